What follows belongs to an exercise in optimizing a design on an open flow for small area; a production flow would make more cautious choices. Only simulation tests tie the RTL to the original design; equivalence was not proved. Runs are listed by start time; runs that overlapped did not see each other's results, and the first one shown may already differ from the original design. Not every run is shown, and edits may drop behaviour that the tests do not exercise. No activity file was given, so power comes from the tool's default toggle rates. The flow treats the clock pin as an ideal source, which a real chip does not have.

File: flow/design.v
module	stack	#(parameter STACK_DEPTH=8, LOG2_STACK_DEPTH=3, STACK_WIDTH=72)
		(
		clk, 
		rst_n, 
		data_in, 
		push,
		pop, 
		push_back, 
		read_tos,
		data_vld,
		data_out,
		stack_full, 
		stack_empty
		);
input	clk;
input 	rst_n;
input   [STACK_WIDTH-1:0] data_in;
input	push;
input	pop;
input	push_back;
input	read_tos;
output	data_vld;
output	[STACK_WIDTH-1:0] data_out;
output	stack_full;	
output	stack_empty;	
reg   [STACK_WIDTH-1:0]    STACK[0:STACK_DEPTH-1];
reg   [LOG2_STACK_DEPTH-1:0] top_stack;
reg	data_vld;
reg	[STACK_WIDTH-1:0] data_out;
reg 	stack_full;
wire			      stack_full_next;
wire   [LOG2_STACK_DEPTH-1:0] top_stack_next;
wire   [LOG2_STACK_DEPTH-1:0] top_stack_prev;
wire			      data_valid_next;
parameter MIN_STACK_TOP = 3'h0;
parameter MAX_STACK_TOP = 3'h7;
always @(posedge clk)
begin
	if(!rst_n)
	begin
	stack_full <= 1'b0; 
		top_stack <= 3'h0;
		data_vld  <= 1'b0;
		data_out  <= 72'h0;			
	end	
	else
	begin
	stack_full <= stack_full_next;
	if(push && pop)  
	begin
		STACK[top_stack] <= data_in;
		top_stack 	 <= top_stack_next;
		data_out	 <= STACK[top_stack_prev];
		data_vld 	 <= data_valid_next;
	end
	else if(push)  
	begin
		STACK[top_stack] <= data_in;
		top_stack 	 <= top_stack_next;
		data_vld	 <= data_valid_next;
			data_out  <= 72'h0;			
	end
	else if (pop)  
	begin
		data_out	 <= STACK[top_stack_prev];
		data_vld 	 <= data_valid_next;
		top_stack 	 <= top_stack_next;
	end
	else if(push_back)	 
	begin
		STACK[top_stack_prev] <= data_in;
		data_vld 	 <= data_valid_next;
		top_stack 	 <= top_stack_next;
	end
	else if(read_tos)
	begin
		data_out	 <= STACK[top_stack_prev];
		data_vld 	 <= data_valid_next;
		top_stack 	 <= top_stack_next;	 
	end
	else	
			data_out  <= 72'h0;			
		data_vld 	 <= data_valid_next;
		top_stack 	 <= top_stack_next;
	end
end
assign stack_empty = ((top_stack == MIN_STACK_TOP) && (!stack_full)) ? 1'b1: 1'b0;
assign top_stack_next = push? top_stack + 1'b1 :
			pop ? top_stack - 1'b1 :
			top_stack;
assign top_stack_prev = pop ? top_stack - 1'b1 :
			push_back ? top_stack - 2'b11:
			(top_stack - 1'b1); 
assign data_valid_next = pop ? 1'b1: 1'b0;
assign stack_full_next = ((top_stack == MAX_STACK_TOP) && (top_stack_next == MIN_STACK_TOP)) ? 1'b1: 
			 ((top_stack == MIN_STACK_TOP) && (top_stack_next == MAX_STACK_TOP)) ? 1'b0:
			 stack_full;
endmodule
module 	control_divergence_stack	#(parameter STACK_DEPTH=8, LOG2_STACK_DEPTH=3, STACK_WIDTH=72, PC_WIDTH=32)
					(
					clk, 
					rst_n,
					is_branch, 
					data_in_1, 
					data_in_2,
					new_reconv_PC, 
					fetch_PC,
					stack_full, 
					stack_empty, 
					sm_busy,
					data_out, 
					data_vld
					);
input 	clk;
input	rst_n;
input 	is_branch;
input	[STACK_WIDTH-1:0] data_in_1;
input	[STACK_WIDTH-1:0] data_in_2;
input	[PC_WIDTH-1:0]	  new_reconv_PC;
input	[PC_WIDTH-1:0]	  fetch_PC;
output	stack_full;
output	stack_empty;
output	sm_busy;
output	[STACK_WIDTH-1:0] data_out;
output	data_vld;
parameter SIDLE	= 3'h0;
parameter SPUSH_POP_SAVE = 3'h1;
parameter SPOP	= 3'h2;
parameter SPUSH = 3'h3;
parameter SPUSH_SAVE = 3'h4;
wire 	[PC_WIDTH-1:0] next_reconv_PC;
reg 	[PC_WIDTH-1:0] next_reconv_PC_reg;
wire	[PC_WIDTH-1:0] next_reconv_PC_data;
reg 	[STACK_WIDTH-1:0] popped_data;
wire 	[STACK_WIDTH-1:0] popped_data_next;
reg 	[STACK_WIDTH-1:0] data_in_saved;
wire 	[STACK_WIDTH-1:0] data_in_saved_next;
reg 	[2:0] curr_state;
reg 	[2:0] next_state;
reg 	      read_tos_ff;
wire	[STACK_WIDTH-1:0] data_in;
wire 	push;
wire 	pop;
wire 	push_back;
wire	read_tos;
wire	save_in_data;
stack		#(.STACK_DEPTH(8), .LOG2_STACK_DEPTH(3), .STACK_WIDTH(72))
	STACK	(
		.clk		(clk), 
		.rst_n		(rst_n), 
		.data_in	(data_in), 
		.push		(push),
		.pop		(pop), 
		.push_back	(push_back), 
		.read_tos	(read_tos),
		.data_vld	(data_vld),
		.data_out	(data_out),
		.stack_full	(stack_full),	 
		.stack_empty	(stack_empty)
		);
always @(posedge clk)
begin
	if(!rst_n)
	begin
		curr_state <= SIDLE;
		next_reconv_PC_reg <= 32'h0; 
			popped_data <= 72'h0;
			data_in_saved <= 72'h0;
		read_tos_ff <= 1'b0;
	end
	else
	begin
		curr_state <= next_state;
		next_reconv_PC_reg <= next_reconv_PC_data;
		popped_data <= popped_data_next;
		data_in_saved <= data_in_saved_next;
		read_tos_ff <= read_tos;
	end
end
always @(*)
begin
	case(curr_state)
	SIDLE: 		next_state = (is_branch & !stack_empty) ? SPUSH_POP_SAVE : 
				     (is_branch & stack_empty)  ? SPUSH_SAVE     :
				     (fetch_PC==next_reconv_PC) ? SPOP           : SIDLE;
	SPUSH_POP_SAVE: next_state = SPUSH;
	SPUSH_SAVE    : next_state = SIDLE;
	SPUSH:		next_state = SIDLE;
	SPOP:		next_state = SIDLE;
	default:	next_state = SIDLE;
	endcase
end
assign sm_busy = (curr_state == SIDLE) ? 1'b0: 1'b1;
assign push = 	((curr_state == SIDLE) && (next_state == SPUSH_POP_SAVE)) ? 1'b1:
	 	((curr_state == SIDLE) && (next_state == SPUSH_SAVE))     ? 1'b1:
	 	((curr_state == SPUSH_SAVE) && (next_state == SIDLE))     ? 1'b1:
		((curr_state == SPUSH_POP_SAVE) && (next_state == SPUSH)) ? 1'b1:
		1'b0;
assign pop  =   ((curr_state == SIDLE) && (next_state == SPOP)) 	 ? 1'b1: 
		((curr_state == SIDLE) && (next_state == SPUSH_POP_SAVE)) ? 1'b1:
		1'b0;
assign push_back = ((curr_state == SPUSH) && (next_state == SIDLE)) ? 1'b1: 1'b0;
assign read_tos  = ((curr_state == SPOP) && (next_state == SIDLE)) ? 1'b1: 1'b0;
assign save_in_data = 	((curr_state == SIDLE) && (next_state == SPUSH_POP_SAVE)) ? 1'b1: 
	 		((curr_state == SIDLE) && (next_state == SPUSH_SAVE))     ? 1'b1:
			1'b0;
assign data_in = ((curr_state== SIDLE) && (next_state == SPUSH_POP_SAVE))  ? data_in_1:
	 	 ((curr_state == SIDLE) && (next_state == SPUSH_SAVE))     ? data_in_1:
		 ((curr_state == SPUSH_SAVE) && (next_state == SIDLE))     ? data_in_saved:  
		 ((curr_state == SPUSH_POP_SAVE) && (next_state == SPUSH)) ? data_in_saved: 
		 push_back 						   ? {popped_data[71:32], next_reconv_PC} : 72'h0; 
assign popped_data_next = ((next_state== SPUSH) && (curr_state == SPUSH_POP_SAVE)) ? data_out : popped_data;
assign next_reconv_PC_data	=	((curr_state == SIDLE) && is_branch) ? 	new_reconv_PC :
				        (read_tos_ff && (!stack_empty)) ? data_out[63:32] : next_reconv_PC_reg ;
assign next_reconv_PC = (read_tos_ff && (!stack_empty)) ? data_out[63:32] : next_reconv_PC_reg;
assign data_in_saved_next = save_in_data ? data_in_2: data_in_saved ;
endmodule
File: flow/config.mk
export PLATFORM = sky130hd
export DESIGN_NAME = control_divergence_stack
export DESIGN_NICKNAME = control_divergence_stack
export VERILOG_FILES = /design/flow/design.v
export SDC_FILE = /design/flow/constraint.sdc
export NUM_CORES = 4
export LEC_CHECK = 0
export CAP_MARGIN = 20
export CORE_MARGIN = 2
export CORE_UTILIZATION = 40
export SLEW_MARGIN = 20
File: flow/constraint.sdc
create_clock -name core_clock -period 7.0 [get_ports {clk}]
set_input_delay 1.4000 -clock core_clock [delete_from_list [all_inputs] [get_ports {clk}]]
set_output_delay 1.4000 -clock core_clock [all_outputs]
set_load 0.01 [all_outputs]
File: flow/run.sh
#!/bin/bash
# synth_recipe.tcl (not shown) runs the flow's synth.tcl, then flattens the netlist and writes it again
# the make line also repeats each setting of config.mk as NAME=value (left out here)
make -C /OpenROAD-flow-scripts/flow DESIGN_CONFIG=/design/flow/config.mk WORK_HOME=/design/flow/orfs CLKGATE_MAP_FILE= SYNTH_SCRIPT=/design/flow/synth_recipe.tcl finish
==> results of run 1 <==
final cells by class:
type                            instances  area share (%)
Timing Repair Buffer                  331           8.453
Inverter                                9          0.1006
Multi-Input combinational cell       1189           24.27
Clock inverter                         41           1.204
Antenna cell                            3         0.01948
Clock buffer                          112           5.973
Sequential cell                       801           56.58
Tap cell                             1050           3.409
routing by layer:
metal,up-vias,track usage (%),share of wire [%]
met1,10235,32.33,42
met4,0,5.196,1.6
met3,106,5.152,9.9
met5,-,0,0
met2,928,34.92,46
li1,8667,-,-
stage by stage:
| step | instance area, sq um | total power [W] | hold WS [ps] |
|---|---|---|---|
| floorplan | 31680 | 0.009531 | 436.0 |
| global route | 38540 | 0.01655 | 469.4 |
| CTS | 38520 | 0.01600 | 455.1 |
| detailed placement | 35760 | 0.01153 | 447.0 |
| finish | 38540 | 0.01590 | 455.4 |
| global placement | 35750 | 0.01143 | 441.1 |
Yosys cell counts (all sizes together) (2+ instances only):
master,n,area share [%]
edfxtp,576,55
nand2,382,4.5
dfxtp,225,14
mux4,144,10
clkbuf,135,1.6
a21oi,113,1.8
o21ai,110,1.7
mux2i,75,2.4
a22oi,72,1.7
a211oi,62,1.8
nor2,56,0.66
and2,33,0.66
xnor2,31,0.86
nor2b,30,0.59
nor4bb,26,0.82
buf,16,0.30
inv,9,0.11
nor3,8,0.14
nor4,8,0.16
ha,6,0.24
nand4,4,0.079
xor2,4,0.11
a31oi,3,0.059
and4bb,3,0.12
nand3,3,0.047
or3b,2,0.055
where the power goes:
group | internal (W) | switching [W] | leakage (nW)
sequential | 0.00601 | 0.000437 | 7.14
clock | 0.00268 | 0.00181 | 1.36
combinational | 0.00199 | 0.00297 | 4.40
critical path, cell delays in order, from the launching register on:
cell      delay [ps]
dfxtp_4          470
inv_1            200
ha_1             190
or3b_2           610
buf_4            330
a211oi_1         570
xnor2_1          130
nor4_1           370
nand4_1          230
nor3_2           480
or2_1            230
and2_4           170
inv_2             60
ha_1             200
nor3_1           190
o21ai_0          110
buf_4            210
nor2_4           450
buf_4            490
cells by family (layout without fill, tap and decap cells):
logic type / Yosys count / in the layout / synth area share [%]
multiplexers: 219 / 219 / 12.61
AO/OA/AOI/OAI: 368 / 368 / 7.359
buffers and inverters: 160 / 493 / 2.003
AND/OR/NAND/NOR: 561 / 561 / 7.999
other: 0 / 3 / 0
flip-flops: 801 / 801 / 68.83
adder cells (fa/ha/maj): 6 / 6 / 0.2370
XOR/XNOR: 35 / 35 / 0.9678
how the worst min path moves through the flow:
| stage | slack, ps | end | from | cells past startpoint |
|---|---|---|---|---|
| after floorplan | 440 | data_in_saved[0] | data_in_saved[0] | 2 |
| after global placement | 440 | STACK.data_out[13] | STACK.data_out[13] | 2 |
| after detailed placement | 450 | data_in_saved[0] | data_in_saved[0] | 2 |
| after CTS | 460 | data_in_saved[0] | data_in_saved[0] | 2 |
| after global routing | 470 | data_in_saved[48] | data_in_saved[48] | 2 |
| final | 460 | STACK.data_out[10] | STACK.data_out[10] | 2 |
==> flow_metrics.tcl, run 1 <==
set metrics [dict create \
    ys_seq_area_share_pct 68.83 \
    cts_hold_buf 0 \
    ff2ff_setup_slack_ps 820 \
    maxSlewHeadroom_pct 27.18 \
    cts-root-buf "clkbuf_16" \
    io_buffers 286 \
    drt-initial-drc-count 2438 \
    place_inst 3378 \
    ys_ff_latch 801 \
    clkSinkCount 801 \
    synth_nets 2367 \
    synth-edff-count 576 \
    reg2reg_to "STACK.STACK[2][70]" \
    tns_ps 0 \
    top_regs "STACK.STACK x576, STACK.data_out x72, data_in_saved x72" \
    drive_above_1_share_pct 14.54 \
    hold_viol_final 0 \
    antenna_found_initial 7 \
    fmax_ghz 0.1619 \
    mostFrequentLayoutCell "edfxtp_1" \
    fin_skew_ps 32.61 \
    cts_max_path_buffers 3 \
    post_drt_wl_per_cell_microns 26.07 \
    htree_levels 3 \
    finalMaxSlewViolations 0 \
    grt_pass1_wl_mm 134.0 \
    vdd_drop_max_mv 0.4505 \
    dp_hpwl_mm 60.12 \
    setup_ws_ps 822.9 \
    hold_path_class "reg2reg" \
    final_nets 2632 \
    max_cap_viol_count 0 \
    drt_wl_total_mm 92.19 \
    clkLatencyLatePin_ps 630 \
    largest_reg_flops 576 \
    p_leak_nw 12.90 \
    grtUsageTotal_pct 22.50 \
    crit_required_ps 7250 \
    first_pass_iters 6 \
    cp-end-kind "flip-flop" \
    clkSlewWorstSetupHoldPaths_ps 60 \
    seq_area_sq_mm 0.02181 \
    status "finished clean" \
    power.density_mw_per_mm2 412.5 \
    startpoint "STACK.top_stack[0]" \
    final.min_clock_period_ps 6177 \
    synth.avg_cell_area_sq_um 14.73 \
    final_core_util_pct 48.95 \
    r2r_start "STACK.top_stack[0]" \
    multi_input_area_sq_mm 0.009353 \
    grt_max_degree 80 \
    final_cell_count_no_fill 3536 \
    preCtsSetupSlack_ps 1009 \
    critical_path_class "reg2reg" \
    dieArea_sq_mm 0.08146 \
    avgViaCountPerCell 5.638 \
    worst-r2r-cell-count 18 \
    netlist_area_sq_mm 0.03168 \
    async_flop_share_pct 0 \
    top_register "STACK.STACK" \
    fillers 6660 \
    cts_resized 0 \
    cts_buffers 83 \
    vias 19936 \
    layout_common_cells "edfxtp_1, nand2_1, clkdlybuf4s50_1" \
    cts_post_setup_buffers_inserted 0 \
    drc 0 \
    yosysWarnings 2 \
    initial_core_util_pct 40.23 \
    drtAntennaViolNets 0 \
    rsz0062_at_grt "false" \
    fp.dieH_microns 285.4 \
    ys_types 48 \
    path_max_fanout 27 \
    setup_violations 0 \
    worst_slew_pin_slew_ps 1092 \
    netlist_instances 2150 \
    crit_arrival_ps 6430 \
    coreArea_sq_mm 0.07874 \
    gp_congestion 0.9007 \
    endpoint "STACK.STACK[2][70]" \
    synth_flop_cell "edfxtp_1" \
    cts_tree "yes" \
    die_width_microns 285.4 \
    grt_pass1_vias 19846 \
    fp-row-count 103 \
    overflow 0 \
    post-route-period-util_pct 88.24 \
    critPathLaunchType "flip-flop" \
    syn_to_final_growth_pct 21.68 \
    io_pins 287 \
]
==> run 2: changes to the inputs <==
==> flow/design.v (replaced) <==
module stack #(parameter STACK_DEPTH=8, STACK_WIDTH=72, PC_WIDTH=32)
	(
	input                         clk,
	input  [STACK_DEPTH-1:0]      we_hi,
	input  [STACK_DEPTH-1:0]      we_pc,
	input  [STACK_WIDTH-1:0]      bus_e,
	input  [STACK_WIDTH-1:0]      bus_o,
	input  [STACK_DEPTH-1:0]      rsel,
	output [STACK_WIDTH-1:0]      rd
	);
reg [STACK_WIDTH-1:0] S [0:STACK_DEPTH-1];
genvar r;
generate
for (r = 0; r < STACK_DEPTH; r = r + 1) begin : row
	wire [STACK_WIDTH-1:0] wd = r[0] ? bus_o : bus_e;
	always @(posedge clk) begin
		if (we_hi[r]) S[r][STACK_WIDTH-1:PC_WIDTH] <= wd[STACK_WIDTH-1:PC_WIDTH];
		if (we_pc[r]) S[r][PC_WIDTH-1:0] <= wd[PC_WIDTH-1:0];
	end
end
endgenerate
integer i;
reg [STACK_WIDTH-1:0] rd_r;
always @(*) begin
	rd_r = {STACK_WIDTH{1'b0}};
	for (i = 0; i < STACK_DEPTH; i = i + 1)
		rd_r = rd_r | ({STACK_WIDTH{rsel[i]}} & S[i]);
end
assign rd = rd_r;
endmodule
module 	control_divergence_stack	#(parameter STACK_DEPTH=8, LOG2_STACK_DEPTH=3, STACK_WIDTH=72, PC_WIDTH=32)
					(
					clk,
					rst_n,
					is_branch,
					data_in_1,
					data_in_2,
					new_reconv_PC,
					fetch_PC,
					stack_full,
					stack_empty,
					sm_busy,
					data_out,
					data_vld
					);
input 	clk;
input	rst_n;
input 	is_branch;
input	[STACK_WIDTH-1:0] data_in_1;
input	[STACK_WIDTH-1:0] data_in_2;
input	[PC_WIDTH-1:0]	  new_reconv_PC;
input	[PC_WIDTH-1:0]	  fetch_PC;
output	stack_full;
output	stack_empty;
output	sm_busy;
output	[STACK_WIDTH-1:0] data_out;
output	data_vld;
reg	busy, vld, st_a;
reg	[LOG2_STACK_DEPTH-1:0] top;
reg	full;
reg	[PC_WIDTH-1:0] rpc;
wire	[STACK_WIDTH-1:0] rd;
wire	idle      = !busy;
wire	empty     = (top == 3'd0) && !full;
wire	st_pps    = busy & vld & !st_a;
wire	st_pop    = busy & vld & st_a;
wire	idle_ap   = !busy & st_a;
wire	[PC_WIDTH-1:0] R = (idle_ap && !empty) ? rd[63:32] : rpc;
wire	match     = (fetch_PC == R) && !empty;
wire	br        = idle & is_branch;
wire	do_pop    = idle & !is_branch & match;
wire	inc       = br | (busy & !st_a);
wire	dec       = do_pop;
wire	[LOG2_STACK_DEPTH-1:0] top_p1 = top + 3'd1;
wire	[LOG2_STACK_DEPTH-1:0] top_m1 = top - 3'd1;
wire	[LOG2_STACK_DEPTH-1:0] top_m2 = top - 3'd2;
wire	[LOG2_STACK_DEPTH-1:0] ridx   = st_pps ? top_m2 : st_pop ? top : top_m1;
always @(posedge clk)
begin
	if (!rst_n)
	begin
		busy <= 1'b0;
		vld  <= 1'b0;
		st_a <= 1'b0;
		top  <= 3'd0;
		full <= 1'b0;
	end
	else
	begin
		busy <= br | do_pop | st_pps;
		vld  <= (br & !empty) | do_pop;
		st_a <= do_pop | (busy & vld);
		if (inc)
			top <= top_p1;
		else if (dec)
			top <= top_m1;
		if (inc && top == 3'd7)
			full <= 1'b1;
		else if (dec && top == 3'd0)
			full <= 1'b0;
	end
end
always @(posedge clk)
begin
	if (br)
		rpc <= new_reconv_PC;
	else if (idle_ap && !empty)
		rpc <= rd[63:32];
end
wire	[STACK_WIDTH-1:0] din_e = top[0] ? data_in_2 : data_in_1;
wire	[STACK_WIDTH-1:0] din_o = top[0] ? data_in_1 : data_in_2;
wire	[STACK_WIDTH-1:0] bus_e = {din_e[STACK_WIDTH-1:PC_WIDTH], busy ? rpc : din_e[PC_WIDTH-1:0]};
wire	[STACK_WIDTH-1:0] bus_o = {din_o[STACK_WIDTH-1:PC_WIDTH], busy ? rpc : din_o[PC_WIDTH-1:0]};
wire	[STACK_DEPTH-1:0] sel_t   = 8'd1 << top;
wire	[STACK_DEPTH-1:0] sel_t1  = 8'd1 << top_p1;
wire	[STACK_DEPTH-1:0] rsel    = 8'd1 << ridx;
wire	[STACK_DEPTH-1:0] we_hi   = br ? (sel_t | sel_t1) : 8'd0;
wire	[STACK_DEPTH-1:0] we_pc   = we_hi | (st_pps ? rsel : 8'd0);
stack	#(.STACK_DEPTH(STACK_DEPTH), .STACK_WIDTH(STACK_WIDTH), .PC_WIDTH(PC_WIDTH))
	STACK	(
		.clk	(clk),
		.we_hi	(we_hi),
		.we_pc	(we_pc),
		.bus_e	(bus_e),
		.bus_o	(bus_o),
		.rsel	(rsel),
		.rd	(rd)
		);
assign	sm_busy     = busy;
assign	data_vld    = vld;
assign	stack_full  = full;
assign	stack_empty = empty;
assign	data_out    = rd;
endmodule
==> run 2 against run 1 <==
Still clean. Cell area down 12%. Flip-flop and latch count down 186. Clock-buffer cell count down 26. Critical path depth down 11. Hold slack better by 50 ps. Non-clock buffer count up 28. Final cell count down 5.8%. Sequential share of layout area down 3.5 points. First-iteration DRC count up 5.0%. Combinational power down 35%. Power down 29%. Utilization up 0.68 points. Largest power group unchanged.
==> flow_metrics.tcl, run 2 <==
set metrics [dict create \
    gp_congestion 0.9646 \
    preCtsSetupSlack_ps 1161 \
    vdd_drop_max_mv 0.1557 \
    cp_slowest_stage_delay_ps 1010 \
    cts-root-buf "clkbuf_16" \
    p_seq_share_pct 40.3 \
    drive_above_1_share_pct 13.14 \
    die_width_microns 267.3 \
    synth_top_area_cell "edfxtp_1" \
    final_core_util_pct 49.63 \
    netlist_top_cells_count "edfxtp_1, nand2_1, a21oi_1, mux2i_1, mux2_2" \
    path_max_fanout 25 \
    maxSlewHeadroom_pct 24.21 \
    cts_post_setup_buffers_inserted 0 \
    overflow 0 \
    synth-edff-count 576 \
    grt_max_degree 81 \
    ys_seq_area_share_pct 65.20 \
    cts_resized 0 \
    antenna_found_initial 3 \
    first_pass_iters 6 \
    crit_required_ps 5600 \
    hold_path_class "reg2reg" \
    yosysTopAreaCellShare_pct 62.38 \
    max_cap_viol_count 0 \
    path_cells "nand3b_1, o22ai_1, nand2_1, o21ai_0, nor3b_1, a31oi_1, clkdlybuf4s50_1" \
    tns_ps 0 \
    clkSlewWorstSetupHoldPaths_ps 60 \
    cts_hold_buf 0 \
    ys_ff_latch 615 \
    fmax_ghz 0.1523 \
    ys_types 93 \
    drtAntennaViolNets 0 \
    cp-end-kind "primary output" \
    layout_common_cells "edfxtp_1, clkdlybuf4s50_1, nand2_1" \
    setup_ws_ps 432.6 \
    yosysWarnings 3 \
    crit_buf_inv 1 \
    post-route-period-util_pct 93.82 \
    power.density_mw_per_mm2 330.9 \
    synthTopCellsByArea "edfxtp_1, mux2i_1, mux2_2" \
    worst_slew_pin_slew_ps 1132 \
    p_comb_share_pct 28.5 \
    fillers 5936 \
    p_sw_share_pct 32.21 \
    fp-row-count 96 \
    drc 0 \
    post_drt_wl_per_cell_microns 29.99 \
    top_regs "STACK.S x576, rpc x32, top x3" \
    grtUsageTotal_pct 27.56 \
    clkPwrFrac_pct 31.2 \
    htree_levels 3 \
    synth_most_common_cell "edfxtp_1" \
    vias 20549 \
    async_flop_share_pct 0 \
    setup_violations 0 \
    crit_family "compound AO/OA/AOI/OAI gates" \
    critPathLaunchType "flip-flop" \
    clkLatencyLatePin_ps 620 \
    rsz0062_at_grt "false" \
    dp_hpwl_mm 66.94 \
    cts_max_path_buffers 3 \
    dieArea_sq_mm 0.07144 \
    largest_reg_flops 576 \
    critical_path_class "reg2out" \
    io_buffers 286 \
    netlist_instances 2062 \
    syn_to_final_growth_pct 22.77 \
    synth_nets 2282 \
    synth_flop_cell "edfxtp_1" \
    initial_core_util_pct 40.43 \
    mostFrequentLayoutCell "edfxtp_1" \
    drt_wl_total_mm 99.88 \
    final_nets 2565 \
    final.min_clock_period_ps 6567 \
    grt_pass1_wl_mm 140.5 \
    p_sw_w 0.003628 \
    seq_area_sq_mm 0.01808 \
    netlist_area_sq_mm 0.02773 \
    fp.dieH_microns 267.3 \
    multi_input_area_sq_mm 0.009090 \
    cts_tree "yes" \
    top_register "STACK.S" \
    cp_slowest_cell "dfxtp_1" \
    p_leak_nw 11.55 \
    grt_pass1_vias 19710 \
    hold_viol_final 0 \
    drt-initial-drc-count 2559 \
    fin_skew_ps 17.84 \
    crit_arrival_ps 5170 \
    p_int_w 0.007637 \
    status "finished clean" \
    cts_buffers 66 \
    io_pins 287 \
    coreArea_sq_mm 0.06859 \
    avgViaCountPerCell 6.169 \
    finalMaxSlewViolations 0 \
    synth.avg_cell_area_sq_um 13.45 \
    clkSinkCount 615 \
]
==> run 2: cell count changes in the layout (fill, tap and decap cells not counted), moves of 32 or more <==
cell / change
dfxtp_1: -185
nand2_1: -184
mux4_2: -139
mux2_2: +90
a221oi_1: +61
mux2i_1: +58
o21ai_0: -57
a21oi_1: +43
nand3_1: +43
buf_4: +34
nor2_1: +34
a211oi_1: -32
==> run 2: cell families (layout without fill, tap and decap cells) <==
group	after synthesis	count (layout)	share of synthesized area, %
AND/OR/NAND/NOR	436	436	7.170
multiplexers	232	232	9.025
flip-flops	615	615	65.20
buffers and inverters	172	507	2.640
XOR/XNOR	40	40	1.318
adder cells (fa/ha/maj)	9	9	0.4061
other	0	3	0
AO/OA/AOI/OAI	558	558	14.25
==> run 2: path summary, 6_finish.rpt <==
kind                            startpoint            to  slack, ps  cells past startpoint
worst max-delay path                  busy  data_out[43]        430                      7
worst min-delay path               rpc[28]       rpc[28]        510                      2
worst max register to register      top[0]        top[2]       1480                     13
worst min register to register     rpc[28]       rpc[28]        510                      2
==> run 2: cell type report <==
class / instances / share of cell area, %
Inverter: 28 / 0.3124
Clock inverter: 34 / 1.180
Clock buffer: 86 / 5.190
Timing Repair Buffer: 359 / 10.06
Tap cell: 931 / 3.422
Sequential cell: 615 / 53.12
Multi-Input combinational cell: 1275 / 26.70
Antenna cell: 3 / 0.02205
==> run 2: worst reg2reg max path: stages (launching register included) <==
cell and delay [ps]:
dfxtp_4 710, clkinv_1 280, ha_1 590, a21oi_2 50, buf_4 310, a2bb2oi_1 900
o2111ai_1 770, mux2i_1 530, o32a_1 220, o221ai_1 100, nor3b_1 200, and3_1 360
a31oi_1 150, o31a_1 260
==> run 2: routing by layer <==
layer | wire length [microns] | global-route usage (%)
met4 | 4024 | 11.13
met1 | 38940 | 37.79
met3 | 12620 | 7.310
met2 | 44220 | 41.56
met5 | 84 | 0.6930
==> run 2: per-stage QoR <==
step | hold WS [ps] | total power (W) | cell area [sq um] | instances
floorplan | 463.9 | 0.006165 | 27730 | 2062
global placement | 495.3 | 0.007730 | 31870 | 3208
detailed placement | 495.0 | 0.007758 | 31870 | 3208
CTS | 502.3 | 0.01125 | 34030 | 3328
global route | 533.5 | 0.01161 | 34040 | 3330
finish | 505.8 | 0.01127 | 34040 | 3331
==> run 2: power groups by stage <==
stage	combinational (W)	clock [W]	sequential [W]
after CTS	0.00316	0.00355	0.00454
after global routing	0.00335	0.00370	0.00456
after global placement	0.00313	0	0.00460
after floorplan	0.00161	0	0.00456
after detailed placement	0.00314	0	0.00461
final	0.00321	0.00352	0.00454
==> run 3: changes to the inputs <==
==> flow/flow/run.sh (new file) <==
#!/bin/bash
# The standard layout (standard.sh), with:
#  - the combinational mapping done by an area-oriented abc script,
#  - port buffers of the smallest buffer cell,
#  - a clock tree of clkbuf_4/clkbuf_8 without dummy loads.
set -euo pipefail
here=$(pwd)
export MY_ABC_SCRIPT=$here/flow/area.abc
export BUFFER_PORTS_ARGS="-buffer_cell sky130_fd_sc_hd__buf_1"
export CTS_ARGS="-sink_clustering_enable -repair_clock_nets -dont_use_dummy_load -buf_list {sky130_fd_sc_hd__clkbuf_4 sky130_fd_sc_hd__clkbuf_8} -sink_clustering_size 16 -sink_clustering_max_diameter 50"
sed "s|SYNTH_SCRIPT=[^ ]*|SYNTH_SCRIPT=$here/flow/synth.tcl|" standard.sh > my_standard.sh
grep -q "SYNTH_SCRIPT=$here/flow/synth.tcl" my_standard.sh
bash my_standard.sh > flow.log 2>&1
==> flow/flow/area.abc (new file) <==
strash
dc2
&get -n
&dch -f
&nf -R 1000 -p
&put
topo
==> flow/flow/synth.tcl (new file) <==
# The standard synthesis (synth_recipe.tcl), with only the abc script
# of the combinational mapping replaced by flow/area.abc
proc synth {args} { yosys synth -nofsm -noshare {*}$args }
proc abc {args} {
  set i [lsearch -exact $args -script]
  if {$i >= 0} { lset args [expr {$i + 1}] $::env(MY_ABC_SCRIPT) }
  yosys abc {*}$args
}
source $::env(SCRIPTS_DIR)/synth.tcl
# left out here: clear keep_hierarchy, flatten, clean up, hide names made inside functions, write 1_2_yosys.v
==> flow/standard.sh (new file) <==
#!/bin/bash
# synth_recipe.tcl (not shown) runs the flow's synth.tcl, then flattens the netlist and writes it again
# the make line also repeats each setting of config.mk as NAME=value (left out here)
make -C /OpenROAD-flow-scripts/flow DESIGN_CONFIG=/design/flow/config.mk WORK_HOME=/design/flow/orfs CLKGATE_MAP_FILE= SYNTH_SCRIPT=/design/flow/synth_recipe.tcl "${@:-finish}"
--- a/flow/config.mk
+++ b/flow/config.mk
@@ -8,4 +8,4 @@
 export CAP_MARGIN = 20
 export CORE_MARGIN = 2
-export CORE_UTILIZATION = 40
+export CORE_UTILIZATION = 30
 export SLEW_MARGIN = 20
removed: flow/run.sh
==> run 3 against run 2 <==
Clock-buffer cell count fell by 19. Clock power fell by 43%. Die area rose by 15%. Register-to-register slack improved by 50 ps. Clock skew rose by 48 ps. Critical path type unchanged. First-iteration DRC count fell by 31%. Largest power group unchanged.
==> flow_metrics.tcl, run 3 <==
set metrics [dict create \
    hold_path_class "reg2reg" \
    clkSinkCount 615 \
    fin_skew_ps 66.05 \
    synth_nets 1615 \
    ys_types 33 \
    worst-r2r-cell-count 18 \
    yosysTopAreaCellShare_pct 72.21 \
    critical_path_class "reg2out" \
    first_pass_iters 6 \
    vias 15521 \
    p_leak_nw 8.590 \
    grt_pass1_vias 15722 \
    drt_wl_total_mm 79.70 \
    max_cap_viol_count 0 \
    top_register "STACK.S" \
    setup_ws_ps 1252 \
    crit_arrival_ps 4350 \
    drc 0 \
    clkSlewWorstSetupHoldPaths_ps 60 \
    cts_buffers 67 \
    netlist_area_sq_mm 0.02395 \
    cts_tree "yes" \
    post_drt_wl_per_cell_microns 28.00 \
    power.density_mw_per_mm2 282.1 \
    worst_slew_pin_slew_ps 1129 \
    ys_ff_latch 615 \
    layout_common_cells "edfxtp_1, buf_1, a222oi_1" \
    preCtsSetupSlack_ps 1559 \
    netlist_instances 1395 \
    cpMostUsedCell "buf_4" \
    final_nets 2017 \
    grtUsageTotal_pct 19.03 \
    dpl_cell_area_sq_mm 0.02694 \
    async_flop_share_pct 0 \
    cts_resized 0 \
    largest_reg_flops 576 \
    grt_pass1_wl_mm 112.1 \
    hold_depth 2 \
    dp_hpwl_mm 52.46 \
    grt_max_degree 150 \
    ff2ff_setup_slack_ps 1530 \
    min_to "st_a" \
    r2r_start "top[1]" \
    initial_core_util_pct 30.32 \
    hold_viol_final 0 \
    post-route-period-util_pct 82.12 \
    synth.avg_cell_area_sq_um 17.17 \
    synth_most_common_cell "edfxtp_1" \
    fmax_ghz 0.1740 \
    synth_flop_cell "edfxtp_1" \
    total_power_w 0.007861 \
    final.min_clock_period_ps 5748 \
    gp_congestion 0.8073 \
    dieArea_sq_mm 0.08212 \
    status "finished clean" \
    overflow 0 \
    finalMaxSlewViolations 0 \
    synthTopCellsByArea "edfxtp_1, a222oi_1, mux2i_1" \
    critPathLaunchType "flip-flop" \
    drtAntennaViolNets 0 \
    cp-end-kind "primary output" \
    holdCritStartpoint "vld" \
    syn_to_final_growth_pct 16.32 \
    setup_violations 0 \
    clkLatencyLatePin_ps 650 \
    path_max_fanout 22 \
    netlist_top_cells_count "edfxtp_1, a222oi_1, mux2i_1, a22oi_1, mux2_1" \
    yosysWarnings 3 \
    io_pins 287 \
    reg2reg_to "full" \
    maxSlewHeadroom_pct 24.58 \
    crit_required_ps 5600 \
    cts_max_path_buffers 3 \
    avgViaCountPerCell 5.454 \
    top_regs "STACK.S x576, rpc x32, top x3" \
    synth_top_area_cell "edfxtp_1" \
    multi_input_area_sq_mm 0.006040 \
    rsz0062_at_grt "false" \
    fillers 7541 \
    ys_seq_area_share_pct 75.47 \
    htree_levels 3 \
    coreArea_sq_mm 0.07900 \
    cts_post_setup_buffers_inserted 0 \
    fp-row-count 103 \
    cts_hold_buf 0 \
    cp_slowest_cell "nor2_4" \
    path_cells "clkinv_1, ha_4, a21oi_1, nand2b_1, nor2_4, buf_4, buf_4, a222oi_1, nand4_1, buf_1" \
    vdd_drop_max_mv 0.1062 \
    drive_above_1_share_pct 8.189 \
    die_width_microns 286.6 \
    antenna_found_initial 12 \
    cts-root-buf "clkbuf_8" \
    seq_area_sq_mm 0.01808 \
    mostFrequentLayoutCell "edfxtp_1" \
    final_area_sq_mm 0.02786 \
    cp_slowest_stage_delay_ps 550 \
    fp.dieH_microns 286.6 \
    io_buffers 286 \
    synth-edff-count 576 \
    drt-initial-drc-count 1767 \
]
run 3: cell count changes after synthesis, sizes merged, moves of 19 or more:
| cell | before | now |
|---|---|---|
| clkbuf | 86 | 0 |
| inv | 26 | 0 |
| a221oi | 62 | 7 |
| a22oi | 67 | 91 |
| nor2 | 91 | 57 |
| a22o | 25 | 6 |
| a31oi | 21 | 1 |
| a21oi | 159 | 44 |
| buf | 58 | 0 |
| mux2i | 133 | 94 |
| a222oi | 2 | 123 |
| nand2 | 200 | 56 |
| a32oi | 20 | 0 |
run 3: power breakdown:
part / internal, W / total, W / leakage, nW / switching (W)
logic: 0.000424 / 0.00149 / 2.52 / 0.00107
clock network: 0.000850 / 0.00199 / 0.482 / 0.00114
registers: 0.00431 / 0.00438 / 5.59 / 0.0000743
total: 0.00558 / 0.00786 / 8.59 / 0.00228
run 3: worst max path at each step:
stage	start	to	slack (ps)	cells after the start
final	top[1]	data_out[22]	1250	10
after global routing	top[1]	data_out[22]	930	10
after CTS	top[1]	data_out[22]	1120	10
after detailed placement	top[1]	full	1560	18
after global placement	top[1]	full	1680	18
after floorplan	top[0]	full	-860	14
run 3: area by class of cell:
type / count / area share, %
Sequential cell: 615 / 64.91
Multi-Input combinational cell: 774 / 21.68
Inverter: 6 / 0.08083
Tap cell: 1050 / 4.715
Antenna cell: 1 / 0.008982
Timing Repair Buffer: 333 / 5.299
Clock buffer: 67 / 3.310
run 3: critical path: cells and delay by family, from the launching register on:
kind | cells | cell delay [ps]
buf+inv | 4 | 1270
simple gates | 3 | 990
compound gates | 2 | 620
flops | 1 | 490
fa+ha+maj | 1 | 310
run 3: logic make-up (layout without fill, tap and decap cells):
group                    Yosys count  after routing  share of synthesized area (%)
other                              0              1                              0
multiplexers                     174            174                          7.689
flip-flops                       615            615                          75.47
adder cells (fa/ha/maj)            9              9                         0.4702
AO/OA/AOI/OAI                    357            357                          11.38
AND/OR/NAND/NOR                  207            207                          3.902
XOR/XNOR                          27             27                         0.9873
buffers and inverters              6            406                        0.09402
run 3: metal layers:
layer / wire length (microns) / global-route usage [%]
met1: 32860 / 25.24
met2: 38040 / 30.97
met3: 6306 / 3.863
met4: 2395 / 6.780
met5: 92 / 0
run 3: per-stage QoR:
stage | instances | setup TNS [ps] | utilization, % | hold slack (ps)
floorplan | 1395 | -5452 | - | 551.6
global placement | 2778 | 0 | 34.10 | 575.9
detailed placement | 2778 | 0 | 34.10 | 561.7
CTS | 2845 | 0 | 35.27 | 578.0
global route | 2845 | 0 | 35.27 | 617.1
finish | 2846 | 0 | 35.27 | 584.0
==> run 4: changes to the inputs <==
--- a/flow/design.v
+++ b/flow/design.v
@@ -59,21 +59,20 @@
 reg	[LOG2_STACK_DEPTH-1:0] top;
 reg	full;
-reg	[PC_WIDTH-1:0] rpc;
+reg	[PC_WIDTH-1:0] nrpc_q;
 wire	[STACK_WIDTH-1:0] rd;
 wire	idle      = !busy;
 wire	empty     = (top == 3'd0) && !full;
-wire	st_pps    = busy & vld & !st_a;
+wire	st_save   = busy & !st_a;		 
 wire	st_pop    = busy & vld & st_a;
-wire	idle_ap   = !busy & st_a;
-wire	[PC_WIDTH-1:0] R = (idle_ap && !empty) ? rd[63:32] : rpc;
+wire	[PC_WIDTH-1:0] R = st_a ? rd[63:32] : rd[PC_WIDTH-1:0];
 wire	match     = (fetch_PC == R) && !empty;
 wire	br        = idle & is_branch;
 wire	do_pop    = idle & !is_branch & match;
-wire	inc       = br | (busy & !st_a);
+wire	inc       = br | st_save;
 wire	dec       = do_pop;
 wire	[LOG2_STACK_DEPTH-1:0] top_p1 = top + 3'd1;
 wire	[LOG2_STACK_DEPTH-1:0] top_m1 = top - 3'd1;
-wire	[LOG2_STACK_DEPTH-1:0] top_m2 = top - 3'd2;
-wire	[LOG2_STACK_DEPTH-1:0] ridx   = st_pps ? top_m2 : st_pop ? top : top_m1;
+wire	[LOG2_STACK_DEPTH-1:0] ridx   = busy ? (st_pop ? top : top - 3'd2) :
+					(st_a ? top_m1 : top - 3'd3);
 always @(posedge clk)
 begin
@@ -88,7 +87,7 @@
 	else
 	begin
-		busy <= br | do_pop | st_pps;
+		busy <= br | do_pop | (st_save & vld);
 		vld  <= (br & !empty) | do_pop;
-		st_a <= do_pop | (busy & vld);
+		st_a <= busy ? vld : (do_pop | (st_a & !is_branch));
 		if (inc)
 			top <= top_p1;
@@ -102,19 +101,14 @@
 end
 always @(posedge clk)
-begin
-	if (br)
-		rpc <= new_reconv_PC;
-	else if (idle_ap && !empty)
-		rpc <= rd[63:32];
-end
+	nrpc_q <= new_reconv_PC;
 wire	[STACK_WIDTH-1:0] din_e = top[0] ? data_in_2 : data_in_1;
 wire	[STACK_WIDTH-1:0] din_o = top[0] ? data_in_1 : data_in_2;
-wire	[STACK_WIDTH-1:0] bus_e = {din_e[STACK_WIDTH-1:PC_WIDTH], busy ? rpc : din_e[PC_WIDTH-1:0]};
-wire	[STACK_WIDTH-1:0] bus_o = {din_o[STACK_WIDTH-1:PC_WIDTH], busy ? rpc : din_o[PC_WIDTH-1:0]};
+wire	[STACK_WIDTH-1:0] bus_e = {din_e[STACK_WIDTH-1:PC_WIDTH], busy ? nrpc_q : din_e[PC_WIDTH-1:0]};
+wire	[STACK_WIDTH-1:0] bus_o = {din_o[STACK_WIDTH-1:PC_WIDTH], busy ? nrpc_q : din_o[PC_WIDTH-1:0]};
 wire	[STACK_DEPTH-1:0] sel_t   = 8'd1 << top;
 wire	[STACK_DEPTH-1:0] sel_t1  = 8'd1 << top_p1;
 wire	[STACK_DEPTH-1:0] rsel    = 8'd1 << ridx;
 wire	[STACK_DEPTH-1:0] we_hi   = br ? (sel_t | sel_t1) : 8'd0;
-wire	[STACK_DEPTH-1:0] we_pc   = we_hi | (st_pps ? rsel : 8'd0);
+wire	[STACK_DEPTH-1:0] we_pc   = we_hi | (st_save ? rsel : 8'd0);
 stack	#(.STACK_DEPTH(STACK_DEPTH), .STACK_WIDTH(STACK_WIDTH), .PC_WIDTH(PC_WIDTH))
 	STACK	(
==> run 4 against run 3 <==
Highest routed layer unchanged. Combinational power up 38%. Setup slack worse by 480 ps. Clock skew up 14 ps. Sequential share of layout area up 0.31 points. Still clean. Hold slack better by 33 ps. Synthesized cell count down 2.1%. Sequential power up 3%. Final cell count down 1.2%. Cell area down 0.47%. Die area down 0.75%. Register-to-register slack worse by 760 ps.
==> flow_metrics.tcl, run 4 <==
set metrics [dict create \
    cts_max_path_buffers 3 \
    cts_tree "yes" \
    synthTopCellsByArea "edfxtp_1, a222oi_1, mux2_1" \
    largest_reg_flops 576 \
    status "finished clean" \
    ff2ff_setup_slack_ps 770 \
    hold_path_class "reg2reg" \
    synth.avg_cell_area_sq_um 17.40 \
    synth_flop_cell "edfxtp_1" \
    wl_met3_mm 7.683 \
    setup_violations 0 \
    final_core_util_pct 35.22 \
    cp-end-kind "flip-flop" \
    synth_nets 1586 \
    first_pass_iters 9 \
    critPathLaunchType "flip-flop" \
    dieArea_sq_mm 0.08150 \
    async_flop_share_pct 0 \
    gp_congestion 0.8637 \
    drive_above_1_share_pct 7.666 \
    hold_viol_final 0 \
    fmax_ghz 0.1606 \
    final.min_clock_period_ps 6226 \
    finalMaxSlewViolations 0 \
    dp_hpwl_mm 49.56 \
    reg2reg_to "top[0]" \
    synth_most_common_cell "edfxtp_1" \
    top_register "STACK.S" \
    fp.dieH_microns 285.5 \
    grt_max_degree 74 \
    grtUsageTotal_pct 17.68 \
    seq_area_sq_mm 0.01808 \
    netlist_instances 1366 \
    cts_hold_buf 0 \
    netlist_top_cells_count "edfxtp_1, a222oi_1, a22oi_1, mux2i_1" \
    initial_core_util_pct 30.19 \
    holdCritStartpoint "nrpc_q[7]" \
    netlist_area_sq_mm 0.02377 \
    synthAdderAreaFrac_pct 0.4738 \
    drtAntennaViolNets 0 \
    r2r_start "busy" \
    wl_met1_mm 30.95 \
    rsz0062_at_grt "false" \
    tns_ps 0 \
    yosysTopAreaCellShare_pct 72.77 \
    clkLatencyLatePin_ps 710 \
    drt_wl_total_mm 74.02 \
    total_power_w 0.008431 \
    fin_skew_ps 79.87 \
    drc 0 \
    power.density_mw_per_mm2 304.0 \
    crit_required_ps 7550 \
    htree_levels 2 \
    synth_mux_area_share_pct 7.370 \
    post_drt_wl_per_cell_microns 26.33 \
    layout_common_cells "edfxtp_1, buf_1, a222oi_1" \
    cts_resized 0 \
    place_inst 2749 \
    synth_top_family_by_area "compound AO/OA/AOI/OAI gates" \
    synthSimpleGateAreaFrac_pct 3.880 \
    max_cap_viol_count 0 \
    drt-initial-drc-count 1949 \
    ys_types 35 \
    clkSlewWorstSetupHoldPaths_ps 90 \
    final_cell_count_no_fill 2811 \
    vdd_drop_max_mv 0.1660 \
    path_max_fanout 65 \
    hold_depth 2 \
    antennaDiodeCount 0 \
    antenna_found_initial 3 \
    die_width_microns 285.5 \
    syn_to_final_growth_pct 16.67 \
    clkSinkCount 615 \
    min_to "STACK.S[7][7]" \
    top_regs "STACK.S x576, nrpc_q x32, top x3" \
    synth-compound-area-share_pct 11.05 \
    worst-r2r-cell-count 18 \
    ys_ff_latch 615 \
    synth_top_area_cell "edfxtp_1" \
    multi_input_area_sq_mm 0.005879 \
    p_leak_nw 8.602 \
    coreArea_sq_mm 0.07874 \
    cts-root-buf "clkbuf_8" \
    cts_post_setup_buffers_inserted 0 \
    post-route-period-util_pct 88.95 \
    crit_arrival_ps 6780 \
    mostFrequentLayoutCell "edfxtp_1" \
    synth_xor_area_share_pct 0.8844 \
    cts_buffers 61 \
    io_pins 287 \
    fp-row-count 103 \
    ys_seq_area_share_pct 76.05 \
    io_buffers 286 \
    synth-edff-count 576 \
    critical_path_class "reg2reg" \
    maxSlewHeadroom_pct 22.06 \
    setup_ws_ps 773.5 \
    topRoutingLayerUsed "met5" \
    vias 15118 \
    yosysWarnings 3 \
    met2WireLength_mm 33.06 \
    final_nets 1983 \
    overflow 0 \
    grt_pass1_vias 15042 \
    worst_slew_pin_slew_ps 1166 \
    fillers 7456 \
    avgViaCountPerCell 5.378 \
    preCtsSetupSlack_ps 898.8 \
    grt_pass1_wl_mm 105.1 \
]
[run 4: cell count changes after synthesis, sizes merged, moves of 7 or more]
cell	previous run	this run
a21oi	44	7
mux2i	94	85
nand2	56	66
nor2	57	39
o32ai	0	7
and3	1	9
a21o	9	0
clkinv	6	18
o21ai	68	80
[run 4: kinds of logic after synthesis]
group                      Yosys count
DFF                                615
buffers and inverters               18
muxes                              165
xor gates and xnor gates            24
AOI/OAI and AO/OA                  334
adders and majority gates            9
and+or+nand+nor                    201
[run 4: metal layers]
layer  up-vias  GRT usage (%)
li1       6602              -
met1      7638          23.97
met2       765          27.11
met3       107          5.502
met4         6          5.537
met5         -              0
[run 4: worst max-delay path by stage]
stage | from | endpoint | slack [ps] | cells after the start
global placement | busy | top[1] | 1110 | 18
CTS | busy | top[0] | 880 | 18
detailed placement | top[0] | top[1] | 900 | 17
floorplan | top[0] | top[1] | 120 | 18
global route | busy | top[0] | 420 | 18
finish | busy | top[0] | 770 | 18
[run 4: where the power goes]
part / leakage [nW] / total [W] / switching (W) / internal (W)
sequential: 5.61 / 0.00449 / 0.0000746 / 0.00441
combinational: 2.55 / 0.00206 / 0.00149 / 0.000577
clock: 0.439 / 0.00188 / 0.00111 / 0.000767
[run 4: through the flow]
stage,hold slack (ps),cell area (sq um)
after global placement,615.4,26870
after global routing,677.9,27730
after detailed placement,634.6,26870
final,616.7,27730
after CTS,620.6,27710
after floorplan,575.0,23790
[run 4: area by class of cell]
class                   count  share of cell area, %
flip-flops and latches    615                  65.22
multi-input cells         733                  21.20
repair buffers            334                  5.572
well taps                1050                  4.738
clock buffers              61                  3.028
inverters                  18                 0.2436
[run 4: critical path, cell delays in order (launching register included)]
cell and delay, ps:
dfxtp_4 780, nand3_1 150, nand2_1 130, xnor2_1 130, nand2_1 90, o21a_1 410
nor2_4 1010, buf_4 370, a22oi_1 120, nand3_1 160, mux2i_1 100, xnor2_1 150
nor4_1 480, nand4_1 150, nor4_1 230, nor4b_1 960, or2_0 370, o21ai_0 130
a21oi_1 140
==> run 5: changes to the inputs <==
--- a/flow/flow/run.sh
+++ b/flow/flow/run.sh
@@ -8,5 +8,5 @@
 export MY_ABC_SCRIPT=$here/flow/area.abc
 export BUFFER_PORTS_ARGS="-buffer_cell sky130_fd_sc_hd__buf_1"
-export CTS_ARGS="-sink_clustering_enable -repair_clock_nets -dont_use_dummy_load -buf_list {sky130_fd_sc_hd__clkbuf_4 sky130_fd_sc_hd__clkbuf_8} -sink_clustering_size 16 -sink_clustering_max_diameter 50"
+export CTS_ARGS="-sink_clustering_enable -repair_clock_nets -dont_use_dummy_load -buf_list {sky130_fd_sc_hd__clkbuf_8 sky130_fd_sc_hd__clkbuf_16} -sink_clustering_size 30 -sink_clustering_max_diameter 80"
 sed "s|SYNTH_SCRIPT=[^ ]*|SYNTH_SCRIPT=$here/flow/synth.tcl|" standard.sh > my_standard.sh
 grep -q "SYNTH_SCRIPT=$here/flow/synth.tcl" my_standard.sh
==> run 5 against run 4 <==
Sequential power hardly changed. Critical endpoint is now top[1]. Cell area is 0.41% lower. Synthesized area stayed put. First-iteration DRC count is 2.1% lower. Still clean. Critical path depth is 1 lower. Power is 1.2% lower. Die area stayed put. Synthesized cell count stayed put. Combinational power hardly changed. Clock-buffer cell count is 32 lower.
==> flow_metrics.tcl, run 5 <==
set metrics [dict create \
    ys_seq_area_share_pct 76.05 \
    vias 14970 \
    r2r_start "top[2]" \
    synth_most_common_cell "edfxtp_1" \
    cts_resized 0 \
    p_leak_nw 8.521 \
    tns_ps 0 \
    post-route-period-util_pct 88.95 \
    cp-end-kind "flip-flop" \
    fp.dieH_microns 285.5 \
    cts_post_setup_buffers_inserted 0 \
    final_cell_count_no_fill 2779 \
    io_buffers 286 \
    ys_types 35 \
    cp_slowest_stage_delay_ps 1020 \
    synth_mux_area_share_pct 7.370 \
    syn_to_final_growth_pct 16.19 \
    finalMaxSlewViolations 0 \
    worst-r2r-cell-count 17 \
    critPathLaunchType "flip-flop" \
    first_pass_iters 10 \
    synth_nets 1586 \
    cts_hold_buf 0 \
    clkSlewWorstSetupHoldPaths_ps 110 \
    yosysWarnings 3 \
    largest_reg_flops 576 \
    power.density_mw_per_mm2 301.5 \
    max_cap_viol_count 0 \
    reg2reg_to "top[1]" \
    top_register "STACK.S" \
    fp-row-count 103 \
    rsz0062_at_grt "false" \
    path_max_fanout 31 \
    hold_depth 2 \
    critical_path_class "reg2reg" \
    synth_top_area_cell "edfxtp_1" \
    vdd_drop_max_mv 0.2102 \
    crit_buf_inv 2 \
    htree_levels 1 \
    coreArea_sq_mm 0.07874 \
    fin_skew_ps 63.31 \
    hold_slack_ps 615.3 \
    io_pins 287 \
    die_width_microns 285.5 \
    final_area_sq_mm 0.02762 \
    yosysTopAreaCellShare_pct 72.77 \
    hold_viol_final 0 \
    overflow 0 \
    gp_congestion 0.8637 \
    cp_slowest_cell "nor2_4" \
    maxSlewHeadroom_pct 20.77 \
    dpl_cell_area_sq_mm 0.02687 \
    synth_top_family_by_area "compound AO/OA/AOI/OAI gates" \
    async_flop_share_pct 0 \
    crit_family "simple AND/OR/NAND/NOR gates" \
    post_drt_wl_per_cell_microns 26.31 \
    initial_core_util_pct 30.19 \
    netlist_top_cells_count "edfxtp_1, a222oi_1, a22oi_1, mux2i_1" \
    cts-root-buf "clkbuf_16" \
    fmax_ghz 0.1606 \
    total_power_w 0.008328 \
    layout_common_cells "edfxtp_1, buf_1, a222oi_1" \
    ys_ff_latch 615 \
    avgViaCountPerCell 5.387 \
    dp_hpwl_mm 49.56 \
    synthTopCellsByArea "edfxtp_1, a222oi_1, mux2_1" \
    grt_pass1_wl_mm 103.7 \
    grt_pass1_vias 14672 \
    synth_flop_cell "edfxtp_1" \
    synth_xor_area_share_pct 0.8844 \
    drc 0 \
    drtAntennaViolNets 0 \
    ff2ff_setup_slack_ps 770 \
    top_regs "STACK.S x576, nrpc_q x32, top x3" \
    path_cells "clkinv_1, ha_1, mux2i_1, o21a_1, nor2_4, buf_4, a22oi_1, nand3_1, mux2i_1, xnor2_1, nor4_1, nand4_1, nor4_1, nor4b_1, or2_0, o21ai_0, and2_0" \
    hold_path_class "reg2reg" \
    holdCritStartpoint "nrpc_q[26]" \
    drt-initial-drc-count 1909 \
    synthSimpleGateAreaFrac_pct 3.880 \
    worst_slew_pin_slew_ps 1186 \
    cts_max_path_buffers 3 \
    synth.avg_cell_area_sq_um 17.40 \
    grtUsageTotal_pct 17.35 \
    drt_wl_total_mm 73.13 \
    cts_buffers 29 \
    synth-edff-count 576 \
    final.min_clock_period_ps 6226 \
    antenna_found_initial 3 \
    min_to "STACK.S[7][26]" \
    grt_max_degree 74 \
    netlist_instances 1366 \
    clkSinkCount 615 \
    dieArea_sq_mm 0.08150 \
    setup_violations 0 \
    antennaDiodeCount 0 \
    fillers 7474 \
    drive_above_1_share_pct 5.957 \
    synthAdderAreaFrac_pct 0.4738 \
    final_nets 1951 \
    status "finished clean" \
    synth-compound-area-share_pct 11.05 \
    netlist_area_sq_mm 0.02377 \
    mostFrequentLayoutCell "edfxtp_1" \
    place_inst 2749 \
    clkLatencyLatePin_ps 610 \
    crit_required_ps 7500 \
    cts_tree "yes" \
    crit_arrival_ps 6730 \
]
[run 5: worst max path at each step]
stage	from	end	slack, ps	depth (start not counted)
finish	top[2]	top[1]	770	17
global route	top[2]	top[1]	380	17
CTS	top[2]	top[1]	860	17
detailed placement	top[0]	top[1]	900	17
global placement	busy	top[1]	1110	18
floorplan	top[0]	top[1]	120	18
[run 5: layer usage]
layer	GRT usage, %	up-vias	wire length, microns
li1	-	6551	-
met1	23.97	7568	30860
met2	26.71	759	32620
met3	4.721	86	7489
met4	5.196	6	2125
met5	0	-	35
[run 5: tightest hold or removal path, delay by kind of cell (launching register included)]
family / cells / cell delay, ps
flip-flops: 1 / 290
AO/OA/AOI/OAI: 1 / 170
AND/OR/NAND/NOR: 1 / 50
[run 5: cell families (layout without fill, tap and decap cells)]
kind of cell / after synthesis / in the layout
AOI/OAI and AO/OA: 334 / 334
xor gates and xnor gates: 24 / 24
adders and majority gates: 9 / 9
buffers and inverters: 18 / 381
DFF: 615 / 615
muxes: 165 / 165
and+or+nand+nor: 201 / 201
[run 5: final cells by class]
cell class	instances	area, sq um	area share, %
well taps	1050	1314	4.757
repair buffers	334	1545	5.595
clock buffers	29	725.7	2.628
multi-input cells	733	5879	21.29
flip-flops and latches	615	18080	65.49
inverters	18	67.56	0.2447
[run 5: stage by stage]
step | worst slack (ps) | utilization, %
6_report | 773.8 | 35.07
5_1_grt | 383.8 | 35.07
4_1_cts | 855.6 | 35.05
3_5_place_dp | 898.8 | 34.13
3_3_place_gp | 1113 | 34.13
2_1_floorplan | 115.2 | -
[run 5: where the power goes]
part	total (W)	switching (W)	internal, W	leakage [nW]
clock network	0.00179	0.00105	0.000737	0.357
logic	0.00206	0.00148	0.000576	2.55
registers	0.00448	0.0000745	0.00441	5.61
total	0.00833	0.00261	0.00572	8.52
==> run 6: changes to the inputs <==
==> flow/flow/area.abc (replaced) <==
strash
dc2
&get -n
&dch -f
&nf -R 1000 -p
&put
strash
&get -n
&dch -f
&nf -R 1000 -p
&put
topo
--- a/flow/config.mk
+++ b/flow/config.mk
@@ -6,6 +6,6 @@
 export NUM_CORES = 4
 export LEC_CHECK = 0
-export CAP_MARGIN = 20
+export CAP_MARGIN = 5
 export CORE_MARGIN = 2
 export CORE_UTILIZATION = 30
-export SLEW_MARGIN = 20
+export SLEW_MARGIN = 5
==> run 6 against run 5 <==
Non-clock buffer count increased by 2. Largest cell class unchanged. Routed wire length rose by 0.59%. Utilization shrank 0.063 points. Setup slack better by 320 ps. Critical endpoint is now data_out[58]. Cell area shrank 0.34%. Final cell count is 0.61% higher.
==> flow_metrics.tcl, run 6 <==
set metrics [dict create \
    status "finished clean" \
    initial_core_util_pct 30.11 \
    overflow 0 \
    die_width_microns 284.9 \
    grt_pass1_vias 14681 \
    drt_wl_total_mm 73.56 \
    largest_reg_flops 576 \
    crit_required_ps 5600 \
    ff2ff_setup_slack_ps 1220 \
    synthTopCellsByArea "edfxtp_1, a22oi_1, a222oi_1" \
    crit_arrival_ps 4510 \
    dieArea_sq_mm 0.08118 \
    post_drt_wl_per_cell_microns 26.31 \
    power.density_mw_per_mm2 304.4 \
    drtAntennaViolNets 0 \
    finalMaxSlewViolations 0 \
    ys_types 35 \
    yosysTopAreaCellShare_pct 73.06 \
    critical_path_class "reg2out" \
    min_to "STACK.S[5][30]" \
    synth_top_area_cell "edfxtp_1" \
    coreArea_sq_mm 0.07861 \
    final_nets 1967 \
    rsz0062_at_grt "false" \
    fp-row-count 103 \
    worst-r2r-cell-count 19 \
    ys_ff_latch 615 \
    avgViaCountPerCell 5.424 \
    netlist_area_sq_mm 0.02367 \
    clkPwrFrac_pct 21.4 \
    cts-root-buf "clkbuf_16" \
    cp-end-kind "primary output" \
    top_register "STACK.S" \
    io_buffers 286 \
    p_leak_nw 8.553 \
    drive_above_1_share_pct 6.189 \
    crit_buf_inv 3 \
    grt_max_degree 65 \
    synth_most_common_cell "edfxtp_1" \
    cts_resized 0 \
    clkLatencyLatePin_ps 620 \
    final.min_clock_period_ps 5911 \
    async_flop_share_pct 0 \
    reg2reg_to "top[1]" \
    tns_ps 0 \
    synth-edff-count 576 \
    clkSinkCount 615 \
    yosysWarnings 3 \
    setup_ws_ps 1089 \
    io_pins 287 \
    fin_skew_ps 62.49 \
    vias 15165 \
    hold_path_class "reg2reg" \
    cts_post_setup_buffers_inserted 0 \
    holdCritStartpoint "nrpc_q[30]" \
    p_sw_share_pct 31.31 \
    drc 0 \
    vdd_drop_max_mv 0.1918 \
    netlist_instances 1380 \
    cts_max_path_buffers 3 \
    netlist_top_cells_count "edfxtp_1, a22oi_1, a222oi_1, nand2_1, mux2_1" \
    top_regs "STACK.S x576, nrpc_q x32, top x3" \
    maxSlewHeadroom_pct 26.64 \
    cp_slowest_stage_delay_ps 900 \
    crit_family "simple AND/OR/NAND/NOR gates" \
    cts_tree "yes" \
    gp_congestion 0.8952 \
    synth_flop_cell "edfxtp_1" \
    p_int_w 0.005755 \
    mostFrequentLayoutCell "edfxtp_1" \
    fmax_ghz 0.1692 \
    max_cap_viol_count 0 \
    syn_to_final_growth_pct 16.25 \
    p_comb_share_pct 24.8 \
    drt-initial-drc-count 1919 \
    path_max_fanout 25 \
    grt_pass1_wl_mm 104.1 \
    path_cells "clkinv_1, ha_1, nor2_1, a21oi_1, o21a_1, nor2_4, buf_4, a22oi_1, nand4_1, buf_1" \
    grtUsageTotal_pct 17.37 \
    cp_slowest_cell "nor2_4" \
    p_seq_share_pct 53.8 \
    dp_hpwl_mm 48.78 \
    cts_hold_buf 0 \
    synth_nets 1600 \
    p_sw_w 0.002624 \
    hold_viol_final 0 \
    worst_slew_pin_slew_ps 1100 \
    critPathLaunchType "flip-flop" \
    first_pass_iters 9 \
    fp.dieH_microns 284.9 \
    cts_buffers 29 \
    ys_seq_area_share_pct 76.36 \
    preCtsSetupSlack_ps 1377 \
    setup_violations 0 \
    hold_depth 2 \
    synth.avg_cell_area_sq_um 17.16 \
    post-route-period-util_pct 84.44 \
    htree_levels 1 \
    r2r_start "top[2]" \
    antenna_found_initial 3 \
    layout_common_cells "edfxtp_1, buf_1, a22oi_1" \
    clkSlewWorstSetupHoldPaths_ps 110 \
]
[run 6: cell count changes after synthesis, moves of 22 or more]
cell	before	now
a22oi_1	94	207
clkinv_1	18	46
mux2i_1	85	23
nand3_1	60	38
nand4_1	15	39
o21ai_0	80	4
[run 6: kinds of logic (layout without fill, tap and decap cells)]
kind of cell | count (synthesis) | after routing | synth area share (%)
flip-flops | 615 | 615 | 76.36
multiplexers | 105 | 105 | 4.873
other | 0 | 1 | 0
AND/OR/NAND/NOR | 225 | 225 | 4.397
XOR/XNOR | 24 | 24 | 0.8879
buffers and inverters | 46 | 411 | 0.7294
adder cells (fa/ha/maj) | 9 | 9 | 0.4757
AO/OA/AOI/OAI | 356 | 356 | 12.28
[run 6: tightest hold or removal path, stage by stage, from the launching register on]
cell,delay [ps]
dfxtp_1,330
a222oi_1,110
clkinv_1,90
[run 6: routing by layer]
metal,vias to the layer above,global-route usage [%],part of all wire [%]
met1,7707,24.54,42
met2,791,27.54,46
met3,69,3.600,9.7
li1,6596,-,-
met5,-,0,0.018
met4,2,3.979,2.1
[run 6: stage by stage]
step | hold WS, ps | std cells | instance area, sq um | total power (W) | util (%)
finish | 590.9 | 2796 | 27520 | 0.008379 | 35.01
global route | 622.7 | 2795 | 27520 | 0.008711 | 35.01
CTS | 594.6 | 2795 | 27520 | 0.008445 | 35.01
detailed placement | 556.4 | 2766 | 26790 | 0.006686 | 34.08
global placement | 574.0 | 2766 | 26790 | 0.006662 | 34.08
floorplan | 567.2 | 1380 | 23700 | 0.005617 | -
[run 6: power groups by stage]
stage	Combinational (W)	Clock, W	Sequential [W]
3_5_place_dp	0.00210	0	0.00459
6_report	0.00208	0.00179	0.00450
2_1_floorplan	0.00103	0	0.00459
4_1_cts	0.00210	0.00184	0.00451
3_3_place_gp	0.00208	0	0.00458
5_1_grt	0.00224	0.00195	0.00453
[run 6: final cells by class]
cell class	count	area [sq um]
Timing Repair Buffer	336	1574
Sequential cell	615	18080
Fill cell	7613	51090
Clock buffer	29	725.7
Multi-Input combinational cell	719	5648
Antenna cell	1	2.502
Inverter	46	172.7
Tap cell	1050	1314
[run 6: how the worst max path moves through the flow]
stage	cells past startpoint	startpoint	slack, ps	endpoint
after floorplan	18	top[0]	460	top[1]
after global placement	20	top[2]	1380	top[1]
after detailed placement	19	top[2]	1380	top[1]
after CTS	11	top[2]	1170	data_out[46]
after global routing	19	top[2]	900	top[0]
final	10	top[2]	1090	data_out[58]
==> run 7: changes to the inputs <==
--- a/flow/config.mk
+++ b/flow/config.mk
@@ -6,6 +6,8 @@
 export NUM_CORES = 4
 export LEC_CHECK = 0
-export CAP_MARGIN = 5
+export CAP_MARGIN = 20
 export CORE_MARGIN = 2
 export CORE_UTILIZATION = 30
-export SLEW_MARGIN = 5
+export GPL_ROUTABILITY_DRIVEN = 0
+export GPL_TIMING_DRIVEN = 0
+export SLEW_MARGIN = 20
==> run 7 against run 6 <==
Hold slack worse by 8.0 ps. Combinational power up about 10%. Register-to-register slack lost 960 ps. Global-route usage increased by 0.39 points. Routed wire length increased by 0.22%. Clock skew is 6.4 ps lower. Largest power group unchanged. Critical path type is now reg2reg. Highest routed layer unchanged.
==> flow_metrics.tcl, run 7 <==
set metrics [dict create \
    io_buffers 286 \
    fin_skew_ps 56.05 \
    yosysWarnings 3 \
    clkSlewWorstSetupHoldPaths_ps 70 \
    clkPwrFrac_pct 21.1 \
    top_regs "STACK.S x576, nrpc_q x32, top x3" \
    hold_depth 2 \
    synth.avg_cell_area_sq_um 17.16 \
    cts_hold_buf 0 \
    synth-edff-count 576 \
    drive_above_1_share_pct 7.426 \
    clkLatencyLatePin_ps 610 \
    final_core_util_pct 36.58 \
    htree_levels 1 \
    cts_max_path_buffers 3 \
    grt_max_degree 66 \
    dieArea_sq_mm 0.08118 \
    fp.dieH_microns 284.9 \
    critPathLaunchType "flip-flop" \
    cts-root-buf "clkbuf_16" \
    drtAntennaViolNets 0 \
    rsz0062_at_grt "false" \
    power.density_mw_per_mm2 299.5 \
    cp_slowest_stage_delay_ps 710 \
    overflow 0 \
    ys_types 35 \
    finalMaxSlewViolations 0 \
    status "finished clean" \
    post_drt_wl_per_cell_microns 26.20 \
    crit_family "simple AND/OR/NAND/NOR gates" \
    path_depth 22 \
    post-route-period-util_pct 96.26 \
    path_max_fanout 32 \
    largest_reg_flops 576 \
    worst_slew_pin_slew_ps 877.7 \
    netlist_instances 1380 \
    cp-end-kind "flip-flop" \
    vdd_drop_max_mv 0.1929 \
    p_sw_share_pct 31.03 \
    drt-initial-drc-count 1657 \
    maxSlewHeadroom_pct 41.04 \
    mostFrequentLayoutCell "edfxtp_1" \
    cp_slowest_cell "nor3_1" \
    synth_flop_cell "edfxtp_1" \
    ys_ff_latch 615 \
    hold_viol_final 0 \
    cts_buffers 30 \
    die_width_microns 284.9 \
    cpMostUsedCell "nand4_1" \
    final.min_clock_period_ps 6738 \
    p_leak_nw 8.991 \
    synth_top_area_cell "edfxtp_1" \
    setup_violations 0 \
    worst-r2r-cell-count 22 \
    layout_common_cells "edfxtp_1, buf_1, a22oi_1" \
    clkSinkCount 615 \
    p_sw_w 0.002673 \
    grtUsageTotal_pct 17.76 \
    antenna_found_initial 9 \
    netlist_area_sq_mm 0.02367 \
    drt_wl_total_mm 73.73 \
    async_flop_share_pct 0 \
    dp_hpwl_mm 51.95 \
    synth_nets 1600 \
    top_register "STACK.S" \
    antennaDiodeCount 0 \
    initial_core_util_pct 30.11 \
    max_cap_viol_count 0 \
    fmax_ghz 0.1484 \
    crit_buf_inv 4 \
    grt_pass1_vias 15567 \
    drc 0 \
    grt_pass1_wl_mm 106.2 \
    p_comb_share_pct 26.6 \
    path_cells "buf_12, clkinv_1, ha_1, xor2_1, nor2_1, a31oi_1, nand2_1, nor2_4, buf_16, buf_16, a22oi_1, nand4_1, mux2i_1, xnor2_1, nor3_1, nand4_1, a221oi_1, nand4_1, nor2_1, or2_0, o21ai_0, a21oi_1" \
    ys_seq_area_share_pct 76.36 \
    synthTopCellsByArea "edfxtp_1, a22oi_1, a222oi_1" \
    synth_most_common_cell "edfxtp_1" \
    hold_slack_ps 582.9 \
    fp-row-count 103 \
    final_nets 1986 \
    coreArea_sq_mm 0.07861 \
    io_pins 287 \
    avgViaCountPerCell 5.392 \
    vias 15172 \
    p_int_w 0.005941 \
    critical_path_class "reg2reg" \
    netlist_top_cells_count "edfxtp_1, a22oi_1, a222oi_1, nand2_1, mux2_1" \
    hold_path_class "reg2reg" \
    cts_tree "yes" \
    p_seq_share_pct 52.2 \
    syn_to_final_growth_pct 21.47 \
    yosysTopAreaCellShare_pct 73.06 \
    first_pass_iters 8 \
    crit_required_ps 7530 \
    crit_arrival_ps 7270 \
]
## run 7: cell counts after synthesis
No cell type changed its count.
## run 7: logic make-up after synthesis
group | share of synthesized area (%)
compound gates | 12.28
simple gates | 4.397
flops | 76.36
mux | 4.873
buf+inv | 0.7294
fa+ha+maj | 0.4757
xor+xnor | 0.8879
## run 7: worst paths after layout
check / start / end / slack (ps)
worst min-delay path: full / full / 580
worst min register to register: full / full / 580
worst max register to register: top[0] / top[0] / 260
worst max-delay path: top[0] / top[0] / 260
## run 7: layout make-up
class                           instances  area [sq um]
Sequential cell                       615         18080
Clock buffer                           30         750.7
Inverter                               46         173.9
Fill cell                            7406         49860
Multi-Input combinational cell        719          5682
Tap cell                             1050          1314
Timing Repair Buffer                  354          2753
## run 7: worst reg2reg max path, delay by kind of cell, from the launching register on
family	cells	cell delay, ps
AO/OA/AOI/OAI	5	1110
XOR/XNOR	2	350
adder cells (fa/ha/maj)	1	400
buffers and inverters	4	920
flip-flops	1	620
multiplexers	1	140
AND/OR/NAND/NOR	9	3120
## run 7: layer usage
layer  vias up  GRT usage (%)  wire, microns
met5         -              0            112
li1       6653              -              -
met3       116          3.544           5473
met2       633          29.36          34760
met4        18          4.568           2091
met1      7752          23.96          31280
## run 7: what timing repair did
item / in CTS / in global routing
buffers inserted: 0 / 1
endpoints found under the setup margin: 0 / 3
gates resized for setup: 0 / 2
## run 7: per-stage QoR
step	std cells	setup TNS, ps	worst slack [ps]	power, W	instance area (sq um)
floorplan	1380	0	459.5	0.005617	23700
global placement	2716	-801150	-4629	0.006588	26080
detailed placement	2783	0	277.9	0.006881	27990
CTS	2813	0	235.6	0.008673	28740
global route	2814	0	15.36	0.008957	28760
finish	2814	0	261.8	0.008614	28760
## run 7: power by group through the flow
| stage | combinational [W] | sequential [W] | clock (W) |
|---|---|---|---|
| 2_1_floorplan | 0.00103 | 0.00459 | 0 |
| 3_3_place_gp | 0.00195 | 0.00464 | 0 |
| 3_5_place_dp | 0.00230 | 0.00459 | 0 |
| 4_1_cts | 0.00230 | 0.00450 | 0.00187 |
| 5_1_grt | 0.00245 | 0.00452 | 0.00198 |
| 6_report | 0.00229 | 0.00450 | 0.00182 |
==> run 8: changes to the inputs <==
--- a/flow/config.mk
+++ b/flow/config.mk
@@ -9,5 +9,4 @@
 export CORE_MARGIN = 2
 export CORE_UTILIZATION = 30
-export GPL_ROUTABILITY_DRIVEN = 0
 export GPL_TIMING_DRIVEN = 0
 export SLEW_MARGIN = 20
==> run 8 against run 7 <==
Global-route usage unchanged. Final cell count unchanged. Fmax unchanged. Setup slack unchanged. Largest power group unchanged. Routed wire length unchanged. Synthesized cell count unchanged.
==> flow_metrics.tcl, run 8 <==
set metrics [dict create \
    status "finished clean" \
    synth.avg_cell_area_sq_um 17.16 \
    initial_core_util_pct 30.11 \
    avgViaCountPerCell 5.392 \
    vdd_drop_max_mv 0.1929 \
    grt_max_degree 66 \
    finalMaxSlewViolations 0 \
    fp.dieH_microns 284.9 \
    synth_top_area_cell "edfxtp_1" \
    top_register "STACK.S" \
    synthTopCellsByArea "edfxtp_1, a22oi_1, a222oi_1" \
    yosysTopAreaCellShare_pct 73.06 \
    crit_arrival_ps 7270 \
    fp-row-count 103 \
    synth_most_common_cell "edfxtp_1" \
    dieArea_sq_mm 0.08118 \
    preCtsSetupSlack_ps 277.9 \
    holdCritStartpoint "full" \
    critPathLaunchType "flip-flop" \
    ys_types 35 \
    hold_path_class "reg2reg" \
    worst_slew_pin_slew_ps 877.7 \
    io_pins 287 \
    synth-edff-count 576 \
    clkSlewWorstSetupHoldPaths_ps 70 \
    power.density_mw_per_mm2 299.5 \
    min_to "full" \
    p_leak_nw 8.991 \
    syn_to_final_growth_pct 21.47 \
    post_drt_wl_per_cell_microns 26.20 \
    async_flop_share_pct 0 \
    vias 15172 \
    path_cells "buf_12, clkinv_1, ha_1, xor2_1, nor2_1, a31oi_1, nand2_1, nor2_4, buf_16, buf_16, a22oi_1, nand4_1, mux2i_1, xnor2_1, nor3_1, nand4_1, a221oi_1, nand4_1, nor2_1, or2_0, o21ai_0, a21oi_1" \
    coreArea_sq_mm 0.07861 \
    largest_reg_flops 576 \
    top_regs "STACK.S x576, nrpc_q x32, top x3" \
    synth_flop_cell "edfxtp_1" \
    final_cell_count_no_fill 2814 \
    max_cap_viol_count 0 \
    hold_slack_ps 582.9 \
    dpl_cell_area_sq_mm 0.02799 \
    fmax_ghz 0.1484 \
    gp_congestion 0.8039 \
    reg2reg_to "top[0]" \
    place_inst 2783 \
    drtAntennaViolNets 0 \
    cts_hold_buf 0 \
    path_max_fanout 32 \
    tns_ps 0 \
    drt-initial-drc-count 1657 \
    drive_above_1_share_pct 7.426 \
    dp_hpwl_mm 51.95 \
    synth_nets 1600 \
    use_met2_pct 29.36 \
    io_buffers 286 \
    ys_ff_latch 615 \
    cp_slowest_stage_delay_ps 710 \
    setup_violations 0 \
    netlist_top_cells_count "edfxtp_1, a22oi_1, a222oi_1, nand2_1, mux2_1" \
    r2r_start "top[0]" \
    maxSlewHeadroom_pct 41.04 \
    cp-end-kind "flip-flop" \
    layout_common_cells "edfxtp_1, buf_1, a22oi_1" \
    mostFrequentLayoutCell "edfxtp_1" \
    grtUsageTotal_pct 17.76 \
    antenna_found_initial 9 \
    met3_usage_pct 3.544 \
    htree_levels 1 \
    cts_buffers 30 \
    hold_depth 2 \
    critical_path_class "reg2reg" \
    die_width_microns 284.9 \
    final.min_clock_period_ps 6738 \
    cts_tree "yes" \
    grt_pass1_wl_mm 106.2 \
    clkSinkCount 615 \
    final_nets 1986 \
    overflow 0 \
    ys_seq_area_share_pct 76.36 \
    final_area_sq_mm 0.02876 \
    yosysWarnings 3 \
    grt_pass1_vias 15567 \
    ff2ff_setup_slack_ps 260 \
    hold_viol_final 0 \
    drt_wl_total_mm 73.73 \
    grtUsageMet1_pct 23.96 \
    crit_required_ps 7530 \
    netlist_instances 1380 \
    post-route-period-util_pct 96.26 \
    top_usage_layer "met2" \
    antennaDiodeCount 0 \
    setup_ws_ps 261.8 \
    cts-root-buf "clkbuf_16" \
    drc 0 \
    worst-r2r-cell-count 22 \
    cpMostUsedCell "nand4_1" \
    rsz0062_at_grt "false" \
    fin_skew_ps 56.05 \
    first_pass_iters 8 \
    cts_max_path_buffers 3 \
    cp_slowest_cell "nor3_1" \
    clkLatencyLatePin_ps 610 \
    netlist_area_sq_mm 0.02367 \
]
[run 8: cell counts after synthesis]
Identical to the previous run, type by type.
[run 8: kinds of logic (layout without fill, tap and decap cells)]
group / Yosys count / in the layout / synth area share, %
compound gates: 356 / 356 / 12.28
mux: 105 / 105 / 4.873
xor+xnor: 24 / 24 / 0.8879
simple gates: 225 / 225 / 4.397
flops: 615 / 615 / 76.36
buf+inv: 46 / 430 / 0.7294
fa+ha+maj: 9 / 9 / 0.4757
[run 8: power by group]
part / leakage [nW] / internal, W / total [W] / switching (W)
logic: 3.00 / 0.000763 / 0.00229 / 0.00153
clock network: 0.370 / 0.000758 / 0.00182 / 0.00106
registers: 5.62 / 0.00442 / 0.00450 / 0.0000799
total: 8.99 / 0.00594 / 0.00861 / 0.00267
[run 8: cell type report]
cell class	instances	area (sq um)
fill	7406	49860
timing repair buffer	354	2753
inverter	46	173.9
clock buffer	30	750.7
tap	1050	1314
sequential	615	18080
multi-input combinational	719	5682
[run 8: worst max path at each step]
stage,from,end,slack [ps],cells past startpoint
6_report,top[0],top[0],260,22
5_1_grt,top[0],top[0],20,22
4_1_cts,top[0],top[1],240,21
3_5_place_dp,top[0],top[1],280,21
3_3_place_gp,top[0],top[0],-4630,19
2_1_floorplan,top[0],top[1],460,18
[run 8: repair_timing]
item / in CTS / in global routing
endpoints found under the setup margin: 0 / 3
resized for setup: 0 / 2
setup buffers: 0 / 1
[run 8: routing by layer]
layer	vias up	part of all wire, %
met5	-	0.15
met4	18	2.8
met3	116	7.4
met2	633	47
met1	7752	42
li1	6653	-
[run 8: worst max-delay path: cells and delay by family (launching register included)]
family / cells / cell delay (ps)
compound gates: 5 / 1090
xor+xnor: 2 / 340
fa+ha+maj: 1 / 400
buf+inv: 4 / 900
flops: 1 / 620
mux: 1 / 140
simple gates: 9 / 3120
[run 8: per-stage QoR]
| stage | power, W | util (%) |
|---|---|---|
| 2_1_floorplan | 0.005617 | - |
| 3_3_place_gp | 0.006588 | 33.18 |
| 3_5_place_dp | 0.006881 | 35.61 |
| 4_1_cts | 0.008673 | 36.56 |
| 5_1_grt | 0.008957 | 36.58 |
| 6_report | 0.008614 | 36.58 |
==> run 9: changes to the inputs <==
--- a/flow/config.mk
+++ b/flow/config.mk
@@ -9,4 +9,3 @@
 export CORE_MARGIN = 2
 export CORE_UTILIZATION = 30
-export GPL_TIMING_DRIVEN = 0
 export SLEW_MARGIN = 20
==> run 9 against run 8 <==
Via count barely moved. Register-to-register slack improved by 960 ps. Flip-flop and latch count did not move. Largest power group unchanged. Highest routed layer unchanged.
==> flow_metrics.tcl, run 9 <==
set metrics [dict create \
    status "finished clean" \
    fmax_ghz 0.1692 \
    p_leak_nw 8.553 \
    drt-initial-drc-count 1919 \
    tns_ps 0 \
    fillers 7613 \
    drt_wl_total_mm 73.56 \
    hold_viol_final 0 \
    netlist_area_sq_mm 0.02367 \
    initial_core_util_pct 30.11 \
    vias 15165 \
    io_pins 287 \
    cts-root-buf "clkbuf_16" \
    grt_max_degree 65 \
    clkSinkCount 615 \
    fin_skew_ps 62.49 \
    largest_reg_flops 576 \
    worst_slew_pin_slew_ps 1100 \
    crit_arrival_ps 4510 \
    drtAntennaViolNets 0 \
    yosysWarnings 3 \
    path_max_fanout 25 \
    final_nets 1967 \
    dp_hpwl_mm 48.78 \
    netlist_instances 1380 \
    synth-edff-count 576 \
    hold_path_class "reg2reg" \
    drive_above_1_share_pct 6.189 \
    async_flop_share_pct 0 \
    post_drt_wl_per_cell_microns 26.31 \
    cts_max_path_buffers 3 \
    syn_to_final_growth_pct 16.25 \
    grt_pass1_wl_mm 104.1 \
    antenna_found_initial 3 \
    max_cap_viol_count 0 \
    fp.dieH_microns 284.9 \
    mostFrequentLayoutCell "edfxtp_1" \
    synth_top_area_cell "edfxtp_1" \
    synth_most_common_cell "edfxtp_1" \
    hold_slack_ps 590.9 \
    gp_congestion 0.8952 \
    avgViaCountPerCell 5.424 \
    maxSlewHeadroom_pct 26.64 \
    cp-end-kind "primary output" \
    ys_seq_area_share_pct 76.36 \
    crit_buf_inv 3 \
    synth_nets 1600 \
    holdCritStartpoint "nrpc_q[30]" \
    critPathLaunchType "flip-flop" \
    top_regs "STACK.S x576, nrpc_q x32, top x3" \
    grtUsageTotal_pct 17.37 \
    drc 0 \
    rsz0062_at_grt "false" \
    place_inst 2766 \
    htree_levels 1 \
    ys_ff_latch 615 \
    critical_path_class "reg2out" \
    synth.avg_cell_area_sq_um 17.16 \
    layout_common_cells "edfxtp_1, buf_1, a22oi_1" \
    grt_pass1_vias 14681 \
    final.min_clock_period_ps 5911 \
    top_register "STACK.S" \
    path_cells "clkinv_1, ha_1, nor2_1, a21oi_1, o21a_1, nor2_4, buf_4, a22oi_1, nand4_1, buf_1" \
    synth_flop_cell "edfxtp_1" \
    cp_slowest_cell "nor2_4" \
    cts_tree "yes" \
    first_pass_iters 9 \
    synthTopCellsByArea "edfxtp_1, a22oi_1, a222oi_1" \
    fp-row-count 103 \
    ys_types 35 \
    clkLatencyLatePin_ps 620 \
    io_buffers 286 \
    die_width_microns 284.9 \
    overflow 0 \
    coreArea_sq_mm 0.07861 \
    post-route-period-util_pct 84.44 \
    yosysTopAreaCellShare_pct 73.06 \
    power.density_mw_per_mm2 304.4 \
    cts_hold_buf 0 \
    final_cell_count_no_fill 2796 \
    crit_required_ps 5600 \
    dieArea_sq_mm 0.08118 \
    final_core_util_pct 35.01 \
    cts_buffers 29 \
    startpoint "top[2]" \
    cts_post_setup_buffers_inserted 0 \
    r2r_start "top[2]" \
    cp_slowest_stage_delay_ps 900 \
    finalMaxSlewViolations 0 \
    vdd_drop_max_mv 0.1918 \
    cts_resized 0 \
    setup_violations 0 \
    clkSlewWorstSetupHoldPaths_ps 110 \
    netlist_top_cells_count "edfxtp_1, a22oi_1, a222oi_1, nand2_1, mux2_1" \
    crit_family "simple AND/OR/NAND/NOR gates" \
]
-- run 9: cell types whose count changed in the layout (fill, tap and decap cells not counted), moves of 2 or more --
| cell | before | now |
|---|---|---|
| buf_16 | 44 | 0 |
| a21o_4 | 2 | 0 |
| buf_12 | 23 | 10 |
| buf_4 | 1 | 40 |
| a21o_2 | 0 | 2 |
-- run 9: final timing paths --
kind	endpoint	slack (ps)	cells past startpoint
max	data_out[58]	1090	10
min reg2reg	STACK.S[5][30]	590	2
max reg2reg	top[1]	1220	19
min	STACK.S[5][30]	590	2
-- run 9: cell families after synthesis --
logic type / share of synthesized area, %
and+or+nand+nor: 4.397
xor gates and xnor gates: 0.8879
AOI/OAI and AO/OA: 12.28
DFF: 76.36
buffers and inverters: 0.7294
adders and majority gates: 0.4757
muxes: 4.873
-- run 9: tightest hold or removal path, cell delays in order, from the launching register on --
cell and delay, ps:
dfxtp_1 330, a222oi_1 110, clkinv_1 90
-- run 9: where the power goes --
| part | internal [W] | switching [W] | leakage (nW) |
|---|---|---|---|
| Combinational | 0.000594 | 0.00149 | 2.58 |
| Clock | 0.000737 | 0.00106 | 0.357 |
| Sequential | 0.00442 | 0.0000800 | 5.62 |
| Total | 0.00575 | 0.00262 | 8.55 |
-- run 9: through the flow --
step	power (W)	area, sq um	setup WS (ps)
floorplan	0.005617	23700	459.5
global placement	0.006662	26790	1383
detailed placement	0.006686	26790	1377
CTS	0.008445	27520	1169
global route	0.008711	27520	899.1
finish	0.008379	27520	1089
-- run 9: routing by layer --
layer | track usage [%] | vias up | part of all wire [%]
met5 | 0 | - | 0.018
met2 | 27.54 | 791 | 46
met4 | 3.979 | 2 | 2.1
li1 | - | 6596 | -
met1 | 24.54 | 7707 | 42
met3 | 3.600 | 69 | 9.7
-- run 9: cell type report --
type	count	area (sq um)	area share (%)
Sequential cell	615	18080	65.71
Multi-Input combinational cell	719	5648	20.52
Timing Repair Buffer	336	1574	5.719
Tap cell	1050	1314	4.774
Clock buffer	29	725.7	2.637
Inverter	46	172.7	0.6274
Antenna cell	1	2.502	0.009093
==> run 10: changes to the inputs <==
--- a/flow/flow/run.sh
+++ b/flow/flow/run.sh
@@ -7,4 +7,5 @@
 here=$(pwd)
 export MY_ABC_SCRIPT=$here/flow/area.abc
+export RECOVER_POWER=100
 export BUFFER_PORTS_ARGS="-buffer_cell sky130_fd_sc_hd__buf_1"
 export CTS_ARGS="-sink_clustering_enable -repair_clock_nets -dont_use_dummy_load -buf_list {sky130_fd_sc_hd__clkbuf_8 sky130_fd_sc_hd__clkbuf_16} -sink_clustering_size 30 -sink_clustering_max_diameter 80"
==> run 10 against run 9 <==
The layout now fails its checks (max-capacitance violations, max-slew violations). Combinational power hardly changed. Clock-buffer cell count is the same. Clock skew shrank 1.3 ps. Routed wire length grew 0.17%. Via count increased by 0.22%. Setup slack worse by 260 ps. Register-to-register slack lost 260 ps. Hold slack better by 2.9 ps. Largest cell class unchanged. Largest power group unchanged.
==> flow_metrics.tcl, run 10 <==
set metrics [dict create \
    status "complete, but fails checks" \
    checkFailReasons "max-capacitance violations, max-slew violations" \
    io_buffers 286 \
    critical_path_class "reg2out" \
    grt_pass1_wl_mm 104.1 \
    grtUsageTotal_pct 17.37 \
    tns_ps 0 \
    syn_to_final_growth_pct 15.64 \
    p_leak_nw 8.463 \
    p_int_w 0.005758 \
    top_regs "STACK.S x576, nrpc_q x32, top x3" \
    cts_buffers 29 \
    min_to "STACK.S[5][30]" \
    hold_depth 2 \
    crit_required_ps 5600 \
    cts_tree "yes" \
    setup_ws_ps 830.9 \
    vias 15199 \
    cp-end-kind "primary output" \
    cts_hold_buf 0 \
    synth.avg_cell_area_sq_um 17.16 \
    final_area_sq_mm 0.02738 \
    synth_flop_cell "edfxtp_1" \
    clkSinkCount 615 \
    cts_max_path_buffers 3 \
    io_pins 287 \
    ys_ff_latch 615 \
    async_flop_share_pct 0 \
    place_inst 2766 \
    finalMaxSlewViolations 691 \
    dieArea_sq_mm 0.08118 \
    dpl_cell_area_sq_mm 0.02679 \
    p_seq_share_pct 54.0 \
    drt-initial-drc-count 1871 \
    coreArea_sq_mm 0.07861 \
    r2r_start "top[2]" \
    drt_wl_total_mm 73.68 \
    grt_pass1_vias 14681 \
    initial_core_util_pct 30.11 \
    largest_reg_flops 576 \
    overflow 0 \
    first_pass_iters 6 \
    drc 0 \
    netlist_instances 1380 \
    final_nets 1967 \
    p_comb_share_pct 24.6 \
    maxSlewHeadroom_pct -121.4 \
    layout_common_cells "edfxtp_1, buf_1, a22oi_1" \
    p_sw_share_pct 31.24 \
    drtAntennaViolNets 0 \
    hold_viol_final 0 \
    hold_path_class "reg2reg" \
    ys_seq_area_share_pct 76.36 \
    fmax_ghz 0.1621 \
    rsz0062_at_grt "false" \
    avgViaCountPerCell 5.436 \
    path_max_fanout 23 \
    antenna_found_initial 3 \
    synth_top_area_cell "edfxtp_1" \
    drive_above_1_share_pct 4.527 \
    clkSlewWorstSetupHoldPaths_ps 110 \
    p_sw_w 0.002616 \
    critPathLaunchType "flip-flop" \
    grt_max_degree 65 \
    power.density_mw_per_mm2 305.9 \
    post-route-period-util_pct 88.13 \
    setup_violations 0 \
    netlist_area_sq_mm 0.02367 \
    final_cell_count_no_fill 2796 \
    cts_post_setup_buffers_inserted 0 \
    mostFrequentLayoutCell "edfxtp_1" \
    netlist_top_cells_count "edfxtp_1, a22oi_1, a222oi_1, nand2_1, mux2_1" \
    dp_hpwl_mm 48.78 \
    clkLatencyLatePin_ps 620 \
    holdCritStartpoint "nrpc_q[30]" \
    fp-row-count 103 \
    synthTopCellsByArea "edfxtp_1, a22oi_1, a222oi_1" \
    fillers 7626 \
    max_cap_viol_count 19 \
    synth_most_common_cell "edfxtp_1" \
    reg2reg_to "top[1]" \
    hold_slack_ps 593.8 \
    gp_congestion 0.8952 \
    vdd_drop_max_mv 0.1915 \
    post_drt_wl_per_cell_microns 26.35 \
    synth-edff-count 576 \
    top_register "STACK.S" \
    ys_types 35 \
    final.min_clock_period_ps 6169 \
    synth_nets 1600 \
    clkPwrFrac_pct 21.4 \
    ff2ff_setup_slack_ps 960 \
    preCtsSetupSlack_ps 1377 \
    yosysTopAreaCellShare_pct 73.06 \
    crit_arrival_ps 4770 \
    cts-root-buf "clkbuf_16" \
    die_width_microns 284.9 \
    fp.dieH_microns 284.9 \
    cts_resized 0 \
    yosysWarnings 3 \
    worst-r2r-cell-count 19 \
    fin_skew_ps 61.18 \
    htree_levels 1 \
    worst_slew_pin_slew_ps 3320 \
]
[run 10: cell count changes in the layout (fill, tap and decap cells not counted), sizes merged]
cell / delta
buf: -37
clkbuf: +37
[run 10: area by class of cell]
| type | instances | area (sq um) | share of cell area [%] |
|---|---|---|---|
| Antenna cell | 1 | 2.502 | 0.009140 |
| Clock buffer | 29 | 725.7 | 2.651 |
| Inverter | 46 | 172.7 | 0.6307 |
| Multi-Input combinational cell | 719 | 5590 | 20.42 |
| Sequential cell | 615 | 18080 | 66.04 |
| Tap cell | 1050 | 1314 | 4.799 |
| Timing Repair Buffer | 336 | 1491 | 5.448 |
[run 10: how the worst max path moves through the flow]
| stage | start | end | slack (ps) | cells past startpoint |
|---|---|---|---|---|
| 2_1_floorplan | top[0] | top[1] | 460 | 18 |
| 3_3_place_gp | top[2] | top[1] | 1380 | 20 |
| 3_5_place_dp | top[2] | top[1] | 1380 | 19 |
| 4_1_cts | top[2] | data_out[46] | 1170 | 11 |
| 5_1_grt | top[2] | top[0] | 500 | 21 |
| 6_report | top[2] | data_out[19] | 830 | 11 |
[run 10: cell families (layout without fill, tap and decap cells)]
group / after synthesis / after routing / share of synthesized area [%]
AOI/OAI and AO/OA: 356 / 356 / 12.28
buffers and inverters: 46 / 411 / 0.7294
other: 0 / 1 / 0
DFF: 615 / 615 / 76.36
xor gates and xnor gates: 24 / 24 / 0.8879
muxes: 105 / 105 / 4.873
adders and majority gates: 9 / 9 / 0.4757
and+or+nand+nor: 225 / 225 / 4.397
[run 10: power by group through the flow]
stage,sequential (W),clock (W),combinational (W)
6_report,0.00452,0.00179,0.00206
5_1_grt,0.00455,0.00195,0.00221
4_1_cts,0.00451,0.00184,0.00210
3_5_place_dp,0.00459,0,0.00210
3_3_place_gp,0.00458,0,0.00208
2_1_floorplan,0.00459,0,0.00103
[run 10: metal layers]
layer / track usage [%] / routed length (microns) / vias up
li1: - / - / 6602
met1: 24.54 / 31130 / 7743
met2: 27.54 / 34040 / 775
met3: 3.600 / 6944 / 77
met4: 3.979 / 1554 / 2
met5: 0 / 13 / -
[run 10: critical path, stage by stage (launching register included)]
cell and delay [ps]:
dfxtp_1 490, clkinv_1 260, ha_1 440, nor2_1 150, a21oi_1 80, o21ai_0 690, clkbuf_1 450, nor2_4 290
clkbuf_1 330, a222oi_1 560, nand2_1 240, buf_1 190
[run 10: per-stage QoR]
step | util, % | total power (W)
floorplan | - | 0.005617
global placement | 34.08 | 0.006662
detailed placement | 34.08 | 0.006686
CTS | 35.01 | 0.008445
global route | 34.82 | 0.008707
finish | 34.83 | 0.008374
==> run 11: changes to the inputs <==
--- a/flow/flow/run.sh
+++ b/flow/flow/run.sh
@@ -7,5 +7,4 @@
 here=$(pwd)
 export MY_ABC_SCRIPT=$here/flow/area.abc
-export RECOVER_POWER=100
 export BUFFER_PORTS_ARGS="-buffer_cell sky130_fd_sc_hd__buf_1"
 export CTS_ARGS="-sink_clustering_enable -repair_clock_nets -dont_use_dummy_load -buf_list {sky130_fd_sc_hd__clkbuf_8 sky130_fd_sc_hd__clkbuf_16} -sink_clustering_size 30 -sink_clustering_max_diameter 80"
--- a/flow/config.mk
+++ b/flow/config.mk
@@ -8,4 +8,4 @@
 export CAP_MARGIN = 20
 export CORE_MARGIN = 2
-export CORE_UTILIZATION = 30
+export CORE_UTILIZATION = 35
 export SLEW_MARGIN = 20
==> run 11 against run 10 <==
The run now finishes clean. Via count rose by 0.45%. Clock power barely moved. First-iteration DRC count rose by 17%. Register-to-register slack got worse by 60 ps. Non-clock buffer count did not move. Combinational power barely moved. Cell area fell by 0.48%. Sequential power barely moved. Die area fell by 14%. Power rose by 0.14%. Setup slack improved by 71 ps. Routed wire length fell by 1.4%.
==> flow_metrics.tcl, run 11 <==
set metrics [dict create \
    status "finished clean" \
    ys_types 35 \
    wl_met3_mm 5.892 \
    crit_arrival_ps 6630 \
    htree_levels 1 \
    drt_wl_total_mm 72.64 \
    wl_met1_mm 29.84 \
    cts_resized 0 \
    crit_family "simple AND/OR/NAND/NOR gates" \
    critical_path_class "reg2reg" \
    gp_congestion 0.9199 \
    synth_nets 1600 \
    cts_buffers 29 \
    finalMaxSlewViolations 0 \
    setup_violations 0 \
    fp-row-count 95 \
    clkLatencyLatePin_ps 600 \
    vdd_drop_max_mv 0.2086 \
    cts_max_path_buffers 3 \
    grt_pass1_vias 14895 \
    post_drt_wl_per_cell_microns 27.74 \
    ys_ff_latch 615 \
    initial_core_util_pct 35.31 \
    grt_pass1_wl_mm 104.0 \
    rsz0062_at_grt "false" \
    crit_buf_inv 2 \
    netlist_top_cells_count "edfxtp_1, a22oi_1, a222oi_1, nand2_1, mux2_1" \
    fp.dieH_microns 264.1 \
    path_max_fanout 39 \
    largest_reg_flops 576 \
    seq_area_sq_mm 0.01808 \
    min_to "top[0]" \
    clkSlewWorstSetupHoldPaths_ps 100 \
    die_width_microns 264.1 \
    coreArea_sq_mm 0.06704 \
    netlist_instances 1380 \
    worst_slew_pin_slew_ps 922.2 \
    syn_to_final_growth_pct 15.08 \
    io_pins 287 \
    cp_slowest_stage_delay_ps 660 \
    tns_ps 0 \
    cts-root-buf "clkbuf_16" \
    crit_required_ps 7530 \
    synth-edff-count 576 \
    clkSinkCount 615 \
    hold_viol_final 0 \
    async_flop_share_pct 0 \
    reg2reg_to "top[1]" \
    yosysTopAreaCellShare_pct 73.06 \
    drtAntennaViolNets 0 \
    grt_max_degree 65 \
    maxSlewHeadroom_pct 38.37 \
    io_buffers 286 \
    synthTopCellsByArea "edfxtp_1, a22oi_1, a222oi_1" \
    path_cells "clkinv_1, ha_1, nor2_1, a21oi_1, o21a_1, nor2_4, buf_4, a222oi_1, nand3_1, a21oi_1, xnor2_1, nor3_1, nand4_1, nor2_1, or2_0, o21ai_0, and2_0" \
    antenna_found_initial 1 \
    layout_common_cells "edfxtp_1, buf_1, a22oi_1" \
    mostFrequentLayoutCell "edfxtp_1" \
    topRoutingLayerUsed "met5" \
    power.density_mw_per_mm2 307.8 \
    fillers 6189 \
    multi_input_area_sq_mm 0.005645 \
    cp-end-kind "flip-flop" \
    hold_depth 1 \
    avgViaCountPerCell 5.830 \
    drt-initial-drc-count 2180 \
    final_nets 1967 \
    netlist_area_sq_mm 0.02367 \
    ff2ff_setup_slack_ps 900 \
    synth_top_area_cell "edfxtp_1" \
    cts_post_setup_buffers_inserted 0 \
    synth.avg_cell_area_sq_um 17.16 \
    drive_above_1_share_pct 6.074 \
    fin_skew_ps 60.77 \
    final.min_clock_period_ps 6098 \
    vias 15268 \
    drc 0 \
    met2WireLength_mm 35.04 \
    dieArea_sq_mm 0.06974 \
    ys_seq_area_share_pct 76.36 \
    hold_slack_ps 531.5 \
    dp_hpwl_mm 48.30 \
    synth_most_common_cell "edfxtp_1" \
    r2r_start "top[2]" \
    cts_tree "yes" \
    post-route-period-util_pct 87.12 \
    startpoint "top[2]" \
    grtUsageTotal_pct 20.24 \
    worst-r2r-cell-count 17 \
    fmax_ghz 0.1640 \
    total_power_w 0.008385 \
    top_register "STACK.S" \
    max_cap_viol_count 0 \
    p_leak_nw 8.544 \
    holdCritStartpoint "top[0]" \
    top_regs "STACK.S x576, nrpc_q x32, top x3" \
    cp_slowest_cell "nor3_1" \
    overflow 0 \
    hold_path_class "reg2reg" \
    synth_flop_cell "edfxtp_1" \
    first_pass_iters 10 \
    cts_hold_buf 0 \
    yosysWarnings 3 \
    critPathLaunchType "flip-flop" \
]
-- run 11: through the flow --
stage,cells,area [sq um],util (%),setup WS [ps]
floorplan,1380,23700,-,459.5
global placement,2589,26520,39.55,1264
detailed placement,2589,26520,39.55,1135
CTS,2618,27240,40.64,1083
global route,2618,27240,40.64,687.0
finish,2619,27240,40.64,901.8
-- run 11: power by group --
group	switching [W]	internal (W)	total [W]
sequential	0.0000791	0.00442	0.00450
clock	0.00108	0.000737	0.00182
combinational	0.00148	0.000582	0.00207
-- run 11: worst max-delay path by stage --
stage | slack (ps) | cells past startpoint | end
3_5_place_dp | 1140 | 17 | top[1]
6_report | 900 | 17 | top[1]
4_1_cts | 1080 | 10 | data_out[21]
2_1_floorplan | 460 | 18 | top[1]
3_3_place_gp | 1260 | 17 | top[1]
5_1_grt | 690 | 20 | top[1]
-- run 11: metal layers --
layer	GRT usage, %	up-vias
met5	0	-
met1	28.13	7795
met3	2.601	93
met4	5.482	2
met2	33.54	781
li1	-	6597
-- run 11: cell type report --
| cell class | instances | area share [%] |
|---|---|---|
| multi-input cells | 719 | 20.72 |
| diodes | 1 | 0.009185 |
| inverters | 46 | 0.6338 |
| well taps | 873 | 4.009 |
| flip-flops and latches | 615 | 66.37 |
| clock buffers | 29 | 2.664 |
| repair buffers | 336 | 5.594 |
-- run 11: kinds of logic (layout without fill, tap and decap cells) --
family / Yosys count / in the layout / share of synthesized area [%]
XOR/XNOR: 24 / 24 / 0.8879
adder cells (fa/ha/maj): 9 / 9 / 0.4757
other: 0 / 1 / 0
flip-flops: 615 / 615 / 76.36
AND/OR/NAND/NOR: 225 / 225 / 4.397
AO/OA/AOI/OAI: 356 / 356 / 12.28
buffers and inverters: 46 / 411 / 0.7294
multiplexers: 105 / 105 / 4.873
==> run 12: changes to the inputs <==
--- a/flow/flow/run.sh
+++ b/flow/flow/run.sh
@@ -8,5 +8,5 @@
 export MY_ABC_SCRIPT=$here/flow/area.abc
 export BUFFER_PORTS_ARGS="-buffer_cell sky130_fd_sc_hd__buf_1"
-export CTS_ARGS="-sink_clustering_enable -repair_clock_nets -dont_use_dummy_load -buf_list {sky130_fd_sc_hd__clkbuf_8 sky130_fd_sc_hd__clkbuf_16} -sink_clustering_size 30 -sink_clustering_max_diameter 80"
+export CTS_ARGS="-sink_clustering_enable -repair_clock_nets -dont_use_dummy_load -buf_list {sky130_fd_sc_hd__clkbuf_4 sky130_fd_sc_hd__clkbuf_8} -sink_clustering_buffer sky130_fd_sc_hd__clkbuf_16 -sink_clustering_size 30 -sink_clustering_max_diameter 80"
 sed "s|SYNTH_SCRIPT=[^ ]*|SYNTH_SCRIPT=$here/flow/synth.tcl|" standard.sh > my_standard.sh
 grep -q "SYNTH_SCRIPT=$here/flow/synth.tcl" my_standard.sh
--- a/flow/config.mk
+++ b/flow/config.mk
@@ -8,4 +8,4 @@
 export CAP_MARGIN = 20
 export CORE_MARGIN = 2
-export CORE_UTILIZATION = 35
+export CORE_UTILIZATION = 30
 export SLEW_MARGIN = 20
==> run 12 against run 11 <==
Still clean. Via count shrank 0.83%. Clock-buffer cell count did not move. Routed wire length grew 1.2%. Global-route usage is 2.8 points lower. Clock power decreased by 4%. Die area increased by 16%. Largest power group unchanged.
==> flow_metrics.tcl, run 12 <==
set metrics [dict create \
    setup_violations 0 \
    first_pass_iters 9 \
    vias 15142 \
    path_max_fanout 25 \
    p_sw_w 0.002620 \
    final_nets 1967 \
    cp-end-kind "primary output" \
    worst_slew_pin_slew_ps 1107 \
    yosysWarnings 3 \
    synth.avg_cell_area_sq_um 17.16 \
    crit_arrival_ps 4570 \
    post_drt_wl_per_cell_microns 26.30 \
    maxSlewHeadroom_pct 26.20 \
    grt_pass1_wl_mm 104.3 \
    grt_pass1_vias 14696 \
    layout_common_cells "edfxtp_1, buf_1, a22oi_1" \
    p_sw_share_pct 31.45 \
    ys_ff_latch 615 \
    fin_skew_ps 63.65 \
    netlist_top_cells_count "edfxtp_1, a22oi_1, a222oi_1, nand2_1, mux2_1" \
    clkSlewWorstSetupHoldPaths_ps 110 \
    cts_buffers 29 \
    dp_hpwl_mm 48.78 \
    largest_reg_flops 576 \
    grt_max_degree 65 \
    ys_types 35 \
    synthTopCellsByArea "edfxtp_1, a22oi_1, a222oi_1" \
    clkPwrFrac_pct 20.9 \
    dieArea_sq_mm 0.08118 \
    hold_viol_final 0 \
    fmax_ghz 0.1676 \
    antenna_found_initial 3 \
    final_core_util_pct 34.97 \
    clkSinkCount 615 \
    top_register "STACK.S" \
    critical_path_class "reg2out" \
    fp-row-count 103 \
    overflow 0 \
    cts_post_setup_buffers_inserted 0 \
    synth_flop_cell "edfxtp_1" \
    io_buffers 286 \
    yosysTopAreaCellShare_pct 73.06 \
    drive_above_1_share_pct 6.189 \
    p_seq_share_pct 54.1 \
    async_flop_share_pct 0 \
    fp.dieH_microns 284.9 \
    avgViaCountPerCell 5.416 \
    clkLatencyLatePin_ps 750 \
    critPathLaunchType "flip-flop" \
    grtUsageTotal_pct 17.39 \
    finalMaxSlewViolations 0 \
    hold_slack_ps 589.3 \
    crit_required_ps 5600 \
    p_int_w 0.005710 \
    gp_congestion 0.8952 \
    mostFrequentLayoutCell "edfxtp_1" \
    cts_hold_buf 0 \
    seq_area_sq_mm 0.01808 \
    vdd_drop_max_mv 0.1732 \
    coreArea_sq_mm 0.07861 \
    post-route-period-util_pct 85.23 \
    multi_input_area_sq_mm 0.005648 \
    netlist_instances 1380 \
    drtAntennaViolNets 0 \
    synth_top_area_cell "edfxtp_1" \
    htree_levels 1 \
    io_pins 287 \
    rsz0062_at_grt "false" \
    drt_wl_total_mm 73.54 \
    total_power_w 0.008329 \
    cts_resized 0 \
    status "finished clean" \
    cts-root-buf "clkbuf_8" \
    place_inst 2766 \
    max_cap_viol_count 0 \
    hold_path_class "reg2reg" \
    power.density_mw_per_mm2 303.0 \
    drc 0 \
    p_leak_nw 8.537 \
    final.min_clock_period_ps 5966 \
    p_comb_share_pct 25.0 \
    tns_ps 0 \
    top_regs "STACK.S x576, nrpc_q x32, top x3" \
    die_width_microns 284.9 \
    synth_nets 1600 \
    drt-initial-drc-count 1995 \
    netlist_area_sq_mm 0.02367 \
    cts_max_path_buffers 3 \
    synth_most_common_cell "edfxtp_1" \
    synth-edff-count 576 \
    syn_to_final_growth_pct 16.11 \
    cts_tree "yes" \
    initial_core_util_pct 30.11 \
    ys_seq_area_share_pct 76.36 \
    final_cell_count_no_fill 2796 \
    fillers 7614 \
]
## run 12: cell types whose count changed in the layout (fill, tap and decap cells not counted)
cell,change
buf_12,+4
buf_4,-4
dfxtp_2,-1
a21o_1,-2
dfxtp_4,+1
clkbuf_16,-3
clkbuf_8,+3
a21o_2,+2
## run 12: kinds of logic (layout without fill, tap and decap cells)
logic type	Yosys count	after routing	share of synthesized area, %
DFF	615	615	76.36
adders and majority gates	9	9	0.4757
other	0	1	0
xor gates and xnor gates	24	24	0.8879
muxes	105	105	4.873
and+or+nand+nor	225	225	4.397
buffers and inverters	46	411	0.7294
AOI/OAI and AO/OA	356	356	12.28
## run 12: through the flow
stage | setup slack, ps | instance area [sq um]
finish | 1034 | 27490
global route | 832.9 | 27490
CTS | 1055 | 27490
detailed placement | 1377 | 26790
global placement | 1383 | 26790
floorplan | 459.5 | 23700
## run 12: power by group through the flow
| stage | clock, W | combinational [W] | sequential, W |
|---|---|---|---|
| 3_5_place_dp | 0 | 0.00210 | 0.00459 |
| 5_1_grt | 0.00190 | 0.00224 | 0.00453 |
| 3_3_place_gp | 0 | 0.00208 | 0.00458 |
| 4_1_cts | 0.00179 | 0.00210 | 0.00451 |
| 6_report | 0.00174 | 0.00208 | 0.00450 |
| 2_1_floorplan | 0 | 0.00103 | 0.00459 |
## run 12: area by class of cell
cell class | count | area share, %
Inverter | 46 | 0.6282
Sequential cell | 615 | 65.79
Timing Repair Buffer | 336 | 5.726
Multi-Input combinational cell | 719 | 20.55
Clock buffer | 29 | 2.517
Tap cell | 1050 | 4.779
Antenna cell | 1 | 0.009104
## run 12: path summary, 6_finish.rpt
| path | startpoint | end | slack, ps | cells past startpoint |
|---|---|---|---|---|
| worst max-delay path | top[2] | data_out[58] | 1030 | 10 |
| worst min-delay path | nrpc_q[30] | STACK.S[5][30] | 590 | 2 |
| worst max register to register | top[2] | top[1] | 1310 | 19 |
| worst min register to register | nrpc_q[30] | STACK.S[5][30] | 590 | 2 |
## run 12: worst max-delay path, cell delays in order (launching register included)
cell      delay, ps
dfxtp_1         490
clkinv_1        260
ha_1            440
nor2_1          130
a21oi_1          70
o21a_1          450
nor2_4          900
buf_4           430
a22oi_1         140
nand4_1         250
buf_1           250
## run 12: routing by layer
| layer | wire (microns) | share of wire (%) | vias up | global-route usage [%] |
|---|---|---|---|---|
| met5 | 13 | 0.018 | - | 0 |
| met1 | 31030 | 42 | 7711 | 24.64 |
| met4 | 1489 | 2.0 | 2 | 3.966 |
| met2 | 33910 | 46 | 758 | 27.55 |
| met3 | 7093 | 9.6 | 70 | 3.544 |
| li1 | - | - | 6601 | - |
==> run 13: changes to the inputs <==
--- a/flow/flow/run.sh
+++ b/flow/flow/run.sh
@@ -7,4 +7,5 @@
 here=$(pwd)
 export MY_ABC_SCRIPT=$here/flow/area.abc
+export DONT_USE_CELLS="sky130_fd_sc_hd__buf_6 sky130_fd_sc_hd__buf_8 sky130_fd_sc_hd__buf_12 sky130_fd_sc_hd__buf_16"
 export BUFFER_PORTS_ARGS="-buffer_cell sky130_fd_sc_hd__buf_1"
 export CTS_ARGS="-sink_clustering_enable -repair_clock_nets -dont_use_dummy_load -buf_list {sky130_fd_sc_hd__clkbuf_4 sky130_fd_sc_hd__clkbuf_8} -sink_clustering_buffer sky130_fd_sc_hd__clkbuf_16 -sink_clustering_size 30 -sink_clustering_max_diameter 80"
--- a/flow/config.mk
+++ b/flow/config.mk
@@ -8,4 +8,4 @@
 export CAP_MARGIN = 20
 export CORE_MARGIN = 2
-export CORE_UTILIZATION = 30
+export CORE_UTILIZATION = 35
 export SLEW_MARGIN = 20
==> run 13 against run 12 <==
Final cell count fell by 6.4%. Highest routed layer unchanged. First-iteration DRC count rose by 7.5%. Synthesized area did not move. Hold slack got worse by 59 ps. Clock-buffer cell count did not move. Largest power group unchanged.
==> flow_metrics.tcl, run 13 <==
set metrics [dict create \
    tns_ps 0 \
    crit_family "buffers and inverters" \
    drive_above_1_share_pct 6.074 \
    total_power_w 0.008331 \
    fp-row-count 95 \
    path_cells "clkinv_1, ha_1, nor2_1, a21oi_1, o21a_1, nor2_4, buf_4, a22oi_1, nand4_1, buf_1" \
    die_width_microns 264.1 \
    yosysTopAreaCellShare_pct 73.06 \
    cts_tree "yes" \
    r2r_start "top[2]" \
    cts-root-buf "clkbuf_8" \
    cts_resized 0 \
    synth_most_common_cell "edfxtp_1" \
    ys_types 35 \
    cts_hold_buf 0 \
    fmax_ghz 0.1659 \
    cp_slowest_stage_delay_ps 700 \
    clkSlewWorstSetupHoldPaths_ps 100 \
    clkLatencyLatePin_ps 750 \
    ys_ff_latch 615 \
    vdd_drop_max_mv 0.1837 \
    fillers 6193 \
    status "finished clean" \
    grt_max_degree 65 \
    yosysWarnings 3 \
    layout_common_cells "edfxtp_1, buf_1, a22oi_1" \
    synth_top_area_cell "edfxtp_1" \
    synth_nets 1600 \
    grtUsageTotal_pct 20.19 \
    holdCritStartpoint "top[0]" \
    reg2reg_to "top[1]" \
    min_to "top[0]" \
    power.density_mw_per_mm2 306.2 \
    hold_path_class "reg2reg" \
    final.min_clock_period_ps 6027 \
    fin_skew_ps 64.07 \
    drc 0 \
    io_buffers 286 \
    gp_congestion 0.9199 \
    ys_seq_area_share_pct 76.36 \
    finalMaxSlewViolations 0 \
    maxSlewHeadroom_pct 36.69 \
    hold_depth 1 \
    post-route-period-util_pct 86.10 \
    worst-r2r-cell-count 17 \
    drtAntennaViolNets 0 \
    clkSinkCount 615 \
    post_drt_wl_per_cell_microns 27.70 \
    final_nets 1967 \
    first_pass_iters 9 \
    dp_hpwl_mm 48.30 \
    critPathLaunchType "flip-flop" \
    critical_path_class "reg2out" \
    io_pins 287 \
    netlist_instances 1380 \
    synth-edff-count 576 \
    vias 15259 \
    crit_required_ps 5600 \
    worst_slew_pin_slew_ps 941.0 \
    antennaDiodeCount 0 \
    netlist_area_sq_mm 0.02367 \
    grt_pass1_vias 14874 \
    overflow 0 \
    syn_to_final_growth_pct 14.93 \
    initial_core_util_pct 35.31 \
    drt_wl_total_mm 72.53 \
    drt-initial-drc-count 2144 \
    coreArea_sq_mm 0.06704 \
    hold_slack_ps 530.8 \
    netlist_top_cells_count "edfxtp_1, a22oi_1, a222oi_1, nand2_1, mux2_1" \
    cts_post_setup_buffers_inserted 0 \
    hold_viol_final 0 \
    ff2ff_setup_slack_ps 980 \
    max_cap_viol_count 0 \
    top_register "STACK.S" \
    cts_max_path_buffers 3 \
    fp.dieH_microns 264.1 \
    mostFrequentLayoutCell "edfxtp_1" \
    cp_slowest_cell "nor2_4" \
    rsz0062_at_grt "false" \
    largest_reg_flops 576 \
    p_leak_nw 8.529 \
    synth_flop_cell "edfxtp_1" \
    crit_arrival_ps 4630 \
    top_regs "STACK.S x576, nrpc_q x32, top x3" \
    path_max_fanout 39 \
    htree_levels 1 \
    avgViaCountPerCell 5.828 \
    grt_pass1_wl_mm 103.9 \
    async_flop_share_pct 0 \
    crit_buf_inv 3 \
    synthTopCellsByArea "edfxtp_1, a22oi_1, a222oi_1" \
    cp-end-kind "primary output" \
    dieArea_sq_mm 0.06974 \
    setup_violations 0 \
    antenna_found_initial 1 \
    synth.avg_cell_area_sq_um 17.16 \
    cts_buffers 29 \
]
## run 13: cell counts after synthesis
Identical to the previous run, type by type.
## run 13: power breakdown
| part | internal (W) | switching, W |
|---|---|---|
| combinational | 0.000582 | 0.00148 |
| clock | 0.000692 | 0.00107 |
| sequential | 0.00442 | 0.0000788 |
| total | 0.00570 | 0.00263 |
## run 13: stage by stage
step	util, %	cells	instance area [sq um]	setup slack, ps
after floorplan	-	1380	23700	459.5
after global placement	39.55	2589	26520	1264
after detailed placement	39.55	2589	26520	1135
after CTS	40.59	2618	27210	954.7
after global routing	40.59	2618	27210	693.7
final	40.59	2618	27210	973.1
## run 13: layout make-up
class	instances	area (sq um)	area share (%)
multi-input combinational	719	5645	20.75
inverter	46	172.7	0.6346
timing repair buffer	336	1524	5.601
sequential	615	18080	66.46
tap	873	1092	4.015
clock buffer	29	691.9	2.543
## run 13: worst max-delay path by stage
stage / start / to / slack (ps) / cells after the start
finish: top[2] / data_out[53] / 970 / 10
global placement: top[2] / top[1] / 1260 / 17
floorplan: top[0] / top[1] / 460 / 18
CTS: top[2] / data_out[21] / 950 / 10
detailed placement: top[2] / top[1] / 1140 / 17
global route: top[2] / top[1] / 690 / 20
## run 13: logic make-up after synthesis
logic type                 count (synthesis)  share of synthesized area [%]
buffers and inverters                     46                         0.7294
and+or+nand+nor                          225                          4.397
muxes                                    105                          4.873
adders and majority gates                  9                         0.4757
xor gates and xnor gates                  24                         0.8879
DFF                                      615                          76.36
AOI/OAI and AO/OA                        356                          12.28
## run 13: per-layer routing
metal | up-vias | global-route usage (%) | routed length [microns]
met4 | 2 | 5.236 | 1767
li1 | 6594 | - | -
met1 | 7801 | 28.06 | 29870
met5 | - | 0 | 14
met3 | 83 | 2.517 | 5751
met2 | 779 | 33.63 | 35120
==> run 14: changes to the inputs <==
==> flow/run.sh (new file) <==
#!/bin/bash
# synth_recipe.tcl (not shown) runs the flow's synth.tcl, then flattens the netlist and writes it again
# the make line also repeats each setting of config.mk as NAME=value (left out here)
make -C /OpenROAD-flow-scripts/flow DESIGN_CONFIG=/design/flow/config.mk WORK_HOME=/design/flow/orfs CLKGATE_MAP_FILE= SYNTH_SCRIPT=/design/flow/synth_recipe.tcl finish
--- a/flow/config.mk
+++ b/flow/config.mk
@@ -6,6 +6,10 @@
 export NUM_CORES = 4
 export LEC_CHECK = 0
+export ABC_AREA = 1
 export CAP_MARGIN = 20
 export CORE_MARGIN = 2
 export CORE_UTILIZATION = 35
+export CTS_BUF_LIST = sky130_fd_sc_hd__clkbuf_8 sky130_fd_sc_hd__clkbuf_16
+export CTS_CLUSTER_DIAMETER = 80
+export CTS_CLUSTER_SIZE = 30
 export SLEW_MARGIN = 20
removed: flow/flow/run.sh
removed: flow/flow/area.abc
removed: flow/flow/synth.tcl
removed: flow/standard.sh
==> run 14 against run 13 <==
Final cell count is 48% higher. Hold slack worse by 32 ps. Clock-buffer cell count is 6 higher. Still clean.
==> flow_metrics.tcl, run 14 <==
set metrics [dict create \
    crit_buf_inv 4 \
    grtUsageTotal_pct 21.48 \
    p_int_w 0.006333 \
    top_regs "STACK.S x576, nrpc_q x32, top x3" \
    io_buffers 286 \
    ys_seq_area_share_pct 67.33 \
    initial_core_util_pct 35.35 \
    final_nets 3040 \
    dieArea_sq_mm 0.07895 \
    synth-edff-count 576 \
    dp_hpwl_mm 55.91 \
    fp.dieH_microns 281.0 \
    cts_post_setup_buffers_inserted 0 \
    crit_family "buffers and inverters" \
    p_sw_w 0.003202 \
    finalMaxSlewViolations 0 \
    p_comb_share_pct 28.3 \
    p_seq_share_pct 47.3 \
    vias 19447 \
    netlist_instances 2582 \
    grt_max_degree 97 \
    fin_skew_ps 31.96 \
    clkSinkCount 615 \
    largest_reg_flops 576 \
    synth_most_common_cell "nand2_1" \
    r2r_start "top[1]" \
    drive_above_1_share_pct 5.274 \
    status "finished clean" \
    setup_violations 0 \
    drc 0 \
    overflow 0 \
    drt_wl_total_mm 86.20 \
    antenna_found_initial 1 \
    synth_nets 2802 \
    p_leak_nw 12.47 \
    hold_path_class "reg2reg" \
    synthTopCellsByArea "edfxtp_1, nand2_1, o21ai_0" \
    ys_types 36 \
    top_register "STACK.S" \
    critical_path_class "reg2out" \
    coreArea_sq_mm 0.07595 \
    clkSlewWorstSetupHoldPaths_ps 100 \
    yosysWarnings 3 \
    place_inst 3814 \
    crit_arrival_ps 4820 \
    cts_buffers 34 \
    critPathLaunchType "flip-flop" \
    clkPwrFrac_pct 24.4 \
    async_flop_share_pct 0 \
    post-route-period-util_pct 88.82 \
    final.min_clock_period_ps 6217 \
    cts_tree "yes" \
    max_cap_viol_count 0 \
    startpoint "top[1]" \
    cp_slowest_stage_delay_ps 540 \
    grt_pass1_wl_mm 123.1 \
    cp_slowest_cell "clkdlybuf4s50_1" \
    maxSlewHeadroom_pct 33.15 \
    ff2ff_setup_slack_ps 1830 \
    cp-end-kind "primary output" \
    vdd_drop_max_mv 0.2102 \
    io_pins 287 \
    cts_max_path_buffers 3 \
    fillers 7152 \
    crit_required_ps 5600 \
    ys_ff_latch 615 \
    rsz0062_at_grt "false" \
    layout_common_cells "nand2_1, edfxtp_1, clkdlybuf4s50_1" \
    yosysTopAreaCellShare_pct 64.42 \
    synth.avg_cell_area_sq_um 10.40 \
    final_core_util_pct 42.18 \
    hold_slack_ps 498.7 \
    fp-row-count 101 \
    drtAntennaViolNets 0 \
    netlist_area_sq_mm 0.02685 \
    cts-root-buf "clkbuf_16" \
    p_sw_share_pct 33.58 \
    grt_pass1_vias 18048 \
    synth_top_area_cell "edfxtp_1" \
    cts_resized 0 \
    first_pass_iters 7 \
    path_cells "ha_1, ha_1, inv_1, nand2_1, nand3_2, nand2_4, nand3_2, inv_2, buf_4, a22o_1, a21oi_1, nand3_1, clkdlybuf4s50_1" \
    clkLatencyLatePin_ps 580 \
    syn_to_final_growth_pct 19.31 \
    power.density_mw_per_mm2 297.7 \
    htree_levels 2 \
    synth_flop_cell "edfxtp_1" \
    final_cell_count_no_fill 3875 \
    cts_hold_buf 0 \
    worst_slew_pin_slew_ps 992.3 \
    gp_congestion 0.9037 \
    hold_viol_final 0 \
    holdCritStartpoint "full" \
    tns_ps 0 \
    netlist_top_cells_count "nand2_1, edfxtp_1, o21ai_0, nor2_1, inv_1" \
    post_drt_wl_per_cell_microns 22.25 \
    mostFrequentLayoutCell "nand2_1" \
    avgViaCountPerCell 5.019 \
    path_max_fanout 43 \
    drt-initial-drc-count 1879 \
    fmax_ghz 0.1608 \
    die_width_microns 281.0 \
]
## run 14: cell types whose count changed after synthesis, sizes merged, moves of 82 or more
cell	previous run	this run
inv	0	188
buf	0	82
nand2	83	890
o21ai	4	204
mux2	82	0
a222oi	107	0
a22oi	207	0
nor2	44	191
## run 14: per-layer routing
metal	track usage (%)	part of all wire (%)
met1	29.50	43
met3	3.650	7.5
met5	0	0
met4	5.375	2.4
met2	35.32	48
## run 14: final timing paths
path / end / cells past startpoint
setup / recovery: data_out[68] / 13
hold / removal: full / 2
setup reg to reg: top[2] / 21
hold reg to reg: full / 2
## run 14: final cells by class
class	instances	area, sq um	area share [%]
Antenna cell	1	2.502	0.007812
Clock buffer	35	875.8	2.734
Clock inverter	25	292.8	0.9140
Inverter	190	715.7	2.234
Multi-Input combinational cell	1645	7540	23.54
Sequential cell	615	18080	56.45
Tap cell	1030	1289	4.023
Timing Repair Buffer	334	3236	10.10
## run 14: per-stage QoR
stage | instance area (sq um) | worst slack, ps | power, W
final | 32030 | 782.7 | 0.009535
after CTS | 32030 | 722.8 | 0.009605
after global placement | 30860 | 1443 | 0.007293
after global routing | 32030 | 488.7 | 0.009952
after detailed placement | 30860 | 1393 | 0.007303
after floorplan | 26850 | 1858 | 0.005963
## run 14: kinds of logic (layout without fill, tap and decap cells)
logic type,Yosys count,count (layout),share of synthesized area [%]
AO/OA/AOI/OAI,321,321,6.533
XOR/XNOR,3,3,0.1258
adder cells (fa/ha/maj),9,9,0.4194
buffers and inverters,322,584,5.121
flip-flops,615,615,67.33
other,0,1,0
AND/OR/NAND/NOR,1312,1312,20.48
## run 14: tightest hold or removal path, stage by stage, from the launching register on
cell,delay [ps]
dfxtp_1,340
nand2_1,70
a21oi_1,50
## run 14: power groups by stage
stage / clock network (W) / registers (W) / logic [W]
5_1_grt: 0.00249 / 0.00454 / 0.00293
3_5_place_dp: 0 / 0.00460 / 0.00270
2_1_floorplan: 0 / 0.00459 / 0.00137
3_3_place_gp: 0 / 0.00459 / 0.00270
4_1_cts: 0.00237 / 0.00451 / 0.00272
6_report: 0.00233 / 0.00451 / 0.00270
==> run 15: changes to the inputs <==
==> flow/flow/run.sh (new file) <==
#!/bin/bash
# The standard layout (standard.sh), with:
#  - the combinational mapping done by an area-oriented abc script,
#  - port buffers of the smallest buffer cell,
#  - a clock tree of clkbuf_4/clkbuf_8 without dummy loads.
set -euo pipefail
here=$(pwd)
export MY_ABC_SCRIPT=$here/flow/area.abc
export BUFFER_PORTS_ARGS="-buffer_cell sky130_fd_sc_hd__buf_1"
export CTS_ARGS="-sink_clustering_enable -repair_clock_nets -dont_use_dummy_load -buf_list {sky130_fd_sc_hd__clkbuf_4 sky130_fd_sc_hd__clkbuf_8} -sink_clustering_buffer sky130_fd_sc_hd__clkbuf_16 -sink_clustering_size 30 -sink_clustering_max_diameter 80"
sed "s|SYNTH_SCRIPT=[^ ]*|SYNTH_SCRIPT=$here/flow/synth.tcl|" standard.sh > my_standard.sh
grep -q "SYNTH_SCRIPT=$here/flow/synth.tcl" my_standard.sh
bash my_standard.sh > flow.log 2>&1
==> flow/flow/area.abc (new file) <==
strash
dc2
&get -n
&dch -f
&nf -R 1000 -p
&put
strash
&get -n
&dch
&nf -R 1000 -p
&put
topo
==> flow/flow/synth.tcl (new file) <==
# The standard synthesis (synth_recipe.tcl), with only the abc script
# of the combinational mapping replaced by flow/area.abc
proc synth {args} { yosys synth -nofsm -noshare {*}$args }
proc abc {args} {
  set i [lsearch -exact $args -script]
  if {$i >= 0} { lset args [expr {$i + 1}] $::env(MY_ABC_SCRIPT) }
  yosys abc {*}$args
}
source $::env(SCRIPTS_DIR)/synth.tcl
# left out here: clear keep_hierarchy, flatten, clean up, hide names made inside functions, write 1_2_yosys.v
==> flow/standard.sh (new file) <==
#!/bin/bash
# synth_recipe.tcl (not shown) runs the flow's synth.tcl, then flattens the netlist and writes it again
# the make line also repeats each setting of config.mk as NAME=value (left out here)
make -C /OpenROAD-flow-scripts/flow DESIGN_CONFIG=/design/flow/config.mk WORK_HOME=/design/flow/orfs CLKGATE_MAP_FILE= SYNTH_SCRIPT=/design/flow/synth_recipe.tcl "${@:-finish}"
==> flow/config.mk (replaced) <==
export PLATFORM = sky130hd
export DESIGN_NAME = control_divergence_stack
export DESIGN_NICKNAME = control_divergence_stack
export VERILOG_FILES = /design/flow/design.v
export SDC_FILE = /design/flow/constraint.sdc
export NUM_CORES = 4
export LEC_CHECK = 0
export CAP_MARGIN = 20
export CORE_MARGIN = 2
export CORE_UTILIZATION = 35
export SLEW_MARGIN = 20
removed: flow/run.sh
==> run 15 against run 14 <==
Clock power shrank 25%. Cell area shrank 16%. First-iteration DRC count grew 6.7%. Critical endpoint is now data_out[61].
==> flow_metrics.tcl, run 15 <==
set metrics [dict create \
    netlist_instances 1400 \
    p_leak_nw 8.525 \
    ys_seq_area_share_pct 76.50 \
    grt_pass1_wl_mm 101.8 \
    setup_ws_ps 1045 \
    netlist_top_cells_count "edfxtp_1, a22oi_1, nand2_1, a222oi_1, mux2_1" \
    initial_core_util_pct 35.25 \
    mostFrequentLayoutCell "edfxtp_1" \
    r2r_start "top[2]" \
    fmax_ghz 0.1679 \
    async_flop_share_pct 0 \
    top_regs "STACK.S x576, nrpc_q x32, top x3" \
    p_sw_share_pct 31.07 \
    synth_top_area_cell "edfxtp_1" \
    p_comb_share_pct 24.1 \
    clkSlewWorstSetupHoldPaths_ps 110 \
    overflow 0 \
    grt_pass1_vias 14793 \
    clkSinkCount 615 \
    first_pass_iters 9 \
    tns_ps 0 \
    status "finished clean" \
    fp.dieH_microns 263.8 \
    dp_hpwl_mm 45.49 \
    reg2reg_to "top[1]" \
    cts_tree "yes" \
    synth_nets 1620 \
    drt_wl_total_mm 70.88 \
    ys_types 33 \
    final_area_sq_mm 0.02706 \
    io_buffers 286 \
    dieArea_sq_mm 0.06961 \
    synth.avg_cell_area_sq_um 16.88 \
    syn_to_final_growth_pct 14.51 \
    hold_path_class "reg2reg" \
    fin_skew_ps 44.90 \
    dpl_cell_area_sq_mm 0.02635 \
    synthSimpleGateAreaFrac_pct 5.925 \
    synth-edff-count 576 \
    vdd_drop_max_mv 0.1868 \
    post-route-period-util_pct 85.06 \
    finalMaxSlewViolations 0 \
    io_pins 287 \
    maxSlewHeadroom_pct 26.41 \
    yosysWarnings 3 \
    cts-root-buf "clkbuf_8" \
    avgViaCountPerCell 5.684 \
    die_width_microns 263.8 \
    synth_flop_cell "edfxtp_1" \
    synth_mux_area_share_pct 4.983 \
    synthAdderAreaFrac_pct 0.4765 \
    fillers 6214 \
    post_drt_wl_per_cell_microns 26.94 \
    worst_slew_pin_slew_ps 1104 \
    grtUsageTotal_pct 19.77 \
    cts_post_setup_buffers_inserted 0 \
    critPathLaunchType "flip-flop" \
    largest_reg_flops 576 \
    crit_required_ps 5600 \
    clkLatencyLatePin_ps 720 \
    cts_resized 0 \
    drc 0 \
    synth_top_family_by_area "compound AO/OA/AOI/OAI gates" \
    p_sw_w 0.002553 \
    yosysTopAreaCellShare_pct 73.20 \
    endpoint "data_out[61]" \
    ff2ff_setup_slack_ps 1120 \
    cts_max_path_buffers 3 \
    synth_xor_area_share_pct 0.9266 \
    crit_arrival_ps 4550 \
    vias 14954 \
    top_register "STACK.S" \
    power.density_mw_per_mm2 303.7 \
    path_max_fanout 23 \
    critical_path_class "reg2out" \
    coreArea_sq_mm 0.06704 \
    drt-initial-drc-count 2005 \
    max_cap_viol_count 0 \
    clkPwrFrac_pct 21.2 \
    p_int_w 0.005665 \
    synth-compound-area-share_pct 10.79 \
    fp-row-count 95 \
    netlist_area_sq_mm 0.02363 \
    synthTopCellsByArea "edfxtp_1, a22oi_1, a222oi_1" \
    preCtsSetupSlack_ps 744.4 \
    final.min_clock_period_ps 5955 \
    drive_above_1_share_pct 5.641 \
    layout_common_cells "edfxtp_1, buf_1, a22oi_1" \
    cts_buffers 29 \
    cts_hold_buf 0 \
    ys_ff_latch 615 \
    antenna_found_initial 2 \
    hold_viol_final 0 \
    cp-end-kind "primary output" \
    setup_violations 0 \
    grt_max_degree 81 \
    p_seq_share_pct 54.7 \
    drtAntennaViolNets 0 \
    worst-r2r-cell-count 18 \
    final_core_util_pct 40.36 \
    final_nets 1977 \
    htree_levels 1 \
    synth_most_common_cell "edfxtp_1" \
    gp_congestion 0.8571 \
    startpoint "top[2]" \
    rsz0062_at_grt "false" \
]
run 15: worst min path at each step:
stage | from | to | slack [ps] | cells after the start
after floorplan | nrpc_q[10] | STACK.S[0][10] | 550 | 2
after global placement | full | full | 550 | 2
after CTS | full | full | 580 | 2
final | nrpc_q[2] | STACK.S[0][2] | 570 | 2
after global routing | full | full | 630 | 2
after detailed placement | full | full | 560 | 2
run 15: metal layers:
layer  up-vias  GRT usage (%)  wire (microns)
li1       6591              -               -
met1      7614          26.90           29020
met3        68          2.946            5526
met2       681          33.37           34780
met5         -              0               0
met4         0          4.883            1558
run 15: cell families (layout without fill, tap and decap cells):
family                     count (synthesis)  in the layout
AOI/OAI and AO/OA                        307            307
xor gates and xnor gates                  25             25
adders and majority gates                  9              9
buffers and inverters                     25            380
DFF                                      615            615
muxes                                    107            107
other                                      0              3
and+or+nand+nor                          312            312
run 15: metrics by stage:
step	cells	hold slack [ps]	total power, W
3_5_place_dp	2599	556.8	0.006585
2_1_floorplan	1400	555.0	0.005598
4_1_cts	2628	580.1	0.008283
3_3_place_gp	2599	553.4	0.006553
5_1_grt	2630	631.5	0.008543
6_report	2631	574.1	0.008218
run 15: layout make-up:
type | instances | area [sq um] | share of cell area (%)
diodes | 3 | 7.507 | 0.02774
clock buffers | 29 | 691.9 | 2.557
inverters | 25 | 93.84 | 0.3468
multi-input cells | 760 | 5689 | 21.02
flip-flops and latches | 615 | 18080 | 66.82
well taps | 873 | 1092 | 4.037
repair buffers | 326 | 1403 | 5.183
run 15: power groups by stage:
stage               Combinational, W  Sequential [W]  Clock [W]
finish                       0.00198         0.00450    0.00174
global route                 0.00214         0.00452    0.00188
CTS                          0.00201         0.00450    0.00178
detailed placement           0.00200         0.00458          0
global placement             0.00198         0.00457          0
floorplan                    0.00101         0.00459          0
run 15: worst max-delay path: stages, from the launching register on:
cell and delay, ps:
dfxtp_1 500, clkinv_1 240, ha_1 440, nor2_1 130, a211oi_1 80, a21o_1 410, nor2_4 710, buf_4 430
buf_4 260, a22oi_1 120, nand4_1 260, buf_1 240
==> run 16: changes to the inputs <==
==> flow/flow/area.abc (replaced) <==
strash
dc2
&get -n
&dch -f
&nf -R 1000 -p
&put
strash
&get -n
&dch -f
&nf -R 1000 -p
&put
topo
==> run 16 against run 15 <==
Combinational power up 5%. Routed wire length is 2.3% higher. Non-clock buffer count is 10 higher. Still clean on timing, DRC and antenna.
==> flow_metrics.tcl, run 16 <==
set metrics [dict create \
    htree_levels 1 \
    grt_max_degree 65 \
    path_max_fanout 39 \
    maxSlewHeadroom_pct 36.69 \
    clkSinkCount 615 \
    post-route-period-util_pct 86.10 \
    fin_skew_ps 64.07 \
    yosysWarnings 3 \
    cts_hold_buf 0 \
    drt_wl_total_mm 72.53 \
    p_sw_share_pct 31.62 \
    synth_top_area_cell "edfxtp_1" \
    ys_seq_area_share_pct 76.36 \
    drtAntennaViolNets 0 \
    syn_to_final_growth_pct 14.93 \
    synthSimpleGateAreaFrac_pct 4.397 \
    die_width_microns 264.1 \
    synth_flop_cell "edfxtp_1" \
    grtUsageTotal_pct 20.19 \
    largest_reg_flops 576 \
    p_int_w 0.005697 \
    power.density_mw_per_mm2 306.2 \
    top_regs "STACK.S x576, nrpc_q x32, top x3" \
    overflow 0 \
    max_cap_viol_count 0 \
    total_power_w 0.008331 \
    drc 0 \
    cts_post_setup_buffers_inserted 0 \
    p_seq_share_pct 54.0 \
    fp.dieH_microns 264.1 \
    synth_nets 1600 \
    ff2ff_setup_slack_ps 980 \
    avgViaCountPerCell 5.828 \
    tns_ps 0 \
    synth_mux_area_share_pct 4.873 \
    drive_above_1_share_pct 6.074 \
    synth_xor_area_share_pct 0.8879 \
    async_flop_share_pct 0 \
    worst_slew_pin_slew_ps 941.0 \
    final_nets 1967 \
    antennaDiodeCount 0 \
    cts_buffers 29 \
    netlist_top_cells_count "edfxtp_1, a22oi_1, a222oi_1, nand2_1, mux2_1" \
    cts_tree "yes" \
    dp_hpwl_mm 48.30 \
    crit_arrival_ps 4630 \
    finalMaxSlewViolations 0 \
    top_register "STACK.S" \
    crit_required_ps 5600 \
    p_sw_w 0.002634 \
    critical_path_class "reg2out" \
    io_pins 287 \
    vdd_drop_max_mv 0.1837 \
    ys_ff_latch 615 \
    io_buffers 286 \
    synth-edff-count 576 \
    post_drt_wl_per_cell_microns 27.70 \
    hold_viol_final 0 \
    synth_most_common_cell "edfxtp_1" \
    fmax_ghz 0.1659 \
    clkLatencyLatePin_ps 750 \
    setup_violations 0 \
    hold_path_class "reg2reg" \
    first_pass_iters 9 \
    mostFrequentLayoutCell "edfxtp_1" \
    grt_pass1_wl_mm 103.9 \
    rsz0062_at_grt "false" \
    netlist_area_sq_mm 0.02367 \
    initial_core_util_pct 35.31 \
    synth_top_family_by_area "compound AO/OA/AOI/OAI gates" \
    hold_slack_ps 530.8 \
    coreArea_sq_mm 0.06704 \
    p_leak_nw 8.529 \
    p_comb_share_pct 24.8 \
    cts-root-buf "clkbuf_8" \
    synth-compound-area-share_pct 12.28 \
    synthTopCellsByArea "edfxtp_1, a22oi_1, a222oi_1" \
    antenna_found_initial 1 \
    fillers 6193 \
    synth.avg_cell_area_sq_um 17.16 \
    layout_common_cells "edfxtp_1, buf_1, a22oi_1" \
    fp-row-count 95 \
    ys_types 35 \
    dieArea_sq_mm 0.06974 \
    grt_pass1_vias 14874 \
    final.min_clock_period_ps 6027 \
    cts_max_path_buffers 3 \
    critPathLaunchType "flip-flop" \
    final_core_util_pct 40.59 \
    clkSlewWorstSetupHoldPaths_ps 100 \
    status "finished clean" \
    netlist_instances 1380 \
    cp-end-kind "primary output" \
    drt-initial-drc-count 2144 \
    vias 15259 \
    gp_congestion 0.9199 \
    clkPwrFrac_pct 21.2 \
    synthAdderAreaFrac_pct 0.4757 \
    cts_resized 0 \
    yosysTopAreaCellShare_pct 73.06 \
]
[run 16: per-layer routing]
layer	track usage (%)	routed length, microns	up-vias
met2	33.63	35120	779
met4	5.236	1767	2
met5	0	14	-
met3	2.517	5751	83
met1	28.06	29870	7801
li1	-	-	6594
[run 16: kinds of logic after synthesis]
group	count (synthesis)
multiplexers	105
XOR/XNOR	24
AO/OA/AOI/OAI	356
flip-flops	615
AND/OR/NAND/NOR	225
adder cells (fa/ha/maj)	9
buffers and inverters	46
[run 16: worst max-delay path, cell delays in order (launching register included)]
cell and delay (ps):
dfxtp_1 510, clkinv_1 270, ha_1 440, nor2_1 130
a21oi_1 70, o21a_1 450, nor2_4 700, buf_4 620
a22oi_1 200, nand4_1 200, buf_1 270
[run 16: worst paths after layout]
check	start	depth (start not counted)	to
worst max-delay path	top[2]	10	data_out[53]
worst min-delay path	top[0]	1	top[0]
worst max register to register	top[2]	17	top[1]
worst min register to register	top[0]	1	top[0]
[run 16: final cells by class]
type | instances | area, sq um | area share, %
sequential | 615 | 18080 | 66.46
multi-input combinational | 719 | 5645 | 20.75
timing repair buffer | 336 | 1524 | 5.601
tap | 873 | 1092 | 4.015
clock buffer | 29 | 691.9 | 2.543
inverter | 46 | 172.7 | 0.6346
[run 16: power by group through the flow]
stage / sequential (W) / clock [W] / combinational, W
after floorplan: 0.00459 / 0 / 0.00103
after global placement: 0.00458 / 0 / 0.00205
after detailed placement: 0.00459 / 0 / 0.00208
after CTS: 0.00450 / 0.00179 / 0.00208
after global routing: 0.00453 / 0.00189 / 0.00220
final: 0.00450 / 0.00176 / 0.00207
[run 16: stage by stage]
| stage | setup slack, ps | cells | area, sq um |
|---|---|---|---|
| 3_3_place_gp | 1264 | 2589 | 26520 |
| 3_5_place_dp | 1135 | 2589 | 26520 |
| 2_1_floorplan | 459.5 | 1380 | 23700 |
| 5_1_grt | 693.7 | 2618 | 27210 |
| 6_report | 973.1 | 2618 | 27210 |
| 4_1_cts | 954.7 | 2618 | 27210 |
==> run 17: changes to the inputs <==
==> flow/flow/area.abc (replaced) <==
strash
dc2
&get -n
&dch -f
&nf -R 1000 -p
&put
strash
&get -n
&dch
&nf -R 1000 -p
&put
topo
--- a/flow/config.mk
+++ b/flow/config.mk
@@ -9,3 +9,4 @@
 export CORE_MARGIN = 2
 export CORE_UTILIZATION = 35
+export GPL_ROUTABILITY_DRIVEN = 0
 export SLEW_MARGIN = 20
==> run 17 against run 16 <==
Critical path type unchanged. Global-route usage fell by 0.42 points. Sequential power barely moved. Combinational power fell by 4%. Largest power group unchanged. Still clean. Power fell by 1.4%. Synthesized cell count rose by 1.4%. Sequential share of layout area rose by 0.37 points. Utilization fell by 0.22 points. Synthesized area fell by 0.18%. Highest routed layer is now met4. Hold slack improved by 43 ps. Critical path depth rose by 1.
==> flow_metrics.tcl, run 17 <==
set metrics [dict create \
    synth-edff-count 576 \
    drt-initial-drc-count 2005 \
    hold_path_class "reg2reg" \
    path_cells "clkinv_1, ha_1, nor2_1, a211oi_1, a21o_1, nor2_4, buf_4, buf_4, a22oi_1, nand4_1, buf_1" \
    p_seq_share_pct 54.7 \
    finalMaxSlewViolations 0 \
    final.min_clock_period_ps 5955 \
    p_int_w 0.005665 \
    ff2ff_setup_slack_ps 1120 \
    synth_top_area_cell "edfxtp_1" \
    drc 0 \
    path_depth 11 \
    io_buffers 286 \
    rsz0062_at_grt "false" \
    reg2reg_to "top[1]" \
    io_pins 287 \
    setup_violations 0 \
    status "finished clean" \
    power.density_mw_per_mm2 303.7 \
    critical_path_class "reg2out" \
    grt_max_degree 81 \
    yosysWarnings 3 \
    crit_arrival_ps 4550 \
    largest_reg_flops 576 \
    clkLatencyLatePin_ps 720 \
    cp-end-kind "primary output" \
    worst-r2r-cell-count 18 \
    mostFrequentLayoutCell "edfxtp_1" \
    drtAntennaViolNets 0 \
    fillers 6214 \
    hold_depth 2 \
    final_nets 1977 \
    maxSlewHeadroom_pct 26.41 \
    yosysTopAreaCellShare_pct 73.20 \
    r2r_start "top[2]" \
    clkSlewWorstSetupHoldPaths_ps 110 \
    synthTopCellsByArea "edfxtp_1, a22oi_1, a222oi_1" \
    synth_most_common_cell "edfxtp_1" \
    async_flop_share_pct 0 \
    cp_slowest_stage_delay_ps 710 \
    ys_ff_latch 615 \
    cts_tree "yes" \
    top_regs "STACK.S x576, nrpc_q x32, top x3" \
    synth_flop_cell "edfxtp_1" \
    cts-root-buf "clkbuf_8" \
    p_comb_share_pct 24.1 \
    holdCritStartpoint "nrpc_q[2]" \
    place_inst 2599 \
    fp.dieH_microns 263.8 \
    post_drt_wl_per_cell_microns 26.94 \
    cts_hold_buf 0 \
    crit_required_ps 5600 \
    initial_core_util_pct 35.25 \
    netlist_instances 1400 \
    drt_wl_total_mm 70.88 \
    min_to "STACK.S[0][2]" \
    drive_above_1_share_pct 5.641 \
    cp_slowest_cell "nor2_4" \
    grtUsageTotal_pct 19.77 \
    netlist_area_sq_mm 0.02363 \
    crit_buf_inv 4 \
    avgViaCountPerCell 5.684 \
    vias 14954 \
    top_register "STACK.S" \
    synth.avg_cell_area_sq_um 16.88 \
    fin_skew_ps 44.90 \
    ys_seq_area_share_pct 76.50 \
    ys_types 33 \
    cts_max_path_buffers 3 \
    syn_to_final_growth_pct 14.51 \
    p_sw_w 0.002553 \
    max_cap_viol_count 0 \
    fp-row-count 95 \
    dp_hpwl_mm 45.49 \
    layout_common_cells "edfxtp_1, buf_1, a22oi_1" \
    path_max_fanout 23 \
    clkSinkCount 615 \
    tns_ps 0 \
    grt_pass1_wl_mm 101.8 \
    synth_nets 1620 \
    final_core_util_pct 40.36 \
    crit_family "buffers and inverters" \
    coreArea_sq_mm 0.06704 \
    antenna_found_initial 2 \
    netlist_top_cells_count "edfxtp_1, a22oi_1, nand2_1, a222oi_1, mux2_1" \
    critPathLaunchType "flip-flop" \
    seq_area_sq_mm 0.01808 \
    overflow 0 \
    post-route-period-util_pct 85.06 \
    die_width_microns 263.8 \
    fmax_ghz 0.1679 \
    hold_viol_final 0 \
    dieArea_sq_mm 0.06961 \
    htree_levels 1 \
    grt_pass1_vias 14793 \
    first_pass_iters 9 \
    cts_buffers 29 \
    worst_slew_pin_slew_ps 1104 \
    cpMostUsedCell "buf_4" \
    p_sw_share_pct 31.07 \
    hold_slack_ps 574.1 \
    p_leak_nw 8.525 \
    vdd_drop_max_mv 0.1868 \
    cts_resized 0 \
    clkPwrFrac_pct 21.2 \
    multi_input_area_sq_mm 0.005689 \
    final_cell_count_no_fill 2631 \
    cts_post_setup_buffers_inserted 0 \
]
[run 17: power groups by stage]
stage / registers, W / clock network, W / logic, W
2_1_floorplan: 0.00459 / 0 / 0.00101
3_3_place_gp: 0.00457 / 0 / 0.00198
3_5_place_dp: 0.00458 / 0 / 0.00200
4_1_cts: 0.00450 / 0.00178 / 0.00201
5_1_grt: 0.00452 / 0.00188 / 0.00214
6_report: 0.00450 / 0.00174 / 0.00198
[run 17: cell type report]
| type | count | area share, % |
|---|---|---|
| Sequential cell | 615 | 66.82 |
| Multi-Input combinational cell | 760 | 21.02 |
| Timing Repair Buffer | 326 | 5.183 |
| Tap cell | 873 | 4.037 |
| Clock buffer | 29 | 2.557 |
| Inverter | 25 | 0.3468 |
| Antenna cell | 3 | 0.02774 |
[run 17: worst min-delay path, stage by stage, from the launching register on]
cell     delay, ps
dfxtp_1        300
nand2_1         60
nand3_1        130
[run 17: cell families (layout without fill, tap and decap cells)]
kind of cell / count (synthesis) / in the layout / synth area share, %
xor gates and xnor gates: 25 / 25 / 0.9266
adders and majority gates: 9 / 9 / 0.4766
DFF: 615 / 615 / 76.50
and+or+nand+nor: 312 / 312 / 5.925
muxes: 107 / 107 / 4.983
AOI/OAI and AO/OA: 307 / 307 / 10.79
other: 0 / 3 / 0
buffers and inverters: 25 / 380 / 0.3971
[run 17: metal layers]
metal	part of all wire, %	GRT usage [%]	routed length (microns)
met5	0	0	0
met4	2.2	4.883	1558
met3	7.8	2.946	5526
met2	49	33.37	34780
met1	41	26.90	29020
[run 17: worst max-delay path by stage]
stage | end | from
2_1_floorplan | top[0] | top[0]
3_3_place_gp | top[1] | top[2]
3_5_place_dp | top[1] | top[2]
4_1_cts | top[1] | top[2]
5_1_grt | top[1] | top[2]
6_report | data_out[61] | top[2]
[run 17: per-stage QoR]
stage / area (sq um) / power, W / setup slack, ps
2_1_floorplan: 23650 / 0.005598 / 69.25
3_3_place_gp: 26350 / 0.006553 / 1068
3_5_place_dp: 26350 / 0.006585 / 744.4
4_1_cts: 27040 / 0.008283 / 695.1
5_1_grt: 27060 / 0.008543 / 603.3
6_report: 27060 / 0.008218 / 1045
==> run 18: changes to the inputs <==
==> flow/flow/run.sh (replaced) <==
#!/bin/bash
# The standard layout (standard.sh), with:
#  - the combinational mapping done by an area-oriented abc script,
#  - port buffers of the smallest buffer cell,
#  - a clock tree of clkbuf_4/clkbuf_8 without dummy loads.
set -euo pipefail
here=$(pwd)
export MY_ABC_SCRIPT=$here/flow/area.abc
export BUFFER_PORTS_ARGS="-buffer_cell sky130_fd_sc_hd__buf_1"
export CTS_ARGS="-sink_clustering_enable -repair_clock_nets -dont_use_dummy_load -buf_list {sky130_fd_sc_hd__clkbuf_4 sky130_fd_sc_hd__clkbuf_8} -sink_clustering_buffer sky130_fd_sc_hd__clkbuf_16 -sink_clustering_size 33 -sink_clustering_max_diameter 90"
sed "s|SYNTH_SCRIPT=[^ ]*|SYNTH_SCRIPT=$here/flow/synth.tcl|" standard.sh > my_standard.sh
grep -q "SYNTH_SCRIPT=$here/flow/synth.tcl" my_standard.sh
bash my_standard.sh > flow.log 2>&1
--- a/flow/config.mk
+++ b/flow/config.mk
@@ -9,4 +9,3 @@
 export CORE_MARGIN = 2
 export CORE_UTILIZATION = 35
-export GPL_ROUTABILITY_DRIVEN = 0
 export SLEW_MARGIN = 20
==> run 18 against run 17 <==
Still clean on timing, DRC and antenna. Clock skew is 10 ps higher. Routed wire length is 0.53% lower. Utilization is 0.15 points lower. Final cell count is 0.19% lower. Sequential power hardly changed. Flip-flop and latch count stayed put. Via count is 0.31% lower. Fmax hardly changed. Setup slack better by 5.6 ps. Cell area is 0.38% lower. First-iteration DRC count is 6.2% lower. Largest cell class unchanged.
==> flow_metrics.tcl, run 18 <==
set metrics [dict create \
    status "finished clean" \
    ys_ff_latch 615 \
    netlist_area_sq_mm 0.02363 \
    tns_ps 0 \
    finalMaxSlewViolations 0 \
    grtUsageTotal_pct 19.73 \
    mostFrequentLayoutCell "edfxtp_1" \
    yosysTopAreaCellShare_pct 73.20 \
    power.density_mw_per_mm2 300.5 \
    clkLatencyLatePin_ps 700 \
    grt_max_degree 81 \
    fillers 6211 \
    antenna_found_initial 2 \
    async_flop_share_pct 0 \
    post_drt_wl_per_cell_microns 26.85 \
    clkSinkCount 615 \
    overflow 0 \
    p_leak_nw 8.476 \
    crit_arrival_ps 4550 \
    io_pins 287 \
    fp.dieH_microns 263.8 \
    hold_path_class "reg2reg" \
    yosysWarnings 3 \
    cp-end-kind "primary output" \
    worst_slew_pin_slew_ps 1076 \
    critical_path_class "reg2out" \
    largest_reg_flops 576 \
    cts_hold_buf 0 \
    vdd_drop_max_mv 0.1780 \
    clkSlewWorstSetupHoldPaths_ps 120 \
    cts-root-buf "clkbuf_8" \
    grt_pass1_wl_mm 101.4 \
    netlist_instances 1400 \
    dp_hpwl_mm 45.49 \
    io_buffers 286 \
    gp_congestion 0.8571 \
    vias 14907 \
    first_pass_iters 7 \
    final_area_sq_mm 0.02696 \
    fp-row-count 95 \
    cts_resized 0 \
    cts_max_path_buffers 3 \
    syn_to_final_growth_pct 14.08 \
    fin_skew_ps 55.33 \
    avgViaCountPerCell 5.677 \
    setup_violations 0 \
    netlist_top_cells_count "edfxtp_1, a22oi_1, nand2_1, a222oi_1, mux2_1" \
    synthTopCellsByArea "edfxtp_1, a22oi_1, a222oi_1" \
    drt-initial-drc-count 1880 \
    layout_common_cells "edfxtp_1, buf_1, a22oi_1" \
    crit_required_ps 5600 \
    synth_most_common_cell "edfxtp_1" \
    synth_nets 1620 \
    synth_top_area_cell "edfxtp_1" \
    synth.avg_cell_area_sq_um 16.88 \
    cts_buffers 25 \
    total_power_w 0.008099 \
    synth_flop_cell "edfxtp_1" \
    grt_pass1_vias 14753 \
    fmax_ghz 0.1681 \
    path_max_fanout 23 \
    drc 0 \
    drtAntennaViolNets 0 \
    dpl_cell_area_sq_mm 0.02635 \
    top_regs "STACK.S x576, nrpc_q x32, top x3" \
    cts_tree "yes" \
    die_width_microns 263.8 \
    maxSlewHeadroom_pct 28.29 \
    ys_types 33 \
    coreArea_sq_mm 0.06704 \
    ys_seq_area_share_pct 76.50 \
    final_cell_count_no_fill 2626 \
    top_register "STACK.S" \
    post-route-period-util_pct 84.98 \
    initial_core_util_pct 35.25 \
    cts_post_setup_buffers_inserted 0 \
    final.min_clock_period_ps 5949 \
    synth-edff-count 576 \
    final_nets 1973 \
    ff2ff_setup_slack_ps 1130 \
    drt_wl_total_mm 70.50 \
    hold_viol_final 0 \
    rsz0062_at_grt "false" \
    place_inst 2599 \
    drive_above_1_share_pct 5.425 \
    dieArea_sq_mm 0.06961 \
    critPathLaunchType "flip-flop" \
    htree_levels 1 \
    max_cap_viol_count 0 \
]
## run 18: cell count changes in the layout (fill, tap and decap cells not counted), sizes merged
cell / delta
clkbuf: -4
diode: -1
## run 18: worst paths after layout
| kind | from | endpoint | depth (start not counted) |
|---|---|---|---|
| worst min register to register | nrpc_q[2] | STACK.S[0][2] | 2 |
| worst max register to register | top[2] | top[1] | 18 |
| worst min-delay path | nrpc_q[2] | STACK.S[0][2] | 2 |
| worst max-delay path | top[2] | data_out[61] | 11 |
## run 18: worst max-delay path, cell delays in order (launching register included)
cell      delay [ps]
dfxtp_1          500
clkinv_1         230
ha_1             430
nor2_1           130
a211oi_1          80
a21o_1           410
nor2_4           710
buf_4            440
buf_4            270
a22oi_1          120
nand4_1          250
buf_1            240
## run 18: area by class of cell
cell class              count  area (sq um)  area share, %
multi-input cells         760          5689          21.10
well taps                 873          1092          4.052
clock buffers              25         591.8          2.195
flip-flops and latches    615         18080          67.08
repair buffers            326          1403          5.203
inverters                  25         93.84         0.3481
diodes                      2         5.005        0.01857
## run 18: where the power goes
| group | internal, W | switching, W |
|---|---|---|
| Sequential | 0.00442 | 0.0000713 |
| Clock | 0.000597 | 0.00102 |
| Combinational | 0.000549 | 0.00144 |
## run 18: routing by layer
layer / track usage (%) / part of all wire [%] / routed length, microns / vias to the layer above
met5: 0 / 0 / 0 / -
met1: 26.78 / 41 / 28680 / 7611
met4: 4.469 / 2.3 / 1599 / 0
met3: 3.141 / 7.9 / 5553 / 72
li1: - / - / - / 6568
met2: 33.41 / 49 / 34670 / 656
## run 18: cell families (layout without fill, tap and decap cells)
group / after synthesis / count (layout) / share of synthesized area [%]
compound gates: 307 / 307 / 10.79
xor+xnor: 25 / 25 / 0.9266
fa+ha+maj: 9 / 9 / 0.4766
buf+inv: 25 / 376 / 0.3971
flops: 615 / 615 / 76.50
mux: 107 / 107 / 4.983
other cells: 0 / 2 / 0
simple gates: 312 / 312 / 5.925
## run 18: stage by stage
stage	util [%]	worst slack [ps]	hold WS (ps)
2_1_floorplan	-	69.25	555.0
3_3_place_gp	39.31	1068	553.4
3_5_place_dp	39.31	744.4	556.8
4_1_cts	40.19	692.3	579.2
5_1_grt	40.21	604.1	630.9
6_report	40.21	1051	573.9
==> run 19: changes to the inputs <==
--- a/flow/flow/run.sh
+++ b/flow/flow/run.sh
@@ -3,5 +3,5 @@
 #  - the combinational mapping done by an area-oriented abc script,
 #  - port buffers of the smallest buffer cell,
-#  - a clock tree of clkbuf_4/clkbuf_8 without dummy loads.
+#  - a clock tree without dummy loads: clkbuf_16 at the leaves, clkbuf_4/8 above.
 set -euo pipefail
 here=$(pwd)
==> run 19 against run 18 <==
Clock skew is the same. Clock-buffer cell count is the same. Still clean on timing, DRC and antenna. Utilization unchanged. Sequential power about the same. Critical endpoint unchanged. Global-route usage did not move. Clock power barely moved. Final cell count stayed put.
==> flow_metrics.tcl, run 19 <==
set metrics [dict create \
    mostFrequentLayoutCell "edfxtp_1" \
    cp_slowest_stage_delay_ps 710 \
    cts_max_path_buffers 3 \
    drtAntennaViolNets 0 \
    ys_seq_area_share_pct 76.50 \
    post_drt_wl_per_cell_microns 26.85 \
    io_buffers 286 \
    gp_congestion 0.8571 \
    fp.dieH_microns 263.8 \
    fmax_ghz 0.1681 \
    p_sw_share_pct 31.23 \
    tns_ps 0 \
    final_core_util_pct 40.21 \
    yosysWarnings 3 \
    dieArea_sq_mm 0.06961 \
    post-route-period-util_pct 84.98 \
    grt_max_degree 81 \
    cpMostUsedCell "buf_4" \
    cts_post_setup_buffers_inserted 0 \
    critical_path_class "reg2out" \
    holdCritStartpoint "nrpc_q[2]" \
    worst_slew_pin_slew_ps 1076 \
    crit_arrival_ps 4550 \
    cts_buffers 25 \
    path_cells "clkinv_1, ha_1, nor2_1, a211oi_1, a21o_1, nor2_4, buf_4, buf_4, a22oi_1, nand4_1, buf_1" \
    grt_pass1_vias 14753 \
    crit_required_ps 5600 \
    hold_path_class "reg2reg" \
    grt_pass1_wl_mm 101.4 \
    overflow 0 \
    ys_types 33 \
    finalMaxSlewViolations 0 \
    netlist_instances 1400 \
    synth_nets 1620 \
    clkSlewWorstSetupHoldPaths_ps 120 \
    min_to "STACK.S[0][2]" \
    critPathLaunchType "flip-flop" \
    htree_levels 1 \
    layout_common_cells "edfxtp_1, buf_1, a22oi_1" \
    vias 14907 \
    first_pass_iters 7 \
    r2r_start "top[2]" \
    ff2ff_setup_slack_ps 1130 \
    total_power_w 0.008099 \
    netlist_area_sq_mm 0.02363 \
    synth_flop_cell "edfxtp_1" \
    ys_ff_latch 615 \
    rsz0062_at_grt "false" \
    hold_depth 2 \
    fp-row-count 95 \
    cp-end-kind "primary output" \
    synth_most_common_cell "edfxtp_1" \
    clkSinkCount 615 \
    p_int_w 0.005570 \
    coreArea_sq_mm 0.06704 \
    async_flop_share_pct 0 \
    synth_top_area_cell "edfxtp_1" \
    grtUsageTotal_pct 19.73 \
    antenna_found_initial 2 \
    worst-r2r-cell-count 18 \
    synthTopCellsByArea "edfxtp_1, a22oi_1, a222oi_1" \
    cts_tree "yes" \
    p_sw_w 0.002530 \
    io_pins 287 \
    path_max_fanout 23 \
    final.min_clock_period_ps 5949 \
    largest_reg_flops 576 \
    avgViaCountPerCell 5.677 \
    p_leak_nw 8.476 \
    drt-initial-drc-count 1880 \
    cts_hold_buf 0 \
    setup_violations 0 \
    drc 0 \
    cp_slowest_cell "nor2_4" \
    drt_wl_total_mm 70.50 \
    top_regs "STACK.S x576, nrpc_q x32, top x3" \
    fin_skew_ps 55.33 \
    top_register "STACK.S" \
    power.density_mw_per_mm2 300.5 \
    reg2reg_to "top[1]" \
    initial_core_util_pct 35.25 \
    vdd_drop_max_mv 0.1780 \
    cts_resized 0 \
    maxSlewHeadroom_pct 28.29 \
    cts-root-buf "clkbuf_8" \
    hold_viol_final 0 \
    p_comb_share_pct 24.5 \
    synth.avg_cell_area_sq_um 16.88 \
    p_seq_share_pct 55.5 \
    status "finished clean" \
    dp_hpwl_mm 45.49 \
    synth-edff-count 576 \
    drive_above_1_share_pct 5.425 \
    final_nets 1973 \
    yosysTopAreaCellShare_pct 73.20 \
    max_cap_viol_count 0 \
    syn_to_final_growth_pct 14.08 \
    clkPwrFrac_pct 20.0 \
    netlist_top_cells_count "edfxtp_1, a22oi_1, nand2_1, a222oi_1, mux2_1" \
    clkLatencyLatePin_ps 700 \
    die_width_microns 263.8 \
]
## run 19: cell counts after synthesis
Identical to the previous run, type by type.
## run 19: power by group through the flow
| stage | Combinational [W] | Sequential [W] | Clock, W |
|---|---|---|---|
| after global routing | 0.00214 | 0.00452 | 0.00176 |
| after detailed placement | 0.00200 | 0.00458 | 0 |
| after global placement | 0.00198 | 0.00457 | 0 |
| final | 0.00199 | 0.00449 | 0.00162 |
| after CTS | 0.00201 | 0.00450 | 0.00166 |
| after floorplan | 0.00101 | 0.00459 | 0 |
## run 19: final cells by class
cell class | count | area (sq um)
diodes | 2 | 5.005
clock buffers | 25 | 591.8
fillers | 6211 | 40080
inverters | 25 | 93.84
multi-input cells | 760 | 5689
flip-flops and latches | 615 | 18080
well taps | 873 | 1092
repair buffers | 326 | 1403
## run 19: metrics by stage
stage                     hold slack, ps  std cells  cell area (sq um)  setup WS, ps
after floorplan                    555.0       1400              23650         69.25
after global placement             553.4       2599              26350          1068
after detailed placement           556.8       2599              26350         744.4
after CTS                          579.2       2624              26940         692.3
after global routing               630.9       2626              26960         604.1
final                              573.9       2626              26960          1051
## run 19: layer usage
layer	vias to the layer above	part of all wire (%)	track usage, %
li1	6568	-	-
met1	7611	41	26.78
met2	656	49	33.41
met3	72	7.9	3.141
met4	0	2.3	4.469
met5	-	0	0
## run 19: kinds of logic after synthesis
family / share of synthesized area (%)
AOI/OAI and AO/OA: 10.79
muxes: 4.983
and+or+nand+nor: 5.925
buffers and inverters: 0.3971
adders and majority gates: 0.4766
xor gates and xnor gates: 0.9266
DFF: 76.50
## run 19: critical path: cells and delay by family (launching register included)
kind,cells,cell delay (ps)
and+or+nand+nor,3,1090
DFF,1,500
AOI/OAI and AO/OA,3,610
buffers and inverters,4,1180
adders and majority gates,1,430
## run 19: worst max path at each step
stage               startpoint           end  depth (start not counted)
global route            top[2]        top[1]                         18
CTS                     top[2]        top[1]                         18
floorplan               top[0]        top[0]                         19
finish                  top[2]  data_out[61]                         11
global placement        top[2]        top[1]                         18
detailed placement      top[2]        top[1]                         18
==> run 20: changes to the inputs <==
--- a/flow/design.v
+++ b/flow/design.v
@@ -15,6 +15,6 @@
 	wire [STACK_WIDTH-1:0] wd = r[0] ? bus_o : bus_e;
 	always @(posedge clk) begin
-		if (we_hi[r]) S[r][STACK_WIDTH-1:PC_WIDTH] <= wd[STACK_WIDTH-1:PC_WIDTH];
-		if (we_pc[r]) S[r][PC_WIDTH-1:0] <= wd[PC_WIDTH-1:0];
+		if (we_hi[r]) S[r][STACK_WIDTH-1:PC_WIDTH] <= ~wd[STACK_WIDTH-1:PC_WIDTH];
+		if (we_pc[r]) S[r][PC_WIDTH-1:0] <= ~wd[PC_WIDTH-1:0];
 	end
 end
@@ -27,5 +27,5 @@
 		rd_r = rd_r | ({STACK_WIDTH{rsel[i]}} & S[i]);
 end
-assign rd = rd_r;
+assign rd = ~rd_r;
 endmodule
 module 	control_divergence_stack	#(parameter STACK_DEPTH=8, LOG2_STACK_DEPTH=3, STACK_WIDTH=72, PC_WIDTH=32)
==> run 20 against run 19 <==
Flip-flop and latch count did not move. Routed wire length rose by 1.8%. Cell area fell by 0.50%. Critical path depth did not move. Largest cell class unchanged. Fmax fell by 4.5%. Synthesized area fell by 0.75%. Global-route usage rose by 0.31 points.
==> flow_metrics.tcl, run 20 <==
set metrics [dict create \
    fillers 6034 \
    largest_reg_flops 576 \
    p_leak_nw 8.055 \
    finalMaxSlewViolations 0 \
    ff2ff_setup_slack_ps 830 \
    grt_pass1_vias 14177 \
    clkLatencyLatePin_ps 710 \
    coreArea_sq_mm 0.06610 \
    antenna_found_initial 2 \
    crit_buf_inv 4 \
    synth_nets 1513 \
    cts_max_path_buffers 3 \
    drc 0 \
    io_buffers 286 \
    cts_hold_buf 0 \
    ys_seq_area_share_pct 77.08 \
    cts_tree "yes" \
    crit_required_ps 5600 \
    preCtsSetupSlack_ps 793.2 \
    top_register "STACK.S" \
    rsz0062_at_grt "false" \
    synth_flop_cell "edfxtp_1" \
    drt_wl_total_mm 71.81 \
    mostFrequentLayoutCell "edfxtp_1" \
    cts_buffers 24 \
    async_flop_share_pct 0 \
    vdd_drop_max_mv 0.1708 \
    critical_path_class "reg2out" \
    netlist_area_sq_mm 0.02345 \
    hold_viol_final 0 \
    layout_common_cells "edfxtp_1, buf_1, a222oi_1" \
    drive_above_1_share_pct 6.053 \
    grt_max_degree 65 \
    final.min_clock_period_ps 6231 \
    drt-initial-drc-count 2061 \
    final_cell_count_no_fill 2517 \
    dpl_cell_area_sq_mm 0.02625 \
    post_drt_wl_per_cell_microns 28.53 \
    crit_arrival_ps 4830 \
    die_width_microns 262.9 \
    netlist_instances 1293 \
    synth_most_common_cell "edfxtp_1" \
    place_inst 2492 \
    synth_top_area_cell "edfxtp_1" \
    final_nets 1874 \
    clkSinkCount 615 \
    cts_post_setup_buffers_inserted 0 \
    htree_levels 1 \
    cts-root-buf "clkbuf_8" \
    cp_slowest_cell "a21o_1" \
    ys_types 35 \
    grt_pass1_wl_mm 101.9 \
    final_area_sq_mm 0.02682 \
    avgViaCountPerCell 5.810 \
    fp.dieH_microns 262.9 \
    top_regs "STACK.S x576, nrpc_q x32, top x3" \
    dieArea_sq_mm 0.06909 \
    cts_resized 0 \
    worst_slew_pin_slew_ps 987.4 \
    grtUsageTotal_pct 20.04 \
    hold_path_class "reg2reg" \
    clkSlewWorstSetupHoldPaths_ps 110 \
    critPathLaunchType "flip-flop" \
    synthTopCellsByArea "edfxtp_1, a222oi_1, mux2i_1" \
    fin_skew_ps 77.92 \
    ys_ff_latch 615 \
    synth.avg_cell_area_sq_um 18.14 \
    synth-edff-count 576 \
    gp_congestion 0.9358 \
    initial_core_util_pct 35.48 \
    io_pins 287 \
    fmax_ghz 0.1605 \
    dp_hpwl_mm 47.81 \
    drtAntennaViolNets 0 \
    netlist_top_cells_count "edfxtp_1, a222oi_1, mux2i_1, a22oi_1, o221ai_1" \
    path_cells "clkinv_1, ha_1, nor2_1, a211oi_1, a21o_1, nor2_4, buf_12, buf_4, a222oi_1, nor2b_1, buf_1" \
    setup_violations 0 \
    power.density_mw_per_mm2 317.5 \
    max_cap_viol_count 0 \
    tns_ps 0 \
    cp-end-kind "primary output" \
    fp-row-count 94 \
    final_core_util_pct 40.58 \
    first_pass_iters 8 \
    syn_to_final_growth_pct 14.37 \
    yosysTopAreaCellShare_pct 73.75 \
    crit_family "compound AO/OA/AOI/OAI gates" \
    path_max_fanout 36 \
    overflow 0 \
    vias 14623 \
    status "finished clean" \
    post-route-period-util_pct 89.01 \
    yosysWarnings 3 \
    maxSlewHeadroom_pct 34.02 \
    cp_slowest_stage_delay_ps 550 \
    setup_ws_ps 769.3 \
]
==> run 20: layout make-up <==
type                    instances  area, sq um  area share (%)
well taps                     864         1081           4.030
repair buffers                335         1504           5.607
multi-input cells             674         5569           20.76
clock buffers                  24        566.8           2.113
inverters                       4        15.01         0.05598
diodes                          1        2.502        0.009330
flip-flops and latches        615        18080           67.42
==> run 20: logic make-up after synthesis <==
kind of cell / share of synthesized area (%)
AO/OA/AOI/OAI: 11.94
XOR/XNOR: 0.7843
adder cells (fa/ha/maj): 0.4802
buffers and inverters: 0.06400
flip-flops: 77.08
multiplexers: 4.823
AND/OR/NAND/NOR: 4.828
==> run 20: worst paths after layout <==
path,from,endpoint,cells past startpoint
worst max-delay path,top[2],data_out[61],11
worst min-delay path,top[1],top[1],2
worst max register to register,top[2],top[0],20
worst min register to register,top[1],top[1],2
==> run 20: tightest hold or removal path, stage by stage, from the launching register on <==
cell,delay [ps]
dfxtp_1,390
nand2_1,80
a21boi_0,80
==> run 20: where the power goes <==
part / internal (W) / total, W / switching [W] / leakage [nW]
combinational: 0.000671 / 0.00234 / 0.00167 / 2.16
sequential: 0.00450 / 0.00459 / 0.0000845 / 5.62
clock: 0.000574 / 0.00159 / 0.00102 / 0.280
==> run 20: stage by stage <==
step	hold slack, ps	total power [W]
after CTS	590.5	0.008567
after global placement	536.4	0.006990
after global routing	622.9	0.008844
after detailed placement	573.8	0.007029
after floorplan	504.8	0.005846
final	592.7	0.008517
==> run 20: metal layers <==
layer | vias to the layer above | GRT usage (%) | routed length [microns]
met2 | 725 | 32.88 | 34260
li1 | 6364 | - | -
met1 | 7465 | 27.83 | 29440
met5 | - | 0 | 0
met3 | 69 | 3.636 | 6626
met4 | 0 | 4.463 | 1480
==> run 21: changes to the inputs <==
==> flow/flow/run.sh (replaced) <==
#!/bin/bash
# The standard layout (standard.sh), with:
#  - the combinational mapping done by an area-oriented abc script,
#  - port buffers of the smallest buffer cell,
#  - a clock tree without dummy loads: clkbuf_16 at the leaves, clkbuf_4/8 above.
set -euo pipefail
here=$(pwd)
export MY_ABC_SCRIPT=$here/flow/area.abc
export BUFFER_PORTS_ARGS="-buffer_cell sky130_fd_sc_hd__buf_1"
export CTS_ARGS="-sink_clustering_enable -repair_clock_nets -dont_use_dummy_load -buf_list {sky130_fd_sc_hd__clkbuf_4 sky130_fd_sc_hd__clkbuf_8} -sink_clustering_buffer sky130_fd_sc_hd__clkbuf_16 -sink_clustering_size 30 -sink_clustering_max_diameter 80"
sed "s|SYNTH_SCRIPT=[^ ]*|SYNTH_SCRIPT=$here/flow/synth.tcl|" standard.sh > my_standard.sh
grep -q "SYNTH_SCRIPT=$here/flow/synth.tcl" my_standard.sh
bash my_standard.sh > flow.log 2>&1
==> run 21 against run 20 <==
Fmax hardly changed. Sequential share of layout area is 0.25 points lower. Highest routed layer unchanged. Routed wire length is 0.25% lower. Power is 1.3% higher. Flip-flop and latch count stayed put.
==> flow_metrics.tcl, run 21 <==
set metrics [dict create \
    status "finished clean" \
    p_seq_share_pct 53.1 \
    p_leak_nw 8.104 \
    post-route-period-util_pct 89.01 \
    clkPwrFrac_pct 19.7 \
    hold_slack_ps 587.9 \
    dp_hpwl_mm 47.81 \
    io_pins 287 \
    hold_viol_final 0 \
    clkSlewWorstSetupHoldPaths_ps 100 \
    cts_max_path_buffers 3 \
    synth_mux_area_share_pct 4.823 \
    vias 14699 \
    critPathLaunchType "flip-flop" \
    fin_skew_ps 43.26 \
    cts-root-buf "clkbuf_8" \
    clkLatencyLatePin_ps 710 \
    antenna_found_initial 2 \
    drc 0 \
    syn_to_final_growth_pct 14.79 \
    vdd_drop_max_mv 0.1579 \
    fillers 6014 \
    top_register "STACK.S" \
    avgViaCountPerCell 5.831 \
    critical_path_class "reg2reg" \
    p_comb_share_pct 27.2 \
    top_regs "STACK.S x576, nrpc_q x32, top x3" \
    cts_tree "yes" \
    yosysWarnings 3 \
    netlist_instances 1293 \
    htree_levels 1 \
    p_int_w 0.005840 \
    netlist_area_sq_mm 0.02345 \
    drt-initial-drc-count 1955 \
    grtUsageTotal_pct 20.00 \
    synth-edff-count 576 \
    gp_congestion 0.9358 \
    max_cap_viol_count 0 \
    synth_nets 1513 \
    finalMaxSlewViolations 0 \
    path_max_fanout 22 \
    first_pass_iters 7 \
    hold_path_class "reg2reg" \
    initial_core_util_pct 35.48 \
    p_sw_w 0.002790 \
    tns_ps 0 \
    grt_pass1_wl_mm 101.8 \
    io_buffers 286 \
    cts_hold_buf 0 \
    ys_seq_area_share_pct 77.08 \
    cts_post_setup_buffers_inserted 0 \
    fp-row-count 94 \
    cts_buffers 28 \
    layout_common_cells "edfxtp_1, buf_1, a222oi_1" \
    cp-end-kind "flip-flop" \
    drtAntennaViolNets 0 \
    final_nets 1878 \
    grt_pass1_vias 14257 \
    clkSinkCount 615 \
    synth.avg_cell_area_sq_um 18.14 \
    post_drt_wl_per_cell_microns 28.41 \
    synth_top_area_cell "edfxtp_1" \
    setup_violations 0 \
    rsz0062_at_grt "false" \
    async_flop_share_pct 0 \
    coreArea_sq_mm 0.06610 \
    cts_resized 0 \
    fmax_ghz 0.1605 \
    crit_required_ps 7610 \
    largest_reg_flops 576 \
    synthSimpleGateAreaFrac_pct 4.828 \
    synth_most_common_cell "edfxtp_1" \
    fp.dieH_microns 262.9 \
    ys_types 35 \
    final.min_clock_period_ps 6231 \
    synth_flop_cell "edfxtp_1" \
    synth-compound-area-share_pct 11.94 \
    power.density_mw_per_mm2 320.6 \
    maxSlewHeadroom_pct 35.38 \
    p_sw_share_pct 32.33 \
    synth_top_family_by_area "compound AO/OA/AOI/OAI gates" \
    drt_wl_total_mm 71.63 \
    die_width_microns 262.9 \
    ys_ff_latch 615 \
    synthTopCellsByArea "edfxtp_1, a222oi_1, mux2i_1" \
    yosysTopAreaCellShare_pct 73.75 \
    mostFrequentLayoutCell "edfxtp_1" \
    netlist_top_cells_count "edfxtp_1, a222oi_1, mux2i_1, a22oi_1, o221ai_1" \
    synthAdderAreaFrac_pct 0.4802 \
    synth_xor_area_share_pct 0.7843 \
    drive_above_1_share_pct 6.280 \
    crit_arrival_ps 6840 \
    worst_slew_pin_slew_ps 967.0 \
    dieArea_sq_mm 0.06909 \
    grt_max_degree 65 \
    overflow 0 \
]
run 21: cell type report:
type | instances | area (sq um) | area share [%]
flip-flops and latches | 615 | 18080 | 67.17
multi-input cells | 674 | 5569 | 20.69
repair buffers | 335 | 1504 | 5.586
well taps | 864 | 1081 | 4.015
clock buffers | 28 | 666.9 | 2.477
inverters | 4 | 15.01 | 0.05577
diodes | 1 | 2.502 | 0.009295
run 21: logic make-up after synthesis:
group                    count (synthesis)
flip-flops                             615
buffers and inverters                    4
adder cells (fa/ha/maj)                  9
AO/OA/AOI/OAI                          321
XOR/XNOR                                21
AND/OR/NAND/NOR                        210
multiplexers                           113
run 21: worst max-delay path, stage by stage (launching register included):
cell and delay, ps:
dfxtp_1 500, clkinv_1 260, ha_1 470, nor2_1 70, a211oi_1 360, a21oi_1 280
buf_4 290, nor2_4 600, buf_4 410, a222oi_1 150, and4_1 260, mux2i_1 180
xor2_1 250, o2111ai_1 150, a2111oi_0 420, o2111ai_1 180, nor4_1 690, nor2_1 240
xnor2_1 180, and2_0 160
run 21: power groups by stage:
stage | Combinational (W) | Clock (W) | Sequential (W)
after floorplan | 0.00116 | 0 | 0.00468
after global placement | 0.00233 | 0 | 0.00466
after detailed placement | 0.00236 | 0 | 0.00467
after CTS | 0.00236 | 0.00173 | 0.00459
after global routing | 0.00250 | 0.00185 | 0.00461
final | 0.00234 | 0.00170 | 0.00459
run 21: layer usage:
metal  GRT usage (%)  part of all wire (%)  up-vias
li1                -                     -     6380
met1           27.57                    41     7541
met5               0                     0        -
met4           5.004                   2.4        0
met2           32.73                    48      710
met3           3.720                   9.0       68
run 21: metrics by stage:
stage / setup slack [ps] / instances / total power, W / util [%] / instance area [sq um]
floorplan: 194.5 / 1293 / 0.005846 / - / 23480
global placement: 956.3 / 2492 / 0.006990 / 39.72 / 26250
detailed placement: 793.2 / 2492 / 0.007029 / 39.72 / 26250
CTS: 760.9 / 2520 / 0.008683 / 40.73 / 26920
global route: 218.9 / 2521 / 0.008960 / 40.73 / 26920
finish: 769.1 / 2521 / 0.008630 / 40.73 / 26920
run 21: final timing paths:
path	start	end	slack [ps]	cells after the start
min	top[1]	top[1]	590	2
max reg2reg	top[2]	top[0]	770	19
min reg2reg	top[1]	top[1]	590	2
max	top[2]	top[0]	770	19

-- separate check: timing with driven ports --
The results above use ideal ports. As a check the final layouts listed here were re-extracted and re-timed, cells and wires unchanged. Step 1 sets driving cells, clkbuf_16 on the clock port and buf_2 on the other inputs (assumed; they add their load-dependent delay and slew). Step 2 times the ports against the registers' clock, not the clock port: input delays grow and output delays shrink by t, the midpoint of the rising clock arrivals with the driver on. Three values: ideal ports, drivers, drivers and shift; two values: the first two.
| run | t (ns) | slack for setup (ns) | latest minus earliest clock arrival (ns) | worst data-port slew with drivers (ns) | cell pins on the clock port's net |
|---|---|---|---|---|---|
| run 1 | 0.682 | 0.823 / 0.823 / 0.823 | 0.032 / 0.032 | 0.10 | 1 |
| run 2 | 0.671 | 0.433 / 0.372 / 1.043 | 0.021 / 0.021 | 0.12 | 1 |
| run 3 | 0.691 | 1.252 / 1.195 / 1.534 | 0.102 / 0.101 | 0.14 | 1 |
| run 4 | 0.713 | 0.774 / 0.774 / 0.774 | 0.103 / 0.103 | 0.09 | 1 |
| run 5 | 0.642 | 0.774 / 0.774 / 0.774 | 0.066 / 0.066 | 0.09 | 1 |
| run 6 | 0.654 | 1.089 / 1.029 / 1.224 | 0.067 / 0.067 | 0.12 | 1 |
| run 7 | 0.661 | 0.262 / 0.262 / 0.262 | 0.087 / 0.087 | 0.12 | 1 |
| run 8 | 0.661 | 0.262 / 0.262 / 0.262 | 0.087 / 0.087 | 0.12 | 1 |
| run 9 | 0.654 | 1.089 / 1.029 / 1.224 | 0.067 / 0.067 | 0.12 | 1 |
| run 10 | 0.655 | 0.831 / 0.771 / 0.958 | 0.065 / 0.065 | 0.13 | 1 |
| run 11 | 0.650 | 0.902 / 0.902 / 0.902 | 0.100 / 0.099 | 0.13 | 1 |
| run 12 | 0.777 | 1.034 / 0.978 / 1.308 | 0.068 / 0.068 | 0.13 | 1 |
| run 13 | 0.765 | 0.973 / 0.917 / 0.978 | 0.107 / 0.106 | 0.12 | 1 |
| run 14 | 0.627 | 0.783 / 0.726 / 1.353 | 0.040 / 0.040 | 0.11 | 1 |
| run 15 | 0.763 | 1.045 / 0.986 / 1.121 | 0.052 / 0.052 | 0.11 | 1 |
| run 16 | 0.765 | 0.973 / 0.917 / 0.978 | 0.107 / 0.106 | 0.12 | 1 |
| run 17 | 0.763 | 1.045 / 0.986 / 1.121 | 0.052 / 0.052 | 0.11 | 1 |
| run 18 | 0.738 | 1.051 / 0.993 / 1.134 | 0.060 / 0.059 | 0.10 | 1 |
| run 19 | 0.738 | 1.051 / 0.993 / 1.134 | 0.060 / 0.059 | 0.10 | 1 |
| run 20 | 0.731 | 0.769 / 0.713 / 0.833 | 0.080 / 0.080 | 0.12 | 1 |
| run 21 | 0.750 | 0.769 / 0.749 / 0.769 | 0.058 / 0.058 | 0.12 | 1 |
